Background: an optimization exercise with open tools, aiming at small area and a short achievable clock period. Do not read the settings as production practice.
At most, simulation tests tie the RTL to the original design; equivalence was not proved.
The runs stand in the order in which they began. Some may have run side by side, so a run need not build on the results above it, and the first need not be the original design.
The series may have gaps, and a smaller design here may also do less where the tests do not look.
Function not checked in runs 2 to 4, 6, 7, 9, 10 and 12: the RTL went through the layout flow alone.

$ cat config.mk
export PLATFORM = sky130hd
export DESIGN_NAME = evm_display
export DESIGN_NICKNAME = evm_display
export VERILOG_FILES = /design/flow/design.v
export SDC_FILE = /design/flow/constraint.sdc
export NUM_CORES = 4
export LEC_CHECK = 0
export CAP_MARGIN = 20
export CORE_MARGIN = 2
export CORE_UTILIZATION = 40
export SLEW_MARGIN = 20
$ cat constraint.sdc
create_clock -name core_clock -period 36.0 [get_ports {clk}]
set_input_delay 7.2000 -clock core_clock [delete_from_list [all_inputs] [get_ports {clk}]]
set_output_delay 7.2000 -clock core_clock [all_outputs]
set_load 0.01 [all_outputs]
$ cat design.v
module debounce(clk,rst_n,nextButton,buttonOut);
input clk;
input rst_n;
input nextButton;
output buttonOut;
reg buttonOut;
reg [1:0]button_pressed, button_not_pressed;
reg button_state;
always @ (posedge clk or negedge rst_n)
begin
	if(!rst_n) 
		begin
		button_pressed<= 2'b00;
		button_not_pressed<= 2'b00;
		buttonOut <= 0;
		end
	else
		begin
		if(!nextButton & !button_state)
			begin
			button_pressed <= button_pressed + 1'b1;		 
			end
		else
			begin
			button_pressed <= 2'b00;  
			end
		if(button_pressed == 2'b01  ) 
			begin
			buttonOut <= 1;
			button_state <= 1'b1;
			button_pressed <= 2'b00;
			end
		if(nextButton & button_state)
			begin
			button_not_pressed <= button_not_pressed + 1'b1;
			buttonOut <= 0;
			end
		else
			begin
			button_not_pressed <= 2'b0;
			end
		if(button_not_pressed == 2'b01)
			begin
			button_not_pressed <= 2'b0;
			button_state <= 1'b0;
			end
		end 
end 
endmodule
module countvote(clk,result,status_switch,counter_A, counter_B, counter_DC_A, counter_DC_B, counter_MD_A, counter_MD_B, 
						  counter_VA_A, counter_VA_B);
input clk;
input status_switch;
input[28:0] counter_A;
input[28:0] counter_B;
input[28:0] counter_DC_A;
input[28:0] counter_DC_B;
input[28:0] counter_MD_A;
input[28:0] counter_MD_B;
input[28:0] counter_VA_A;
input[28:0] counter_VA_B;
output[3:0] result;
reg[3:0] result;
always @ (posedge clk)
begin
	if (status_switch)
	begin
		result[3] <= 1;
		if (counter_DC_A > counter_DC_B)
			result[2] <= 1;
		else
			result[2] <= 0;
		if (counter_MD_A > counter_MD_B)
			result[1] <= 1;
		else
			result[1] <= 0;
		if (counter_VA_A > counter_VA_B)
			result[0] <= 1;
		else
			result[0] <= 0;
	end
	else
	begin
		result[3] <= 0; 
		if (counter_A > counter_B)
			result[2:0] <= 3'b111;
		else
			result[2:0] <= 3'b011;
	end
end					  						  
endmodule
module segmentdisplay(clk, rst_n, DC_switch, MD_switch, VA_switch, 
						  counter_A, counter_B, counter_DC_A, counter_DC_B, counter_MD_A, counter_MD_B, 
						  counter_VA_A, counter_VA_B, counter_total, counter_DC_total, counter_MD_total, counter_VA_total,
						  LED_out0, LED_out1, LED_out2, LED_out3, LED_out4, LED_out5, LED_out6, LED_out7);
parameter total_showvote = 2'b00, DC_showvote = 2'b01, MD_showvote = 2'b10, VA_showvote = 2'b11;
input clk;
input rst_n;
input DC_switch;
input MD_switch;
input VA_switch;
input[28:0] counter_A;
input[28:0] counter_B;
input[28:0] counter_DC_A;
input[28:0] counter_DC_B;
input[28:0] counter_MD_A;
input[28:0] counter_MD_B;
input[28:0] counter_VA_A;
input[28:0] counter_VA_B;
input[28:0] counter_total;
input[28:0] counter_DC_total;
input[28:0] counter_MD_total;
input[28:0] counter_VA_total;
output reg [6:0] LED_out0;
output reg [6:0] LED_out1;
output reg [6:0] LED_out2;
output reg [6:0] LED_out3;
output reg [6:0] LED_out4;
output reg [6:0] LED_out5;
output reg [6:0] LED_out6;
output reg [6:0] LED_out7;
reg[28:0] showvote;
reg[2:0] currentState;
reg[2:0] nextState;
reg[10:0] timer;
reg[1:0] votestag;
wire[28:0] LED_BCD0;
wire[28:0] LED_BCD1;
wire[28:0] LED_BCD2;
wire[28:0] LED_BCD3;
wire[28:0] LED_BCD4;
wire[28:0] LED_BCD5;
wire[28:0] LED_BCD6;
always @ (posedge clk or negedge rst_n)
	begin
		if (!rst_n)
			timer <= 0;
		else
			begin
			if (timer == 24)
				timer <= 0;
			else
				timer <= timer + 1;
			end
	end
always @ (posedge clk or negedge rst_n)
	begin
	if (!rst_n)
		currentState <= total_showvote;
	else
		currentState <= nextState;		
	end
always @ (posedge clk)
	begin
		case(currentState)
		total_showvote: begin
							 if (DC_switch && !MD_switch && !VA_switch)
								nextState <= DC_showvote;
							 else if (MD_switch && !VA_switch && !DC_switch)
								nextState <= MD_showvote;
							 else if (VA_switch && !MD_switch && !DC_switch)
								nextState <= VA_showvote;
							 else
								nextState <= total_showvote;
							 end
		DC_showvote: begin
						 if (DC_switch && !MD_switch && !VA_switch)
							   nextState <= DC_showvote;
						 else if (MD_switch && !VA_switch && !DC_switch)
								nextState <= MD_showvote;
						 else if (VA_switch && !MD_switch && !DC_switch)
								nextState <= VA_showvote;
						 else
								nextState <= total_showvote;
						 end
		MD_showvote: begin
						 if (DC_switch && !MD_switch && !VA_switch)
							   nextState <= DC_showvote;
						 else if (MD_switch && !VA_switch && !DC_switch)
								nextState <= MD_showvote;
						 else if (VA_switch && !MD_switch && !DC_switch)
								nextState <= VA_showvote;
						 else
								nextState <= total_showvote;
						 end
		VA_showvote: begin
						 if (DC_switch && !MD_switch && !VA_switch)
							   nextState <= DC_showvote;
						 else if (MD_switch && !VA_switch && !DC_switch)
								nextState <= MD_showvote;
						 else if (VA_switch && !MD_switch && !DC_switch)
								nextState <= VA_showvote;
						 else
								nextState <= total_showvote;
						 end
		default: nextState <= total_showvote;
		endcase	
	end
always @ (posedge clk)
	begin
		case(nextState)
		total_showvote: begin
							 if (timer < 8)
							 begin
								showvote <= counter_A;
								votestag <= 0;
							 end
							 else if (timer < 16)
							 begin
								showvote <= counter_B;
								votestag <= 1;
							 end
							 else
							 begin
								showvote <= counter_total; 
								votestag <= 2;
							 end
							 end
		DC_showvote: begin
						 if (timer < 8)
						 begin
							showvote <= counter_DC_A;
							votestag <= 0;
						 end
						 else if (timer < 16)
						 begin
							showvote <= counter_DC_B;
							votestag <= 1;
						 end
						 else
						 begin
							showvote <= counter_DC_total;
							votestag <= 2;
						 end
						 end
		MD_showvote: begin
						 if (timer < 8)
						 begin
							showvote <= counter_MD_A;
							votestag <= 0;
						 end
						 else if (timer < 16)
						 begin
							showvote <= counter_MD_B;
							votestag <= 1;
						 end
						 else
						 begin
							showvote <= counter_MD_total;
							votestag <= 2;
						 end
						 end
		VA_showvote: begin
						 if (timer < 8)
						 begin
							showvote <= counter_VA_A;
							votestag <= 0;
						 end
						 else if (timer < 16)
						 begin
							showvote <= counter_VA_B;
							votestag <= 1;
						 end
						 else
						 begin
							showvote <= counter_VA_total;
							votestag <= 2;
						 end
						 end
		endcase
	end
	assign LED_BCD6 = (showvote%10000000)/1000000;
	assign LED_BCD5 = ((showvote%10000000)%1000000)/100000;
	assign LED_BCD4 = (((showvote%10000000)%1000000)%100000)/10000;
   assign LED_BCD3 = ((((showvote%10000000)%1000000)%100000)%10000)/1000;
	assign LED_BCD2 = (((((showvote%10000000)%1000000)%100000)%10000)%1000)/100;
	assign LED_BCD1 = ((((((showvote%10000000)%1000000)%100000)%10000)%1000)%100)/10;
	assign LED_BCD0 = ((((((showvote%10000000)%1000000)%100000)%10000)%1000)%100)%10;
always @(*)
    begin
        case(LED_BCD0)
        4'b0000: LED_out0 = 7'b1000000;  
        4'b0001: LED_out0 = 7'b1111001;  
        4'b0010: LED_out0 = 7'b0100100;  
        4'b0011: LED_out0 = 7'b0110000;  
        4'b0100: LED_out0 = 7'b0011001;  
        4'b0101: LED_out0 = 7'b0010010;  
        4'b0110: LED_out0 = 7'b0000010;  
        4'b0111: LED_out0 = 7'b1111000;  
        4'b1000: LED_out0 = 7'b0000000;  
        4'b1001: LED_out0 = 7'b0011000;  
        default: LED_out0 = 7'b1000000;  
        endcase
    end
always @(*)
    begin
        case(LED_BCD1)
        4'b0000: LED_out1 = 7'b1000000;  
        4'b0001: LED_out1 = 7'b1111001;  
        4'b0010: LED_out1 = 7'b0100100;  
        4'b0011: LED_out1 = 7'b0110000;  
        4'b0100: LED_out1 = 7'b0011001;  
        4'b0101: LED_out1 = 7'b0010010;  
        4'b0110: LED_out1 = 7'b0000010;  
        4'b0111: LED_out1 = 7'b1111000;  
        4'b1000: LED_out1 = 7'b0000000;  
        4'b1001: LED_out1 = 7'b0011000;  
        default: LED_out1 = 7'b1000000;  
        endcase
    end
always @(*)
    begin
        case(LED_BCD2)
        4'b0000: LED_out2 = 7'b1000000;  
        4'b0001: LED_out2 = 7'b1111001;  
        4'b0010: LED_out2 = 7'b0100100;  
        4'b0011: LED_out2 = 7'b0110000;  
        4'b0100: LED_out2 = 7'b0011001;  
        4'b0101: LED_out2 = 7'b0010010;  
        4'b0110: LED_out2 = 7'b0000010;  
        4'b0111: LED_out2 = 7'b1111000;  
        4'b1000: LED_out2 = 7'b0000000;  
        4'b1001: LED_out2 = 7'b0011000;  
        default: LED_out2 = 7'b1000000;  
        endcase
    end
always @(*)
    begin
        case(LED_BCD3)
        4'b0000: LED_out3 = 7'b1000000;  
        4'b0001: LED_out3 = 7'b1111001;  
        4'b0010: LED_out3 = 7'b0100100;  
        4'b0011: LED_out3 = 7'b0110000;  
        4'b0100: LED_out3 = 7'b0011001;  
        4'b0101: LED_out3 = 7'b0010010;  
        4'b0110: LED_out3 = 7'b0000010;  
        4'b0111: LED_out3 = 7'b1111000;  
        4'b1000: LED_out3 = 7'b0000000;  
        4'b1001: LED_out3 = 7'b0011000;  
        default: LED_out3 = 7'b1000000;  
        endcase
    end
always @(*)
    begin
        case(LED_BCD4)
        4'b0000: LED_out4 = 7'b1000000;  
        4'b0001: LED_out4 = 7'b1111001;  
        4'b0010: LED_out4 = 7'b0100100;  
        4'b0011: LED_out4 = 7'b0110000;  
        4'b0100: LED_out4 = 7'b0011001;  
        4'b0101: LED_out4 = 7'b0010010;  
        4'b0110: LED_out4 = 7'b0000010;  
        4'b0111: LED_out4 = 7'b1111000;  
        4'b1000: LED_out4 = 7'b0000000;  
        4'b1001: LED_out4 = 7'b0011000;  
        default: LED_out4 = 7'b1000000;  
        endcase
    end
always @(*)
    begin
        case(LED_BCD5)
        4'b0000: LED_out5 = 7'b1000000;  
        4'b0001: LED_out5 = 7'b1111001;  
        4'b0010: LED_out5 = 7'b0100100;  
        4'b0011: LED_out5 = 7'b0110000;  
        4'b0100: LED_out5 = 7'b0011001;  
        4'b0101: LED_out5 = 7'b0010010;  
        4'b0110: LED_out5 = 7'b0000010;  
        4'b0111: LED_out5 = 7'b1111000;  
        4'b1000: LED_out5 = 7'b0000000;  
        4'b1001: LED_out5 = 7'b0011000;  
        default: LED_out5 = 7'b1000000;  
        endcase
    end
always @(*)
    begin
        case(LED_BCD6)
        4'b0000: LED_out6 = 7'b1000000;  
        4'b0001: LED_out6 = 7'b1111001;  
        4'b0010: LED_out6 = 7'b0100100;  
        4'b0011: LED_out6 = 7'b0110000;  
        4'b0100: LED_out6 = 7'b0011001;  
        4'b0101: LED_out6 = 7'b0010010;  
        4'b0110: LED_out6 = 7'b0000010;  
        4'b0111: LED_out6 = 7'b1111000;  
        4'b1000: LED_out6 = 7'b0000000;  
        4'b1001: LED_out6 = 7'b0011000;  
        default: LED_out6 = 7'b1000000;  
        endcase
    end
always @(*)
    begin
        case(votestag)
        0: LED_out7 = 7'b0001000;  
        1: LED_out7 = 7'b0000011;  
        2: LED_out7 = 7'b1000110;  
		  default: LED_out7 = 7'b1111111;
        endcase
    end
endmodule 
module evm_display(clk, rst_n, button, DC_switch, MD_switch, VA_switch, status_switch,
                   counter_A, counter_B, counter_DC_A, counter_DC_B, counter_MD_A, counter_MD_B,
                   counter_VA_A, counter_VA_B, counter_total, counter_DC_total, counter_MD_total,
                   counter_VA_total,
                   nextButton, result,
                   LED_out0, LED_out1, LED_out2, LED_out3, LED_out4, LED_out5, LED_out6, LED_out7);
input clk;
input rst_n;
input button;
input DC_switch;
input MD_switch;
input VA_switch;
input status_switch;
input [28:0] counter_A;
input [28:0] counter_B;
input [28:0] counter_DC_A;
input [28:0] counter_DC_B;
input [28:0] counter_MD_A;
input [28:0] counter_MD_B;
input [28:0] counter_VA_A;
input [28:0] counter_VA_B;
input [28:0] counter_total;
input [28:0] counter_DC_total;
input [28:0] counter_MD_total;
input [28:0] counter_VA_total;
output nextButton;
output [3:0] result;
output [6:0] LED_out0;
output [6:0] LED_out1;
output [6:0] LED_out2;
output [6:0] LED_out3;
output [6:0] LED_out4;
output [6:0] LED_out5;
output [6:0] LED_out6;
output [6:0] LED_out7;
debounce bk1(.clk(clk),
             .rst_n(rst_n),
             .nextButton(button),
             .buttonOut(nextButton));
countvote bk3(.clk(clk),
              .status_switch(status_switch),
              .counter_A(counter_A),
              .counter_B(counter_B),
              .counter_DC_A(counter_DC_A),
              .counter_DC_B(counter_DC_B),
              .counter_MD_A(counter_MD_A),
              .counter_MD_B(counter_MD_B),
              .counter_VA_A(counter_VA_A),
              .counter_VA_B(counter_VA_B),
              .result(result));
segmentdisplay bk4(.clk(clk),
                   .rst_n(rst_n),
                   .DC_switch(DC_switch),
                   .MD_switch(MD_switch),
                   .VA_switch(VA_switch),
                   .counter_A(counter_A),
                   .counter_B(counter_B),
                   .counter_DC_A(counter_DC_A),
                   .counter_DC_B(counter_DC_B),
                   .counter_MD_A(counter_MD_A),
                   .counter_MD_B(counter_MD_B),
                   .counter_VA_A(counter_VA_A),
                   .counter_VA_B(counter_VA_B),
                   .counter_total(counter_total),
                   .counter_DC_total(counter_DC_total),
                   .counter_MD_total(counter_MD_total),
                   .counter_VA_total(counter_VA_total),
                   .LED_out0(LED_out0),
                   .LED_out1(LED_out1),
                   .LED_out2(LED_out2),
                   .LED_out3(LED_out3),
                   .LED_out4(LED_out4),
                   .LED_out5(LED_out5),
                   .LED_out6(LED_out6),
                   .LED_out7(LED_out7));
endmodule
$ cat run.sh
#!/bin/bash
# synth_recipe.tcl (not shown) runs the flow's synth.tcl, then flattens the netlist and writes it again
# the make line also repeats each setting of config.mk as NAME=value (left out here)
make -C /OpenROAD-flow-scripts/flow DESIGN_CONFIG=/design/flow/config.mk WORK_HOME=/design/flow/orfs CLKGATE_MAP_FILE= SYNTH_SCRIPT=/design/flow/synth_recipe.tcl finish
==> key figures, run 1 <==
STA
  • Final Skew: 17.71 ps
  • Setup slack after layout: 1367 ps
  • Endpoints failing hold: 0
  • Max_slew headroom: 30.74%
  • Peak Freq: 28.87 MHz
  • Worst-Margin Slew: 1031 ps
  • Crit share post-route: 96.20%
  • Max-slew violation count: 0
  • Post-route minimum period: ~35000 ps
  • Final setup vio count: 0

CTS
  • CTS max path bufs: 2
  • Max H-tree Level: 2
  • CTS tree: done
  • Clock Tree Root: clkbuf_16
  • Num CTS Buffers: 5
  • CTS clk-pin slew, worst paths: approximately 90 ps
  • Clock Sinks: 54
  • Worst-Skew Late Latency: 330 ps

Synth
  • FF+latch count, synth: 54
  • Leading area contributor after synthesis: ha_1
  • Post-Syn Area: 25720 µm²
  • Post-Synthesis Cells: 3621
  • Top-count cell post-synth: nor2_1
  • Post-synth top cells: nor2_1, a21oi_1, nand2_1, inv_1, mux2i_1
  • Yosys top cell area share: 7.833%
  • Syn avg cell area: 7.103 µm²
  • Synth cell types: about 160
  • Ys Warns: 3
  • Async S/R FF share, synth: 29.63%
  • Seq/Total Area, Yosys: 5.760%
  • Post-synth top flop: edfxtp_1
  • Largest cells by area after synthesis: ha_1, mux2i_1, a21oi_1
  • Number of flops mapped to enable cells by yosys: 32

Drt
  • DR WL/cell: 21.40 µm
  • DR iter-0 viols: 2607
  • Final ANT Viol Nets: 0
  • # DRC: 0
  • Via count: slightly above 30000
  • Initial DRT Pass Iterations: 6
  • Via density: 6.012
  • Routed wire length: approximately 110 mm

GRT
  • Pin count of the biggest net entering global routing: 199
  • First-pass GRT wire length: 164.1 mm
  • Global route overflow: 0
  • Vias in the first global route: 28101
  • Initial antenna violation count: 9
  • GRT Util Overall: 30.74%

Die
  • Initial core utilization: between 40% and 50%
  • Die footprint: approximately 66000 µm²
  • Die width: 257.6 µm
  • Chip height: ~260 µm
  • Standard-cell rows: 92
  • Area of the core: between 60000 and 70000 µm²
  • Top Ports: ~420

Setup path
  • CP peak stage delay: roughly 600 ps
  • Worst EP arrival: 27430 ps
  • Worst Path Required: about 29000 ps
  • Reg2reg path depth: 5
  • CP most frequent cell: buf_4
  • CP Capture Type: output pin
  • Startpoint types: register
  • Slowest cell on crit path: clkdlybuf4s50_1
  • Critical path class: reg -> out
  • Critical path peak fanout: 23

Placement
  • Placed Cells: 4962
  • Post-DP HPWL: approximately 89 mm
  • Port Buffer Count: 415
  • RePlAce Congestion: 0.9461
  • Place WS: 214.7 ps

Layout
  • Final #Nets: approximately 4700
  • Share of layout cells above drive strength 1: 15.74%
  • Synth-to-Final Area Change: 29.49%
  • Post-Layout Cell Count: 5043
  • Final Util: roughly 53%

Worst hold path
  • Hold crit path type: reg -> reg
  • Hold Path Depth: 1

Flow run
  • Total of max-cap violations: 0

Status
  • Outcome: complete, no violations
-- critical path, delay by kind of cell (launching register included) --
kind / cells / cell delay [ps]
AO/OA/AOI/OAI: 55 / 14310
XOR/XNOR: 4 / 750
AND/OR/NAND/NOR: 25 / 6790
adder cells (fa/ha/maj): 1 / 270
flip-flops: 1 / 330
buffers and inverters: 17 / 3420
multiplexers: 4 / 1220
-- flip-flops by register name, indices dropped and copies added, names as in the netlist, 2 cells and up --
name,cells
bk1.button_not_pressed,2
bk1.button_pressed,2
bk3.result,4
bk4.nextState,2
bk4.showvote,29
bk4.timer,11
bk4.votestag,2
-- kinds of logic after synthesis --
logic type,after synthesis,share of synthesized area [%]
fa+ha+maj,171,8.222
flops,54,5.760
xor+xnor,205,7.375
other cells,1,0.01458
buf+inv,415,7.341
compound gates,1231,34.96
simple gates,1303,25.28
mux,241,11.04
-- per-layer routing --
metal	share of wire, %	vias to the layer above	GRT usage (%)	routed length (µm)
met5	0.052	-	0	56
met4	3.5	8	10.16	3724
met3	5.6	133	3.514	5997
met2	48	1085	52.62	51410
met1	43	14319	40.08	46740
li1	-	14772	-	-
-- final timing paths --
kind	from	endpoint	slack (ps)
max reg2reg	bk4.timer[3]	bk4.showvote[18]	32080
min	bk1.button_not_pressed[0]	bk1.button_not_pressed[0]	440
max	bk4.showvote[12]	LED_out0[6]	1370
max in group asynchronous	rst_n	bk4.timer[3]	27960
min reg2reg	bk1.button_not_pressed[0]	bk1.button_not_pressed[0]	440
min in group asynchronous	rst_n	bk1.buttonOut	7370
-- timing repair --
action                     in CTS  in global routing
cloned                          1                  1
hold endpoints to repair        0                  0
setup endpoints to repair       7                 21
pin swaps                       1                 25
setup buffers                   1                 65
resized for setup               3                129
hold buffers                    0                  0
-- placed cells by master (no fill, tap or decap), drive strengths merged, types with 55 or more instances in the layout --
cell | netlist | routed
a211oi | 57 | 57
buf | 111 | 320
o21ai | 215 | 216
a21o | 58 | 58
nor3 | 117 | 117
a21oi | 343 | 344
xnor2 | 154 | 154
inv | 211 | 212
clkdlybuf4s50 | 0 | 415
nor2 | 418 | 418
nand3 | 119 | 119
nand4 | 55 | 55
ha | 161 | 161
mux2i | 188 | 188
o211ai | 65 | 65
nand2 | 256 | 256
-- cell type report --
cell class                 count  area, µm²
fill                        6363      30010
multi-input combinational   3184      23170
timing repair buffer         735       6601
sequential                    54       1486
tap                          846       1059
inverter                     211      802.0
clock buffer                   5      125.1
clock inverter                 3      42.54
antenna                        5      12.51
-- stage by stage --
stage | TNS (ps) | instance area [µm²] | hold WS, ps
3_3_place_gp | 0 | 31890 | 428.5
3_5_place_dp | 0 | 31890 | 430.7
4_1_cts | 0 | 32090 | 445.7
5_1_grt | -96.46 | 33300 | 474.2
2_1_floorplan | 0 | 25830 | 415.0
6_report | 0 | 33300 | 440.7
Power of run 1 is left out: the tool's default activity adds up to more than one toggle a clock period on the data nets, which glitch-free logic cannot reach.
==> run 2, diff against run 1 <==
==> design.v (replaced) <==
module debounce(clk,rst_n,nextButton,buttonOut);
input clk;
input rst_n;
input nextButton;
output buttonOut;
reg buttonOut;
reg button_pressed, button_not_pressed;
reg button_state;
always @ (posedge clk or negedge rst_n)
begin
	if (!rst_n)
		begin
		button_pressed <= 1'b0;
		button_not_pressed <= 1'b0;
		buttonOut <= 1'b0;
		end
	else
		begin
		button_pressed <= !nextButton & !button_state & !button_pressed;
		button_not_pressed <= nextButton & button_state & !button_not_pressed;
		if (nextButton & button_state)
			buttonOut <= 1'b0;
		else if (button_pressed)
			buttonOut <= 1'b1;
		end
end
always @ (posedge clk)
begin
	if (rst_n)
		begin
		if (button_not_pressed)
			button_state <= 1'b0;
		else if (button_pressed)
			button_state <= 1'b1;
		end
end
endmodule
module countvote(clk,result,status_switch,counter_A, counter_B, counter_DC_A, counter_DC_B, counter_MD_A, counter_MD_B,
						  counter_VA_A, counter_VA_B);
input clk;
input status_switch;
input[28:0] counter_A;
input[28:0] counter_B;
input[28:0] counter_DC_A;
input[28:0] counter_DC_B;
input[28:0] counter_MD_A;
input[28:0] counter_MD_B;
input[28:0] counter_VA_A;
input[28:0] counter_VA_B;
output[3:0] result;
reg[3:0] result;
wire gt    = counter_A > counter_B;
wire gt_dc = counter_DC_A > counter_DC_B;
wire gt_md = counter_MD_A > counter_MD_B;
wire gt_va = counter_VA_A > counter_VA_B;
always @ (posedge clk)
begin
	result[3] <= status_switch;
	result[2] <= status_switch ? gt_dc : gt;
	result[1] <= status_switch ? gt_md : 1'b1;
	result[0] <= status_switch ? gt_va : 1'b1;
end
endmodule
module segmentdisplay(clk, rst_n, DC_switch, MD_switch, VA_switch,
						  counter_A, counter_B, counter_DC_A, counter_DC_B, counter_MD_A, counter_MD_B,
						  counter_VA_A, counter_VA_B, counter_total, counter_DC_total, counter_MD_total, counter_VA_total,
						  LED_out0, LED_out1, LED_out2, LED_out3, LED_out4, LED_out5, LED_out6, LED_out7);
parameter SPLIT = 14;
input clk;
input rst_n;
input DC_switch;
input MD_switch;
input VA_switch;
input[28:0] counter_A;
input[28:0] counter_B;
input[28:0] counter_DC_A;
input[28:0] counter_DC_B;
input[28:0] counter_MD_A;
input[28:0] counter_MD_B;
input[28:0] counter_VA_A;
input[28:0] counter_VA_B;
input[28:0] counter_total;
input[28:0] counter_DC_total;
input[28:0] counter_MD_total;
input[28:0] counter_VA_total;
output [6:0] LED_out0;
output [6:0] LED_out1;
output [6:0] LED_out2;
output [6:0] LED_out3;
output [6:0] LED_out4;
output [6:0] LED_out5;
output [6:0] LED_out6;
output [6:0] LED_out7;
reg [4:0] timer;
reg [1:0] group;      
reg tagA, tagC;       
function [3:0] add3;
	input [3:0] a;
	reg c;
	begin
		c = a[3] | a[2] & (a[1] | a[0]);
		add3[3] = c;
		add3[0] = a[0] ^ c;
		add3[1] = c ? ~(a[1] ^ a[0]) : a[1];
		add3[2] = c ? a[2] ^ (a[1] | a[0]) : a[2];
	end
endfunction
function [27:0] dd_step;
	input [27:0] d;
	input b;
	reg [27:0] a;
	integer k;
	begin
		for (k = 0; k < 7; k = k + 1)
			a[4*k +: 4] = add3(d[4*k +: 4]);
		dd_step = {a[26:0], b};
	end
endfunction
function [6:0] seg;
	input [3:0] d;
	case (d)
	4'd0: seg = 7'b1000000;
	4'd1: seg = 7'b1111001;
	4'd2: seg = 7'b0100100;
	4'd3: seg = 7'b0110000;
	4'd4: seg = 7'b0011001;
	4'd5: seg = 7'b0010010;
	4'd6: seg = 7'b0000010;
	4'd7: seg = 7'b1111000;
	4'd8: seg = 7'b0000000;
	4'd9: seg = 7'b0011000;
	default: seg = 7'b1000000;
	endcase
endfunction
always @ (posedge clk or negedge rst_n)
	if (!rst_n)
		timer <= 5'd0;
	else if (timer == 5'd24)
		timer <= 5'd0;
	else
		timer <= timer + 5'd1;
always @ (posedge clk)
	if (DC_switch && !MD_switch && !VA_switch)
		group <= 2'd1;
	else if (MD_switch && !VA_switch && !DC_switch)
		group <= 2'd2;
	else if (VA_switch && !MD_switch && !DC_switch)
		group <= 2'd3;
	else
		group <= 2'd0;
wire slotA = timer < 5'd8;
wire slotB = !slotA && timer < 5'd16;
wire slotC = !slotA && !slotB;
wire [28:0] candA = group == 2'd1 ? counter_DC_A : group == 2'd2 ? counter_MD_A :
                    group == 2'd3 ? counter_VA_A : counter_A;
wire [28:0] candB = group == 2'd1 ? counter_DC_B : group == 2'd2 ? counter_MD_B :
                    group == 2'd3 ? counter_VA_B : counter_B;
wire [28:0] candT = group == 2'd1 ? counter_DC_total : group == 2'd2 ? counter_MD_total :
                    group == 2'd3 ? counter_VA_total : counter_total;
wire [28:0] sel = slotA ? candA : slotB ? candB : candT;
reg [27:0] pre_bcd;
integer i;
always @(*) begin
	pre_bcd = 28'd0;
	for (i = 28; i > 28 - SPLIT; i = i - 1)
		pre_bcd = dd_step(pre_bcd, sel[i]);
end
reg [27:0] bcd_q;
reg [28-SPLIT:0] bin_q;
always @ (posedge clk) begin
	bcd_q <= pre_bcd;
	bin_q <= sel[28-SPLIT:0];
	tagA <= slotA;
	tagC <= slotC;
end
reg [27:0] bcd;
integer j;
always @(*) begin
	bcd = bcd_q;
	for (j = 28 - SPLIT; j >= 0; j = j - 1)
		bcd = dd_step(bcd, bin_q[j]);
end
assign LED_out0 = seg(bcd[3:0]);
assign LED_out1 = seg(bcd[7:4]);
assign LED_out2 = seg(bcd[11:8]);
assign LED_out3 = seg(bcd[15:12]);
assign LED_out4 = seg(bcd[19:16]);
assign LED_out5 = seg(bcd[23:20]);
assign LED_out6 = seg(bcd[27:24]);
assign LED_out7 = {tagC, 1'b0, 1'b0, tagA, tagC, !tagA, !tagA && !tagC};
endmodule
module evm_display(clk, rst_n, button, DC_switch, MD_switch, VA_switch, status_switch,
                   counter_A, counter_B, counter_DC_A, counter_DC_B, counter_MD_A, counter_MD_B,
                   counter_VA_A, counter_VA_B, counter_total, counter_DC_total, counter_MD_total,
                   counter_VA_total,
                   nextButton, result,
                   LED_out0, LED_out1, LED_out2, LED_out3, LED_out4, LED_out5, LED_out6, LED_out7);
input clk;
input rst_n;
input button;
input DC_switch;
input MD_switch;
input VA_switch;
input status_switch;
input [28:0] counter_A;
input [28:0] counter_B;
input [28:0] counter_DC_A;
input [28:0] counter_DC_B;
input [28:0] counter_MD_A;
input [28:0] counter_MD_B;
input [28:0] counter_VA_A;
input [28:0] counter_VA_B;
input [28:0] counter_total;
input [28:0] counter_DC_total;
input [28:0] counter_MD_total;
input [28:0] counter_VA_total;
output nextButton;
output [3:0] result;
output [6:0] LED_out0;
output [6:0] LED_out1;
output [6:0] LED_out2;
output [6:0] LED_out3;
output [6:0] LED_out4;
output [6:0] LED_out5;
output [6:0] LED_out6;
output [6:0] LED_out7;
debounce bk1(.clk(clk),
             .rst_n(rst_n),
             .nextButton(button),
             .buttonOut(nextButton));
countvote bk3(.clk(clk),
              .status_switch(status_switch),
              .counter_A(counter_A),
              .counter_B(counter_B),
              .counter_DC_A(counter_DC_A),
              .counter_DC_B(counter_DC_B),
              .counter_MD_A(counter_MD_A),
              .counter_MD_B(counter_MD_B),
              .counter_VA_A(counter_VA_A),
              .counter_VA_B(counter_VA_B),
              .result(result));
segmentdisplay bk4(.clk(clk),
                   .rst_n(rst_n),
                   .DC_switch(DC_switch),
                   .MD_switch(MD_switch),
                   .VA_switch(VA_switch),
                   .counter_A(counter_A),
                   .counter_B(counter_B),
                   .counter_DC_A(counter_DC_A),
                   .counter_DC_B(counter_DC_B),
                   .counter_MD_A(counter_MD_A),
                   .counter_MD_B(counter_MD_B),
                   .counter_VA_A(counter_VA_A),
                   .counter_VA_B(counter_VA_B),
                   .counter_total(counter_total),
                   .counter_DC_total(counter_DC_total),
                   .counter_MD_total(counter_MD_total),
                   .counter_VA_total(counter_VA_total),
                   .LED_out0(LED_out0),
                   .LED_out1(LED_out1),
                   .LED_out2(LED_out2),
                   .LED_out3(LED_out3),
                   .LED_out4(LED_out4),
                   .LED_out5(LED_out5),
                   .LED_out6(LED_out6),
                   .LED_out7(LED_out7));
endmodule
==> key figures, run 2 <==
Layout
  • Final #Nets: 3622 (-23%)
  • Most frequent cells in the layout: clkdlybuf4s50_1, inv_1, ha_1, nor2_1, mux2i_1
  • # fillers: 4558 (-28%)
  • Top flop regs: bk4.bcd_q x18, bk4.bin_q x15, bk4.timer x5
  • Largest register FFs: 18 (-38%)
  • Most common cell after layout, fill and taps aside: clkdlybuf4s50_1
  • Share of layout cells above drive strength 1: 6.544% (-9.2 points)
  • Synth-to-Final Area Change: 24.47%
  • Largest reg by FF count: bk4.bcd_q

CTS
  • # hold bufs at CTS: 0 (unchanged)
  • Max H-tree Level: 2 (unchanged)
  • CTS clk-pin slew, worst paths: 80 ps (about the same)
  • Clock Sinks: 50 (-7.4%)
  • CTS tree: done
  • Clock Tree Root: clkbuf_16
  • Num CTS Buffers: 5 (unchanged)
  • Setup bufs post-CTS: 0 (-1)
  • CTS max path bufs: 2 (unchanged)
  • Worst-Skew Late Latency: 340 ps (about the same)
  • PostCTS Resize Cnt: 0 (-3)

Die
  • Initial core utilization: 40.74% (+0.12 points)
  • Die width: 225.0 µm (-13%)
  • Top Ports: 416 (unchanged)
  • Area of the core: 47950 µm² (-24%)
  • Chip height: 225.0 µm (-13%)
  • Standard-cell rows: 80 (-13%)
  • Die footprint: 50620 µm² (-24%)

GRT
  • Global route overflow: 0 (unchanged)
  • Pin count of the biggest net entering global routing: 53 (-73%)
  • Initial antenna violation count: 18 (+9)
  • Met1 global-route usage: 33.28% (-6.8 points)
  • Met3 Track Usage GR: 3.351% (-0.16 points)
  • Most Used Layer, Global Route: met2
  • Grt met2 use: 48.50% (-4.1 points)
  • Vias in the first global route: 19657 (-30%)
  • GRT Util Overall: 26.65% (-4.1 points)
  • First-pass GRT wire length: 106.9 mm (-35%)

Drt
  • Initial DRT Pass Iterations: 5 (-1)
  • Final ANT Viol Nets: 0 (unchanged)
  • # DRC: 0 (unchanged)
  • Via count: 20040 (-34%)
  • DR iter-0 viols: 1167 (-55%)
  • Via density: 5.703 (-5.1%)
  • DR WL/cell: 19.65 µm (-8.2%)
  • Routed wire length: 69.04 mm (-36%)

Synth
  • Ys Warns: 3 (unchanged)
  • Yosys top cell area share: 24.34% (+17 points)
  • Largest cells by area after synthesis: ha_1, mux2i_1, inv_1
  • Post-Syn Area: 19530 µm² (-24%)
  • Post-Synthesis Cells: 2545 (-30%)
  • Post-synth top flop: dfxtp_1
  • Leading area contributor after synthesis: ha_1
  • Async S/R FF share, synth: 16.00% (-14 points)
  • Post-synth top cells: inv_1, ha_1, nor2_1, mux2i_1, o21ai_0
  • Syn avg cell area: 7.676 µm² (+8.1%)
  • Top-count cell post-synth: inv_1
  • Seq/Total Area, Yosys: 5.380% (-0.38 points)
  • Number of flops mapped to enable cells by yosys: 1 (-97%)
  • Synth cell types: 127 (-23%)
  • FF+latch count, synth: 50 (-7.4%)

STA
  • Endpoints failing hold: 0 (unchanged)
  • Setup TNS: 0 ps (unchanged)
  • Final setup vio count: 0 (unchanged)
  • Peak Freq: 33.99 MHz (+18%)
  • Final Skew: 15.04 ps (-2.665 ps)
  • Max_slew headroom: 30.12% (-0.62 points)
  • Worst-Margin Slew: 1022 ps (-9.639 ps)
  • Max-slew violation count: 0 (unchanged)
  • RSZ-0062 raised after global routing: false
  • Crit share post-route: 81.72% (-14 points)
  • Post-route minimum period: 29420 ps (-5213 ps)

Setup path
  • Worst EP arrival: 22220 ps (-5210 ps)
  • Slowest cell on crit path: mux2i_1
  • Critical path class: reg -> out
  • Worst Path Required: 28800 ps (about the same)
  • CP most frequent cell: ha_1
  • Reg-to-reg slack, setup: 21830 ps (-10250 ps)
  • Critical path peak fanout: 15 (-35%)
  • CP peak stage delay: 680 ps (+80 ps)
  • Reg2reg path depth: 61 (+56)
  • Startpoint types: register
  • CP Capture Type: output pin

Placement
  • RePlAce Congestion: 0.9591 (+1.4%)
  • Port Buffer Count: 413 (-0.48%)
  • Post-DP HPWL: 60.20 mm (-32%)

Worst hold path
  • Hold crit path type: reg -> reg
  • Hold Path Depth: 1 (unchanged)

Status
  • Outcome: complete, no violations

Flow run
  • Total of max-cap violations: 0 (unchanged)
## run 2: changes by cell type in the layout (fill, tap and decap cells not counted), moves of 84 or more
cell     change
a21oi_1    -225
buf_4      -302
ha_1       +219
inv_1      +182
nand2_1    -176
nand3_1     -84
nor2_1     -227
## run 2: metrics by stage
stage,hold slack [ps],utilization (%),worst slack [ps],instances,cell area (µm²)
after floorplan,410.8,-,9891,2546,19540
after global routing,477.3,50.69,4585,3510,24300
after CTS,458.4,50.65,6639,3503,24290
after global placement,439.4,50.34,7829,3495,24140
final,456.2,50.71,6580,3514,24310
after detailed placement,446.8,50.34,7104,3495,24140
## run 2: kinds of logic after synthesis
kind of cell    after synthesis  share of synthesized area (%)
flops                        50                          5.380
compound gates              655                          25.15
fa+ha+maj                   380                          24.34
mux                         204                          12.17
buf+inv                     495                          9.921
xor+xnor                    116                          5.201
simple gates                644                          17.82
other cells                   1                        0.01920
## run 2: per-layer routing
metal	vias to the layer above	share of wire [%]
li1	9958	-
met1	9479	44
met2	528	49
met3	65	4.9
met4	10	1.5
met5	-	0.097
## run 2: path summary, 6_finish.rpt
kind,startpoint,endpoint
min reg2reg,bk1.button_not_pressed,bk1.button_not_pressed
min,bk1.button_not_pressed,bk1.button_not_pressed
min in group asynchronous,rst_n,bk4.timer[4]
max,bk4.bcd_q[4],LED_out5[4]
max reg2reg,bk4.group[0],bk4.bcd_q[7]
max in group asynchronous,rst_n,bk4.timer[3]
## run 2: cell type report
cell class                 instances  area, µm²  area share (%)
tap                              615      769.5           3.165
antenna                           11      27.53          0.1132
sequential                        50       1060           4.359
clock inverter                     3      26.28          0.1081
inverter                         403       1523           6.263
clock buffer                       5      125.1          0.5146
multi-input combinational       2001      16550           68.07
timing repair buffer             426       4232           17.40
## run 2: critical path: cells and delay by family, from the launching register on
family | cells | cell delay, ps
compound gates | 17 | 4780
buf+inv | 28 | 3580
xor+xnor | 10 | 2020
flops | 1 | 330
mux | 4 | 1440
fa+ha+maj | 30 | 5960
simple gates | 13 | 3720
Power of run 2 is left out for the same reason.
==> run 3, diff against run 2 <==
--- a/design.v
+++ b/design.v
@@ -50,8 +50,18 @@
 output[3:0] result;
 reg[3:0] result;
-wire gt    = counter_A > counter_B;
-wire gt_dc = counter_DC_A > counter_DC_B;
-wire gt_md = counter_MD_A > counter_MD_B;
-wire gt_va = counter_VA_A > counter_VA_B;
+function greater;
+	input [28:0] a;
+	input [28:0] b;
+	integer i;
+	begin
+		greater = 1'b0;
+		for (i = 0; i < 29; i = i + 1)
+			greater = a[i] & !b[i] | (a[i] | !b[i]) & greater;
+	end
+endfunction
+wire gt    = greater(counter_A, counter_B);
+wire gt_dc = greater(counter_DC_A, counter_DC_B);
+wire gt_md = greater(counter_MD_A, counter_MD_B);
+wire gt_va = greater(counter_VA_A, counter_VA_B);
 always @ (posedge clk)
 begin
@@ -97,11 +107,9 @@
 function [3:0] add3;
 	input [3:0] a;
-	reg c;
 	begin
-		c = a[3] | a[2] & (a[1] | a[0]);
-		add3[3] = c;
-		add3[0] = a[0] ^ c;
-		add3[1] = c ? ~(a[1] ^ a[0]) : a[1];
-		add3[2] = c ? a[2] ^ (a[1] | a[0]) : a[2];
+		add3[3] = a[3] | a[2] & (a[1] | a[0]);
+		add3[2] = a[2] & !a[1] & !a[0] | a[3] & a[0];
+		add3[1] = !a[2] & a[1] | a[2] & a[1] & a[0] | a[3] & !a[0];
+		add3[0] = !a[3] & !a[2] & a[0] | a[2] & a[1] & !a[0] | a[3] & !a[0];
 	end
 endfunction
@@ -152,11 +160,11 @@
 wire slotB = !slotA && timer < 5'd16;
 wire slotC = !slotA && !slotB;
-wire [28:0] candA = group == 2'd1 ? counter_DC_A : group == 2'd2 ? counter_MD_A :
-                    group == 2'd3 ? counter_VA_A : counter_A;
-wire [28:0] candB = group == 2'd1 ? counter_DC_B : group == 2'd2 ? counter_MD_B :
-                    group == 2'd3 ? counter_VA_B : counter_B;
-wire [28:0] candT = group == 2'd1 ? counter_DC_total : group == 2'd2 ? counter_MD_total :
-                    group == 2'd3 ? counter_VA_total : counter_total;
-wire [28:0] sel = slotA ? candA : slotB ? candB : candT;
+wire g0 = group == 2'd0, g1 = group == 2'd1, g2 = group == 2'd2, g3 = group == 2'd3;
+wire [28:0] sel = {29{slotA & g0}} & counter_A        | {29{slotA & g1}} & counter_DC_A |
+                  {29{slotA & g2}} & counter_MD_A     | {29{slotA & g3}} & counter_VA_A |
+                  {29{slotB & g0}} & counter_B        | {29{slotB & g1}} & counter_DC_B |
+                  {29{slotB & g2}} & counter_MD_B     | {29{slotB & g3}} & counter_VA_B |
+                  {29{slotC & g0}} & counter_total    | {29{slotC & g1}} & counter_DC_total |
+                  {29{slotC & g2}} & counter_MD_total | {29{slotC & g3}} & counter_VA_total;
 reg [27:0] pre_bcd;
 integer i;
--- a/config.mk
+++ b/config.mk
@@ -6,4 +6,5 @@
 export NUM_CORES = 4
 export LEC_CHECK = 0
+export ABC_AREA = 1
 export CAP_MARGIN = 20
 export CORE_MARGIN = 2
==> key figures, run 3 <==
Status
  • Outcome: complete, no violations

GRT
  • GRT Util Overall: 31.26% (+4.6 points)
  • First-pass GRT wire length: 98.83 mm (-7.5%)
  • Initial antenna violation count: 16 (-2)
  • Vias in the first global route: 19492 (-0.84%)
  • Global route overflow: 0 (unchanged)
  • Pin count of the biggest net entering global routing: 31 (-42%)

Drt
  • Met1 WL: 26.55 mm (-13%)
  • DR WL/cell: 16.18 µm (-18%)
  • Top Metal Used: met5
  • Via density: 5.388 (-5.5%)
  • WL met2: 30.98 mm (-8.8%)
  • DR WL met3: 3.562 mm (+5.6%)
  • Final ANT Viol Nets: 0 (unchanged)
  • # DRC: 0 (unchanged)
  • Initial DRT Pass Iterations: 6 (+1)
  • Via count: 21020 (+4.9%)
  • DR iter-0 viols: 1577 (+35%)
  • Routed wire length: 63.10 mm (-8.6%)

Synth
  • Largest family of logic cells by synthesized area: simple AND/OR/NAND/NOR gates
  • Leading area contributor after synthesis: nand2_1
  • Mux cell area share after synthesis: 0% (-12 points)
  • Post-synthesis compound-gate area fraction: 22.47% (-2.7 points)
  • Largest cells by area after synthesis: nand2_1, nand3_1, inv_1
  • Number of flops mapped to enable cells by yosys: 1 (unchanged)
  • Post-synth top cells: nand2_1, inv_1, nand3_1, nor2_1, o21ai_0
  • Adder-Cell Fraction of Synth Area: 1.982% (-22 points)
  • FF+latch count, synth: 50 (unchanged)
  • XOR/XNOR Fraction of Synth Area: 0.1735% (-5.0 points)
  • Post-Syn Area: 15150 µm² (-22%)
  • Post-synth top flop: dfxtp_1
  • Yosys top cell area share: 25.77% (+1.4 points)
  • Synth Area in Simple Gates: 55.55% (+38 points)
  • Syn avg cell area: 5.080 µm² (-34%)
  • Post-Synthesis Cells: 2982 (+17%)
  • Synth cell types: 62 (-51%)
  • Seq/Total Area, Yosys: 6.938% (+1.6 points)
  • Ys Warns: 3 (unchanged)
  • Async S/R FF share, synth: 16.00% (unchanged)
  • Top-count cell post-synth: nand2_1

Setup path
  • Reg2reg path depth: 36 (-41%)
  • Worst EP arrival: 6480 ps (-15740 ps)
  • Slowest cell on crit path: clkdlybuf4s50_1
  • CP most frequent cell: nand2_1
  • Startpoint types: register
  • Critical path class: reg -> out
  • CP Capture Type: output pin
  • CP peak stage delay: 580 ps (-100 ps)
  • Critical path peak fanout: 6 (-9)
  • Worst Path Required: 28800 ps (about the same)

Die
  • Standard-cell rows: 71 (-11%)
  • Initial core utilization: 40.41% (-0.34 points)
  • Die footprint: 39440 µm² (-22%)
  • Chip height: 198.6 µm (-12%)
  • Top Ports: 416 (unchanged)
  • Area of the core: 37490 µm² (-22%)
  • Die width: 198.6 µm (-12%)

CTS
  • Clock Sinks: 50 (unchanged)
  • # hold bufs at CTS: 0 (unchanged)
  • PostCTS Resize Cnt: 0 (unchanged)
  • CTS tree: done
  • Clock Tree Root: clkbuf_16
  • CTS clk-pin slew, worst paths: 80 ps (about the same)
  • Max H-tree Level: 2 (unchanged)
  • Num CTS Buffers: 5 (unchanged)
  • Setup bufs post-CTS: 0 (unchanged)
  • CTS max path bufs: 2 (unchanged)
  • Worst-Skew Late Latency: 320 ps (-20 ps)

STA
  • Post-route minimum period: 13680 ps (-15740 ps)
  • Setup TNS: 0 ps (unchanged)
  • Peak Freq: 73.11 MHz (+120%)
  • Crit share post-route: 38.00% (-44 points)
  • Endpoints failing hold: 0 (unchanged)
  • Final Skew: 10.11 ps (-4.927 ps)
  • RSZ-0062 raised after global routing: false
  • Max_slew headroom: 36.02% (+5.9 points)
  • Worst-Margin Slew: 957.4 ps (-64.38 ps)
  • Final setup vio count: 0 (unchanged)
  • Max-slew violation count: 0 (unchanged)

Layout
  • Top flop regs: bk4.bcd_q x18, bk4.bin_q x15, bk4.timer x5
  • Most common cell after layout, fill and taps aside: nand2_1
  • Final #Nets: 3753 (+3.6%)
  • Synth-to-Final Area Change: 32.21%
  • Most frequent cells in the layout: nand2_1, clkdlybuf4s50_1, inv_1, nand3_1, nor2_1
  • Largest reg by FF count: bk4.bcd_q
  • Largest register FFs: 18 (unchanged)
  • Share of layout cells above drive strength 1: 10.25% (+3.7 points)
  • Final Util: 53.42% (+2.7 points)

Worst hold path
  • Hold Path Depth: 1 (unchanged)
  • Hold crit path type: reg -> reg

Flow run
  • Total of max-cap violations: 0 (unchanged)

Placement
  • Port Buffer Count: 413 (unchanged)
  • RePlAce Congestion: 1.016 (+5.9%)
  • Post-DP HPWL: 54.37 mm (-9.7%)
## run 3: cell count changes in the layout (fill, tap and decap cells not counted), sizes merged, moves of 61 or more
cell and change:
mux2i -149, nor2 +99, inv +70, ha -356, nand2 +1075, nand3 +319, xnor2 -95, o22ai +61
## run 3: routing by layer
| layer | vias up | global-route usage, % |
|---|---|---|
| met1 | 9550 | 37.68 |
| met5 | - | 0 |
| met3 | 100 | 3.645 |
| met4 | 2 | 10.89 |
| li1 | 10669 | - |
| met2 | 699 | 56.98 |
## run 3: area by class of cell
type                    count  area, µm²
flip-flops and latches     50       1051
clock buffers               6      138.9
well taps                 511      639.4
repair buffers            422       4202
clock inverters             2      16.27
diodes                     15      37.54
inverters                 472       1774
fillers                  3826      17460
multi-input cells        2423      12170
## run 3: logic make-up (layout without fill, tap and decap cells)
| family | Yosys count | in the layout |
|---|---|---|
| compound gates | 508 | 508 |
| xor+xnor | 3 | 3 |
| fa+ha+maj | 24 | 24 |
| buf+inv | 511 | 902 |
| flops | 50 | 50 |
| other cells | 1 | 18 |
| simple gates | 1885 | 1885 |
## run 3: metrics by stage
stage	hold slack, ps	std cells	setup WS [ps]	cell area [µm²]
final	446.1	3901	22320	20030
after detailed placement	431.9	3878	22740	19830
after global placement	421.0	3878	22930	19830
after CTS	441.4	3886	22350	19980
after global routing	470.6	3899	21430	20020
after floorplan	410.8	2984	23940	15160
## run 3: worst paths after layout
kind / start / endpoint / slack, ps
setup / recovery: bk4.bcd_q[0] / LED_out3[3] / 22320
hold / removal: bk1.button_state / bk1.button_pressed / 450
setup reg to reg: bk4.timer[4] / bk4.bcd_q[14] / 29230
hold reg to reg: bk1.button_state / bk1.button_pressed / 450
max in group asynchronous: rst_n / bk1.button_not_pressed / 28460
min in group asynchronous: rst_n / bk4.timer[4] / 7200
## run 3: critical path: cells and delay by family, from the launching register on
kind,cells,cell delay [ps]
and+or+nand+nor,33,3170
DFF,1,480
buffers and inverters,4,840
adders and majority gates,1,300
AOI/OAI and AO/OA,6,1330
Power of run 3 is left out for the same reason.
==> run 4, diff against run 3 <==
--- a/design.v
+++ b/design.v
@@ -76,5 +76,5 @@
 						  counter_VA_A, counter_VA_B, counter_total, counter_DC_total, counter_MD_total, counter_VA_total,
 						  LED_out0, LED_out1, LED_out2, LED_out3, LED_out4, LED_out5, LED_out6, LED_out7);
-parameter SPLIT = 14;
+parameter SPLIT = 16;
 input clk;
 input rst_n;
==> flow/run.sh (new file) <==
#!/bin/bash
# Standard layout, except that the port buffers are the smallest buffer cell
# instead of the one buffer_ports picks by default. Each step's full output
# goes to its own log file here; ORFS also keeps per-step logs under orfs/logs.
set -euo pipefail
export BUFFER_PORTS_ARGS="-buffer_cell sky130_fd_sc_hd__buf_1"
bash standard.sh synth > synth.log 2>&1
bash standard.sh floorplan > floorplan.log 2>&1
bash standard.sh place > place.log 2>&1
bash standard.sh cts > cts.log 2>&1
bash standard.sh route > route.log 2>&1
bash standard.sh finish > finish.log 2>&1
==> standard.sh (new file) <==
#!/bin/bash
# synth_recipe.tcl (not shown) runs the flow's synth.tcl, then flattens the netlist and writes it again
# the make line also repeats each setting of config.mk as NAME=value (left out here)
make -C /OpenROAD-flow-scripts/flow DESIGN_CONFIG=/design/flow/config.mk WORK_HOME=/design/flow/orfs CLKGATE_MAP_FILE= SYNTH_SCRIPT=/design/flow/synth_recipe.tcl "${@:-finish}"
removed: run.sh
==> key figures, run 4 <==
GRT
  • Global route overflow: 0 (unchanged)
  • Pin count of the biggest net entering global routing: 28 (-9.7%)
  • Initial antenna violation count: 20 (+4)
  • GRT Util Overall: 30.29% (-0.97 points)
  • First-pass GRT wire length: 94.38 mm (-4.5%)
  • Vias in the first global route: 18743 (-3.8%)

STA
  • Post-route minimum period: 12930 ps (-751.8 ps)
  • Max_slew headroom: 30.95% (-5.1 points)
  • Final Skew: 16.81 ps (+6.692 ps)
  • RSZ-0062 raised after global routing: false
  • Worst-Margin Slew: 1026 ps (+68.85 ps)
  • Final setup vio count: 0 (unchanged)
  • Max-slew violation count: 0 (unchanged)
  • Crit share post-route: 35.91% (-2.1 points)
  • Setup TNS: 0 ps (unchanged)
  • Peak Freq: 77.36 MHz (+5.8%)
  • Endpoints failing hold: 0 (unchanged)

Setup path
  • Startpoint types: register
  • Reg2reg path depth: 30 (-17%)
  • Critical path class: reg -> out
  • CP Capture Type: output pin
  • Crit Reg-Reg Startpoint: bk4.timer[4]
  • Slowest cell on crit path: dfxtp_1
  • FF-to-FF End: bk4.bcd_q[13]
  • Cell family with most CP delay: simple AND/OR/NAND/NOR gates
  • WP buf/inv: 7 (+3)
  • Critical path peak fanout: 7 (+1)
  • CP most frequent cell: nand2_1
  • Worst EP arrival: 5730 ps (-750 ps)
  • Reg-to-reg slack, setup: 29870 ps (+640 ps)
  • CP peak stage delay: 420 ps (-160 ps)
  • Worst Path Required: 28800 ps (about the same)

Die
  • Top Ports: 416 (unchanged)
  • Chip height: 197.8 µm (-0.40%)
  • Initial core utilization: 40.85% (+0.44 points)
  • Die footprint: 39130 µm² (-0.79%)
  • Area of the core: 36790 µm² (-1.9%)
  • Die width: 197.8 µm (-0.40%)
  • Standard-cell rows: 70 (-1.4%)

Layout
  • Most common cell after layout, fill and taps aside: nand2_1
  • Largest reg by FF count: bk4.bcd_q
  • # fillers: 4204 (+9.9%)
  • Top flop regs: bk4.bcd_q x21, bk4.bin_q x13, bk4.timer x5
  • Final #Nets: 3878 (+3.3%)
  • Synth-to-Final Area Change: 15.09%
  • Largest register FFs: 21 (+3)
  • Most frequent cells in the layout: nand2_1, inv_1, buf_1, nand3_1, nor2_1
  • Share of layout cells above drive strength 1: 5.411% (-4.8 points)

Placement
  • Port Buffer Count: 413 (unchanged)
  • Post-DP HPWL: 53.17 mm (-2.2%)
  • RePlAce Congestion: 1.053 (+3.7%)

Synth
  • Yosys top cell area share: 29.63% (+3.9 points)
  • Post-Syn Area: 15030 µm² (-0.81%)
  • Leading area contributor after synthesis: nand2_1
  • Post-Synthesis Cells: 3092 (+3.7%)
  • Ys Warns: 3 (unchanged)
  • Async S/R FF share, synth: 15.69% (-0.31 points)
  • Largest cells by area after synthesis: nand2_1, nand3_1, inv_1
  • Post-synth top cells: nand2_1, inv_1, nand3_1, nor2_1, o21ai_0
  • XOR/XNOR Fraction of Synth Area: 0.1749% (+0.0014 points)
  • Seq/Total Area, Yosys: 7.128% (+0.19 points)
  • Top-count cell post-synth: nand2_1
  • Mux cell area share after synthesis: 0% (unchanged)
  • Syn avg cell area: 4.860 µm² (-4.3%)
  • Post-synthesis compound-gate area fraction: 19.50% (-3.0 points)
  • Synth cell types: 55 (-11%)
  • Adder-Cell Fraction of Synth Area: 2.581% (+0.60 points)
  • Largest family of logic cells by synthesized area: simple AND/OR/NAND/NOR gates
  • Post-synth top flop: dfxtp_1
  • Synth Area in Simple Gates: 57.22% (+1.7 points)
  • FF+latch count, synth: 51 (+2.0%)
  • Number of flops mapped to enable cells by yosys: 1 (unchanged)

Drt
  • Final ANT Viol Nets: 0 (unchanged)
  • Initial DRT Pass Iterations: 6 (unchanged)
  • Via density: 5.297 (-1.7%)
  • DR iter-0 viols: 1549 (-1.8%)
  • Routed wire length: 61.36 mm (-2.8%)
  • # DRC: 0 (unchanged)
  • DR WL/cell: 15.43 µm (-4.6%)
  • Via count: 21072 (+0.25%)

CTS
  • Clock Tree Root: clkbuf_16
  • CTS tree: done
  • Num CTS Buffers: 5 (unchanged)
  • Setup bufs post-CTS: 0 (unchanged)
  • Worst-Skew Late Latency: 310 ps (about the same)
  • CTS clk-pin slew, worst paths: 80 ps (about the same)
  • Clock Sinks: 51 (+2.0%)
  • Max H-tree Level: 2 (unchanged)
  • CTS max path bufs: 2 (unchanged)
  • PostCTS Resize Cnt: 0 (unchanged)
  • # hold bufs at CTS: 0 (unchanged)

Worst hold path
  • Min-delay src: bk1.button_state
  • Hold crit path type: reg -> reg
  • Hold Path Depth: 1 (unchanged)
  • Min-Delay Endpoint: bk1.button_pressed

Flow run
  • Total of max-cap violations: 0 (unchanged)

Status
  • Outcome: complete, no violations
[run 4: changes by cell type after synthesis, moves of 12 or more]
cell and delta:
a221oi_1 -19, inv_2 -51, o22ai_1 -13, nand3_1 +29, a22oi_1 +12, inv_1 +73
nand3_2 -25, nor2_1 +40, nand2_2 -57, nand2_1 +146
[run 4: per-stage QoR]
| step | utilization (%) | hold slack [ps] | setup WS [ps] | instance area (µm²) | std cells |
|---|---|---|---|---|---|
| 3_3_place_gp | 46.43 | 432.9 | 23430 | 17080 | 3953 |
| 3_5_place_dp | 46.43 | 433.2 | 23440 | 17080 | 3953 |
| 5_1_grt | 46.98 | 460.3 | 22170 | 17280 | 3973 |
| 2_1_floorplan | - | 410.8 | 24250 | 15040 | 3095 |
| 6_report | 47.01 | 446.2 | 23070 | 17290 | 3978 |
| 4_1_cts | 46.84 | 443.5 | 23090 | 17230 | 3961 |
[run 4: worst max path at each step]
stage	start	end	slack, ps	cells after the start
after floorplan	bk4.bcd_q[4]	LED_out6[3]	24250	38
after global routing	bk4.bcd_q[3]	LED_out6[3]	22170	40
after global placement	bk4.bcd_q[8]	LED_out5[3]	23430	41
after CTS	bk4.bcd_q[3]	LED_out5[3]	23090	39
after detailed placement	bk4.bcd_q[8]	LED_out5[3]	23440	38
final	bk4.bcd_q[3]	LED_out5[3]	23070	39
[run 4: final cells by class]
type	instances	area, µm²	share of cell area [%]
Multi-Input combinational cell	2519	11980	69.26
Tap cell	468	585.6	3.386
Clock inverter	3	27.53	0.1592
Inverter	495	1861	10.76
Clock buffer	5	125.1	0.7235
Timing Repair Buffer	420	1603	9.269
Antenna cell	17	42.54	0.2460
Sequential cell	51	1071	6.194
[run 4: cells by family (layout without fill, tap and decap cells)]
family	Yosys count	after routing
compound gates	466	466
simple gates	2015	2015
buf+inv	525	923
flops	51	51
other cells	1	21
xor+xnor	3	3
fa+ha+maj	31	31
[run 4: routing by layer]
metal,part of all wire [%],track usage (%)
met4,5.3,14.51
met5,0.080,0
met1,42,36.48
met3,8.9,6.626
met2,44,51.08
Power of run 4 is left out for the same reason.
==> run 5, diff against run 4 <==
--- a/design.v
+++ b/design.v
@@ -105,24 +105,4 @@
 reg [1:0] group;      
 reg tagA, tagC;       
-function [3:0] add3;
-	input [3:0] a;
-	begin
-		add3[3] = a[3] | a[2] & (a[1] | a[0]);
-		add3[2] = a[2] & !a[1] & !a[0] | a[3] & a[0];
-		add3[1] = !a[2] & a[1] | a[2] & a[1] & a[0] | a[3] & !a[0];
-		add3[0] = !a[3] & !a[2] & a[0] | a[2] & a[1] & !a[0] | a[3] & !a[0];
-	end
-endfunction
-function [27:0] dd_step;
-	input [27:0] d;
-	input b;
-	reg [27:0] a;
-	integer k;
-	begin
-		for (k = 0; k < 7; k = k + 1)
-			a[4*k +: 4] = add3(d[4*k +: 4]);
-		dd_step = {a[26:0], b};
-	end
-endfunction
 function [6:0] seg;
 	input [3:0] d;
@@ -167,26 +147,42 @@
                   {29{slotC & g0}} & counter_total    | {29{slotC & g1}} & counter_DC_total |
                   {29{slotC & g2}} & counter_MD_total | {29{slotC & g3}} & counter_VA_total;
-reg [27:0] pre_bcd;
-integer i;
-always @(*) begin
-	pre_bcd = 28'd0;
-	for (i = 28; i > 28 - SPLIT; i = i - 1)
-		pre_bcd = dd_step(pre_bcd, sel[i]);
-end
+function integer maxval;
+	input integer n;
+	input integer k;
+	integer m, p, j;
+	begin
+		m = (1 << n) - 1;
+		p = 1;
+		for (j = 0; j < k; j = j + 1) p = p * 10;
+		if (m / p >= 10) maxval = 9;
+		else maxval = m / p;
+	end
+endfunction
+wire [27:0] st [0:29];      
+assign st[0] = 28'd0;
 reg [27:0] bcd_q;
 reg [28-SPLIT:0] bin_q;
+genvar n, k;
+generate
+	for (n = 1; n <= 29; n = n + 1) begin : step
+		wire [27:0] prev = (n == SPLIT + 1) ? bcd_q : st[n-1];
+		wire b = (n <= SPLIT) ? sel[29-n] : bin_q[29-n];
+		wire [27:0] adj;
+		for (k = 0; k < 7; k = k + 1) begin : dig
+			if (maxval(n-1, k) >= 5)
+				add3 c(.a(prev[4*k +: 4]), .y(adj[4*k +: 4]));
+			else
+				assign adj[4*k +: 4] = prev[4*k +: 4];
+		end
+		assign st[n] = {adj[26:0], b};
+	end
+endgenerate
 always @ (posedge clk) begin
-	bcd_q <= pre_bcd;
+	bcd_q <= st[SPLIT];
 	bin_q <= sel[28-SPLIT:0];
 	tagA <= slotA;
 	tagC <= slotC;
 end
-reg [27:0] bcd;
-integer j;
-always @(*) begin
-	bcd = bcd_q;
-	for (j = 28 - SPLIT; j >= 0; j = j - 1)
-		bcd = dd_step(bcd, bin_q[j]);
-end
+wire [27:0] bcd = st[29];
 assign LED_out0 = seg(bcd[3:0]);
 assign LED_out1 = seg(bcd[7:4]);
@@ -197,4 +193,12 @@
 assign LED_out6 = seg(bcd[27:24]);
 assign LED_out7 = {tagC, 1'b0, 1'b0, tagA, tagC, !tagA, !tagA && !tagC};
+endmodule
+module add3(a, y);
+input [3:0] a;
+output [3:0] y;
+assign y[3] = a[3] | a[2] & (a[1] | a[0]);
+assign y[2] = a[2] & !a[1] & !a[0] | a[3] & a[0];
+assign y[1] = !a[2] & a[1] | a[2] & a[1] & a[0] | a[3] & !a[0];
+assign y[0] = !a[3] & !a[2] & a[0] | a[2] & a[1] & !a[0] | a[3] & !a[0];
 endmodule
 module evm_display(clk, rst_n, button, DC_switch, MD_switch, VA_switch, status_switch,
==> flow/run.sh (replaced) <==
#!/bin/bash
# The standard layout (standard.sh) with two changes to how it is made:
#  - ABC maps for area first ("map -a") and then buffers and sizes, instead of
#    the stock area script's "map -B 0.9"; see flow/abc_area.script;
#  - the port buffers are the smallest buffer cell instead of the one
#    buffer_ports picks by default.
# The ORFS scripts folder is copied here with only abc_area.script replaced.
# Each step's full output goes to its own log file in this folder; ORFS also
# keeps per-step logs under orfs/logs.
set -euo pipefail
rm -rf scripts
cp -r "$FLOW_HOME/scripts" scripts
cp flow/abc_area.script scripts/abc_area.script
export SCRIPTS_DIR="$PWD/scripts"
export BUFFER_PORTS_ARGS="-buffer_cell sky130_fd_sc_hd__buf_1"
bash standard.sh synth > synth.log 2>&1
bash standard.sh floorplan > floorplan.log 2>&1
bash standard.sh place > place.log 2>&1
bash standard.sh cts > cts.log 2>&1
bash standard.sh route > route.log 2>&1
bash standard.sh finish > finish.log 2>&1
==> flow/abc_area.script (new file) <==
strash
dch
map -a
topo
stime -c
buffer -c
upsize -c
dnsize -c
--- a/config.mk
+++ b/config.mk
@@ -11,2 +11,3 @@
 export CORE_UTILIZATION = 40
 export SLEW_MARGIN = 20
+export SYNTH_HIERARCHICAL = 1
==> key figures, run 5 <==
Status
  • Outcome: complete, no violations

Setup path
  • CP peak stage delay: 390 ps (-30 ps)
  • Crit Reg-Reg Startpoint: bk4.timer[4]
  • Cell family with most CP delay: compound AO/OA/AOI/OAI gates
  • WP buf/inv: 5 (-2)
  • Worst EP arrival: 5920 ps (+190 ps)
  • Critical path origin: bk4.bcd_q[0]
  • Startpoint types: register
  • Critical path class: reg -> out
  • Worst Path Required: 28800 ps (about the same)
  • Slowest cell on crit path: dfxtp_1
  • Critical path peak fanout: 4 (-3)
  • CP Capture Type: output pin

STA
  • RSZ-0062 raised after global routing: false
  • Endpoints failing hold: 0 (unchanged)
  • Worst-Margin Slew: 757.0 ps (-269.3 ps)
  • Final setup vio count: 0 (unchanged)
  • Setup slack after layout: 22880 ps (-188.3 ps)
  • Max_slew headroom: 49.41% (+18 points)
  • Fin Hold WS: 453.9 ps (+7.738 ps)
  • Peak Freq: 76.25 MHz (-1.4%)
  • Final Skew: 22.73 ps (+5.925 ps)
  • Post-route minimum period: 13120 ps (+188.3 ps)
  • Setup TNS: 0 ps (unchanged)
  • Crit share post-route: 36.43% (+0.52 points)
  • Max-slew violation count: 0 (unchanged)

CTS
  • Worst-Skew Late Latency: 330 ps (+20 ps)
  • Num CTS Buffers: 5 (unchanged)
  • CTS tree: done
  • PostCTS Resize Cnt: 0 (unchanged)
  • CTS max path bufs: 2 (unchanged)
  • # hold bufs at CTS: 0 (unchanged)
  • CTS clk-pin slew, worst paths: 90 ps (about the same)
  • Setup bufs post-CTS: 0 (unchanged)
  • Clock Tree Root: clkbuf_16
  • Max H-tree Level: 2 (unchanged)
  • Clock Sinks: 49 (-3.9%)

GRT
  • Vias in the first global route: 17495 (-6.7%)
  • Global route overflow: 0 (unchanged)
  • Pin count of the biggest net entering global routing: 34 (+21%)
  • GRT Util Overall: 32.16% (+1.9 points)
  • Initial antenna violation count: 17 (-15%)
  • First-pass GRT wire length: 85.14 mm (-9.8%)

Layout
  • Final #Nets: 3263 (-16%)
  • # fillers: 3478 (-17%)
  • Synth-to-Final Area Change: 16.84%
  • Share of layout cells above drive strength 1: 5.420% (+0.0096 points)
  • Largest register FFs: 19 (-9.5%)
  • Top flop regs: bk4.bcd_q x19, bk4.bin_q x13, bk4.timer x5
  • Largest reg by FF count: bk4.bcd_q
  • Most common cell after layout, fill and taps aside: nand2_1
  • Most frequent cells in the layout: nand2_1, inv_1, buf_1, nand3_1, o21ai_1

Worst hold path
  • Min-delay src: bk1.button_state
  • Hold crit path type: reg -> reg

Synth
  • Syn avg cell area: 5.094 µm² (+4.8%)
  • Post-Syn Area: 12670 µm² (-16%)
  • Ys Warns: 9 (+6)
  • Post-Synthesis Cells: 2487 (-20%)

Drt
  • # DRC: 0 (unchanged)
  • DR WL/cell: 16.89 µm (+9.5%)
  • Final ANT Viol Nets: 0 (unchanged)
  • Via count: 18534 (-12%)
  • Routed wire length: 55.60 mm (-9.4%)
  • DR iter-0 viols: 1190 (-23%)
  • Initial DRT Pass Iterations: 6 (unchanged)
  • Via density: 5.630 (+6.3%)

Die
  • Die width: 182.0 µm (-8.0%)
  • Standard-cell rows: 65 (-7.1%)
  • Die footprint: 33110 µm² (-15%)
  • Top Ports: 416 (unchanged)
  • Chip height: 182.0 µm (-8.0%)
  • Area of the core: 31390 µm² (-15%)
  • Initial core utilization: 40.36% (-0.49 points)

Placement
  • Place WS: 23310 ps (-132.1 ps)
  • RePlAce Congestion: 1.029 (-2.3%)
  • Post-DP HPWL: 47.03 mm (-12%)
  • Port Buffer Count: 413 (unchanged)

Flow run
  • Total of max-cap violations: 0 (unchanged)
## run 5: through the flow
| step | util (%) | instance area, µm² | std cells |
|---|---|---|---|
| 4_1_cts | 47.06 | 14770 | 3280 |
| 2_1_floorplan | - | 12710 | 2498 |
| 5_1_grt | 47.11 | 14790 | 3287 |
| 6_report | 47.15 | 14800 | 3292 |
| 3_3_place_gp | 46.58 | 14620 | 3272 |
| 3_5_place_dp | 46.58 | 14620 | 3272 |
## run 5: final timing paths
kind | slack, ps | cells after the start | endpoint
max | 22880 | 36 | LED_out6[3]
min | 450 | 1 | bk1.button_pressed
max reg2reg | 28730 | 42 | bk4.bcd_q[13]
min reg2reg | 450 | 1 | bk1.button_pressed
max in group asynchronous | 28700 | 1 | bk4.timer[3]
min in group asynchronous | 6860 | 1 | bk1.buttonOut
## run 5: per-layer routing
metal | track usage [%] | vias up | part of all wire [%]
met1 | 35.12 | 8523 | 39
li1 | - | 9188 | -
met5 | 0 | - | 0.13
met4 | 14.48 | 12 | 4.3
met2 | 60.03 | 665 | 49
met3 | 6.137 | 146 | 7.2
## run 5: cell type report
type,count,area [µm²],share of cell area [%]
inverter,552,2072,14.00
antenna,12,30.03,0.2029
timing repair buffer,427,1655,11.18
sequential,49,1031,6.965
clock inverter,3,23.77,0.1606
tap,402,503.0,3.398
multi-input combinational,1842,9363,63.25
clock buffer,5,125.1,0.8452
Power of run 5 is left out for the same reason.
==> run 6, diff against run 5 <==
--- a/design.v
+++ b/design.v
@@ -124,8 +124,9 @@
 	if (!rst_n)
 		timer <= 5'd0;
-	else if (timer == 5'd24)
+	else if (timer[4] & timer[3])
 		timer <= 5'd0;
 	else
-		timer <= timer + 5'd1;
+		timer <= {timer[4] ^ (&timer[3:0]), timer[3] ^ (&timer[2:0]), timer[2] ^ (&timer[1:0]),
+		          timer[1] ^ timer[0], !timer[0]};
 always @ (posedge clk)
 	if (DC_switch && !MD_switch && !VA_switch)
@@ -137,14 +138,24 @@
 	else
 		group <= 2'd0;
-wire slotA = timer < 5'd8;
-wire slotB = !slotA && timer < 5'd16;
-wire slotC = !slotA && !slotB;
+wire slotA = !timer[4] & !timer[3];
+wire slotB = !timer[4] & timer[3];
+wire slotC = timer[4];
 wire g0 = group == 2'd0, g1 = group == 2'd1, g2 = group == 2'd2, g3 = group == 2'd3;
-wire [28:0] sel = {29{slotA & g0}} & counter_A        | {29{slotA & g1}} & counter_DC_A |
-                  {29{slotA & g2}} & counter_MD_A     | {29{slotA & g3}} & counter_VA_A |
-                  {29{slotB & g0}} & counter_B        | {29{slotB & g1}} & counter_DC_B |
-                  {29{slotB & g2}} & counter_MD_B     | {29{slotB & g3}} & counter_VA_B |
-                  {29{slotC & g0}} & counter_total    | {29{slotC & g1}} & counter_DC_total |
-                  {29{slotC & g2}} & counter_MD_total | {29{slotC & g3}} & counter_VA_total;
+wire [11:0] s = {slotC & g3, slotB & g3, slotA & g3,
+                 slotC & g2, slotB & g2, slotA & g2,
+                 slotC & g1, slotB & g1, slotA & g1,
+                 slotC & g0, slotB & g0, slotA & g0};
+wire [28:0] sel;
+genvar m;
+generate
+	for (m = 0; m < 29; m = m + 1) begin : mux
+		wire n0, n1, n2, n3;
+		m_a222oi r0(.A1(counter_A[m]),    .A2(s[0]),  .B1(counter_B[m]),    .B2(s[1]),  .C1(counter_total[m]),    .C2(s[2]),  .Y(n0));
+		m_a222oi r1(.A1(counter_DC_A[m]), .A2(s[3]),  .B1(counter_DC_B[m]), .B2(s[4]),  .C1(counter_DC_total[m]), .C2(s[5]),  .Y(n1));
+		m_a222oi r2(.A1(counter_MD_A[m]), .A2(s[6]),  .B1(counter_MD_B[m]), .B2(s[7]),  .C1(counter_MD_total[m]), .C2(s[8]),  .Y(n2));
+		m_a222oi r3(.A1(counter_VA_A[m]), .A2(s[9]),  .B1(counter_VA_B[m]), .B2(s[10]), .C1(counter_VA_total[m]), .C2(s[11]), .Y(n3));
+		m_nand4 o(.A(n0), .B(n1), .C(n2), .D(n3), .Y(sel[m]));
+	end
+endgenerate
 function integer maxval;
 	input integer n;
@@ -170,5 +181,7 @@
 		wire [27:0] adj;
 		for (k = 0; k < 7; k = k + 1) begin : dig
-			if (maxval(n-1, k) >= 5)
+			if (maxval(n-1, k) >= 5 && k == 6)
+				add3_top c(.a(prev[4*k +: 4]), .y(adj[4*k +: 3]));
+			else if (maxval(n-1, k) >= 5)
 				add3 c(.a(prev[4*k +: 4]), .y(adj[4*k +: 4]));
 			else
@@ -202,4 +215,20 @@
 assign y[0] = !a[3] & !a[2] & a[0] | a[2] & a[1] & !a[0] | a[3] & !a[0];
 endmodule
+module add3_top(a, y);
+input [3:0] a;
+output [2:0] y;
+assign y[2] = a[2] & !a[1] & !a[0] | a[3] & a[0];
+assign y[1] = !a[2] & a[1] | a[2] & a[1] & a[0] | a[3] & !a[0];
+assign y[0] = !a[3] & !a[2] & a[0] | a[2] & a[1] & !a[0] | a[3] & !a[0];
+endmodule
+module m_a221oi(input A1, A2, B1, B2, C1, output Y); assign Y = !(A1 & A2 | B1 & B2 | C1); endmodule
+module m_a222oi(input A1, A2, B1, B2, C1, C2, output Y); assign Y = !(A1 & A2 | B1 & B2 | C1 & C2); endmodule
+module m_nand4(input A, B, C, D, output Y); assign Y = !(A & B & C & D); endmodule
+module m_xnor2(input A, B, output Y); assign Y = !(A ^ B); endmodule
+module m_a22o(input A1, A2, B1, B2, output X); assign X = A1 & A2 | B1 & B2; endmodule
+module m_o21ai(input A1, A2, B1, output Y); assign Y = !((A1 | A2) & B1); endmodule
+module m_nand2b(input A_N, B, output Y); assign Y = !(!A_N & B); endmodule
+module m_nand2(input A, B, output Y); assign Y = !(A & B); endmodule
+module m_inv(input A, output Y); assign Y = !A; endmodule
 module evm_display(clk, rst_n, button, DC_switch, MD_switch, VA_switch, status_switch,
                    counter_A, counter_B, counter_DC_A, counter_DC_B, counter_MD_A, counter_MD_B,
==> key figures, run 6 <==
Synth
  • Post-synth top cells: nand2_1, inv_1, nand3_1, o21ai_1, nor2_1
  • Syn avg cell area: 5.403 µm² (+6.1%)
  • Yosys top cell area share: between 10% and 20%
  • Seq/Total Area, Yosys: 8.008%
  • FF+latch count, synth: slightly below 50
  • Post-Synthesis Cells: 2383 (-4.2%)
  • Synth cell types: 36
  • Number of flops mapped to enable cells by yosys: 1
  • Largest cells by area after synthesis: nand3_1, o21ai_1, nand2_1
  • Leading area contributor after synthesis: nand3_1
  • Async S/R FF share, synth: 16.33%
  • Post-Syn Area: 12870 µm² (+1.6%)
  • Post-synth top flop: dfxtp_1
  • Ys Warns: 9 (unchanged)
  • Top-count cell post-synth: nand2_1

Worst hold path
  • Hold Path Depth: 0 (-1)
  • Hold crit path type: reg -> reg

Setup path
  • Startpoint types: register
  • Critical path peak fanout: 5 (+1)
  • Critical path class: reg -> out
  • CP peak stage delay: 390 ps (about the same)
  • Reg2reg path depth: 43 (+2.4%)
  • Worst Path Required: 28800 ps (about the same)
  • CP Capture Type: output pin
  • Worst EP arrival: 6040 ps (+120 ps)
  • Slowest cell on crit path: dfxtp_1
  • CP most frequent cell: o21ai_1

Drt
  • Routed wire length: 54.24 mm (-2.4%)
  • Final ANT Viol Nets: 0 (unchanged)
  • # DRC: 0 (unchanged)
  • DR WL/cell: 16.75 µm (-0.81%)
  • Via density: 5.523 (-1.9%)
  • Via count: 17883 (-3.5%)
  • Initial DRT Pass Iterations: 6 (unchanged)
  • DR iter-0 viols: 1188 (-0.17%)

Die
  • Die footprint: 33640 µm² (+1.6%)
  • Initial core utilization: 40.70% (+0.34 points)
  • Chip height: 183.4 µm (+0.79%)
  • Die width: 183.4 µm (+0.79%)
  • Top Ports: 416 (unchanged)
  • Standard-cell rows: 65 (unchanged)
  • Area of the core: 31640 µm² (+0.78%)

STA
  • Post-route minimum period: 13240 ps (+122.4 ps)
  • Max-slew violation count: 0 (unchanged)
  • Setup TNS: 0 ps (unchanged)
  • Max_slew headroom: 37.18% (-12 points)
  • Peak Freq: 75.54 MHz (-0.92%)
  • Endpoints failing hold: 0 (unchanged)
  • RSZ-0062 raised after global routing: false
  • Crit share post-route: 36.77% (+0.34 points)
  • Final setup vio count: 0 (unchanged)
  • Worst-Margin Slew: 937.2 ps (+180.2 ps)
  • Final Skew: 13.15 ps (-9.583 ps)

GRT
  • Pin count of the biggest net entering global routing: 30 (-12%)
  • First-pass GRT wire length: 83.37 mm (-2.1%)
  • Initial antenna violation count: 23 (+6)
  • GRT Util Overall: 31.26% (-0.90 points)
  • Vias in the first global route: 17054 (-2.5%)
  • Global route overflow: 0 (unchanged)

CTS
  • Clock Sinks: 49 (unchanged)
  • # hold bufs at CTS: 0 (unchanged)
  • CTS max path bufs: 2 (unchanged)
  • CTS clk-pin slew, worst paths: 80 ps (about the same)
  • CTS tree: done
  • PostCTS Resize Cnt: 0 (unchanged)
  • Num CTS Buffers: 5 (unchanged)
  • Worst-Skew Late Latency: 320 ps (about the same)
  • Setup bufs post-CTS: 0 (unchanged)
  • Clock Tree Root: clkbuf_16
  • Max H-tree Level: 2 (unchanged)

Layout
  • Most frequent cells in the layout: nand2_1, buf_1, inv_1, nand3_1, o21ai_1
  • # fillers: 3489 (+0.32%)
  • Top flop regs: bk4.bcd_q x19, bk4.bin_q x13, bk4.timer x5
  • Multi-input logic area: 9876 µm² (+5.5%)
  • Share of layout cells above drive strength 1: 10.73% (+5.3 points)
  • Most common cell after layout, fill and taps aside: nand2_1
  • Largest reg by FF count: bk4.bcd_q
  • Final #Nets: 3206 (-1.7%)
  • Register area: 1031 µm² (unchanged)
  • Synth-to-Final Area Change: 18.33%
  • Largest register FFs: 19 (unchanged)

Flow run
  • Total of max-cap violations: 0 (unchanged)

Placement
  • RePlAce Congestion: 1.031 (+0.15%)
  • Post-DP HPWL: 47.56 mm (+1.1%)
  • Port Buffer Count: 413 (unchanged)

Status
  • Outcome: complete, no violations
## run 6: cell families after synthesis
kind of cell	share of synthesized area [%]
other cells	0.02913
flops	8.008
buf+inv	16.07
fa+ha+maj	3.926
simple gates	33.90
compound gates	37.99
mux	0.07775
## run 6: path summary, 6_finish.rpt
kind | slack [ps] | startpoint | end
worst min register to register | 450 | bk4.timer[4] | bk4.tagC
max in group asynchronous | 28850 | rst_n | bk4.timer[4]
worst min-delay path | 450 | bk4.timer[4] | bk4.tagC
worst max-delay path | 22760 | bk4.bcd_q[0] | LED_out6[3]
min in group asynchronous | 6810 | rst_n | bk4.timer[2]
worst max register to register | 29420 | bk4.timer[3] | bk4.bcd_q[13]
## run 6: area by class of cell
class / count / share of cell area [%]
Antenna cell: 21 / 0.3449
Clock buffer: 5 / 0.8213
Clock inverter: 3 / 0.1889
Inverter: 519 / 12.79
Multi-Input combinational cell: 1810 / 64.82
Sequential cell: 49 / 6.767
Tap cell: 402 / 3.302
Timing Repair Buffer: 429 / 10.96
## run 6: stage by stage
stage               setup WS [ps]  instance area, µm²  std cells  hold WS, ps  utilization, %
floorplan                   23990               12920       2394        405.6               -
finish                      22760               15230       3238        447.9           48.16
global route                21870               15220       3231        460.6           48.10
detailed placement          23130               15030       3209        424.5           47.50
global placement            23430               15030       3209        425.7           47.50
CTS                         22790               15180       3217        448.2           47.99
## run 6: metal layers
layer | global-route usage [%] | up-vias | share of wire, %
li1 | - | 8995 | -
met1 | 34.20 | 8195 | 39
met2 | 56.54 | 554 | 49
met3 | 6.652 | 133 | 7.1
met4 | 16.26 | 6 | 4.9
met5 | 0 | - | 0.070
## run 6: critical path: cells and delay by family (launching register included)
family                     cells  cell delay (ps)
DFF                            1              390
buffers and inverters          7              730
AOI/OAI and AO/OA             12             2420
adders and majority gates      1              310
and+or+nand+nor               18             1860
## run 6: Yosys stat by module, one instance, submodules excluded, a selection
| module | cell area (µm²) | flip-flops and latches | times used |
|---|---|---|---|
| m_nand4 | 6.256 | 0 | 29 |
| add3 | 56.30 | 0 | 108 |
| debounce | 136.4 | 4 | 1 |
| segmentdisplay | 2335 | 41 | 1 |
| add3_top | 58.81 | 0 | 6 |
| m_a222oi | 17.52 | 0 | 116 |
| countvote | 1757 | 4 | 1 |
Power of run 6 is left out for the same reason.
==> run 7, diff against run 6 <==
--- a/design.v
+++ b/design.v
@@ -142,20 +142,10 @@
 wire slotC = timer[4];
 wire g0 = group == 2'd0, g1 = group == 2'd1, g2 = group == 2'd2, g3 = group == 2'd3;
-wire [11:0] s = {slotC & g3, slotB & g3, slotA & g3,
-                 slotC & g2, slotB & g2, slotA & g2,
-                 slotC & g1, slotB & g1, slotA & g1,
-                 slotC & g0, slotB & g0, slotA & g0};
-wire [28:0] sel;
-genvar m;
-generate
-	for (m = 0; m < 29; m = m + 1) begin : mux
-		wire n0, n1, n2, n3;
-		m_a222oi r0(.A1(counter_A[m]),    .A2(s[0]),  .B1(counter_B[m]),    .B2(s[1]),  .C1(counter_total[m]),    .C2(s[2]),  .Y(n0));
-		m_a222oi r1(.A1(counter_DC_A[m]), .A2(s[3]),  .B1(counter_DC_B[m]), .B2(s[4]),  .C1(counter_DC_total[m]), .C2(s[5]),  .Y(n1));
-		m_a222oi r2(.A1(counter_MD_A[m]), .A2(s[6]),  .B1(counter_MD_B[m]), .B2(s[7]),  .C1(counter_MD_total[m]), .C2(s[8]),  .Y(n2));
-		m_a222oi r3(.A1(counter_VA_A[m]), .A2(s[9]),  .B1(counter_VA_B[m]), .B2(s[10]), .C1(counter_VA_total[m]), .C2(s[11]), .Y(n3));
-		m_nand4 o(.A(n0), .B(n1), .C(n2), .D(n3), .Y(sel[m]));
-	end
-endgenerate
+wire [28:0] sel = {29{slotA & g0}} & counter_A        | {29{slotA & g1}} & counter_DC_A |
+                  {29{slotA & g2}} & counter_MD_A     | {29{slotA & g3}} & counter_VA_A |
+                  {29{slotB & g0}} & counter_B        | {29{slotB & g1}} & counter_DC_B |
+                  {29{slotB & g2}} & counter_MD_B     | {29{slotB & g3}} & counter_VA_B |
+                  {29{slotC & g0}} & counter_total    | {29{slotC & g1}} & counter_DC_total |
+                  {29{slotC & g2}} & counter_MD_total | {29{slotC & g3}} & counter_VA_total;
 function integer maxval;
 	input integer n;
@@ -181,7 +171,5 @@
 		wire [27:0] adj;
 		for (k = 0; k < 7; k = k + 1) begin : dig
-			if (maxval(n-1, k) >= 5 && k == 6)
-				add3_top c(.a(prev[4*k +: 4]), .y(adj[4*k +: 3]));
-			else if (maxval(n-1, k) >= 5)
+			if (maxval(n-1, k) >= 5)
 				add3 c(.a(prev[4*k +: 4]), .y(adj[4*k +: 4]));
 			else
@@ -215,20 +203,4 @@
 assign y[0] = !a[3] & !a[2] & a[0] | a[2] & a[1] & !a[0] | a[3] & !a[0];
 endmodule
-module add3_top(a, y);
-input [3:0] a;
-output [2:0] y;
-assign y[2] = a[2] & !a[1] & !a[0] | a[3] & a[0];
-assign y[1] = !a[2] & a[1] | a[2] & a[1] & a[0] | a[3] & !a[0];
-assign y[0] = !a[3] & !a[2] & a[0] | a[2] & a[1] & !a[0] | a[3] & !a[0];
-endmodule
-module m_a221oi(input A1, A2, B1, B2, C1, output Y); assign Y = !(A1 & A2 | B1 & B2 | C1); endmodule
-module m_a222oi(input A1, A2, B1, B2, C1, C2, output Y); assign Y = !(A1 & A2 | B1 & B2 | C1 & C2); endmodule
-module m_nand4(input A, B, C, D, output Y); assign Y = !(A & B & C & D); endmodule
-module m_xnor2(input A, B, output Y); assign Y = !(A ^ B); endmodule
-module m_a22o(input A1, A2, B1, B2, output X); assign X = A1 & A2 | B1 & B2; endmodule
-module m_o21ai(input A1, A2, B1, output Y); assign Y = !((A1 | A2) & B1); endmodule
-module m_nand2b(input A_N, B, output Y); assign Y = !(!A_N & B); endmodule
-module m_nand2(input A, B, output Y); assign Y = !(A & B); endmodule
-module m_inv(input A, output Y); assign Y = !A; endmodule
 module evm_display(clk, rst_n, button, DC_switch, MD_switch, VA_switch, status_switch,
                    counter_A, counter_B, counter_DC_A, counter_DC_B, counter_MD_A, counter_MD_B,
==> key figures, run 7 <==
CTS
  • CTS max path bufs: 2 (unchanged)
  • Setup bufs post-CTS: 0 (unchanged)
  • PostCTS Resize Cnt: 0 (unchanged)
  • Worst-Skew Late Latency: 310 ps (about the same)
  • Clock Tree Root: clkbuf_16
  • Clock Sinks: 49 (unchanged)
  • CTS clk-pin slew, worst paths: 80 ps (about the same)
  • # hold bufs at CTS: 0 (unchanged)
  • Max H-tree Level: 2 (unchanged)
  • CTS tree: done
  • Num CTS Buffers: 5 (unchanged)

Setup path
  • Critical path class: reg -> out
  • Slowest cell on crit path: dfxtp_1
  • Worst EP arrival: 5960 ps (-80 ps)
  • CP peak stage delay: 350 ps (-40 ps)
  • Reg2reg path depth: 45 (+4.7%)
  • Critical path peak fanout: 4 (-1)
  • Startpoint types: register
  • Worst Path Required: 28800 ps (about the same)
  • CP Capture Type: output pin
  • CP most frequent cell: o21ai_1

Drt
  • Final ANT Viol Nets: 0 (unchanged)
  • Routed wire length: 54.49 mm (+0.46%)
  • DR iter-0 viols: 1324 (+11%)
  • Initial DRT Pass Iterations: 6 (unchanged)
  • Via density: 5.682 (+2.9%)
  • # DRC: 0 (unchanged)
  • DR WL/cell: 16.99 µm (+1.4%)
  • Via count: 18222 (+1.9%)

Die
  • Standard-cell rows: 64 (-1.5%)
  • Die footprint: 32540 µm² (-3.2%)
  • Area of the core: 30590 µm² (-3.3%)
  • Chip height: 180.4 µm (-1.6%)
  • Top Ports: 416 (unchanged)
  • Initial core utilization: 40.69% (about the same)
  • Die width: 180.4 µm (-1.6%)

Layout
  • Largest reg by FF count: bk4.bcd_q
  • Top flop regs: bk4.bcd_q x19, bk4.bin_q x13, bk4.timer x5
  • Synth-to-Final Area Change: 17.53%
  • Most common cell after layout, fill and taps aside: nand2_1
  • Most frequent cells in the layout: nand2_1, buf_1, inv_1, nand3_1, o21ai_1
  • # fillers: 3332 (-4.5%)
  • Largest register FFs: 19 (unchanged)
  • Final #Nets: 3182 (-0.75%)
  • Share of layout cells above drive strength 1: 5.540% (-5.2 points)

STA
  • Max-slew violation count: 0 (unchanged)
  • Setup TNS: 0 ps (unchanged)
  • RSZ-0062 raised after global routing: false
  • Peak Freq: 75.97 MHz (+0.56%)
  • Endpoints failing hold: 0 (unchanged)
  • Crit share post-route: 36.57% (-0.21 points)
  • Post-route minimum period: 13160 ps (-74.20 ps)
  • Final setup vio count: 0 (unchanged)
  • Worst-Margin Slew: 896.5 ps (-40.65 ps)
  • Final Skew: 14.03 ps (+0.8771 ps)
  • Max_slew headroom: 40.16% (+3.0 points)

GRT
  • Vias in the first global route: 17036 (-0.11%)
  • GRT Util Overall: 31.85% (+0.60 points)
  • Pin count of the biggest net entering global routing: 58 (+93%)
  • First-pass GRT wire length: 84.39 mm (+1.2%)
  • Met3 Track Usage GR: 5.962% (-0.69 points)
  • Grt met2 use: 56.49% (about the same)
  • Global route overflow: 0 (unchanged)
  • Initial antenna violation count: 15 (-35%)
  • Met1 global-route usage: 35.98% (+1.8 points)
  • Most Used Layer, Global Route: met2

Worst hold path
  • Hold Path Depth: 1 (+1)
  • Hold crit path type: reg -> reg

Synth
  • Ys Warns: 9 (unchanged)
  • Post-Syn Area: 12450 µm² (-3.3%)
  • Post-Synthesis Cells: 2403 (+0.84%)
  • Syn avg cell area: 5.180 µm² (-4.1%)

Flow run
  • Total of max-cap violations: 0 (unchanged)

Placement
  • RePlAce Congestion: 1.087 (+5.4%)
  • Port Buffer Count: 413 (unchanged)
  • Post-DP HPWL: 45.84 mm (-3.6%)

Status
  • Outcome: complete, no violations
==> run 7: worst max-delay path, delay by kind of cell, from the launching register on <==
kind | cells | cell delay (ps)
buf+inv | 8 | 810
flops | 1 | 350
compound gates | 11 | 2400
simple gates | 17 | 1770
fa+ha+maj | 1 | 300
==> run 7: per-stage QoR <==
step / worst slack (ps) / instance area, µm² / util (%) / hold slack (ps) / cells
floorplan: 24090 / 12490 / - / 409.9 / 2414
global placement: 23590 / 14430 / 47.18 / 421.3 / 3186
detailed placement: 23250 / 14430 / 47.18 / 425.3 / 3186
CTS: 22880 / 14600 / 47.72 / 437.6 / 3194
global route: 22020 / 14620 / 47.80 / 449.9 / 3204
finish: 22840 / 14630 / 47.82 / 438.9 / 3207
==> run 7: per-layer routing <==
layer	part of all wire, %	vias up	wire length, µm
met3	7.8	158	4226
met1	39	8322	21420
met5	0.081	-	44
met2	47	722	25750
met4	5.6	6	3048
li1	-	9014	-
==> run 7: path summary, 6_finish.rpt <==
check	start	to	slack (ps)
setup / recovery	bk4.bcd_q[2]	LED_out6[3]	22840
hold / removal	bk4.timer[0]	bk4.timer[0]	440
setup reg to reg	bk4.timer[3]	bk4.bcd_q[9]	28870
hold reg to reg	bk4.timer[0]	bk4.timer[0]	440
max in group asynchronous	rst_n	bk4.timer[1]	28820
min in group asynchronous	rst_n	bk1.buttonOut	6830
==> run 7: cell type report <==
class / count / area (µm²) / share of cell area, %
diodes: 13 / 32.53 / 0.2224
clock buffers: 6 / 128.9 / 0.8809
clock inverters: 2 / 35.03 / 0.2395
inverters: 519 / 1948 / 13.32
multi-input cells: 1797 / 9318 / 63.69
flip-flops and latches: 49 / 1031 / 7.048
well taps: 396 / 495.5 / 3.387
repair buffers: 425 / 1640 / 11.21
Power of run 7 is left out for the same reason.
==> run 8, diff against run 7 <==
--- a/design.v
+++ b/design.v
@@ -105,20 +105,4 @@
 reg [1:0] group;      
 reg tagA, tagC;       
-function [6:0] seg;
-	input [3:0] d;
-	case (d)
-	4'd0: seg = 7'b1000000;
-	4'd1: seg = 7'b1111001;
-	4'd2: seg = 7'b0100100;
-	4'd3: seg = 7'b0110000;
-	4'd4: seg = 7'b0011001;
-	4'd5: seg = 7'b0010010;
-	4'd6: seg = 7'b0000010;
-	4'd7: seg = 7'b1111000;
-	4'd8: seg = 7'b0000000;
-	4'd9: seg = 7'b0011000;
-	default: seg = 7'b1000000;
-	endcase
-endfunction
 always @ (posedge clk or negedge rst_n)
 	if (!rst_n)
@@ -142,10 +126,20 @@
 wire slotC = timer[4];
 wire g0 = group == 2'd0, g1 = group == 2'd1, g2 = group == 2'd2, g3 = group == 2'd3;
-wire [28:0] sel = {29{slotA & g0}} & counter_A        | {29{slotA & g1}} & counter_DC_A |
-                  {29{slotA & g2}} & counter_MD_A     | {29{slotA & g3}} & counter_VA_A |
-                  {29{slotB & g0}} & counter_B        | {29{slotB & g1}} & counter_DC_B |
-                  {29{slotB & g2}} & counter_MD_B     | {29{slotB & g3}} & counter_VA_B |
-                  {29{slotC & g0}} & counter_total    | {29{slotC & g1}} & counter_DC_total |
-                  {29{slotC & g2}} & counter_MD_total | {29{slotC & g3}} & counter_VA_total;
+wire [11:0] s = {slotC & g3, slotB & g3, slotA & g3,
+                 slotC & g2, slotB & g2, slotA & g2,
+                 slotC & g1, slotB & g1, slotA & g1,
+                 slotC & g0, slotB & g0, slotA & g0};
+wire [28:0] sel;
+genvar m;
+generate
+	for (m = 0; m < 29; m = m + 1) begin : mux
+		wire n0, n1, n2, n3;
+		m_a222oi r0(.A1(counter_A[m]),    .A2(s[0]),  .B1(counter_B[m]),    .B2(s[1]),  .C1(counter_total[m]),    .C2(s[2]),  .Y(n0));
+		m_a222oi r1(.A1(counter_DC_A[m]), .A2(s[3]),  .B1(counter_DC_B[m]), .B2(s[4]),  .C1(counter_DC_total[m]), .C2(s[5]),  .Y(n1));
+		m_a222oi r2(.A1(counter_MD_A[m]), .A2(s[6]),  .B1(counter_MD_B[m]), .B2(s[7]),  .C1(counter_MD_total[m]), .C2(s[8]),  .Y(n2));
+		m_a222oi r3(.A1(counter_VA_A[m]), .A2(s[9]),  .B1(counter_VA_B[m]), .B2(s[10]), .C1(counter_VA_total[m]), .C2(s[11]), .Y(n3));
+		m_nand4 o(.A(n0), .B(n1), .C(n2), .D(n3), .Y(sel[m]));
+	end
+endgenerate
 function integer maxval;
 	input integer n;
@@ -186,11 +180,11 @@
 end
 wire [27:0] bcd = st[29];
-assign LED_out0 = seg(bcd[3:0]);
-assign LED_out1 = seg(bcd[7:4]);
-assign LED_out2 = seg(bcd[11:8]);
-assign LED_out3 = seg(bcd[15:12]);
-assign LED_out4 = seg(bcd[19:16]);
-assign LED_out5 = seg(bcd[23:20]);
-assign LED_out6 = seg(bcd[27:24]);
+seg7 d0(.d(bcd[3:0]), .s(LED_out0));
+seg7 d1(.d(bcd[7:4]), .s(LED_out1));
+seg7 d2(.d(bcd[11:8]), .s(LED_out2));
+seg7 d3(.d(bcd[15:12]), .s(LED_out3));
+seg7 d4(.d(bcd[19:16]), .s(LED_out4));
+seg7 d5(.d(bcd[23:20]), .s(LED_out5));
+seg7 d6(.d(bcd[27:24]), .s(LED_out6));
 assign LED_out7 = {tagC, 1'b0, 1'b0, tagA, tagC, !tagA, !tagA && !tagC};
 endmodule
@@ -203,4 +197,17 @@
 assign y[0] = !a[3] & !a[2] & a[0] | a[2] & a[1] & !a[0] | a[3] & !a[0];
 endmodule
+module seg7(d, s);
+input [3:0] d;
+output [6:0] s;
+assign s[0] = !d[3] & !d[2] & !d[1] & d[0] | d[2] & !d[1] & !d[0];
+assign s[1] = d[2] & !d[1] & d[0] | d[2] & d[1] & !d[0];
+assign s[2] = !d[2] & d[1] & !d[0];
+assign s[3] = !d[2] & !d[1] & d[0] | d[2] & !d[1] & !d[0] | d[2] & d[1] & d[0];
+assign s[4] = d[0] | d[2] & !d[1];
+assign s[5] = !d[2] & d[1] | !d[3] & !d[2] & d[0] | d[1] & d[0];
+assign s[6] = !d[3] & !d[2] & !d[1] | d[2] & d[1] & d[0];
+endmodule
+module m_a222oi(input A1, A2, B1, B2, C1, C2, output Y); assign Y = !(A1 & A2 | B1 & B2 | C1 & C2); endmodule
+module m_nand4(input A, B, C, D, output Y); assign Y = !(A & B & C & D); endmodule
 module evm_display(clk, rst_n, button, DC_switch, MD_switch, VA_switch, status_switch,
                    counter_A, counter_B, counter_DC_A, counter_DC_B, counter_MD_A, counter_MD_B,
==> flow/run.sh (replaced) <==
#!/bin/bash
# The standard layout (standard.sh) with these changes to how it is made:
#  - ABC maps for area first ("map -a") and then buffers and sizes, instead of
#    the stock area script's "map -B 0.9" (flow/abc_area.script);
#  - modules named m_* (single gates written out in the RTL) are mapped
#    beforehand with "amap" (flow/abc_cells.script), which reaches the
#    six-input gates that "map" does not; the registers are untouched;
#  - the port buffers are the smallest buffer cell instead of the one
#    buffer_ports picks by default.
# The ORFS scripts folder is copied here with those two scripts added and
# the one abc call in synth.tcl split in two.
# Each step's full output goes to its own log file in this folder; ORFS also
# keeps per-step logs under orfs/logs.
set -euo pipefail
rm -rf scripts
cp -r "$FLOW_HOME/scripts" scripts
cp flow/abc_area.script scripts/abc_area.script
cp flow/abc_cells.script scripts/abc_cells.script
sed -i 's|^  log_cmd abc {\*}\$abc_args$|  log_cmd abc {*}[lreplace $abc_args 1 1 $::env(SCRIPTS_DIR)/abc_cells.script] m_*\n  log_cmd abc {*}$abc_args|' scripts/synth.tcl
grep -q 'abc_cells.script\] m_\*' scripts/synth.tcl
export SCRIPTS_DIR="$PWD/scripts"
export BUFFER_PORTS_ARGS="-buffer_cell sky130_fd_sc_hd__buf_1"
bash standard.sh synth > synth.log 2>&1
bash standard.sh floorplan > floorplan.log 2>&1
bash standard.sh place > place.log 2>&1
bash standard.sh cts > cts.log 2>&1
bash standard.sh route > route.log 2>&1
bash standard.sh finish > finish.log 2>&1
==> flow/abc_cells.script (new file) <==
strash
amap
topo
==> key figures, run 8 <==
Status
  • Outcome: complete, no violations

GRT
  • Vias in the first global route: 15575 (-8.6%)
  • GRT Util Overall: 33.82% (+2.0 points)
  • Global route overflow: 0 (unchanged)
  • Pin count of the biggest net entering global routing: 29 (-50%)
  • Initial antenna violation count: 14 (-1)
  • First-pass GRT wire length: 80.89 mm (-4.2%)

STA
  • Setup TNS: 0 ps (unchanged)
  • Max-slew violation count: 0 (unchanged)
  • Endpoints failing hold: 0 (unchanged)
  • Final setup vio count: 0 (unchanged)
  • RSZ-0062 raised after global routing: false
  • Post-route minimum period: 12980 ps (-183.3 ps)
  • Worst-Margin Slew: 1019 ps (+122.7 ps)
  • Crit share post-route: 36.06% (-0.51 points)
  • Max_slew headroom: 31.68% (-8.5 points)
  • Final Skew: 17.53 ps (+3.504 ps)
  • Peak Freq: 77.04 MHz (+1.4%)

Setup path
  • CP Capture Type: output pin
  • CP peak stage delay: 470 ps (+120 ps)
  • Worst EP arrival: 5780 ps (-180 ps)
  • Worst Path Required: 28800 ps (about the same)
  • Critical path class: reg -> out
  • Startpoint types: register
  • Critical path peak fanout: 6 (+2)
  • Slowest cell on crit path: o21ai_1

CTS
  • CTS tree: done
  • PostCTS Resize Cnt: 0 (unchanged)
  • # hold bufs at CTS: 0 (unchanged)
  • Clock Sinks: 49 (unchanged)
  • Max H-tree Level: 2 (unchanged)
  • Num CTS Buffers: 5 (unchanged)
  • CTS max path bufs: 2 (unchanged)
  • Clock Tree Root: clkbuf_16
  • Setup bufs post-CTS: 0 (unchanged)
  • Worst-Skew Late Latency: 320 ps (about the same)
  • CTS clk-pin slew, worst paths: 80 ps (about the same)

Placement
  • Post-DP HPWL: 45.94 mm (+0.23%)
  • Port Buffer Count: 413 (unchanged)
  • RePlAce Congestion: 1.046 (-3.7%)

Drt
  • DR iter-0 viols: 1907 (+44%)
  • Final ANT Viol Nets: 0 (unchanged)
  • Via density: 5.681 (about the same)
  • Routed wire length: 52.82 mm (-3.1%)
  • # DRC: 0 (unchanged)
  • Via count: 17124 (-6.0%)
  • Initial DRT Pass Iterations: 12 (+6)
  • DR WL/cell: 17.52 µm (+3.1%)

Die
  • Area of the core: 27930 µm² (-8.7%)
  • Die width: 172.8 µm (-4.2%)
  • Chip height: 172.8 µm (-4.2%)
  • Initial core utilization: 40.78% (+0.092 points)
  • Die footprint: 29850 µm² (-8.3%)
  • Top Ports: 416 (unchanged)
  • Standard-cell rows: 61 (-4.7%)

Layout
  • Synth-to-Final Area Change: 20.88%
  • Largest register FFs: 19 (unchanged)
  • Top flop regs: bk4.bcd_q x19, bk4.bin_q x13, bk4.timer x5
  • Multi-input logic area: 8526 µm² (-8.5%)
  • Final #Nets: 2979 (-6.4%)
  • Most frequent cells in the layout: nand2_1, buf_1, inv_1, nand3_1, o21ai_1
  • Share of layout cells above drive strength 1: 8.159% (+2.6 points)
  • Largest reg by FF count: bk4.bcd_q
  • Most common cell after layout, fill and taps aside: nand2_1
  • # fillers: 3065 (-8.0%)
  • Register area: 1031 µm² (unchanged)

Synth
  • Post-Synthesis Cells: 2182 (-9.2%)
  • Post-Syn Area: 11390 µm² (-8.5%)
  • Syn avg cell area: 5.221 µm² (+0.80%)
  • Ys Warns: 9 (unchanged)

Worst hold path
  • Hold crit path type: reg -> reg

Flow run
  • Total of max-cap violations: 0 (unchanged)
[run 8: worst paths after layout]
| check | slack [ps] | endpoint | cells past startpoint | from |
|---|---|---|---|---|
| min in group asynchronous | 6810 | bk4.timer[4] | 1 | rst_n |
| min | 450 | bk4.timer[0] | 1 | bk4.timer[0] |
| max in group asynchronous | 28840 | bk4.timer[2] | 1 | rst_n |
| max reg2reg | 29330 | bk4.bcd_q[15] | 42 | bk4.timer[4] |
| max | 23020 | LED_out1[6] | 39 | bk4.bcd_q[0] |
| min reg2reg | 450 | bk4.timer[0] | 1 | bk4.timer[0] |
[run 8: layout make-up]
cell class / count / share of cell area (%)
inverter: 506 / 13.79
timing repair buffer: 427 / 12.02
antenna: 13 / 0.2362
clock inverter: 3 / 0.2090
multi-input combinational: 1633 / 61.91
sequential: 49 / 7.487
tap: 378 / 3.434
clock buffer: 5 / 0.9086
[run 8: metal layers]
| layer | track usage, % | share of wire [%] | vias to the layer above | routed length, µm |
|---|---|---|---|---|
| li1 | - | - | 8521 | - |
| met4 | 12.11 | 3.2 | 4 | 1684 |
| met3 | 4.749 | 7.6 | 89 | 3989 |
| met1 | 42.57 | 42 | 7867 | 22260 |
| met5 | 0 | 0.051 | - | 27 |
| met2 | 58.84 | 47 | 643 | 24860 |
[run 8: worst max-delay path: cells and delay by family, from the launching register on]
kind	cells	cell delay, ps
DFF	1	380
AOI/OAI and AO/OA	9	1790
buffers and inverters	8	790
and+or+nand+nor	22	2490
[run 8: stage by stage]
step	hold slack [ps]	worst slack, ps	instances	utilization [%]	cell area, µm²
global placement	420.2	23680	2993	48.63	13580
finish	445.8	23020	3014	49.30	13770
detailed placement	434.8	23470	2993	48.63	13580
floorplan	405.6	24330	2193	-	11430
CTS	446.3	23120	3001	49.18	13740
global route	465.4	22080	3010	49.26	13760
Power of run 8 is left out for the same reason.
==> run 9, diff against run 8 <==
--- a/design.v
+++ b/design.v
@@ -154,6 +154,8 @@
 	end
 endfunction
+localparam [3:0] POL = 4'd15;
+localparam [27:0] POL7 = {7{POL}};
 wire [27:0] st [0:29];      
-assign st[0] = 28'd0;
+assign st[0] = POL7;
 reg [27:0] bcd_q;
 reg [28-SPLIT:0] bin_q;
@@ -163,12 +165,18 @@
 		wire [27:0] prev = (n == SPLIT + 1) ? bcd_q : st[n-1];
 		wire b = (n <= SPLIT) ? sel[29-n] : bin_q[29-n];
-		wire [27:0] adj;
+		wire [27:0] z;
 		for (k = 0; k < 7; k = k + 1) begin : dig
-			if (maxval(n-1, k) >= 5)
-				add3 c(.a(prev[4*k +: 4]), .y(adj[4*k +: 4]));
+			if (maxval(n-1, k) >= 5 && k == 6)
+				add3_top c(.x(prev[4*k +: 4]), .z(z[4*k+1 +: 3]));
+			else if (maxval(n-1, k) >= 5)
+				add3 c(.x(prev[4*k +: 4]), .z(z[4*k +: 4]));
 			else
-				assign adj[4*k +: 4] = prev[4*k +: 4];
+				assign z[4*k +: 4] = {prev[4*k+2] ^ POL[2] ^ POL[3], prev[4*k+1] ^ POL[1] ^ POL[2],
+				                      prev[4*k] ^ POL[0] ^ POL[1], POL[0]};
+			if (k == 0)
+				assign st[n][3:0] = {z[3:1], b ^ POL[0]};
+			else
+				assign st[n][4*k +: 4] = {z[4*k+1 +: 3], z[4*k-4]};
 		end
-		assign st[n] = {adj[26:0], b};
 	end
 endgenerate
@@ -180,20 +188,49 @@
 end
 wire [27:0] bcd = st[29];
-seg7 d0(.d(bcd[3:0]), .s(LED_out0));
-seg7 d1(.d(bcd[7:4]), .s(LED_out1));
-seg7 d2(.d(bcd[11:8]), .s(LED_out2));
-seg7 d3(.d(bcd[15:12]), .s(LED_out3));
-seg7 d4(.d(bcd[19:16]), .s(LED_out4));
-seg7 d5(.d(bcd[23:20]), .s(LED_out5));
-seg7 d6(.d(bcd[27:24]), .s(LED_out6));
+seg7 d0(.d(bcd[3:0] ^ POL), .s(LED_out0));
+seg7 d1(.d(bcd[7:4] ^ POL), .s(LED_out1));
+seg7 d2(.d(bcd[11:8] ^ POL), .s(LED_out2));
+seg7 d3(.d(bcd[15:12] ^ POL), .s(LED_out3));
+seg7 d4(.d(bcd[19:16] ^ POL), .s(LED_out4));
+seg7 d5(.d(bcd[23:20] ^ POL), .s(LED_out5));
+seg7 d6(.d(bcd[27:24] ^ POL), .s(LED_out6));
 assign LED_out7 = {tagC, 1'b0, 1'b0, tagA, tagC, !tagA, !tagA && !tagC};
 endmodule
-module add3(a, y);
-input [3:0] a;
-output [3:0] y;
-assign y[3] = a[3] | a[2] & (a[1] | a[0]);
-assign y[2] = a[2] & !a[1] & !a[0] | a[3] & a[0];
-assign y[1] = !a[2] & a[1] | a[2] & a[1] & a[0] | a[3] & !a[0];
-assign y[0] = !a[3] & !a[2] & a[0] | a[2] & a[1] & !a[0] | a[3] & !a[0];
+module add3(x, z);
+input [3:0] x;
+output [3:0] z;
+wire n_11_, n_12_, n_13_, n_14_, n_15_, n_16_, n_17_, n_22_, n_23_, n_24_, n_25_;
+m_nor2 g0(.A(x[0]), .B(x[2]), .Y(n_17_));
+m_o21ai g1(.A1(x[1]), .A2(x[2]), .B1(x[3]), .Y(n_11_));
+m_nor2 g2(.A(n_17_), .B(n_11_), .Y(n_22_));
+m_inv g3(.A(x[2]), .Y(n_12_));
+m_inv g4(.A(x[3]), .Y(n_13_));
+m_nor3 g5(.A(x[0]), .B(n_12_), .C(n_13_), .Y(n_14_));
+m_a21oi g6(.A1(x[0]), .A2(n_11_), .B1(n_14_), .Y(n_23_));
+m_a21oi g7(.A1(n_12_), .A2(x[0]), .B1(x[1]), .Y(n_15_));
+m_a21oi g8(.A1(x[0]), .A2(n_13_), .B1(n_15_), .Y(n_24_));
+m_nor2 g9(.A(x[0]), .B(x[3]), .Y(n_16_));
+m_a31oi g10(.A1(n_12_), .A2(x[1]), .A3(x[0]), .B1(n_16_), .Y(n_25_));
+assign z[0] = n_22_;
+assign z[1] = n_23_;
+assign z[2] = n_24_;
+assign z[3] = n_25_;
+endmodule
+module add3_top(x, z);
+input [3:0] x;
+output [2:0] z;
+wire n_11_, n_12_, n_13_, n_14_, n_15_, n_16_, n_23_, n_24_, n_25_;
+m_o21ai g1(.A1(x[1]), .A2(x[2]), .B1(x[3]), .Y(n_11_));
+m_inv g3(.A(x[2]), .Y(n_12_));
+m_inv g4(.A(x[3]), .Y(n_13_));
+m_nor3 g5(.A(x[0]), .B(n_12_), .C(n_13_), .Y(n_14_));
+m_a21oi g6(.A1(x[0]), .A2(n_11_), .B1(n_14_), .Y(n_23_));
+m_a21oi g7(.A1(n_12_), .A2(x[0]), .B1(x[1]), .Y(n_15_));
+m_a21oi g8(.A1(x[0]), .A2(n_13_), .B1(n_15_), .Y(n_24_));
+m_nor2 g9(.A(x[0]), .B(x[3]), .Y(n_16_));
+m_a31oi g10(.A1(n_12_), .A2(x[1]), .A3(x[0]), .B1(n_16_), .Y(n_25_));
+assign z[0] = n_23_;
+assign z[1] = n_24_;
+assign z[2] = n_25_;
 endmodule
 module seg7(d, s);
@@ -210,4 +247,10 @@
 module m_a222oi(input A1, A2, B1, B2, C1, C2, output Y); assign Y = !(A1 & A2 | B1 & B2 | C1 & C2); endmodule
 module m_nand4(input A, B, C, D, output Y); assign Y = !(A & B & C & D); endmodule
+module m_a21oi(input A1, A2, B1, output Y); assign Y = !(A1 & A2 | B1); endmodule
+module m_a31oi(input A1, A2, A3, B1, output Y); assign Y = !(A1 & A2 & A3 | B1); endmodule
+module m_inv(input A, output Y); assign Y = !A; endmodule
+module m_nor2(input A, B, output Y); assign Y = !(A | B); endmodule
+module m_nor3(input A, B, C, output Y); assign Y = !(A | B | C); endmodule
+module m_o21ai(input A1, A2, B1, output Y); assign Y = !((A1 | A2) & B1); endmodule
 module evm_display(clk, rst_n, button, DC_switch, MD_switch, VA_switch, status_switch,
                    counter_A, counter_B, counter_DC_A, counter_DC_B, counter_MD_A, counter_MD_B,
==> key figures, run 9 <==
Synth
  • Leading area contributor after synthesis: buf_4
  • FF+latch count, synth: 49
  • Post-synth top cells: buf_4, nor2_1, a21oi_1, clkinv_1, inv_1
  • Top-count cell post-synth: buf_4
  • Ys Warns: 9 (unchanged)
  • Async S/R FF share, synth: 16.33%
  • Syn avg cell area: 5.808 µm² (+11%)
  • Number of flops mapped to enable cells by yosys: 1
  • Post-Synthesis Cells: 2454 (+12%)
  • Post-synth top flop: dfxtp_1
  • Post-Syn Area: 14250 µm² (+25%)
  • Largest cells by area after synthesis: buf_4, a21oi_1, nor2_1
  • Seq/Total Area, Yosys: under 10%
  • Synth cell types: 38
  • Yosys top cell area share: around a quarter

Worst hold path
  • Hold Path Depth: 1 (unchanged)
  • Min-delay src: bk4.timer[0]
  • Min-Delay Endpoint: bk4.timer[0]
  • Hold crit path type: reg -> reg

Status
  • Outcome: complete, no violations

STA
  • Max-slew violation count: 0 (unchanged)
  • Final Skew: 7.899 ps (-9.631 ps)
  • Final setup vio count: 0 (unchanged)
  • RSZ-0062 raised after global routing: false
  • Crit share post-route: 39.90% (+3.8 points)
  • Max_slew headroom: 33.61% (+1.9 points)
  • Worst-Margin Slew: 995.8 ps (-23.46 ps)
  • Endpoints failing hold: 0 (unchanged)
  • Setup TNS: 0 ps (unchanged)
  • Peak Freq: 69.62 MHz (-9.6%)
  • Setup slack after layout: 21640 ps (-1384 ps)
  • Post-route minimum period: 14360 ps (+1384 ps)

Die
  • Top Ports: 416 (unchanged)
  • Area of the core: 35310 µm² (+26%)
  • Chip height: 192.8 µm (+12%)
  • Initial core utilization: 40.36% (-0.42 points)
  • Die footprint: 37160 µm² (+24%)
  • Die width: 192.8 µm (+12%)
  • Standard-cell rows: 69 (+13%)

Setup path
  • CP peak stage delay: 430 ps (-40 ps)
  • Critical path class: reg -> out
  • Worst Path Required: 28800 ps (about the same)
  • Worst EP arrival: 7160 ps (+1380 ps)
  • CP Capture Type: output pin
  • Slowest cell on crit path: dfxtp_1
  • Startpoint types: register
  • Reg-to-reg slack, setup: 28100 ps (-1230 ps)
  • Reg2reg path depth: 32 (-24%)
  • FF-to-FF End: bk4.bcd_q[13]
  • CP most frequent cell: a21oi_1
  • Crit Reg-Reg Startpoint: bk4.group[1]
  • Critical path peak fanout: 7 (+1)

Placement
  • RePlAce Congestion: 0.9641 (-7.9%)
  • Port Buffer Count: 413 (unchanged)
  • Area after DPL: 13180 µm² (-3.0%)
  • Place WS: 22150 ps (-1326 ps)
  • Post-DP HPWL: 42.07 mm (-8.4%)

Drt
  • Routed wire length: 49.16 mm (-6.9%)
  • Final ANT Viol Nets: 0 (unchanged)
  • Via density: 5.575 (-1.9%)
  • Via count: 16300 (-4.8%)
  • DR iter-0 viols: 1721 (-9.8%)
  • # DRC: 0 (unchanged)
  • Initial DRT Pass Iterations: 14 (+2)
  • DR WL/cell: 16.81 µm (-4.1%)

Layout
  • Largest register FFs: 19 (unchanged)
  • Largest reg by FF count: bk4.bcd_q
  • Top flop regs: bk4.bcd_q x19, bk4.bin_q x13, bk4.timer x5
  • Register area: 1031 µm² (unchanged)
  • Share of layout cells above drive strength 1: 4.041% (-4.1 points)
  • Most common cell after layout, fill and taps aside: buf_1
  • Final #Nets: 2806 (-5.8%)
  • Final design instance area without fill: 13390 µm² (-2.8%)
  • Multi-input logic area: 8244 µm² (-3.3%)
  • Synth-to-Final Area Change: -6.084%
  • # fillers: 3934 (+28%)
  • Most frequent cells in the layout: buf_1, nor2_1, a21oi_1, clkinv_1, inv_1

CTS
  • Worst-Skew Late Latency: 300 ps (-20 ps)
  • CTS clk-pin slew, worst paths: 70 ps (about the same)
  • # hold bufs at CTS: 0 (unchanged)
  • Setup bufs post-CTS: 0 (unchanged)
  • Clock Tree Root: clkbuf_16
  • CTS tree: done
  • PostCTS Resize Cnt: 0 (unchanged)
  • Clock Sinks: 49 (unchanged)
  • CTS max path bufs: 2 (unchanged)
  • Max H-tree Level: 2 (unchanged)
  • Num CTS Buffers: 5 (unchanged)

GRT
  • Vias in the first global route: 14066 (-9.7%)
  • Pin count of the biggest net entering global routing: 30 (+3.4%)
  • Global route overflow: 0 (unchanged)
  • First-pass GRT wire length: 70.66 mm (-13%)
  • GRT Util Overall: 24.36% (-9.5 points)
  • Initial antenna violation count: 22 (+8)

Flow run
  • Total of max-cap violations: 0 (unchanged)
==> run 9: worst max path at each step <==
stage                 start  depth (start not counted)     endpoint
5_1_grt        bk4.bcd_q[0]                         33  LED_out4[5]
4_1_cts        bk4.bcd_q[0]                         33  LED_out3[5]
2_1_floorplan  bk4.bcd_q[2]                         45  LED_out0[5]
3_5_place_dp   bk4.bcd_q[0]                         33  LED_out3[5]
3_3_place_gp   bk4.bcd_q[4]                         33  LED_out5[5]
6_report       bk4.bcd_q[0]                         33  LED_out3[5]
==> run 9: area by class of cell <==
type | count | share of cell area, %
inverters | 447 | 12.54
multi-input cells | 1518 | 61.59
diodes | 13 | 0.2430
clock buffers | 6 | 0.9628
flip-flops and latches | 49 | 7.702
well taps | 461 | 4.309
repair buffers | 428 | 12.40
clock inverters | 2 | 0.2524
==> run 9: layer usage <==
layer	GRT usage [%]	share of wire, %
met1	26.55	38
met2	41.94	47
met3	6.910	9.4
met4	14.42	5.2
met5	0	0.22
==> run 9: cells by family after synthesis <==
logic type	share of synthesized area, %
compound gates	37.73
fa+ha+maj	0.4740
simple gates	18.70
mux	0.07023
buf+inv	35.74
flops	7.234
other cells	0.05269
==> run 9: worst max-delay path, delay by kind of cell (launching register included) <==
kind,cells,cell delay [ps]
AOI/OAI and AO/OA,18,3610
buffers and inverters,10,1380
DFF,1,430
and+or+nand+nor,5,1450
==> run 9: modules after synthesis (local to each module, per instance), a selection <==
| module | flops+latches | cell area, µm² | cells inside | copies in the design |
|---|---|---|---|---|
| countvote | 4 | 1757 | 337 | 1 |
| segmentdisplay | 41 | 1295 | 144 | 1 |
| add3 | 0 | 30.03 | 4 | 108 |
| m_a222oi | 0 | 10.01 | 1 | 116 |
| m_a21oi | 0 | 5.005 | 1 | 342 |
| m_nor3 | 0 | 5.005 | 1 | 114 |
| m_o21ai | 0 | 5.005 | 1 | 114 |
| m_inv | 0 | 3.754 | 1 | 228 |
==> run 9: per-stage QoR <==
stage / hold slack (ps) / cells / utilization (%)
floorplan: 405.6 / 2469 / -
global placement: 420.0 / 2901 / 37.32
detailed placement: 428.3 / 2902 / 37.33
CTS: 445.3 / 2910 / 37.79
global route: 465.3 / 2921 / 37.89
finish: 442.6 / 2924 / 37.91
Power of run 9 is left out for the same reason.
==> run 10, diff against run 9 <==
--- a/design.v
+++ b/design.v
@@ -76,5 +76,5 @@
 						  counter_VA_A, counter_VA_B, counter_total, counter_DC_total, counter_MD_total, counter_VA_total,
 						  LED_out0, LED_out1, LED_out2, LED_out3, LED_out4, LED_out5, LED_out6, LED_out7);
-parameter SPLIT = 16;
+parameter SPLIT = 17;
 input clk;
 input rst_n;
@@ -154,8 +154,6 @@
 	end
 endfunction
-localparam [3:0] POL = 4'd15;
-localparam [27:0] POL7 = {7{POL}};
 wire [27:0] st [0:29];      
-assign st[0] = POL7;
+assign st[0] = 28'd0;
 reg [27:0] bcd_q;
 reg [28-SPLIT:0] bin_q;
@@ -165,18 +163,12 @@
 		wire [27:0] prev = (n == SPLIT + 1) ? bcd_q : st[n-1];
 		wire b = (n <= SPLIT) ? sel[29-n] : bin_q[29-n];
-		wire [27:0] z;
+		wire [27:0] adj;
 		for (k = 0; k < 7; k = k + 1) begin : dig
-			if (maxval(n-1, k) >= 5 && k == 6)
-				add3_top c(.x(prev[4*k +: 4]), .z(z[4*k+1 +: 3]));
-			else if (maxval(n-1, k) >= 5)
-				add3 c(.x(prev[4*k +: 4]), .z(z[4*k +: 4]));
+			if (maxval(n-1, k) >= 5)
+				add3 c(.a(prev[4*k +: 4]), .y(adj[4*k +: 4]));
 			else
-				assign z[4*k +: 4] = {prev[4*k+2] ^ POL[2] ^ POL[3], prev[4*k+1] ^ POL[1] ^ POL[2],
-				                      prev[4*k] ^ POL[0] ^ POL[1], POL[0]};
-			if (k == 0)
-				assign st[n][3:0] = {z[3:1], b ^ POL[0]};
-			else
-				assign st[n][4*k +: 4] = {z[4*k+1 +: 3], z[4*k-4]};
+				assign adj[4*k +: 4] = prev[4*k +: 4];
 		end
+		assign st[n] = {adj[26:0], b};
 	end
 endgenerate
@@ -188,49 +180,20 @@
 end
 wire [27:0] bcd = st[29];
-seg7 d0(.d(bcd[3:0] ^ POL), .s(LED_out0));
-seg7 d1(.d(bcd[7:4] ^ POL), .s(LED_out1));
-seg7 d2(.d(bcd[11:8] ^ POL), .s(LED_out2));
-seg7 d3(.d(bcd[15:12] ^ POL), .s(LED_out3));
-seg7 d4(.d(bcd[19:16] ^ POL), .s(LED_out4));
-seg7 d5(.d(bcd[23:20] ^ POL), .s(LED_out5));
-seg7 d6(.d(bcd[27:24] ^ POL), .s(LED_out6));
+seg7 d0(.d(bcd[3:0]), .s(LED_out0));
+seg7 d1(.d(bcd[7:4]), .s(LED_out1));
+seg7 d2(.d(bcd[11:8]), .s(LED_out2));
+seg7 d3(.d(bcd[15:12]), .s(LED_out3));
+seg7 d4(.d(bcd[19:16]), .s(LED_out4));
+seg7 d5(.d(bcd[23:20]), .s(LED_out5));
+seg7 d6(.d(bcd[27:24]), .s(LED_out6));
 assign LED_out7 = {tagC, 1'b0, 1'b0, tagA, tagC, !tagA, !tagA && !tagC};
 endmodule
-module add3(x, z);
-input [3:0] x;
-output [3:0] z;
-wire n_11_, n_12_, n_13_, n_14_, n_15_, n_16_, n_17_, n_22_, n_23_, n_24_, n_25_;
-m_nor2 g0(.A(x[0]), .B(x[2]), .Y(n_17_));
-m_o21ai g1(.A1(x[1]), .A2(x[2]), .B1(x[3]), .Y(n_11_));
-m_nor2 g2(.A(n_17_), .B(n_11_), .Y(n_22_));
-m_inv g3(.A(x[2]), .Y(n_12_));
-m_inv g4(.A(x[3]), .Y(n_13_));
-m_nor3 g5(.A(x[0]), .B(n_12_), .C(n_13_), .Y(n_14_));
-m_a21oi g6(.A1(x[0]), .A2(n_11_), .B1(n_14_), .Y(n_23_));
-m_a21oi g7(.A1(n_12_), .A2(x[0]), .B1(x[1]), .Y(n_15_));
-m_a21oi g8(.A1(x[0]), .A2(n_13_), .B1(n_15_), .Y(n_24_));
-m_nor2 g9(.A(x[0]), .B(x[3]), .Y(n_16_));
-m_a31oi g10(.A1(n_12_), .A2(x[1]), .A3(x[0]), .B1(n_16_), .Y(n_25_));
-assign z[0] = n_22_;
-assign z[1] = n_23_;
-assign z[2] = n_24_;
-assign z[3] = n_25_;
-endmodule
-module add3_top(x, z);
-input [3:0] x;
-output [2:0] z;
-wire n_11_, n_12_, n_13_, n_14_, n_15_, n_16_, n_23_, n_24_, n_25_;
-m_o21ai g1(.A1(x[1]), .A2(x[2]), .B1(x[3]), .Y(n_11_));
-m_inv g3(.A(x[2]), .Y(n_12_));
-m_inv g4(.A(x[3]), .Y(n_13_));
-m_nor3 g5(.A(x[0]), .B(n_12_), .C(n_13_), .Y(n_14_));
-m_a21oi g6(.A1(x[0]), .A2(n_11_), .B1(n_14_), .Y(n_23_));
-m_a21oi g7(.A1(n_12_), .A2(x[0]), .B1(x[1]), .Y(n_15_));
-m_a21oi g8(.A1(x[0]), .A2(n_13_), .B1(n_15_), .Y(n_24_));
-m_nor2 g9(.A(x[0]), .B(x[3]), .Y(n_16_));
-m_a31oi g10(.A1(n_12_), .A2(x[1]), .A3(x[0]), .B1(n_16_), .Y(n_25_));
-assign z[0] = n_23_;
-assign z[1] = n_24_;
-assign z[2] = n_25_;
+module add3(a, y);
+input [3:0] a;
+output [3:0] y;
+assign y[3] = a[3] | a[2] & (a[1] | a[0]);
+assign y[2] = a[2] & !a[1] & !a[0] | a[3] & a[0];
+assign y[1] = !a[2] & a[1] | a[2] & a[1] & a[0] | a[3] & !a[0];
+assign y[0] = !a[3] & !a[2] & a[0] | a[2] & a[1] & !a[0] | a[3] & !a[0];
 endmodule
 module seg7(d, s);
@@ -247,10 +210,4 @@
 module m_a222oi(input A1, A2, B1, B2, C1, C2, output Y); assign Y = !(A1 & A2 | B1 & B2 | C1 & C2); endmodule
 module m_nand4(input A, B, C, D, output Y); assign Y = !(A & B & C & D); endmodule
-module m_a21oi(input A1, A2, B1, output Y); assign Y = !(A1 & A2 | B1); endmodule
-module m_a31oi(input A1, A2, A3, B1, output Y); assign Y = !(A1 & A2 & A3 | B1); endmodule
-module m_inv(input A, output Y); assign Y = !A; endmodule
-module m_nor2(input A, B, output Y); assign Y = !(A | B); endmodule
-module m_nor3(input A, B, C, output Y); assign Y = !(A | B | C); endmodule
-module m_o21ai(input A1, A2, B1, output Y); assign Y = !((A1 | A2) & B1); endmodule
 module evm_display(clk, rst_n, button, DC_switch, MD_switch, VA_switch, status_switch,
                    counter_A, counter_B, counter_DC_A, counter_DC_B, counter_MD_A, counter_MD_B,
==> key figures, run 10 <==
Status
  • Outcome: complete, no violations

Layout
  • Final Util: 49.43% (+12 points)
  • Synth-to-Final Area Change: 20.98%
  • Largest register FFs: 21 (+2)
  • Share of layout cells above drive strength 1: 8.225% (+4.2 points)
  • Top flop regs: bk4.bcd_q x21, bk4.bin_q x12, bk4.timer x5
  • Most frequent cells in the layout: nand2_1, buf_1, inv_1, nand3_1, o21ai_1
  • Final #Nets: 2982 (+6.3%)
  • Most common cell after layout, fill and taps aside: nand2_1
  • # fillers: 3112 (-21%)
  • Largest reg by FF count: bk4.bcd_q

GRT
  • First-pass GRT wire length: 77.05 mm (+9.0%)
  • Vias in the first global route: 15652 (+11%)
  • Initial antenna violation count: 13 (-41%)
  • GRT Util Overall: 31.76% (+7.4 points)
  • Pin count of the biggest net entering global routing: 30 (unchanged)
  • Global route overflow: 0 (unchanged)

Worst hold path
  • Hold Path Depth: 1 (unchanged)
  • Hold crit path type: reg -> reg

Synth
  • Post-Synthesis Cells: 2183 (-11%)
  • Syn avg cell area: 5.228 µm² (-10%)
  • Post-Syn Area: 11410 µm² (-20%)
  • Ys Warns: 9 (unchanged)

CTS
  • Max H-tree Level: 2 (unchanged)
  • Clock Sinks: 50 (+2.0%)
  • # hold bufs at CTS: 0 (unchanged)
  • CTS max path bufs: 2 (unchanged)
  • CTS tree: done
  • PostCTS Resize Cnt: 0 (unchanged)
  • Worst-Skew Late Latency: 310 ps (about the same)
  • CTS clk-pin slew, worst paths: 80 ps (about the same)
  • Num CTS Buffers: 5 (unchanged)
  • Setup bufs post-CTS: 0 (unchanged)
  • Clock Tree Root: clkbuf_16

Drt
  • Routed wire length: 49.95 mm (+1.6%)
  • Via count: 17109 (+5.0%)
  • DR WL/cell: 16.57 µm (-1.5%)
  • Via density: 5.675 (+1.8%)
  • Final ANT Viol Nets: 0 (unchanged)
  • # DRC: 0 (unchanged)
  • Top Metal Used: met5
  • Met1 WL: 19.58 mm (+5.4%)
  • DR WL met3: 3.930 mm (-15%)
  • DR iter-0 viols: 1576 (-8.4%)
  • WL met2: 24.27 mm (+4.3%)
  • Initial DRT Pass Iterations: 12 (-2)

STA
  • Setup TNS: 0 ps (unchanged)
  • Final setup vio count: 0 (unchanged)
  • Endpoints failing hold: 0 (unchanged)
  • Final Skew: 8.927 ps (+1.028 ps)
  • Peak Freq: 78.92 MHz (+13%)
  • Max_slew headroom: 44.75% (+11 points)
  • Max-slew violation count: 0 (unchanged)
  • RSZ-0062 raised after global routing: false
  • Crit share post-route: 35.20% (-4.7 points)
  • Post-route minimum period: 12670 ps (-1694 ps)
  • Worst-Margin Slew: 828.8 ps (-167.0 ps)

Die
  • Die footprint: 29900 µm² (-20%)
  • Die width: 172.9 µm (-10%)
  • Initial core utilization: 40.85% (+0.49 points)
  • Standard-cell rows: 61 (-12%)
  • Chip height: 172.9 µm (-10%)
  • Top Ports: 416 (unchanged)
  • Area of the core: 27930 µm² (-21%)

Placement
  • Port Buffer Count: 413 (unchanged)
  • Post-DP HPWL: 43.12 mm (+2.5%)
  • RePlAce Congestion: 1.017 (+5.4%)

Setup path
  • Startpoint types: register
  • Critical path class: reg -> out
  • CP most frequent cell: o21ai_1
  • Critical path peak fanout: 6 (-1)
  • Slowest cell on crit path: dfxtp_1
  • CP Capture Type: output pin
  • Worst EP arrival: 5470 ps (-1690 ps)
  • Reg2reg path depth: 42 (+31%)
  • Worst Path Required: 28800 ps (about the same)
  • CP peak stage delay: 400 ps (-30 ps)

Flow run
  • Total of max-cap violations: 0 (unchanged)
## run 10: cell types whose count changed in the layout (fill, tap and decap cells not counted), sizes merged, moves of 5 or more
cell	delta
nand2	+342
inv	+289
a31oi	-114
nor2	-216
conb	-5
a21oi	-342
clkinv	-228
o21ai	+222
nand3	+342
nor3	-114
## run 10: routing by layer
layer | up-vias | track usage (%)
li1 | 8545 | -
met2 | 623 | 57.37
met5 | - | 0
met3 | 114 | 5.453
met1 | 7823 | 36.29
met4 | 4 | 14.83
## run 10: area by class of cell
class,instances,area (µm²),area share (%)
Clock inverter,3,28.78,0.2084
Inverter,506,1899,13.76
Tap cell,378,473.0,3.425
Multi-Input combinational cell,1633,8532,61.79
Sequential cell,50,1051,7.612
Timing Repair Buffer,429,1670,12.10
Clock buffer,5,125.1,0.9062
Antenna cell,11,27.53,0.1994
## run 10: worst paths after layout
kind / end / startpoint / slack, ps
max in group asynchronous: bk4.timer[2] / rst_n / 28860
worst max-delay path: LED_out6[0] / bk4.bcd_q[0] / 23330
worst min register to register: bk4.timer[0] / bk4.timer[0] / 440
worst min-delay path: bk4.timer[0] / bk4.timer[0] / 440
min in group asynchronous: bk1.buttonOut / rst_n / 6810
worst max register to register: bk4.bcd_q[19] / bk4.group[0] / 29260
## run 10: worst max-delay path: cells and delay by family (launching register included)
family                 cells  cell delay (ps)
DFF                        1              400
and+or+nand+nor           16             1750
AOI/OAI and AO/OA         10             2270
buffers and inverters      7              690
## run 10: through the flow
step                      area (µm²)  hold slack (ps)  setup WS, ps  cells
after floorplan                11450            405.6         24430   2194
after global placement         13620            420.1         23570   2996
after detailed placement       13620            434.7         23340   2996
after CTS                      13770            447.3         23380   3004
after global routing           13800            460.5         22590   3012
final                          13810            439.8         23330   3015
Power of run 10 is left out for the same reason.
==> run 11, diff against run 10 <==
--- a/design.v
+++ b/design.v
@@ -180,11 +180,11 @@
 end
 wire [27:0] bcd = st[29];
-seg7 d0(.d(bcd[3:0]), .s(LED_out0));
-seg7 d1(.d(bcd[7:4]), .s(LED_out1));
-seg7 d2(.d(bcd[11:8]), .s(LED_out2));
-seg7 d3(.d(bcd[15:12]), .s(LED_out3));
-seg7 d4(.d(bcd[19:16]), .s(LED_out4));
-seg7 d5(.d(bcd[23:20]), .s(LED_out5));
-seg7 d6(.d(bcd[27:24]), .s(LED_out6));
+m_seg7 d0(.d(bcd[3:0]), .s(LED_out0));
+m_seg7 d1(.d(bcd[7:4]), .s(LED_out1));
+m_seg7 d2(.d(bcd[11:8]), .s(LED_out2));
+m_seg7 d3(.d(bcd[15:12]), .s(LED_out3));
+m_seg7 d4(.d(bcd[19:16]), .s(LED_out4));
+m_seg7 d5(.d(bcd[23:20]), .s(LED_out5));
+m_seg7 d6(.d(bcd[27:24]), .s(LED_out6));
 assign LED_out7 = {tagC, 1'b0, 1'b0, tagA, tagC, !tagA, !tagA && !tagC};
 endmodule
@@ -197,5 +197,5 @@
 assign y[0] = !a[3] & !a[2] & a[0] | a[2] & a[1] & !a[0] | a[3] & !a[0];
 endmodule
-module seg7(d, s);
+module m_seg7(d, s);
 input [3:0] d;
 output [6:0] s;
--- a/flow/run.sh
+++ b/flow/run.sh
@@ -3,6 +3,6 @@
 #  - ABC maps for area first ("map -a") and then buffers and sizes, instead of
 #    the stock area script's "map -B 0.9" (flow/abc_area.script);
-#  - modules named m_* (single gates written out in the RTL) are mapped
-#    beforehand with "amap" (flow/abc_cells.script), which reaches the
+#  - modules named m_* (small gates and decoders written out in the RTL) are
+#    mapped beforehand with "amap" (flow/abc_cells.script), which reaches the
 #    six-input gates that "map" does not; the registers are untouched;
 #  - the port buffers are the smallest buffer cell instead of the one
==> key figures, run 11 <==
Status
  • Outcome: complete, no violations

Setup path
  • Worst Setup EP: LED_out5[3]
  • CP Capture Type: output pin
  • Worst Path Required: 28800 ps (about the same)
  • Crit Reg-Reg Startpoint: bk4.timer[4]
  • FF-to-FF End: bk4.bcd_q[17]
  • CP peak stage delay: 390 ps (about the same)
  • Critical path origin: bk4.bcd_q[0]
  • Startpoint types: register
  • Reg-to-reg slack, setup: 28910 ps (-350 ps)
  • Critical path class: reg -> out
  • Reg2reg path depth: 43 (+2.4%)
  • Worst EP arrival: 5560 ps (+90 ps)
  • Critical path peak fanout: 6 (unchanged)
  • Slowest cell on crit path: dfxtp_1

CTS
  • Num CTS Buffers: 5 (unchanged)
  • Setup bufs post-CTS: 0 (unchanged)
  • CTS clk-pin slew, worst paths: 80 ps (about the same)
  • CTS tree: done
  • PostCTS Resize Cnt: 0 (unchanged)
  • # hold bufs at CTS: 0 (unchanged)
  • Worst-Skew Late Latency: 310 ps (about the same)
  • CTS max path bufs: 2 (unchanged)
  • Clock Sinks: 50 (unchanged)
  • Clock Tree Root: clkbuf_16
  • Max H-tree Level: 2 (unchanged)

Synth
  • Syn avg cell area: 5.209 µm² (-0.36%)
  • Ys Warns: 9 (unchanged)
  • Post-Synthesis Cells: 2169 (-0.64%)
  • Post-Syn Area: 11300 µm² (-1.0%)

STA
  • Max-slew violation count: 0 (unchanged)
  • Endpoints failing hold: 0 (unchanged)
  • Final setup vio count: 0 (unchanged)
  • Crit share post-route: 35.44% (+0.24 points)
  • Final Skew: 11.12 ps (+2.194 ps)
  • RSZ-0062 raised after global routing: false
  • Peak Freq: 78.38 MHz (-0.68%)
  • Worst-Margin Slew: 1002 ps (+173.0 ps)
  • Setup TNS: 0 ps (unchanged)
  • Post-route minimum period: 12760 ps (+87.40 ps)
  • Max_slew headroom: 32.85% (-12 points)

Die
  • Standard-cell rows: 61 (unchanged)
  • Die footprint: 29610 µm² (-0.97%)
  • Die width: 172.1 µm (-0.49%)
  • Chip height: 172.1 µm (-0.49%)
  • Area of the core: 27780 µm² (-0.55%)
  • Top Ports: 416 (unchanged)
  • Initial core utilization: 40.67% (-0.19 points)

Drt
  • Final ANT Viol Nets: 0 (unchanged)
  • Routed wire length: 50.14 mm (+0.38%)
  • # DRC: 0 (unchanged)
  • DR iter-0 viols: 1936 (+23%)
  • Initial DRT Pass Iterations: 17 (+5)
  • Via density: 5.713 (+0.68%)
  • DR WL/cell: 16.72 µm (+0.92%)
  • Via count: 17134 (+0.15%)

Placement
  • Area after DPL: 13500 µm² (-0.89%)
  • Placed Cells: 2981 (-0.50%)
  • Post-DP HPWL: 43.14 mm (about the same)
  • RePlAce Congestion: 1.002 (-1.4%)
  • Port Buffer Count: 413 (unchanged)

Layout
  • Largest reg by FF count: bk4.bcd_q
  • Most frequent cells in the layout: nand2_1, buf_1, inv_1, nand3_1, o21ai_1
  • Final design instance area without fill: 13690 µm² (-0.84%)
  • Largest register FFs: 21 (unchanged)
  • Synth-to-Final Area Change: 21.17%
  • Final #Nets: 2967 (-0.50%)
  • Share of layout cells above drive strength 1: 6.358% (-1.9 points)
  • Post-Layout Cell Count: 2999 (-0.53%)
  • Top flop regs: bk4.bcd_q x21, bk4.bin_q x12, bk4.timer x5
  • Most common cell after layout, fill and taps aside: nand2_1

GRT
  • Global route overflow: 0 (unchanged)
  • Vias in the first global route: 15155 (-3.2%)
  • First-pass GRT wire length: 74.51 mm (-3.3%)
  • GRT Util Overall: 32.11% (+0.35 points)
  • Pin count of the biggest net entering global routing: 30 (unchanged)
  • Initial antenna violation count: 14 (+1)

Worst hold path
  • Hold crit path type: reg -> reg

Flow run
  • Total of max-cap violations: 0 (unchanged)
-- run 11: worst min-delay path by stage --
stage,from,endpoint,slack (ps),cells after the start
after floorplan,bk4.timer[4],bk4.tagC,410,0
after global placement,bk4.timer[0],bk4.timer[0],420,1
after detailed placement,bk1.button_state,bk1.button_pressed,420,1
after CTS,bk1.button_state,bk1.button_pressed,440,1
after global routing,bk4.timer[0],bk4.timer[0],460,1
final,bk1.button_state,bk1.button_pressed,440,1
-- run 11: through the flow --
step	utilization (%)	setup slack [ps]	hold WS (ps)
floorplan	-	24350	405.6
global placement	48.59	23360	424.2
detailed placement	48.59	23180	422.1
CTS	49.19	23280	438.9
global route	49.27	22360	462.0
finish	49.28	23240	437.8
-- run 11: area by class of cell --
| type | instances | area [µm²] |
|---|---|---|
| Tap cell | 378 | 473.0 |
| Clock inverter | 2 | 17.52 |
| Clock buffer | 6 | 150.1 |
| Inverter | 492 | 1847 |
| Antenna cell | 10 | 25.02 |
| Timing Repair Buffer | 428 | 1663 |
| Fill cell | 3098 | 14090 |
| Multi-Input combinational cell | 1633 | 8464 |
| Sequential cell | 50 | 1051 |
-- run 11: worst max-delay path: cells and delay by family, from the launching register on --
| kind | cells | cell delay, ps |
|---|---|---|
| compound gates | 9 | 2200 |
| simple gates | 19 | 1950 |
| buf+inv | 5 | 690 |
| flops | 1 | 390 |
-- run 11: routing by layer --
layer	up-vias	routed length [µm]	global-route usage [%]
li1	8519	-	-
met1	7794	19790	37.43
met2	708	23960	57.20
met3	107	4206	6.294
met4	6	2143	13.59
met5	-	41	0
Power of run 11 is left out for the same reason.
==> run 12, diff against run 11 <==
--- a/design.v
+++ b/design.v
@@ -165,6 +165,11 @@
 		wire [27:0] adj;
 		for (k = 0; k < 7; k = k + 1) begin : dig
-			if (maxval(n-1, k) >= 5)
+			if (maxval(n-1, k) >= 5 && k == 6) begin
+				add3_top c(.a(prev[4*k +: 4]), .y(adj[4*k +: 3]));
+				assign adj[4*k+3] = 1'b0;
+			end else if (maxval(n-1, k) >= 8)
 				add3 c(.a(prev[4*k +: 4]), .y(adj[4*k +: 4]));
+			else if (maxval(n-1, k) >= 5)
+				add3_lo c(.a(prev[4*k +: 3]), .y(adj[4*k +: 4]));
 			else
 				assign adj[4*k +: 4] = prev[4*k +: 4];
@@ -193,4 +198,19 @@
 output [3:0] y;
 assign y[3] = a[3] | a[2] & (a[1] | a[0]);
+assign y[2] = a[2] & !a[1] & !a[0] | a[3] & a[0];
+assign y[1] = !a[2] & a[1] | a[2] & a[1] & a[0] | a[3] & !a[0];
+assign y[0] = !a[3] & !a[2] & a[0] | a[2] & a[1] & !a[0] | a[3] & !a[0];
+endmodule
+module add3_lo(a, y);
+input [2:0] a;
+output [3:0] y;
+assign y[3] = a[2] & (a[1] | a[0]);
+assign y[2] = a[2] & !a[1] & !a[0];
+assign y[1] = !a[2] & a[1] | a[2] & a[1] & a[0];
+assign y[0] = !a[2] & a[0] | a[2] & a[1] & !a[0];
+endmodule
+module add3_top(a, y);
+input [3:0] a;
+output [2:0] y;
 assign y[2] = a[2] & !a[1] & !a[0] | a[3] & a[0];
 assign y[1] = !a[2] & a[1] | a[2] & a[1] & a[0] | a[3] & !a[0];
==> key figures, run 12 <==
Worst hold path
  • Min-delay src: bk4.timer[4]
  • Min-Delay Endpoint: bk4.tagC
  • Hold Path Depth: 0 (-1)
  • Hold crit path type: reg -> reg

Layout
  • Final #Nets: 2930 (-1.2%)
  • Synth-to-Final Area Change: 20.65%
  • # fillers: 3109 (+0.36%)
  • Largest reg by FF count: bk4.bcd_q
  • Largest register FFs: 21 (unchanged)
  • Post-Layout Cell Count: 2964 (-1.2%)
  • Share of layout cells above drive strength 1: 7.226% (+0.87 points)
  • Register area: 1051 µm² (unchanged)
  • Top flop regs: bk4.bcd_q x21, bk4.bin_q x12, bk4.timer x5
  • Most common cell after layout, fill and taps aside: nand2_1
  • Most frequent cells in the layout: nand2_1, buf_1, inv_1, nand3_1, o21ai_1
  • Multi-input logic area: 8393 µm² (-0.84%)

Flow run
  • Total of max-cap violations: 0 (unchanged)

Synth
  • Seq/Total Area, Yosys: a little under a tenth
  • Post-Syn Area: 11290 µm² (about the same)
  • Post-synth top flop: dfxtp_1
  • Post-synth top cells: nand2_1, inv_1, nand3_1, o21ai_1, nor2_1
  • Ys Warns: 9 (unchanged)
  • Number of flops mapped to enable cells by yosys: 1
  • Mux cell area share after synthesis: 0.08868%
  • Synth cell types: 38
  • Yosys top cell area share: 14.85%
  • Synth Area in Simple Gates: 37.47%
  • Post-synthesis compound-gate area fraction: 35.61%
  • Async S/R FF share, synth: 16.00%
  • FF+latch count, synth: 50
  • Largest family of logic cells by synthesized area: simple AND/OR/NAND/NOR gates
  • Leading area contributor after synthesis: nand3_1
  • Top-count cell post-synth: nand2_1
  • Largest cells by area after synthesis: nand3_1, o21ai_1, nand2_1
  • XOR/XNOR Fraction of Synth Area: 0%
  • Post-Synthesis Cells: 2144 (-1.2%)
  • Adder-Cell Fraction of Synth Area: 0.5986%
  • Syn avg cell area: 5.264 µm² (+1.1%)

GRT
  • Initial antenna violation count: 12 (-2)
  • Global route overflow: 0 (unchanged)
  • GRT Util Overall: 33.03% (+0.92 points)
  • Pin count of the biggest net entering global routing: 30 (unchanged)
  • First-pass GRT wire length: 76.48 mm (+2.6%)
  • Vias in the first global route: 15232 (+0.51%)

Setup path
  • FF-to-FF End: bk4.bcd_q[15]
  • Critical path peak fanout: 6 (unchanged)
  • Slowest cell on crit path: dfxtp_1
  • Reg-to-reg slack, setup: 29200 ps (+290 ps)
  • CP Capture Type: output pin
  • Reg2reg path depth: 41 (-4.7%)
  • CP peak stage delay: 410 ps (+20 ps)
  • CP most frequent cell: o21ai_1
  • Worst Path Required: 28800 ps (about the same)
  • Worst EP arrival: 5690 ps (+130 ps)
  • Critical path origin: bk4.bcd_q[0]
  • Critical path class: reg -> out
  • Startpoint types: register
  • Crit Reg-Reg Startpoint: bk4.group[1]

CTS
  • Clock Sinks: 50 (unchanged)
  • Max H-tree Level: 2 (unchanged)
  • CTS max path bufs: 2 (unchanged)
  • PostCTS Resize Cnt: 0 (unchanged)
  • Num CTS Buffers: 5 (unchanged)
  • Clock Tree Root: clkbuf_16
  • CTS clk-pin slew, worst paths: 90 ps (about the same)
  • Setup bufs post-CTS: 0 (unchanged)
  • Worst-Skew Late Latency: 320 ps (about the same)
  • # hold bufs at CTS: 0 (unchanged)
  • CTS tree: done

Drt
  • Final ANT Viol Nets: 0 (unchanged)
  • DR WL/cell: 17.30 µm (+3.5%)
  • # DRC: 0 (unchanged)
  • Initial DRT Pass Iterations: 14 (-3)
  • DR iter-0 viols: 1876 (-3.1%)
  • Via density: 5.766 (+0.93%)
  • Via count: 17091 (-0.25%)
  • Routed wire length: 51.28 mm (+2.3%)

Die
  • Top Ports: 416 (unchanged)
  • Area of the core: 27780 µm² (unchanged)
  • Die width: 172.0 µm (about the same)
  • Die footprint: 29580 µm² (about the same)
  • Standard-cell rows: 61 (unchanged)
  • Initial core utilization: 40.63% (about the same)
  • Chip height: 172.0 µm (about the same)

STA
  • Setup TNS: 0 ps (unchanged)
  • Final setup vio count: 0 (unchanged)
  • Post-route minimum period: 12890 ps (+132.6 ps)
  • Endpoints failing hold: 0 (unchanged)
  • Peak Freq: 77.58 MHz (-1.0%)
  • Fin Hold WS: 437.5 ps (-0.2880 ps)
  • Setup slack after layout: 23110 ps (-132.6 ps)
  • Crit share post-route: 35.81% (+0.37 points)
  • Max-slew violation count: 0 (unchanged)
  • Max_slew headroom: 24.30% (-8.5 points)
  • Worst-Margin Slew: 1129 ps (+127.5 ps)
  • Final Skew: 19.86 ps (+8.742 ps)
  • RSZ-0062 raised after global routing: false

Placement
  • Port Buffer Count: 413 (unchanged)
  • Placed Cells: 2944 (-1.2%)
  • Post-DP HPWL: 44.14 mm (+2.3%)
  • RePlAce Congestion: 1.070 (+6.8%)
  • Place WS: 23310 ps (+132.0 ps)

Status
  • Outcome: complete, no violations
run 12: how the worst max path moves through the flow:
stage / endpoint / depth (start not counted)
2_1_floorplan: LED_out6[3] / 42
3_3_place_gp: bk4.bcd_q[17] / 39
3_5_place_dp: bk4.bcd_q[15] / 40
4_1_cts: LED_out6[3] / 33
5_1_grt: LED_out6[3] / 33
6_report: LED_out6[3] / 33
run 12: per-layer routing:
| metal | global-route usage, % | share of wire [%] | up-vias |
|---|---|---|---|
| met4 | 14.32 | 4.0 | 2 |
| met1 | 39.80 | 40 | 7887 |
| met3 | 6.638 | 8.8 | 111 |
| met2 | 56.94 | 47 | 678 |
| li1 | - | - | 8413 |
| met5 | 0 | 0.025 | - |
run 12: stage by stage:
step	area (µm²)	util, %
floorplan	11290	-
global placement	13430	48.36
detailed placement	13430	48.36
CTS	13590	48.91
global route	13620	49.01
finish	13620	49.02
run 12: critical path, delay by kind of cell (launching register included):
family          cells  cell delay (ps)
compound gates     10             2350
simple gates       17             1810
buf+inv             6              790
flops               1              410
run 12: modules after synthesis, one instance, submodules excluded, excerpt:
module	times used	cells
countvote	1	337
segmentdisplay	1	89
m_a222oi	116	1
add3_lo	5	8
add3_top	6	12
m_seg7	7	16
debounce	1	10
m_nand4	29	1
add3	103	13
run 12: final cells by class:
cell class              instances  share of cell area, %
diodes                         12                 0.2205
clock buffers                   5                 0.9188
clock inverters                 3                 0.2113
inverters                     498                  13.73
multi-input cells            1592                  61.63
flip-flops and latches         50                  7.718
well taps                     378                  3.473
repair buffers                426                  12.10
run 12: cells by family (layout without fill, tap and decap cells):
family / after synthesis / after routing
and+or+nand+nor: 976 / 976
AOI/OAI and AO/OA: 607 / 607
buffers and inverters: 503 / 932
DFF: 50 / 50
adders and majority gates: 6 / 6
other: 1 / 14
muxes: 1 / 1
Power of run 12 is left out for the same reason.
==> run 13, diff against run 12 <==
--- a/design.v
+++ b/design.v
@@ -165,11 +165,6 @@
 		wire [27:0] adj;
 		for (k = 0; k < 7; k = k + 1) begin : dig
-			if (maxval(n-1, k) >= 5 && k == 6) begin
-				add3_top c(.a(prev[4*k +: 4]), .y(adj[4*k +: 3]));
-				assign adj[4*k+3] = 1'b0;
-			end else if (maxval(n-1, k) >= 8)
+			if (maxval(n-1, k) >= 5)
 				add3 c(.a(prev[4*k +: 4]), .y(adj[4*k +: 4]));
-			else if (maxval(n-1, k) >= 5)
-				add3_lo c(.a(prev[4*k +: 3]), .y(adj[4*k +: 4]));
 			else
 				assign adj[4*k +: 4] = prev[4*k +: 4];
@@ -198,19 +193,4 @@
 output [3:0] y;
 assign y[3] = a[3] | a[2] & (a[1] | a[0]);
-assign y[2] = a[2] & !a[1] & !a[0] | a[3] & a[0];
-assign y[1] = !a[2] & a[1] | a[2] & a[1] & a[0] | a[3] & !a[0];
-assign y[0] = !a[3] & !a[2] & a[0] | a[2] & a[1] & !a[0] | a[3] & !a[0];
-endmodule
-module add3_lo(a, y);
-input [2:0] a;
-output [3:0] y;
-assign y[3] = a[2] & (a[1] | a[0]);
-assign y[2] = a[2] & !a[1] & !a[0];
-assign y[1] = !a[2] & a[1] | a[2] & a[1] & a[0];
-assign y[0] = !a[2] & a[0] | a[2] & a[1] & !a[0];
-endmodule
-module add3_top(a, y);
-input [3:0] a;
-output [2:0] y;
 assign y[2] = a[2] & !a[1] & !a[0] | a[3] & a[0];
 assign y[1] = !a[2] & a[1] | a[2] & a[1] & a[0] | a[3] & !a[0];
--- a/config.mk
+++ b/config.mk
@@ -10,4 +10,5 @@
 export CORE_MARGIN = 2
 export CORE_UTILIZATION = 40
+export PLACE_DENSITY = 0.75
 export SLEW_MARGIN = 20
 export SYNTH_HIERARCHICAL = 1
==> key figures, run 13 <==
Status
  • Outcome: complete, no violations

STA
  • Max_slew headroom: 33.30% (+9.0 points)
  • Max-slew violation count: 0 (unchanged)
  • Setup slack after layout: 23130 ps (+20.10 ps)
  • Final setup vio count: 0 (unchanged)
  • Fin Hold WS: 448.6 ps (+11.07 ps)
  • Setup TNS: 0 ps (unchanged)
  • Final Skew: 16.04 ps (-3.819 ps)
  • Endpoints failing hold: 0 (unchanged)
  • RSZ-0062 raised after global routing: false
  • Peak Freq: 77.70 MHz (+0.16%)
  • Post-route minimum period: 12870 ps (-20.10 ps)
  • Worst-Margin Slew: 995.0 ps (-134.3 ps)
  • Crit share post-route: 35.75% (-0.056 points)

CTS
  • Setup bufs post-CTS: 0 (unchanged)
  • Max H-tree Level: 2 (unchanged)
  • Clock Tree Root: clkbuf_16
  • # hold bufs at CTS: 0 (unchanged)
  • Clock Sinks: 50 (unchanged)
  • PostCTS Resize Cnt: 0 (unchanged)
  • CTS tree: done
  • CTS clk-pin slew, worst paths: 80 ps (about the same)
  • Worst-Skew Late Latency: 310 ps (about the same)
  • CTS max path bufs: 2 (unchanged)
  • Num CTS Buffers: 5 (unchanged)

Setup path
  • Worst Path Required: 28800 ps (about the same)
  • Cell family with most CP delay: compound AO/OA/AOI/OAI gates
  • Slowest cell on crit path: dfxtp_1
  • Startpoint types: register
  • Worst EP arrival: 5670 ps (-20 ps)
  • Critical path class: reg -> out
  • WP buf/inv: 5 (-1)
  • CP most frequent cell: o21ai_1
  • Critical path peak fanout: 6 (unchanged)
  • CP Capture Type: output pin
  • CP peak stage delay: 390 ps (-20 ps)
  • Reg-to-reg slack, setup: 28910 ps (-290 ps)

Placement
  • RePlAce Congestion: 1.062 (-0.74%)
  • Post-DP HPWL: 44.12 mm (about the same)
  • Place WS: 23280 ps (-31.20 ps)
  • Port Buffer Count: 413 (unchanged)

GRT
  • Global route overflow: 0 (unchanged)
  • Pin count of the biggest net entering global routing: 22 (-27%)
  • GRT Util Overall: 32.90% (-0.13 points)
  • First-pass GRT wire length: 76.58 mm (+0.13%)
  • Initial antenna violation count: 12 (unchanged)
  • Vias in the first global route: 15707 (+3.1%)

Die
  • Die width: 172.1 µm (about the same)
  • Chip height: 172.1 µm (about the same)
  • Die footprint: 29610 µm² (about the same)
  • Standard-cell rows: 61 (unchanged)
  • Top Ports: 416 (unchanged)
  • Initial core utilization: 40.67% (about the same)
  • Area of the core: 27780 µm² (unchanged)

Drt
  • Routed wire length: 51.23 mm (about the same)
  • DR iter-0 viols: 2146 (+14%)
  • Initial DRT Pass Iterations: 15 (+1)
  • Final ANT Viol Nets: 0 (unchanged)
  • # DRC: 0 (unchanged)
  • Via density: 5.820 (+0.94%)
  • Via count: 17443 (+2.1%)
  • DR WL/cell: 17.09 µm (-1.2%)

Synth
  • Syn avg cell area: 5.209 µm² (-1.1%)
  • Post-Syn Area: 11300 µm² (about the same)
  • Ys Warns: 9 (unchanged)
  • Post-Synthesis Cells: 2169 (+1.2%)

Layout
  • Largest register FFs: 21 (unchanged)
  • Top flop regs: bk4.bcd_q x21, bk4.bin_q x12, bk4.timer x5
  • Synth-to-Final Area Change: 21.22%
  • Final #Nets: 2968 (+1.3%)
  • Share of layout cells above drive strength 1: 6.394% (-0.83 points)
  • Most frequent cells in the layout: nand2_1, buf_1, inv_1, nand3_1, o21ai_1
  • Most common cell after layout, fill and taps aside: nand2_1
  • Largest reg by FF count: bk4.bcd_q

Worst hold path
  • Hold crit path type: reg -> reg

Flow run
  • Total of max-cap violations: 0 (unchanged)
## run 13: cell types whose count changed in the layout (fill, tap and decap cells not counted), sizes merged
cell    previous run  this run
a21oi             27        17
buf              426       429
bufinv             0         1
clkinv            23        21
conb               2        12
diode             12         7
inv              478       473
nand2            423       432
nand3            335       351
nor2             164       169
nor3              25        20
o21ai            359       381
o22ai             39        33
## run 13: routing by layer
layer / GRT usage, % / vias to the layer above / wire length [µm]
met3: 7.416 / 156 / 4661
li1: - / 8536 / -
met4: 16.33 / 10 / 2743
met2: 59.32 / 758 / 24510
met5: 0 / - / 56
met1: 36.30 / 7983 / 19260
## run 13: metrics by stage
stage	std cells	util (%)	area, µm²
finish	2997	49.30	13700
CTS	2990	49.23	13680
floorplan	2180	-	11340
global route	2994	49.27	13690
global placement	2982	48.61	13510
detailed placement	2982	48.61	13510
## run 13: worst paths after layout
check                                 start            endpoint  depth (start not counted)
max                            bk4.bcd_q[0]         LED_out6[3]                         31
min in group asynchronous             rst_n       bk1.buttonOut                          1
max reg2reg                    bk4.group[1]       bk4.bcd_q[13]                         44
min reg2reg                bk1.button_state  bk1.button_pressed                          1
min                        bk1.button_state  bk1.button_pressed                          1
max in group asynchronous             rst_n        bk4.timer[0]                          1
## run 13: cell type report
| cell class | count | area [µm²] |
|---|---|---|
| antenna | 7 | 17.52 |
| clock buffer | 5 | 125.1 |
| clock inverter | 3 | 47.55 |
| fill | 2986 | 14090 |
| inverter | 492 | 1847 |
| multi-input combinational | 1633 | 8464 |
| sequential | 50 | 1051 |
| tap | 378 | 473.0 |
| timing repair buffer | 429 | 1670 |
Power of run 13 is left out for the same reason.
==> run 14, diff against run 13 <==
==> flow/abc_area.script (replaced) <==
strash
dc2
dch
map -a
topo
stime -c
upsize -c
dnsize -c
--- a/config.mk
+++ b/config.mk
@@ -10,5 +10,4 @@
 export CORE_MARGIN = 2
 export CORE_UTILIZATION = 40
-export PLACE_DENSITY = 0.75
 export SLEW_MARGIN = 20
 export SYNTH_HIERARCHICAL = 1
==> key figures, run 14 <==
STA
  • Endpoints failing hold: 0 (unchanged)
  • Max-slew violation count: 0 (unchanged)
  • Setup slack after layout: 23120 ps (-6.000 ps)
  • Worst-Margin Slew: 1065 ps (+70.11 ps)
  • Peak Freq: 77.66 MHz (about the same)
  • Max_slew headroom: 28.60% (-4.7 points)
  • Final Skew: 9.799 ps (-6.244 ps)
  • Final setup vio count: 0 (unchanged)
  • RSZ-0062 raised after global routing: false
  • Setup TNS: 0 ps (unchanged)
  • Crit share post-route: 35.77% (about the same)
  • Post-route minimum period: 12880 ps (+6.000 ps)

Worst hold path
  • Hold Path Depth: 1 (unchanged)
  • Min-Delay Endpoint: bk4.timer[0]
  • Hold crit path type: reg -> reg
  • Min-delay src: bk4.timer[0]

Die
  • Die width: 171.9 µm (about the same)
  • Chip height: 171.9 µm (about the same)
  • Area of the core: 27780 µm² (unchanged)
  • Initial core utilization: 40.59% (-0.077 points)
  • Die footprint: 29550 µm² (-0.19%)
  • Standard-cell rows: 61 (unchanged)
  • Top Ports: 416 (unchanged)

Setup path
  • Critical path peak fanout: 6 (unchanged)
  • Crit Reg-Reg Startpoint: bk4.group[0]
  • Worst EP arrival: 5680 ps (about the same)
  • Slowest cell on crit path: o311ai_0
  • CP Capture Type: output pin
  • Startpoint types: register
  • Reg-to-reg slack, setup: 29050 ps (+140 ps)
  • Critical path class: reg -> out
  • Worst Path Required: 28800 ps (about the same)
  • Reg2reg path depth: 44 (unchanged)
  • CP peak stage delay: 410 ps (+20 ps)
  • FF-to-FF End: bk4.bcd_q[13]

Drt
  • # DRC: 0 (unchanged)
  • Routed wire length: 51.54 mm (+0.61%)
  • Via density: 5.859 (+0.67%)
  • Via count: 17425 (-0.10%)
  • Initial DRT Pass Iterations: 10 (-5)
  • Final ANT Viol Nets: 0 (unchanged)
  • DR iter-0 viols: 2076 (-3.3%)
  • DR WL/cell: 17.33 µm (+1.4%)

Placement
  • Area after DPL: 13460 µm² (-0.32%)
  • Post-DP HPWL: 44.64 mm (+1.2%)
  • Place WS: 23240 ps (-39.00 ps)
  • Port Buffer Count: 413 (unchanged)
  • RePlAce Congestion: 1.039 (-2.2%)

CTS
  • CTS clk-pin slew, worst paths: 80 ps (about the same)
  • # hold bufs at CTS: 0 (unchanged)
  • Setup bufs post-CTS: 0 (unchanged)
  • Clock Sinks: 50 (unchanged)
  • Clock Tree Root: clkbuf_16
  • CTS max path bufs: 2 (unchanged)
  • Num CTS Buffers: 5 (unchanged)
  • CTS tree: done
  • Worst-Skew Late Latency: 310 ps (about the same)
  • PostCTS Resize Cnt: 0 (unchanged)
  • Max H-tree Level: 2 (unchanged)

GRT
  • GRT Util Overall: 33.14% (+0.24 points)
  • Global route overflow: 0 (unchanged)
  • Initial antenna violation count: 13 (+1)
  • Vias in the first global route: 15653 (-0.34%)
  • Pin count of the biggest net entering global routing: 30 (+36%)
  • First-pass GRT wire length: 76.94 mm (+0.48%)

Synth
  • Post-Syn Area: 11280 µm² (-0.19%)
  • Syn avg cell area: 5.260 µm² (+0.98%)
  • Ys Warns: 9 (unchanged)
  • Post-Synthesis Cells: 2144 (-1.2%)

Status
  • Outcome: complete, no violations

Layout
  • Share of layout cells above drive strength 1: 10.76% (+4.4 points)
  • Final design instance area without fill: 13650 µm² (-0.37%)
  • Largest reg by FF count: bk4.bcd_q
  • Most frequent cells in the layout: buf_1, nand2_1, nand3_1, o21ai_1, inv_2
  • Largest register FFs: 21 (unchanged)
  • Top flop regs: bk4.bcd_q x21, bk4.bin_q x12, bk4.timer x5
  • # fillers: 3100 (+3.8%)
  • Synth-to-Final Area Change: 21.00%
  • Final #Nets: 2940 (-0.94%)
  • Most common cell after layout, fill and taps aside: buf_1
  • Final Util: 49.12% (-0.18 points)

Flow run
  • Total of max-cap violations: 0 (unchanged)
==> run 14: final cells by class <==
cell class	count	area (µm²)	area share, %
inverters	489	1836	13.45
repair buffers	426	1648	12.08
multi-input cells	1611	8454	61.96
well taps	378	473.0	3.466
clock inverters	3	28.78	0.2109
diodes	12	30.03	0.2201
clock buffers	5	125.1	0.9169
flip-flops and latches	50	1051	7.702
==> run 14: per-layer routing <==
metal  routed length (µm)  GRT usage, %  vias to the layer above
li1                     -             -                     8525
met1                20090         38.07                     8002
met2                24740         59.37                      758
met3                 4300         6.661                      136
met4                 2384         14.58                        4
met5                   26             0                        -
==> run 14: worst max path at each step <==
stage                                 from            end  slack, ps  cells past startpoint
after floorplan               bk4.bcd_q[0]    LED_out6[3]      24350                     32
after global placement    counter_VA_B[26]  bk4.bcd_q[17]      23560                     41
after detailed placement  counter_VA_B[26]  bk4.bcd_q[13]      23240                     41
after CTS                     bk4.bcd_q[0]    LED_out6[3]      23150                     33
after global routing          bk4.bcd_q[0]    LED_out6[3]      22320                     33
final                         bk4.bcd_q[0]    LED_out6[3]      23120                     31
==> run 14: worst max-delay path: cells and delay by family (launching register included) <==
kind	cells	cell delay, ps
buf+inv	4	590
compound gates	9	2440
flops	1	390
simple gates	18	1920
==> run 14: per-stage QoR <==
| step | std cells | hold WS, ps |
|---|---|---|
| after floorplan | 2155 | 405.9 |
| after global placement | 2954 | 422.3 |
| after detailed placement | 2954 | 425.3 |
| after CTS | 2962 | 436.2 |
| after global routing | 2970 | 451.5 |
| final | 2974 | 435.3 |
Power of run 14 is left out for the same reason.

## static timing again, ports no longer ideal
In the flow no input, the clock included, has a driving cell. The finished layouts below were timed again as built, in two steps.
Step 1 sets driving cells, clkbuf_16 on the clock port and buf_2 on the other inputs (assumed; they add their load-dependent delay and slew).
Step 2 times the ports against the registers' clock, not the clock port: input delays grow and output delays shrink by t, the midpoint of the rising clock arrivals with the driver on.
Slacks: no drivers / after step 1 / after step 2; pairs: no drivers / after step 1.
| run | t, ns | setup slack, ns | worst hold slack (ns) | worst data-port slew with drivers (ns) |
|---|---|---|---|---|
| run 1 | 0.375 | 1.367 / 1.313 / 1.688 | 0.441 / 0.441 / 0.441 | 0.15 |
| run 2 | 0.381 | 6.580 / 6.532 / 6.912 | 0.456 / 0.456 / 0.456 | 0.15 |
| run 3 | 0.363 | 22.321 / 22.278 / 22.642 | 0.446 / 0.446 / 0.446 | 0.15 |
| run 4 | 0.353 | 23.073 / 23.022 / 23.375 | 0.446 / 0.446 / 0.446 | 0.15 |
| run 5 | 0.373 | 22.885 / 22.832 / 23.206 | 0.454 / 0.454 / 0.454 | 0.10 |
| run 6 | 0.363 | 22.762 / 22.712 / 23.076 | 0.448 / 0.448 / 0.448 | 0.14 |
| run 7 | 0.355 | 22.836 / 22.786 / 23.142 | 0.439 / 0.439 / 0.439 | 0.10 |
| run 8 | 0.362 | 23.020 / 22.966 / 23.329 | 0.446 / 0.446 / 0.446 | 0.13 |
| run 9 | 0.334 | 21.636 / 21.593 / 21.927 | 0.443 / 0.443 / 0.443 | 0.20 |
| run 10 | 0.361 | 23.329 / 23.278 / 23.296 | 0.440 / 0.440 / 0.440 | 0.12 |
| run 11 | 0.359 | 23.242 / 23.190 / 23.066 | 0.438 / 0.438 / 0.438 | 0.11 |
| run 12 | 0.358 | 23.110 / 23.059 / 23.203 | 0.438 / 0.438 / 0.438 | 0.13 |
| run 13 | 0.353 | 23.130 / 23.081 / 23.072 | 0.449 / 0.449 / 0.449 | 0.14 |
| run 14 | 0.356 | 23.124 / 23.075 / 23.124 | 0.435 / 0.435 / 0.435 | 0.15 |
After both steps setup and hold are still met in every run listed. For run 11, which loses most, drivers alone change the setup slack by -0.052 ns; drivers and shift together by -0.176 ns.
